Context: an optimization exercise on an open-source flow, tuned for small area. The choices shown serve that exercise and are no tape-out recipe. The RTL was checked by simulation tests, not by an equivalence proof against the original design. The runs stand in the order in which they began. Some may have run side by side, so a run need not build on the results above it, and the first need not be the original design. Not every run is shown, and edits may drop behaviour that the tests do not exercise. The flow treats the clock pin as an ideal source, which a real chip does not have.

`flow/config.mk`:
```
export PLATFORM = sky130hd
export DESIGN_NAME = synth_top
export DESIGN_NICKNAME = synth_top
export VERILOG_FILES = /design/flow/design.v
export SDC_FILE = /design/flow/constraint.sdc
export NUM_CORES = 4
export LEC_CHECK = 0
export CAP_MARGIN = 20
export CORE_MARGIN = 2
export CORE_UTILIZATION = 40
export SLEW_MARGIN = 20
```
`flow/constraint.sdc`:
```
create_clock -name core_clock -period 100.0 [get_ports {clk}]
set_input_delay 20.0000 -clock core_clock [delete_from_list [all_inputs] [get_ports {clk}]]
set_output_delay 20.0000 -clock core_clock [all_outputs]
set_load 0.01 [all_outputs]
```
`flow/design.v`:
```
`timescale 1ns / 1ps
module debounce(pb_debounced, pb, clk);
    output pb_debounced;
    input pb;
    input clk;
    reg [3:0] DFF;
    always @(posedge clk) begin
        DFF[3:1] <= DFF[2:0];
        DFF[0] <= pb;
    end
    assign pb_debounced = (DFF == 4'b1111) ? 1'b1 : 1'b0;
endmodule
module button(clk, btn, rst_n);
    input clk;
    input btn;
    output reg rst_n;
    always @(posedge clk) begin
        rst_n <= ~btn;
    end
endmodule
module one_pulse(clk, signal, op);
    input clk;
    input signal;
    output reg op;
    reg delay;
    always @(posedge clk) begin
        if (signal == 1'b1 && delay == 1'b0)
            op <= 1'b1;
        else
            op <= 1'b0;
        delay <= signal;
    end
endmodule
`timescale 1ns / 1ps
module clock_divider(
    input clk,
    input rst_n,
    input [31:0] num,
    output reg clk_div
    );
    reg [31:0] count;
    wire enough;
    assign enough = count >= num - 32'd1;
    always @(posedge clk) begin
        if (~rst_n || !enough) begin
            clk_div <= 1'b0;
        end else begin            
            clk_div <= 1'b1;
        end
        if (~rst_n || enough) begin
            count <= 32'd0;
        end else begin            
            count <= count + 32'd1;
        end
    end
endmodule
`timescale 1ns / 1ps
module pulse_wave_gen(
    input clk,
    input rst,
    input sample_tick,
    input [15:0]wave_length,  
    input [6:0]amplitude,
    input [5:0] duty,
    output [7:0]out
    );
    wire [15:0] high_length;
    wire [15:0] low_length;
    assign high_length = (wave_length * duty) >> 6;
    assign low_length = wave_length - high_length;
    wire state_transition;
    reg state;
    reg [15:0]sample_count;
    parameter up = 1'b0;
    parameter down = 1'b1;
    always @(posedge clk) begin
        if (state_transition || ~rst) begin
            sample_count <= 16'd0;
        end else begin
            if (sample_tick) 
                sample_count <= sample_count + 16'd1;
            else
                sample_count <= sample_count;
        end
        if (~rst) begin
            state <= up;
        end else begin
            if (state_transition)
                state <= ~state;
            else
                state <= state;
        end
    end
    assign state_transition = (sample_count >= high_length && state == up) || (sample_count >= low_length && state == down);
    assign out = (state == down)? (8'd127 - amplitude) : (8'd127 + amplitude);
endmodule
`timescale 1ns / 1ps
module triangle_wave_gen(
    input clk,
    input rst,
    input sample_tick,
    input [15:0]wave_length,  
    input [6:0]amplitude,
    output [7:0]out
    );
    wire [15:0] first_half_length;
    wire [15:0] second_half_length;
    assign first_half_length = wave_length >> 1;
    assign second_half_length = wave_length - first_half_length;
    wire state_transition;
    reg state;
    reg [15:0]sample_count;
    parameter up = 1'b0;
    parameter down = 1'b1;
    always @(posedge clk) begin
        if (state_transition || ~rst) begin
            sample_count <= 16'd0;
        end else begin
            if (sample_tick) 
                sample_count <= sample_count + 16'd1;
            else
                sample_count <= sample_count;
        end
        if (~rst) begin
            state <= up;
        end else begin
            if (state_transition)
                state <= ~state;
            else
                state <= state;
        end
    end
    assign state_transition = (sample_count >= first_half_length && state == up) || (sample_count >= second_half_length && state == down);
    assign out = (state == up)? (sample_count * amplitude * 2 / first_half_length) + (8'd127 - amplitude) : ((second_half_length - sample_count)* amplitude * 2 / second_half_length) + (8'd127 - amplitude);
endmodule
`timescale 1ns / 1ps
module AD_envelope_gen(
    input clk,
    input rst,
    input sample_tick,
    input [15:0]attack_time,
    input [15:0]decay_time,
    input [6:0] amplitude,
    input note_pressed,
    output [7:0]envelope
    );
    wire note_start;
    one_pulse op1(clk, note_pressed, note_start);
    wire state_transition;
    reg [15:0] sample_count;
    reg [1:0] state;
    wire [1:0] next_state;
    parameter attack = 2'd0;
    parameter decay = 2'd1;
    parameter idle = 2'd2;
    assign state_transition = (sample_count >= attack_time && state == attack) || (sample_count >= decay_time && state == decay) || note_start;
    assign next_state = note_start ? attack : (state + 2'd1);
    always @(posedge clk) begin
        if (~rst) begin
            state <= idle;
        end else begin
            if (state_transition)
                state <= next_state;
            else
                state <= state;
        end
        if (~rst || state_transition) begin
            sample_count <= 16'd0;
        end else begin
            if (sample_tick) begin
                sample_count <= sample_count + 16'd1;
            end else begin
                sample_count <= sample_count;
            end
        end
    end
    reg [11:0] ve;
    always @(posedge clk) begin
        if (~rst) begin
            ve <= 8'd0;
        end else begin
            if (sample_tick) begin
                if (state == attack)
                    ve <= amplitude * sample_count / attack_time;
                else if (state == decay)
                    ve <= amplitude * (decay_time - sample_count) / decay_time;
                else
                    ve <= 8'd0;
            end else begin
                ve <= ve;
            end
        end
    end
    assign envelope = ve > 8'd255 ? 8'd255 : ve[7:0];
endmodule
`timescale 1ns / 1ps
module noise_gen(
    input clk,
    input rst,
    input clk_div,
    input [6:0] amplitude,
    output [7:0] out
    );
    reg [7:0] noise;
    always @(posedge clk) begin
        if (~rst) begin
            noise <= 8'd27;
        end else begin
            if (clk_div) begin
                noise[7] <= noise[6];
                noise[6] <= noise[5];
                noise[5] <= noise[4];
                noise[4] <= noise[3];
                noise[3] <= noise[2];
                noise[2] <= noise[1];
                noise[1] <= noise[0];
                noise[0] <= noise[3] ^ noise[7];
            end else begin
                noise <= noise;
            end
        end
    end
    assign out = ((noise * amplitude) / 16'd127) + 8'd127 - amplitude;
endmodule
`timescale 1ns / 1ps
module mixer(
    input clk,
    input rst,
    input sample_tick,
    input [7:0] in0,
    input [7:0] in1,
    input [7:0] in2,
    input [7:0] in3,
    output reg [7:0] out
    );
    reg [9:0] mixed_value;
    wire [7:0] next_value;
    wire [9:0] sum;
    assign sum = ((in0 + in1) + (in2 + in3));
    always @(posedge clk) begin
        if (~rst) begin
            mixed_value <= 10'd0;
            out <= 8'd127;
        end else begin
            mixed_value <= (sum > 10'd381)? sum - 10'd381 : 10'd0;
            out <= sample_tick ? next_value : out;
        end
    end
    assign next_value = (mixed_value > 10'd255)? 8'd255 : mixed_value[7:0];    
endmodule
`timescale 1ns / 1ps
module PWM_gen (
    input clk,
    input rst,
    input [7:0] duty,
    output reg PWM
);
reg [7:0] count;
always @(posedge clk) begin
    if (~rst) begin
        count <= 8'd0;
        PWM <= 1'b0;
    end else begin
        count <= count + 8'd1;
        if(count < duty)
            PWM <= 1'b1;
        else
            PWM <= 1'b0;
    end
end
endmodule
`timescale 1ns / 1ps
module synth_top(
    input clk,
    input rst,
    input btnL,
    input [15:0] sw,
    output [3:0] led,
	output pmod_1,	 
	output pmod_2,	 
	output pmod_4	 
    );
    wire trigger_noise;
    debounce dn(trigger_noise, btnL, clk);
    assign led = sw[3:0];
    assign pmod_2 = 1'd1;	 
    assign pmod_4 = 1'd1;	 
    wire sample_tick;
    wire noise_tick;
    wire rst_n;
    button br(clk, rst, rst_n);
    clock_divider cd(
        clk,
        rst_n,
        16'd1024,
        sample_tick
    );
    clock_divider cdn(
        clk,
        rst_n,
        {16'd0, 16'b1110_1110_0110_0001},
        noise_tick
    );
    wire wnotecd, wnotecd2;
    clock_divider cdnote(
        clk,
        rst_n,
        32'd250_000,
        wnotecd
    );
    clock_divider cdnote2(
        clk,
        rst_n,
        32'd125_000,
        wnotecd2
    );
    reg [15:0] pulse1_wave_len;
    reg [15:0] pulse2_wave_len;
    reg [15:0] tri_wave_len;
    parameter [0:31] score_amp1 = 32'b1111_1111_1111_1111_0000_0000_0000_0000;
    parameter [0:31] score_amp2 = 32'b1000_0010_1000_0000_0000_0000_0000_0000;
    reg [4:0] score_ptr;
    always @(posedge clk) begin
        if (score_ptr == 5'd0) begin
            pulse2_wave_len <= 16'd148;
        end else begin
            pulse2_wave_len <= 16'd187;
        end
        if (~rst_n) begin
            tri_wave_len <= 16'd1493;
        end else begin
            if (wnotecd) begin
                if (tri_wave_len == 16'd747) begin
                    tri_wave_len <= 16'd1493;
                end else begin
                    tri_wave_len <= 16'd747;
                end
            end else begin
                tri_wave_len <= tri_wave_len;
            end
        end
        if (~rst_n) begin
            pulse1_wave_len <= 16'd373;
        end else begin
            if (wnotecd2) begin
                if (pulse1_wave_len == 16'd373) begin
                    pulse1_wave_len <= 16'd333;
                end else if (pulse1_wave_len == 16'd333) begin
                    pulse1_wave_len <= 16'd296;
                end else if (pulse1_wave_len == 16'd296) begin
                    pulse1_wave_len <= 16'd249;
                end else begin
                    pulse1_wave_len <= 16'd373;
                end
            end else begin
                pulse1_wave_len <= pulse1_wave_len;
            end
        end
        if (~rst_n) begin
            score_ptr <= 5'd0;
        end else begin
            if (wnotecd2) begin
                score_ptr <= score_ptr + 5'd1;
            end else begin
                score_ptr <= score_ptr;
            end
        end
    end
    wire [7:0] pulse1_out;
    wire [7:0] pulse2_out;
    wire [7:0] triangle_out;
    wire [7:0] noise_out;
    wire [7:0] mixer_out;
    pulse_wave_gen pwg1(
        .clk(clk),
        .rst(rst_n),
        .sample_tick(sample_tick),
        .wave_length(pulse1_wave_len),  
        .amplitude(7'd7 * score_amp1[score_ptr]),
        .duty(31),
        .out(pulse1_out)
    );
    pulse_wave_gen pwg2(
        .clk(clk),
        .rst(rst_n),
        .sample_tick(sample_tick),
        .wave_length(pulse2_wave_len),  
        .amplitude(7'd15 * score_amp2[score_ptr]),
        .duty(8),
        .out(pulse2_out)
    );
    triangle_wave_gen twg(
        .clk(clk),
        .rst(rst_n),
        .sample_tick(sample_tick),
        .wave_length(tri_wave_len),  
        .amplitude(127),
        .out(triangle_out)
    );
    wire [7:0] noise_envelope;
    AD_envelope_gen noise_ad(
    .clk(clk),
    .rst(rst_n),
    .sample_tick(sample_tick),
    .attack_time(200),
    .decay_time(5000),
    .amplitude(127),
    .note_pressed(trigger_noise),
    .envelope(noise_envelope)
    );
    noise_gen ng(
        .clk(clk),
        .rst(rst_n),
        .clk_div(noise_tick),
        .amplitude(noise_envelope),
        .out(noise_out)
    );
    reg [7:0] pulse1;
    reg [7:0] pulse2;
    reg [7:0] triangle;
    reg [7:0] noise;
    always @(posedge clk) begin
        if (sw[3])
            pulse1 <= pulse1_out;
        else
            pulse1 <= 8'd127;
        if (sw[2])
            pulse2 <= pulse2_out;
        else
            pulse2 <= 8'd127;
        if (sw[1])
            triangle <= triangle_out;
        else
            triangle <= 8'd127;
        if (sw[0])
            noise <= noise_out;
        else
            noise <= 8'd127;
    end
    mixer mx(
        .clk(clk),
        .rst(rst_n),
        .sample_tick(sample_tick),
        .in0(pulse1),
        .in1(pulse2),
        .in2(triangle),
        .in3(noise),
        .out(mixer_out)
    );
    PWM_gen audio_out(
        .clk(clk),
        .rst(rst_n),
        .duty(mixer_out),
        .PWM(pmod_1)
    );
endmodule
```
`flow/run.sh`:
```
#!/bin/bash
# synth_recipe.tcl (not shown) runs the flow's synth.tcl, then flattens the netlist and writes it again
# the make line also repeats each setting of config.mk as NAME=value (left out here)
make -C /OpenROAD-flow-scripts/flow DESIGN_CONFIG=/design/flow/config.mk WORK_HOME=/design/flow/orfs CLKGATE_MAP_FILE= SYNTH_SCRIPT=/design/flow/synth_recipe.tcl finish
```
==> metrics.cfg, run 1 <==
[synthesis]
synth_top_area_cell = ha_1
synth_seq_cells = 291
yosys.area_share.simple_pct = 24.33
synth_compound_area_share_pct = 24.62
async_flop_share_pct = 0
synth_mux_area_share_pct = 3.383
yosysWarnings = 18
synth-xor-area-share_pct = 8.437
synth_top_family_by_area = adder cells
ys_seq_area_share_pct = 9.174
syn-cell-area_um2 = 63500
synth_top_cell_area_share_pct = 17.56
synth_area_leaders = ha_1 18%, dfxtp_1 9.2%, fa_1 7.5%
synthAdderAreaFrac_pct = 25.31
syn_inst = 8372
synth_enable_flop_cells = 0
ys.flop_type = dfxtp_1
syn_area_per_cell_um2 = 7.585
ys_types = 143

[critical_path]
crit_type = reg2reg
startpoint_type = register
crit_family = compound AO/OA/AOI/OAI gates
worstSetupStartpoint = tri_wave_len[9]
path_depth = 554
cpMaxStageDelayCell = or4_4
path_common_cell = o21a_1
worst-path-buf-inv = 30
critPathCaptureType = register
endpoint = triangle[0]
cpPeakStageDelay_ns = 0.58
crit_arrival_ns = 97.26
required_ns = 100.39
critPathMaxFanout = 14
r2r_end = triangle[0]
reg2reg_depth = 554
worstReg2RegStart = tri_wave_len[9]
worst-r2r-setup-slack_ns = 3.13

[global_routing]
grt_usage_pct = 20.27
antenna_found_initial = 1
grt_pass1_vias = 59020
grt_pass1_wl_um = 285100
grt_max_degree = 56
overflow = 0

[die]
initial_core_util_pct = 40.19
row_count = 146
die_x_um = 402.4
die_h_um = 402.4
core-area_um2 = 158000
die_area_um2 = 162000
io_pins = 26

[timing]
finalClockSkew_ns = 0.01870
worstMarginPinSlew_ns = 1.052
setup_viol_count_final = 0
setup_slack_ns = 3.129
rsz0062_at_grt = yes
slew_headroom_pct = 29.57
fin_crit_sh_pct = 96.87
drv_slew = 0
clock.fmax_mhz = 10.32
holdWs_ns = 0.3365
hold_viol = 0
period_needed_ns = 96.87

[drt]
dr.pass1.iters = 6
drt_wl_total_um = 171600
vias_per_cell = 5.620
drtAntennaViolNets = 0
drt-wirelength-per-cell_um = 15.65
drt-initial-drc-count = 3742
drcViolationCount = 0
vias = 61620

[layout]
areaGrowthSynthToFinish_pct = 14.68
final_nets = 10010
fillers = 15620
drive_above_1_share_pct = 13.30
regArea_um2 = 5838
multi_input_area_um2 = 57130
most-common-layout-cells = 862 x ha_1, 757 x nand2_1, 686 x nor2_1
layout_commonest_cell = ha_1

[hold_path]
hold_depth = 0
hp-class = reg2reg
hold_start = dn.DFF[0]
min_delay_worst_endpoint = dn.DFF[1]

[place]
place_congestion = 0.8791
pre_cts_slack_ns = -1.091
portBuffers = 11
dp_hpwl_um = 137400

[cts]
h-tree-depth = 2
clockRootBuffer = clkbuf_16
cts_buffers = 36
path_clk_slew_ns = 0.06
cts_tree = built
cts.sinks = 291
clock_path_buffers = 3
clk_latency_ns = 0.55

[run]
drv_cap = 0

[status]
status = no timing/DRC/antenna violations

-- repair_timing --
action	4_1_cts	5_1_grt
gates cloned	0	4
pin swaps	6	240
setup buffers	8	147
gates resized for setup	19	287
setup endpoints to repair	1	3
hold buffers	0	0
-- Yosys cell counts (18+ instances only) --
cell       instances
mux2_2           102
nor2_1           736
clkbuf_1         125
xor2_1           205
nand3b_1          30
nand4_1          115
nand3_1          210
nor2b_1          110
nor3_1           411
a21oi_1          469
a31oi_1           62
o21ai_1           44
or4_1             26
buf_1             27
mux2i_1           82
dfxtp_1          291
and4_1            21
a21boi_0          29
buf_2             28
ha_1             891
inv_1            556
o2111ai_1         23
a21o_1           157
nand2_1          765
nor3b_1           20
o31ai_1          160
o21bai_1          63
o211ai_1          68
o22ai_1           23
or2_2             82
and3_1            97
o21a_1           356
o31a_1            18
a211o_1           29
a211oi_1          53
or3_1             81
nor4_1            70
o21ai_0          381
a41oi_1           21
xnor2_1          403
and2_1           106
nand2b_1         107
fa_1             239
o211a_1           27
-- flip-flops by register name, summed over array words and instances, names as in the netlist, 4 cells and up --
register / flops
cdn.count: 32
noise_ad.sample_count: 16
pulse1_wave_len: 7
cdnote.count: 32
mx.mixed_value: 10
cdnote2.count: 32
score_ptr: 5
audio_out.count: 8
ng.noise: 8
cd.count: 32
dn.DFF: 4
mx.out: 8
triangle: 8
pulse2: 4
pwg1.sample_count: 16
pulse1: 4
noise: 8
noise_ad.ve: 8
twg.sample_count: 16
pwg2.sample_count: 16
-- metal layers --
metal | vias up | wire, um | GRT usage, %
met3 | 180 | 4660 | 0.9755
met2 | 962 | 82080 | 36.03
met5 | - | 0 | 0
li1 | 31310 | - | -
met1 | 29170 | 82140 | 27.41
met4 | 0 | 2747 | 3.285
-- layout make-up --
cell class | count | area share [%]
antenna | 1 | 0.003436
clock buffer | 47 | 1.335
clock inverter | 19 | 0.2629
inverter | 558 | 2.895
multi-input combinational | 7476 | 78.45
sequential | 291 | 8.016
tap | 2072 | 3.560
timing repair buffer | 501 | 5.477
-- how the worst max path moves through the flow --
stage / to / slack, ns / depth (start not counted)
global placement: triangle[0] / 0.21 / 547
floorplan: triangle[0] / -0.27 / 587
-- stage by stage --
stage	area [um2]	cells	setup TNS (ns)	util, %
after CTS	70280	10810	0	44.48
after detailed placement	68970	10740	-1.091	43.65
final	72830	10970	0	46.09
after global placement	68960	10740	0	43.64
after floorplan	65020	8528	-0.2674	-
after global routing	72820	10960	-3.225	46.09
-- cell families after synthesis --
| group | count (synthesis) |
|---|---|
| xor+xnor | 610 |
| compound gates | 2265 |
| mux | 196 |
| buf+inv | 761 |
| fa+ha+maj | 1144 |
| simple gates | 3103 |
| flops | 291 |
| other cells | 2 |
Power of run 1 is not shown: the default activity estimate is doubtful for this run.
==> run 2, diff against run 1 <==
==> flow/design.v (replaced) <==
`timescale 1ns / 1ps
module synth_top(
    input clk,
    input rst,
    input btnL,
    input [15:0] sw,
    output [3:0] led,
    output pmod_1,   
    output pmod_2,   
    output pmod_4    
    );
    assign led = sw[3:0];
    assign pmod_2 = 1'b1;
    assign pmod_4 = 1'b1;
    reg rst_n;
    always @(posedge clk) rst_n <= ~rst;
    reg [9:0] ph;
    always @(posedge clk) ph <= rst_n ? ph + 10'd1 : 10'd0;
    localparam integer P_NOTE = 125000;
    localparam integer P_NOISE = 61025;
    localparam [6:0] NOTE_FR = P_NOTE / 1024 - 1;
    localparam [6:0] NOTE_PH = (P_NOTE % 1024) / 8;
    localparam [5:0] NOISE_FR = P_NOISE / 1024 - 1;
    localparam [9:0] NOISE_PH = P_NOISE % 1024;
    localparam [5:0] NOISE_FR0 = (P_NOISE - 1022) / 1024;
    localparam [9:0] NOISE_PH0 = (P_NOISE - 1022) % 1024;
    wire upd = ph == 10'd1022;    
    wire ini = ph == 10'd1023;    
    reg [2:0] run;
    always @(posedge clk)
        run <= btnL ? (run[2] ? 3'd5 : run + 3'd1) : 3'd0;
    wire ns1 = run[2] & ~run[0];
    reg nsf;
    always @(posedge clk)
        nsf <= ~rst_n ? ns1 : (upd ? 1'b0 : (nsf | ns1));
    wire ns_win = nsf | ns1;
    reg [6:0] fc;
    reg [6:0] fp;
    wire note_nf = fc == 7'd0;            
    wire note_0 = note_nf & (fp == 7'd0);  
    wire [7:0] fp_sum = fp + NOTE_PH;
    always @(posedge clk) begin
        if (~rst_n) begin
            fc <= NOTE_FR;
            fp <= NOTE_PH;
        end else if (upd) begin
            if (note_nf) begin
                fc <= NOTE_FR + fp_sum[7];
                fp <= fp_sum[6:0];
            end else begin
                fc <= fc - 7'd1;
            end
        end
    end
    reg [5:0] nc;
    reg [9:0] np;
    wire noise_nf = nc == 6'd0;
    wire [10:0] np_sum = np + NOISE_PH;
    always @(posedge clk) begin
        if (~rst_n) begin
            nc <= NOISE_FR0;
            np <= NOISE_PH0;
        end else if (upd) begin
            if (noise_nf) begin
                nc <= NOISE_FR + np_sum[10];
                np <= np_sum[9:0];
            end else begin
                nc <= nc - 6'd1;
            end
        end
    end
    reg [4:0] sp;
    wire [4:0] sp_n = sp + note_nf;
    function [7:0] thr1;
        input s;
        input [1:0] i;
        case ({s, i})
            3'd0: thr1 = 8'd180;
            3'd1: thr1 = 8'd161;
            3'd2: thr1 = 8'd143;
            3'd3: thr1 = 8'd120;
            3'd4: thr1 = 8'd193;
            3'd5: thr1 = 8'd172;
            3'd6: thr1 = 8'd153;
            default: thr1 = 8'd129;
        endcase
    endfunction
    function [7:0] thr2;
        input s;
        input first;
        case ({s, first})
            2'd0: thr2 = 8'd23;
            2'd1: thr2 = 8'd18;
            2'd2: thr2 = 8'd164;
            default: thr2 = 8'd130;
        endcase
    endfunction
    function [9:0] thrt;
        input s;
        input lng;
        case ({s, lng})
            2'd0: thrt = 10'd373;
            2'd1: thrt = 10'd746;
            2'd2: thrt = 10'd374;
            default: thrt = 10'd747;
        endcase
    endfunction
    reg p1s, p2s, ts;
    reg [7:0] p1c, p2c;
    reg [9:0] tc;
    wire [7:0] p1c1 = p1c + 8'd1;
    wire [7:0] p2c1 = p2c + 8'd1;
    wire [9:0] tc1 = tc + 10'd1;
    wire p1t = (~note_0 & (p1c1 >= thr1(p1s, sp[1:0]))) |
               (note_nf & (p1c1 >= thr1(p1s, sp_n[1:0])));
    wire p2t = (p2c1 >= thr2(p2s, sp == 5'd0)) |
               (note_nf & (p2c1 >= thr2(p2s, sp_n == 5'd0)));
    wire tt  = (~note_0 & (tc1 >= thrt(ts, ~sp[1]))) |
               (note_nf & (tc1 >= thrt(ts, ~sp_n[1])));
    reg est;
    reg [6:0] eq;
    reg [12:0] er;
    reg est_n;
    reg [6:0] eq_n;
    reg [12:0] er_n;
    always @(*) begin
        est_n = est;
        eq_n = eq;
        er_n = er;
        if (ns_win) begin
            est_n = 1'b0;
            eq_n = 7'd0;
            er_n = 13'd0;
        end else if (~est) begin
            if (er[7:0] >= 8'd73) begin
                if (eq == 7'd126) begin
                    est_n = 1'b1;
                    eq_n = 7'd9;
                    er_n = 13'd176;
                end else begin
                    eq_n = eq + 7'd1;
                    er_n = er - 13'd73;
                end
            end else begin
                er_n = er + 13'd127;
            end
        end else begin
            if (er >= 13'd127) begin
                er_n = er - 13'd127;
            end else if (eq != 7'd0) begin
                eq_n = eq - 7'd1;
                er_n = er + 13'd4873;
            end else if (er != 13'd0) begin
                eq_n = 7'd13;
                er_n = er + 13'd409;
            end
        end
    end
    reg [7:0] lfsr;
    always @(posedge clk) begin
        if (~rst_n) begin
            sp <= 5'd0;
            p1s <= 1'b0; p1c <= 8'd0;
            p2s <= 1'b0; p2c <= 8'd0;
            ts <= 1'b0;  tc <= 10'd0;
            est <= 1'b1; eq <= 7'd0; er <= 13'd0;
            lfsr <= 8'd27;
        end else if (upd) begin
            sp <= sp_n;
            p1s <= p1s ^ p1t; p1c <= p1t ? 8'd0 : p1c1;
            p2s <= p2s ^ p2t; p2c <= p2t ? 8'd0 : p2c1;
            ts <= ts ^ tt;    tc <= tt ? 10'd0 : tc1;
            est <= est_n; eq <= eq_n; er <= er_n;
            if (noise_nf)
                lfsr <= {lfsr[6:0], lfsr[3] ^ lfsr[7]};
        end
    end
    wire [9:0] tm = thrt(ts, ~sp[1]);
    reg [9:0] tacc;
    reg [7:0] tq;
    wire [10:0] tsum = tacc + 10'd254;
    wire tge = tsum >= {1'b0, tm};
    always @(posedge clk) begin
        if (~rst_n) begin
            tacc <= 10'd0;
            tq <= 8'd0;
        end else if (ini) begin
            tacc <= ts ? tm - 10'd1 : 10'd0;
            tq <= ts ? 8'd254 : 8'd0;
        end else if (ph < tc) begin
            tacc <= tge ? tsum - tm : tsum;
            if (tge)
                tq <= ts ? tq - 8'd1 : tq + 8'd1;
        end
    end
    reg [6:0] nacc;
    reg [7:0] nq;
    wire [7:0] nsum = nacc + eq;
    wire nge = nsum >= 8'd127;
    always @(posedge clk) begin
        if (~rst_n) begin
            nacc <= 7'd0;
            nq <= 8'd127;
        end else if (ini) begin
            nacc <= 7'd0;
            nq <= {1'b0, ~eq};
        end else if (ph[9:8] == 2'd0 && ph[7:0] < lfsr) begin
            nacc <= nge ? nsum - 8'd127 : nsum;
            if (nge)
                nq <= nq + 8'd1;
        end
    end
    wire [6:0] a1 = sp[4] ? 7'd0 : 7'd7;
    wire [6:0] a2 = (sp == 5'd0 || sp == 5'd6 || sp == 5'd8) ? 7'd15 : 7'd0;
    wire [7:0] v1 = sw[3] ? (p1s ? 8'd127 - a1 : 8'd127 + a1) : 8'd127;
    wire [7:0] v2 = sw[2] ? (p2s ? 8'd127 - a2 : 8'd127 + a2) : 8'd127;
    wire [7:0] v3 = sw[1] ? tq : 8'd127;
    wire [7:0] v4 = sw[0] ? nq : 8'd127;
    wire [9:0] sum = (v1 + v2) + (v3 + v4);
    wire [9:0] mixed = (sum > 10'd381) ? sum - 10'd381 : 10'd0;
    wire [7:0] mix = (mixed > 10'd255) ? 8'd255 : mixed[7:0];
    reg [7:0] duty;
    reg nz;
    reg pwm;
    always @(posedge clk) begin
        if (~rst_n) begin
            duty <= 8'd127;
            nz <= 1'b1;
            pwm <= 1'b0;
        end else begin
            if (upd) begin
                duty <= mix;
                nz <= duty != 8'd0;
            end
            pwm <= (ph == 10'd0) ? nz : (ph[7:0] < duty);
        end
    end
    assign pmod_1 = pwm;
endmodule
--- a/flow/config.mk
+++ b/flow/config.mk
@@ -5,7 +5,8 @@
 export SDC_FILE = /design/flow/constraint.sdc
 export NUM_CORES = 4
 export LEC_CHECK = 0
+export ABC_AREA = 1
 export CAP_MARGIN = 20
 export CORE_MARGIN = 2
-export CORE_UTILIZATION = 40
+export CORE_UTILIZATION = 60
 export SLEW_MARGIN = 20
==> run 2 against run 1 <==
Die area decreased by 86%. Cell count decreased by 80%. Clock skew decreased by 0.0082 ns. Sequential share of layout area increased by 14 points. Still clean. Critical endpoint is now led[1].
==> metrics.cfg, run 2 <==
[synthesis]
ys_seq_area_share_pct = 23.50  ; was 9.174%
ys.flop_type = dfxtp_1  ; unchanged
yosysWarnings = 1  ; was 18
synth_top_area_cell = dfxtp_1  ; was ha_1
synth_seq_cells = 151  ; was 291
syn-cell-area_um2 = 12860  ; was 63500 um2
syn_inst = 1883  ; was 8372
syn_area_per_cell_um2 = 6.830  ; was 7.585 um2
ys_types = 66  ; was 143
synth_area_leaders = dfxtp_1 24%, ha_1 13%, nand2_1 11%  ; was ha_1 18%, dfxtp_1 9.2%, fa_1 7.5%
synth_common_cells = 378 x nand2_1, 251 x inv_1, 157 x a21oi_1  ; was 891 x ha_1, 765 x nand2_1, 736 x nor2_1
yosysMostFrequentCell = nand2_1  ; was ha_1
synth_top_cell_area_share_pct = 23.50  ; was 17.56%
synth_enable_flop_cells = 0  ; unchanged
async_flop_share_pct = 0  ; unchanged

[critical_path]
path_cells = clkdlybuf4s50_1, clkdlybuf4s50_1
crit_arrival_ns = 21.13  ; was 97.26 ns
critPathCaptureType = output pin  ; was register
crit_type = in2out  ; was reg2reg
cpPeakStageDelay_ns = 0.57  ; was 0.58 ns
cpMaxStageDelayCell = clkdlybuf4s50_1  ; was or4_4
path_common_cell = clkdlybuf4s50_1  ; was o21a_1
critPathMaxFanout = 5  ; was 14
crit_family = buffers and inverters  ; was compound AO/OA/AOI/OAI gates
startpoint_type = input port  ; was register
required_ns = 80.00  ; was 100.39 ns
worst-path-buf-inv = 2  ; was 30

[cts]
cts.sinks = 151  ; was 291
cts_hold_buf = 0  ; unchanged
path_clk_slew_ns = 0.07  ; was 0.06 ns
h-tree-depth = 4  ; was 2
clk_latency_ns = 0.44  ; was 0.55 ns
clock_path_buffers = 2  ; was 3
clockRootBuffer = clkbuf_16  ; unchanged
cts_setup_buffers = 0  ; was 8
cts_tree = built  ; unchanged
cts_buffers = 17  ; was 36
postCtsResizedCells = 0  ; was 19

[drt]
vias_per_cell = 5.465  ; was 5.620
dr.pass1.iters = 7  ; was 6
drtAntennaViolNets = 0  ; unchanged
drt-wirelength-per-cell_um = 13.42  ; was 15.65 um
drt_wl_total_um = 28810  ; was 171600 um
vias = 11730  ; was 61620
drcViolationCount = 0  ; unchanged
drt-initial-drc-count = 704  ; was 3742

[die]
row_count = 53  ; was 146
core-area_um2 = 21020  ; was 158000 um2
die_h_um = 150.4  ; was 402.4 um
die_x_um = 150.4  ; was 402.4 um
initial_core_util_pct = 61.18  ; was 40.19%
io_pins = 26  ; unchanged
die_area_um2 = 22620  ; was 162000 um2

[global_routing]
antenna_found_initial = 0  ; was 1
grt_max_degree = 68  ; was 56
grt_pass1_wl_um = 49020  ; was 285100 um
overflow = 0  ; unchanged
grt_usage_pct = 26.24  ; was 20.27%
grt_pass1_vias = 10460  ; was 59020

[layout]
most-common-layout-cells = 378 x nand2_1, 251 x inv_1, 157 x a21oi_1  ; was 862 x ha_1, 757 x nand2_1, 686 x nor2_1
drive_above_1_share_pct = 6.895  ; was 13.30%
final_nets = 2031  ; was 10010
largest_reg_flops = 13
areaGrowthSynthToFinish_pct = 6.100  ; was 14.68%
fillers = 1936  ; was 15620
layout_commonest_cell = nand2_1  ; was ha_1
antenna_cells = 0  ; was 1
max_flop_register = er

[timing]
final.setup.tns_ns = 0  ; unchanged
worstMarginPinSlew_ns = 0.7599  ; was 1.052 ns
finalClockSkew_ns = 0.01052  ; was 0.01870 ns
clock.fmax_mhz = 24.31  ; was 10.32 MHz
rsz0062_at_grt = no  ; was yes
period_needed_ns = 41.13  ; was 96.87 ns
slew_headroom_pct = 49.27  ; was 29.57%
setup_viol_count_final = 0  ; unchanged
drv_slew = 0  ; unchanged
hold_viol = 0  ; unchanged
fin_crit_sh_pct = 41.13  ; was 96.87%

[place]
dp_hpwl_um = 21510  ; was 137400 um
place_congestion = 0.9353  ; was 0.8791
portBuffers = 11  ; unchanged

[status]
status = no timing/DRC/antenna violations  ; unchanged

[run]
drv_cap = 0  ; unchanged

[hold_path]
hp-class = reg2reg  ; unchanged

-- run 2: changes by cell type after synthesis, sizes merged, moves of 147 or more --
cell	delta
inv	-289
xor2	-147
nand2	-372
a21oi	-310
ha	-756
o21ai	-308
fa	-220
a21o	-153
o21a	-349
nor3	-389
o31ai	-162
nor2	-570
xnor2	-378
-- run 2: metrics by stage --
step / area (um2) / setup slack [ns] / cells / hold WS, ns / util [%]
finish: 13650 / 58.87 / 2146 / 0.4654 / 64.91
global route: 13650 / 58.83 / 2146 / 0.4849 / 64.91
CTS: 13650 / 58.86 / 2146 / 0.4657 / 64.91
detailed placement: 13050 / 58.87 / 2114 / 0.4463 / 62.06
global placement: 13050 / 58.88 / 2114 / 0.4422 / 62.06
floorplan: 12860 / 59.88 / 1884 / 0.4264 / -
-- run 2: layout make-up --
type / instances / area [um2] / area share (%)
clock inverter: 15 / 175.2 / 1.284
sequential: 151 / 3024 / 22.16
multi-input combinational: 1399 / 8493 / 62.24
clock buffer: 17 / 425.4 / 3.118
tap: 275 / 344.1 / 2.522
timing repair buffer: 16 / 147.6 / 1.082
inverter: 273 / 1036 / 7.592
-- run 2: cells by family after synthesis --
group | Yosys count | synth area share, %
adders and majority gates | 154 | 16.09
AOI/OAI and AO/OA | 343 | 15.12
xor gates and xnor gates | 85 | 5.964
other | 1 | 0.02916
and+or+nand+nor | 815 | 28.74
buffers and inverters | 334 | 10.56
DFF | 151 | 23.50
-- run 2: path summary, 6_finish.rpt --
kind           from       to  cells past startpoint  slack (ns)
max           sw[1]   led[1]                      2       58.87
min          run[2]   run[1]                      1        0.47
max reg2reg   sp[1]  duty[0]                     22       95.25
min reg2reg  run[2]   run[1]                      1        0.47
-- run 2: per-layer routing --
layer | up-vias | wire [um] | global-route usage, %
li1 | 6157 | - | -
met1 | 5351 | 14620 | 37.73
met2 | 200 | 12930 | 42.36
met3 | 19 | 1041 | 3.182
met4 | 0 | 225 | 5.330
met5 | - | 0 | 0
Power of run 2 is not shown: the default activity estimate is doubtful for this run.
==> run 3, diff against run 2 <==
==> flow/design.v (replaced) <==
`timescale 1ns / 1ps
module button(clk, btn, rst_n);
    input clk;
    input btn;
    output reg rst_n;
    always @(posedge clk)
        rst_n <= ~btn;
endmodule
module debounce(clk, rst_n, upd, pb, win);
    input clk;
    input rst_n;
    input upd;
    input pb;
    output win;
    reg [2:0] run;
    always @(posedge clk)
        run <= pb ? (run[2] ? 3'd5 : run + 3'd1) : 3'd0;
    wire ns1 = run[2] & ~run[0];
    reg seen;
    always @(posedge clk)
        seen <= ~rst_n ? ns1 : (~upd & (seen | ns1));
    assign win = seen | ns1;
endmodule
`timescale 1ns / 1ps
module clock_divider(
    input clk,
    input rst_n,
    input upd,
    output note_nf,     
    output note_0,      
    output noise_nf     
    );
    localparam integer P_NOTE = 125000;
    localparam integer P_NOISE = 61025;
    localparam [6:0] NOTE_FR = P_NOTE / 1024 - 1;
    localparam [6:0] NOTE_PH = (P_NOTE % 1024) / 8;
    localparam [5:0] NOISE_FR = P_NOISE / 1024 - 1;
    localparam [9:0] NOISE_PH = P_NOISE % 1024;
    localparam [5:0] NOISE_FR0 = (P_NOISE - 1022) / 1024;
    localparam [9:0] NOISE_PH0 = (P_NOISE - 1022) % 1024;
    reg [6:0] fc;
    reg [6:0] fp;
    assign note_nf = fc == 7'd0;
    assign note_0 = note_nf & (fp == 7'd0);
    wire [7:0] fp_sum = fp + NOTE_PH;
    always @(posedge clk) begin
        if (~rst_n) begin
            fc <= NOTE_FR;
            fp <= NOTE_PH;
        end else if (upd) begin
            if (note_nf) begin
                fc <= NOTE_FR + fp_sum[7];
                fp <= fp_sum[6:0];
            end else begin
                fc <= fc - 7'd1;
            end
        end
    end
    reg [5:0] nc;
    reg [9:0] np;
    assign noise_nf = nc == 6'd0;
    wire [10:0] np_sum = np + NOISE_PH;
    always @(posedge clk) begin
        if (~rst_n) begin
            nc <= NOISE_FR0;
            np <= NOISE_PH0;
        end else if (upd) begin
            if (noise_nf) begin
                nc <= NOISE_FR + np_sum[10];
                np <= np_sum[9:0];
            end else begin
                nc <= nc - 6'd1;
            end
        end
    end
endmodule
`timescale 1ns / 1ps
module pulse1_gen(
    input clk,
    input rst_n,
    input upd,
    input note_nf,
    input note_0,
    input [1:0] idx,
    output reg s
    );
    reg [7:0] c;
    reg hit;
    always @(*)
        case ({s, idx})
            3'd0: hit = c == 8'd179;
            3'd1: hit = c == 8'd160;
            3'd2: hit = c == 8'd142;
            3'd3: hit = c == 8'd119;
            3'd4: hit = c == 8'd192;
            3'd5: hit = c == 8'd171;
            3'd6: hit = c == 8'd152;
            default: hit = c == 8'd128;
        endcase
    reg hit_n;
    always @(*)
        case ({s, idx})
            3'd0: hit_n = c >= 8'd160;
            3'd1: hit_n = c >= 8'd142;
            3'd2: hit_n = c >= 8'd119;
            3'd4: hit_n = c >= 8'd171;
            3'd5: hit_n = c >= 8'd152;
            3'd6: hit_n = c >= 8'd128;
            default: hit_n = 1'b0;
        endcase
    wire t = (~note_0 & hit) | (note_nf & hit_n);
    always @(posedge clk) begin
        if (~rst_n) begin
            s <= 1'b0;
            c <= 8'd0;
        end else if (upd) begin
            s <= s ^ t;
            c <= t ? 8'd0 : c + 8'd1;
        end
    end
endmodule
module pulse2_gen(
    input clk,
    input rst_n,
    input upd,
    input note_nf,
    input [4:0] sp,
    output reg s
    );
    reg [7:0] c;
    wire first = sp == 5'd0;
    wire hit = s ? (first ? c == 8'd129 : c == 8'd163)
                 : (first ? c == 8'd17 : c == 8'd22);
    wire hit_n = (&sp) & (s ? c >= 8'd129 : c >= 8'd17);
    wire t = hit | (note_nf & hit_n);
    always @(posedge clk) begin
        if (~rst_n) begin
            s <= 1'b0;
            c <= 8'd0;
        end else if (upd) begin
            s <= s ^ t;
            c <= t ? 8'd0 : c + 8'd1;
        end
    end
endmodule
`timescale 1ns / 1ps
module triangle_wave_gen(
    input clk,
    input rst_n,
    input upd,
    input ph0,
    input [9:0] ph,
    input note_nf,
    input note_0,
    input sp1,           
    input sp0,           
    output [7:0] out
    );
    reg s;
    reg [9:0] c;
    reg hit;
    always @(*)
        case ({s, sp1})
            2'd0: hit = c == 10'd745;
            2'd1: hit = c == 10'd372;
            2'd2: hit = c == 10'd746;
            default: hit = c == 10'd373;
        endcase
    wire hit_s = s ? c >= 10'd373 : c >= 10'd372;
    wire shorten = note_nf & sp0 & ~sp1;
    wire t = ((~note_0 | ~sp0) & hit) | (shorten & hit_s);
    always @(posedge clk) begin
        if (~rst_n) begin
            s <= 1'b0;
            c <= 10'd0;
        end else if (upd) begin
            s <= s ^ t;
            c <= t ? 10'd0 : c + 10'd1;
        end
    end
    function [9:0] radd;
        input [9:0] x;
        input [9:0] y;
        integer i;
        reg cy;
        begin
            cy = 1'b0;
            for (i = 0; i < 10; i = i + 1) begin
                radd[i] = x[i] ^ y[i] ^ cy;
                cy = (x[i] & y[i]) | (cy & (x[i] ^ y[i]));
            end
        end
    endfunction
    function rle;
        input [9:0] x;
        input [9:0] y;
        integer i;
        reg le;
        begin
            le = 1'b1;
            for (i = 0; i < 10; i = i + 1)
                le = y[i] ? (~x[i] | le) : (~x[i] & le);
            rle = le;
        end
    endfunction
    reg [9:0] acc;
    reg [7:0] q;
    reg ge;
    reg [9:0] wrap;    
    always @(*)
        case ({s, sp1})
            2'd0: begin ge = acc >= 10'd492; wrap = 10'd532; end
            2'd1: begin ge = acc >= 10'd119; wrap = 10'd905; end
            2'd2: begin ge = acc >= 10'd493; wrap = 10'd531; end
            default: begin ge = acc >= 10'd120; wrap = 10'd904; end
        endcase
    always @(posedge clk) begin
        if (ph0) begin
            acc <= s ? (sp1 ? 10'd373 : 10'd746) : 10'd0;
            q <= {7'd0, s};
        end else if (rle(ph, c)) begin
            acc <= radd(acc, ge ? wrap : 10'd254);
            q <= q + ge;
        end
    end
    assign out = q ^ {8{s}};
endmodule
`timescale 1ns / 1ps
module AD_envelope_gen(
    input clk,
    input rst_n,
    input upd,
    input note_start,
    output reg [6:0] q
    );
    reg s;
    reg [12:0] r;
    function [12:0] radd;
        input [12:0] x;
        input [12:0] y;
        integer i;
        reg cy;
        begin
            cy = 1'b0;
            for (i = 0; i < 13; i = i + 1) begin
                radd[i] = x[i] ^ y[i] ^ cy;
                cy = (x[i] & y[i]) | (cy & (x[i] ^ y[i]));
            end
        end
    endfunction
    wire a_wrap = r[7:0] >= 8'd73;           
    wire a_end = a_wrap & (q == 7'd126);     
    wire d_big = r >= 13'd127;               
    wire q_nz = q != 7'd0;
    wire idle = ~q_nz & (r == 13'd0);
    reg [12:0] k;
    always @(*)
        if (~s)
            k = a_wrap ? 13'd8119 : 13'd127;    
        else if (d_big)
            k = 13'd8065;                       
        else if (q_nz)
            k = 13'd4873;                       
        else
            k = 13'd409;                        
    wire [12:0] r_n = radd(r, k);
    function [6:0] qadd;
        input [6:0] x;
        input dn;
        integer i;
        reg cy;
        begin
            cy = 1'b1;
            for (i = 0; i < 7; i = i + 1) begin
                qadd[i] = x[i] ^ cy;
                cy = dn ? (cy & ~x[i]) : (cy & x[i]);
            end
        end
    endfunction
    always @(posedge clk) begin
        if (~rst_n | (upd & note_start)) begin
            s <= rst_n ? 1'b0 : 1'b1;
            q <= 7'd0;
            r <= 13'd0;
        end else if (upd) begin
            if (a_end & ~s) begin
                s <= 1'b1;
                q <= 7'd9;
                r <= 13'd176;
            end else if (~(s & idle)) begin
                r <= r_n;
                if (~s ? a_wrap : ~d_big)
                    q <= (s & ~q_nz) ? 7'd13 : qadd(q, s);
            end
        end
    end
endmodule
`timescale 1ns / 1ps
module noise_gen(
    input clk,
    input rst_n,
    input upd,
    input ph0,
    input [9:0] ph,
    input tick,
    input [6:0] a,
    output reg [7:0] q,
    output corr
    );
    reg [7:0] lfsr;
    always @(posedge clk) begin
        if (~rst_n)
            lfsr <= 8'd27;
        else if (upd & tick)
            lfsr <= {lfsr[6:0], lfsr[3] ^ lfsr[7]};
    end
    function rle;
        input [7:0] x;
        input [7:0] y;
        integer i;
        reg le;
        begin
            le = 1'b1;
            for (i = 0; i < 8; i = i + 1)
                le = y[i] ? (~x[i] | le) : (~x[i] & le);
            rle = le;
        end
    endfunction
    function [7:0] radd;
        input [6:0] x;
        input [6:0] y;
        input ci;
        integer i;
        reg cy;
        begin
            cy = ci;
            for (i = 0; i < 7; i = i + 1) begin
                radd[i] = x[i] ^ y[i] ^ cy;
                cy = (x[i] & y[i]) | (cy & (x[i] ^ y[i]));
            end
            radd[7] = cy;
        end
    endfunction
    reg [6:0] acc;
    reg cy;
    wire [7:0] sum = radd(acc, a, cy);
    always @(posedge clk) begin
        if (ph0) begin
            acc <= 7'd0;
            cy <= 1'b0;
            q <= {1'b0, ~a};
        end else if (ph[9:8] == 2'd0 && rle(ph[7:0], lfsr)) begin
            acc <= sum[6:0];
            cy <= sum[7];
            q <= q + sum[7];
        end
    end
    assign corr = (&acc[6:1]) & (acc[0] | cy);
endmodule
`timescale 1ns / 1ps
module mixer(
    input clk,
    input rst_n,
    input upd,
    input [3:0] sw,
    input [4:0] sp,
    input p1s,
    input p2s,
    input [7:0] tri_v,
    input [7:0] noise_q,
    input noise_c,       
    output reg [7:0] duty,
    output reg nz
    );
    wire a1 = ~sp[4];
    wire a2 = (sp == 5'd0) | (sp == 5'd6) | (sp == 5'd8);
    wire on1 = sw[3] & a1;
    wire on2 = sw[2] & a2;
    wire [7:0] v3 = sw[1] ? tri_v : 8'd127;
    wire [7:0] v4 = sw[0] ? noise_q : 8'd127;
    reg [9:0] k;
    always @(*)
        case ({on1, p1s, on2, p2s})
            4'b1010: k = 10'd919;    
            4'b1011: k = 10'd889;    
            4'b1110: k = 10'd905;    
            4'b1111: k = 10'd875;    
            4'b1000, 4'b1001: k = 10'd904;    
            4'b1100, 4'b1101: k = 10'd890;    
            4'b0010, 4'b0110: k = 10'd912;    
            4'b0011, 4'b0111: k = 10'd882;    
            default: k = 10'd897;    
        endcase
    function [9:0] radd;
        input [9:0] x;
        input [9:0] y;
        input ci;
        integer i;
        reg cy;
        begin
            cy = ci;
            for (i = 0; i < 10; i = i + 1) begin
                radd[i] = x[i] ^ y[i] ^ cy;
                cy = (x[i] & y[i]) | (cy & (x[i] ^ y[i]));
            end
        end
    endfunction
    wire [9:0] x = radd({2'd0, v3}, {2'd0, v4}, sw[0] & noise_c);
    wire [9:0] y = radd(x, k, 1'b0);
    wire [7:0] mix = y[9] ? 8'd0 : (y[8] ? 8'd255 : y[7:0]);
    always @(posedge clk) begin
        if (~rst_n) begin
            duty <= 8'd127;
            nz <= 1'b1;
        end else if (upd) begin
            duty <= mix;
            nz <= duty != 8'd0;
        end
    end
endmodule
`timescale 1ns / 1ps
module PWM_gen (
    input clk,
    input rst_n,
    input ph0,
    input [7:0] count,
    input [7:0] duty,
    input nz,
    output reg PWM
);
always @(posedge clk) begin
    if (~rst_n)
        PWM <= 1'b0;
    else
        PWM <= ph0 ? nz : (count < duty);
end
endmodule
`timescale 1ns / 1ps
module synth_top(
    input clk,
    input rst,
    input btnL,
    input [15:0] sw,
    output [3:0] led,
    output pmod_1,   
    output pmod_2,   
    output pmod_4    
    );
    assign led = sw[3:0];
    assign pmod_2 = 1'b1;
    assign pmod_4 = 1'b1;
    wire rst_n;
    button br(clk, rst, rst_n);
    reg [9:0] ph;
    always @(posedge clk) ph <= rst_n ? ph + 10'd1 : 10'd0;
    wire upd = ph == 10'd1022;    
    wire ph0 = ph == 10'd0;       
    wire ns_win;
    debounce dn(clk, rst_n, upd, btnL, ns_win);
    wire note_nf, note_0, noise_nf;
    clock_divider cd(clk, rst_n, upd, note_nf, note_0, noise_nf);
    reg [4:0] sp;
    wire [4:0] sp_n = sp + note_nf;
    always @(posedge clk)
        if (~rst_n)
            sp <= 5'd0;
        else if (upd)
            sp <= sp_n;
    wire p1s, p2s;
    pulse1_gen pwg1(clk, rst_n, upd, note_nf, note_0, sp[1:0], p1s);
    pulse2_gen pwg2(clk, rst_n, upd, note_nf, sp, p2s);
    wire [7:0] tri_v;
    triangle_wave_gen twg(clk, rst_n, upd, ph0, ph, note_nf, note_0, sp[1], sp[0], tri_v);
    wire [6:0] env;
    AD_envelope_gen noise_ad(clk, rst_n, upd, ns_win, env);
    wire [7:0] noise_q;
    wire noise_c;
    noise_gen ng(clk, rst_n, upd, ph0, ph, noise_nf, env, noise_q, noise_c);
    wire [7:0] duty;
    wire nz;
    mixer mx(clk, rst_n, upd, sw[3:0], sp, p1s, p2s, tri_v, noise_q, noise_c, duty, nz);
    PWM_gen audio_out(clk, rst_n, ph0, ph[7:0], duty, nz, pmod_1);
endmodule
==> run 3 against run 2 <==
Still clean on timing, DRC and antenna. Maximum frequency about the same. Sequential share of layout area grew 8.9 points. Flip-flop and latch count up 1. Synthesized cell count shrank 30%. Area after synthesis decreased by 25%. Worst setup slack got worse by 0.029 ns. Core utilization rose by 1.0 points. Worst hold slack lost 0.025 ns. Via count decreased by 30%. Non-clock buffer count fell by 2. Critical path depth stayed put. Count of clock-buffer cells in the layout increased by 5. Highest routed layer unchanged.
==> metrics.cfg, run 3 <==
[layout]
largest_reg_flops = 13  ; unchanged
most-common-layout-cells = 280 x nand2_1, 195 x inv_1, 134 x nor2_1  ; was 378 x nand2_1, 251 x inv_1, 157 x a21oi_1
drive_above_1_share_pct = 4.604  ; was 6.895%
antenna_cells = 0  ; unchanged
areaGrowthSynthToFinish_pct = 8.288  ; was 6.100%
max_flop_register = noise_ad.r  ; was er
layout_commonest_cell = nand2_1  ; unchanged
final_nets = 1413  ; was 2031

[drt]
vias_per_cell = 5.363  ; was 5.465
drt_wl_total_um = 21200  ; was 28810 um
drt-initial-drc-count = 572  ; was 704
drt-wirelength-per-cell_um = 13.76  ; was 13.42 um
drcViolationCount = 0  ; unchanged
drtAntennaViolNets = 0  ; unchanged
vias = 8264  ; was 11730
dr.pass1.iters = 5  ; was 7

[synthesis]
syn_inst = 1318  ; was 1883
synth_enable_flop_cells = 19  ; was 0
yosysMostFrequentCell = nand2_1  ; unchanged
ys.flop_type = dfxtp_1  ; unchanged
ys_types = 51  ; was 66
synth_top_cell_area_share_pct = 27.73  ; was 23.50%
synth_seq_cells = 152  ; was 151
ys_seq_area_share_pct = 33.67  ; was 23.50%
synth_top_area_cell = dfxtp_1  ; unchanged
synth_area_leaders = dfxtp_1 28%, nand2_1 11%, fa_1 8.5%  ; was dfxtp_1 24%, ha_1 13%, nand2_1 11%
syn-cell-area_um2 = 9602  ; was 12860 um2
synth_common_cells = 280 x nand2_1, 195 x inv_1, 134 x nor2_1  ; was 378 x nand2_1, 251 x inv_1, 157 x a21oi_1
syn_area_per_cell_um2 = 7.285  ; was 6.830 um2
async_flop_share_pct = 0  ; unchanged
yosysWarnings = 11  ; was 1

[timing]
drv_slew = 0  ; unchanged
final.setup.tns_ns = 0  ; unchanged
setup_slack_ns = 58.84  ; was 58.87 ns
worstMarginPinSlew_ns = 0.8592  ; was 0.7599 ns
period_needed_ns = 41.16  ; was 41.13 ns
clock.fmax_mhz = 24.29  ; was 24.31 MHz
slew_headroom_pct = 42.66  ; was 49.27%
rsz0062_at_grt = no  ; unchanged
setup_viol_count_final = 0  ; unchanged
finalClockSkew_ns = 0.01162  ; was 0.01052 ns
hold_viol = 0  ; unchanged
fin_crit_sh_pct = 41.16  ; was 41.13%

[cts]
clock_path_buffers = 2  ; unchanged
cts.sinks = 152  ; was 151
h-tree-depth = 4  ; unchanged
cts_hold_buf = 0  ; unchanged
clockRootBuffer = clkbuf_16  ; unchanged
cts_tree = built  ; unchanged
clk_latency_ns = 0.43  ; was 0.44 ns
cts_setup_buffers = 0  ; unchanged
postCtsResizedCells = 0  ; unchanged
cts_buffers = 17  ; unchanged
path_clk_slew_ns = 0.06  ; was 0.07 ns

[run]
drv_cap = 0  ; unchanged

[critical_path]
path_common_cell = clkdlybuf4s50_1  ; unchanged
cpPeakStageDelay_ns = 0.58  ; was 0.57 ns
startpoint_type = input port  ; unchanged
crit_type = in2out  ; unchanged
crit_family = buffers and inverters  ; unchanged
crit_arrival_ns = 21.16  ; was 21.13 ns
path_cells = clkdlybuf4s50_1, clkdlybuf4s50_1  ; unchanged
worst-path-buf-inv = 2  ; unchanged
critPathMaxFanout = 5  ; unchanged
critPathCaptureType = output pin  ; unchanged
cpMaxStageDelayCell = clkdlybuf4s50_1  ; unchanged
required_ns = 80.00  ; about the same

[global_routing]
grt_pass1_wl_um = 35790  ; was 49020 um
grt_usage_pct = 26.35  ; was 26.24%
overflow = 0  ; unchanged
antenna_found_initial = 0  ; unchanged
grt_pass1_vias = 7542  ; was 10460
grt_max_degree = 44  ; was 68

[status]
status = no timing/DRC/antenna violations  ; unchanged

[place]
dp_hpwl_um = 15200  ; was 21510 um
pre_cts_slack_ns = 58.88  ; was 58.87 ns
portBuffers = 11  ; unchanged
place_congestion = 0.8722  ; was 0.9353

[die]
row_count = 46  ; was 53
core-area_um2 = 15770  ; was 21020 um2
io_pins = 26  ; unchanged
initial_core_util_pct = 60.89  ; was 61.18%
die_area_um2 = 17030  ; was 22620 um2
die_x_um = 130.5  ; was 150.4 um
die_h_um = 130.5  ; was 150.4 um

[hold_path]
hp-class = reg2reg  ; unchanged

run 3: through the flow:
stage          hold slack, ns  instances  util (%)  area, um2
2_1_floorplan          0.4110       1319         -       9605
3_3_place_gp           0.4325       1509     62.18       9806
3_5_place_dp           0.4320       1509     62.18       9806
4_1_cts                0.4420       1541     65.93      10400
5_1_grt                0.4672       1541     65.93      10400
6_report               0.4403       1541     65.93      10400
run 3: metal layers:
| layer | track usage [%] | routed length, um | up-vias |
|---|---|---|---|
| met1 | 35.67 | 10310 | 3834 |
| met5 | 0 | 0 | - |
| met4 | 7.196 | 318 | 0 |
| met2 | 44.06 | 9879 | 133 |
| li1 | - | - | 4270 |
| met3 | 4.275 | 687 | 27 |
run 3: cells by family after synthesis:
| family | share of synthesized area [%] |
|---|---|
| compound gates | 12.90 |
| flops | 33.67 |
| other cells | 0.03906 |
| buf+inv | 10.06 |
| simple gates | 26.43 |
| fa+ha+maj | 13.89 |
| xor+xnor | 3.010 |
run 3: layout make-up:
cell class                      count  area, um2
Timing Repair Buffer               14      132.6
Clock buffer                       22      475.5
Tap cell                          216      270.3
Sequential cell                   152       3233
Multi-Input combinational cell    925       5406
Fill cell                        1439       5373
Clock inverter                     10      116.4
Inverter                          202      763.2
run 3: final timing paths:
kind	start	endpoint	slack, ns	cells after the start
setup / recovery	sw[0]	led[0]	58.84	2
hold / removal	dn.run[2]	dn.run[1]	0.44	1
setup reg to reg	twg.s	twg.acc[9]	93.96	26
hold reg to reg	dn.run[2]	dn.run[1]	0.44	1
Power of run 3 is not shown: the default activity estimate is doubtful for this run.
==> run 4, diff against run 3 <==
--- a/flow/design.v
+++ b/flow/design.v
@@ -42,35 +42,29 @@
     reg [6:0] fp;
     assign note_nf = fc == 7'd0;
     assign note_0 = note_nf & (fp == 7'd0);
-    wire [7:0] fp_sum = fp + NOTE_PH;
+    wire ld = upd & note_nf;
+    wire [7:0] fp_sum = fp + (ld ? NOTE_PH : 7'd0);
     always @(posedge clk) begin
         if (~rst_n) begin
             fc <= NOTE_FR;
             fp <= NOTE_PH;
-        end else if (upd) begin
-            if (note_nf) begin
-                fc <= NOTE_FR + fp_sum[7];
-                fp <= fp_sum[6:0];
-            end else begin
-                fc <= fc - 7'd1;
-            end
+        end else begin
+            fc <= ld ? NOTE_FR + fp_sum[7] : fc - upd;
+            fp <= fp_sum[6:0];
         end
     end
     reg [5:0] nc;
     reg [9:0] np;
     assign noise_nf = nc == 6'd0;
-    wire [10:0] np_sum = np + NOISE_PH;
+    wire nld = upd & noise_nf;
+    wire [10:0] np_sum = np + (nld ? NOISE_PH : 10'd0);
     always @(posedge clk) begin
         if (~rst_n) begin
             nc <= NOISE_FR0;
             np <= NOISE_PH0;
-        end else if (upd) begin
-            if (noise_nf) begin
-                nc <= NOISE_FR + np_sum[10];
-                np <= np_sum[9:0];
-            end else begin
-                nc <= nc - 6'd1;
-            end
+        end else begin
+            nc <= nld ? NOISE_FR + np_sum[10] : nc - upd;
+            np <= np_sum[9:0];
         end
     end
 endmodule
@@ -110,13 +104,8 @@
         endcase
     wire t = (~note_0 & hit) | (note_nf & hit_n);
     always @(posedge clk) begin
-        if (~rst_n) begin
-            s <= 1'b0;
-            c <= 8'd0;
-        end else if (upd) begin
-            s <= s ^ t;
-            c <= t ? 8'd0 : c + 8'd1;
-        end
+        s <= rst_n & (s ^ (upd & t));
+        c <= (~rst_n | (upd & t)) ? 8'd0 : c + upd;
     end
 endmodule
 module pulse2_gen(
@@ -134,13 +123,8 @@
     wire hit_n = (&sp) & (s ? c >= 8'd129 : c >= 8'd17);
     wire t = hit | (note_nf & hit_n);
     always @(posedge clk) begin
-        if (~rst_n) begin
-            s <= 1'b0;
-            c <= 8'd0;
-        end else if (upd) begin
-            s <= s ^ t;
-            c <= t ? 8'd0 : c + 8'd1;
-        end
+        s <= rst_n & (s ^ (upd & t));
+        c <= (~rst_n | (upd & t)) ? 8'd0 : c + upd;
     end
 endmodule
 `timescale 1ns / 1ps
@@ -170,13 +154,8 @@
     wire shorten = note_nf & sp0 & ~sp1;
     wire t = ((~note_0 | ~sp0) & hit) | (shorten & hit_s);
     always @(posedge clk) begin
-        if (~rst_n) begin
-            s <= 1'b0;
-            c <= 10'd0;
-        end else if (upd) begin
-            s <= s ^ t;
-            c <= t ? 10'd0 : c + 10'd1;
-        end
+        s <= rst_n & (s ^ (upd & t));
+        c <= (~rst_n | (upd & t)) ? 10'd0 : c + upd;
     end
     function [9:0] radd;
         input [9:0] x;
@@ -214,16 +193,18 @@
             2'd2: begin ge = acc >= 10'd493; wrap = 10'd531; end
             default: begin ge = acc >= 10'd120; wrap = 10'd904; end
         endcase
+    wire le = rle(ph, c);
+    wire it = s ? (~le & (sp1 ? ph <= 10'd374 : ph <= 10'd747)) : le;
     always @(posedge clk) begin
         if (ph0) begin
-            acc <= s ? (sp1 ? 10'd373 : 10'd746) : 10'd0;
-            q <= {7'd0, s};
-        end else if (rle(ph, c)) begin
-            acc <= radd(acc, ge ? wrap : 10'd254);
-            q <= q + ge;
+            acc <= 10'd0;
+            q <= 8'd0;
+        end else begin
+            acc <= radd(acc, it ? (ge ? wrap : 10'd254) : 10'd0);
+            q <= q + (it & ge);
         end
     end
-    assign out = q ^ {8{s}};
+    assign out = q;
 endmodule
 `timescale 1ns / 1ps
 module AD_envelope_gen(
@@ -263,14 +244,17 @@
             k = 13'd4873;                       
         else
             k = 13'd409;                        
-    wire [12:0] r_n = radd(r, k);
+    wire step = upd & ~(s & idle);
+    wire [12:0] r_n = radd(r, step ? k : 13'd0);
+    wire qstep = step & (~s ? a_wrap : ~d_big);
     function [6:0] qadd;
         input [6:0] x;
+        input en;
         input dn;
         integer i;
         reg cy;
         begin
-            cy = 1'b1;
+            cy = en;
             for (i = 0; i < 7; i = i + 1) begin
                 qadd[i] = x[i] ^ cy;
                 cy = dn ? (cy & ~x[i]) : (cy & x[i]);
@@ -279,19 +263,16 @@
     endfunction
     always @(posedge clk) begin
         if (~rst_n | (upd & note_start)) begin
-            s <= rst_n ? 1'b0 : 1'b1;
+            s <= ~rst_n;
             q <= 7'd0;
             r <= 13'd0;
-        end else if (upd) begin
-            if (a_end & ~s) begin
-                s <= 1'b1;
-                q <= 7'd9;
-                r <= 13'd176;
-            end else if (~(s & idle)) begin
-                r <= r_n;
-                if (~s ? a_wrap : ~d_big)
-                    q <= (s & ~q_nz) ? 7'd13 : qadd(q, s);
-            end
+        end else if (upd & a_end & ~s) begin
+            s <= 1'b1;
+            q <= 7'd9;
+            r <= 13'd176;
+        end else begin
+            r <= r_n;
+            q <= (qstep & s & ~q_nz) ? 7'd13 : qadd(q, qstep, s);
         end
     end
 endmodule
@@ -343,15 +324,16 @@
     endfunction
     reg [6:0] acc;
     reg cy;
-    wire [7:0] sum = radd(acc, a, cy);
+    wire it = (ph[9:8] == 2'd0) & rle(ph[7:0], lfsr);
+    wire [7:0] sum = radd(acc, it ? a : 7'd0, it & cy);
     always @(posedge clk) begin
         if (ph0) begin
             acc <= 7'd0;
             cy <= 1'b0;
             q <= {1'b0, ~a};
-        end else if (ph[9:8] == 2'd0 && rle(ph[7:0], lfsr)) begin
+        end else begin
             acc <= sum[6:0];
-            cy <= sum[7];
+            cy <= it ? sum[7] : cy;
             q <= q + sum[7];
         end
     end
@@ -460,12 +442,8 @@
     wire note_nf, note_0, noise_nf;
     clock_divider cd(clk, rst_n, upd, note_nf, note_0, noise_nf);
     reg [4:0] sp;
-    wire [4:0] sp_n = sp + note_nf;
     always @(posedge clk)
-        if (~rst_n)
-            sp <= 5'd0;
-        else if (upd)
-            sp <= sp_n;
+        sp <= rst_n ? sp + (upd & note_nf) : 5'd0;
     wire p1s, p2s;
     pulse1_gen pwg1(clk, rst_n, upd, note_nf, note_0, sp[1:0], p1s);
     pulse2_gen pwg2(clk, rst_n, upd, note_nf, sp, p2s);
==> run 4 against run 3 <==
Design area is 5.6% lower. Count of clock-buffer cells in the layout is 3 lower. Worst setup slack worse by 0.040 ns. Non-clock buffer count is 2 higher. Largest cell class unchanged.
==> metrics.cfg, run 4 <==
[status]
status = no timing/DRC/antenna violations  ; unchanged

[die]
core-area_um2 = 14590  ; was 15770 um2
die_x_um = 126.3  ; was 130.5 um
io_pins = 26  ; unchanged
die_area_um2 = 15940  ; was 17030 um2
initial_core_util_pct = 61.48  ; was 60.89%
die_h_um = 126.3  ; was 130.5 um
row_count = 44  ; was 46

[global_routing]
overflow = 0  ; unchanged
grt_usage_pct = 25.12  ; was 26.35%
grt_pass1_vias = 7169  ; was 7542
antenna_found_initial = 0  ; unchanged
grt_busiest_layer = met2  ; unchanged
grt_use_met1_pct = 33.87  ; was 35.67%
gr-usage-met3_pct = 4.885  ; was 4.275%
grt_pass1_wl_um = 32750  ; was 35790 um
grtUsageMet2_pct = 41.59  ; was 44.06%
grt_max_degree = 42  ; was 44

[critical_path]
worst-r2r-setup-slack_ns = 93.78  ; was 93.96 ns
startpoint_type = input port  ; unchanged
crit_family = buffers and inverters  ; unchanged
path_cells = clkdlybuf4s50_1, clkdlybuf4s50_1  ; unchanged
path_common_cell = clkdlybuf4s50_1  ; unchanged
critPathMaxFanout = 7  ; was 5
crit_type = in2out  ; unchanged
critPathCaptureType = output pin  ; unchanged
cpPeakStageDelay_ns = 0.61  ; was 0.58 ns
cpMaxStageDelayCell = clkdlybuf4s50_1  ; unchanged
required_ns = 80.00  ; about the same
worst-path-buf-inv = 2  ; unchanged
crit_arrival_ns = 21.20  ; was 21.16 ns

[run]
drv_cap = 0  ; unchanged

[timing]
drv_slew = 0  ; unchanged
fin_crit_sh_pct = 41.20  ; was 41.16%
slew_headroom_pct = 58.86  ; was 42.66%
worstMarginPinSlew_ns = 0.6124  ; was 0.8592 ns
setup_viol_count_final = 0  ; unchanged
period_needed_ns = 41.20  ; was 41.16 ns
final.setup.tns_ns = 0  ; unchanged
finalClockSkew_ns = 0.007727  ; was 0.01162 ns
hold_viol = 0  ; unchanged
setup_slack_ns = 58.80  ; was 58.84 ns
rsz0062_at_grt = no  ; unchanged
clock.fmax_mhz = 24.27  ; was 24.29 MHz

[place]
dp_hpwl_um = 13870  ; was 15200 um
place_congestion = 0.9123  ; was 0.8722
portBuffers = 11  ; unchanged
pre_cts_slack_ns = 58.78  ; was 58.88 ns

[synthesis]
synth_seq_cells = 152  ; unchanged
syn_inst = 1198  ; was 1318
synth_enable_flop_cells = 1  ; was 19
yosysMostFrequentCell = inv_1  ; was nand2_1
syn_area_per_cell_um2 = 7.486  ; was 7.285 um2
syn-cell-area_um2 = 8969  ; was 9602 um2
ys.flop_type = dfxtp_1  ; unchanged
synth_top_area_cell = dfxtp_1  ; unchanged
ys_seq_area_share_pct = 34.04  ; was 33.67%
yosysWarnings = 11  ; unchanged
ys_types = 50  ; was 51
synth_area_leaders = dfxtp_1 34%, fa_1 9.2%, inv_1 9.1%  ; was dfxtp_1 28%, nand2_1 11%, fa_1 8.5%
synth_common_cells = 217 x inv_1, 179 x nand2_1, 159 x nor2_1  ; was 280 x nand2_1, 195 x inv_1, 134 x nor2_1
synth_top_cell_area_share_pct = 33.71  ; was 27.73%
async_flop_share_pct = 0  ; unchanged

[layout]
layout_commonest_cell = inv_1  ; was nand2_1
max_flop_register = noise_ad.r  ; unchanged
antenna_cells = 0  ; unchanged
largest_reg_flops = 13  ; unchanged
drive_above_1_share_pct = 6.306  ; was 4.604%
most-common-layout-cells = 217 x inv_1, 179 x nand2_1, 159 x nor2_1  ; was 280 x nand2_1, 195 x inv_1, 134 x nor2_1
fillers = 1299  ; was 1439
areaGrowthSynthToFinish_pct = 9.417  ; was 8.288%
final_nets = 1311  ; was 1413

[cts]
cts_setup_buffers = 0  ; unchanged
clk_latency_ns = 0.42  ; was 0.43 ns
cts_buffers = 17  ; unchanged
h-tree-depth = 4  ; unchanged
cts_hold_buf = 0  ; unchanged
clock_path_buffers = 2  ; unchanged
cts_tree = built  ; unchanged
clockRootBuffer = clkbuf_16  ; unchanged
path_clk_slew_ns = 0.06  ; about the same
postCtsResizedCells = 0  ; unchanged
cts.sinks = 152  ; unchanged

[drt]
drt_wl_total_um = 18790  ; was 21200 um
dr.pass1.iters = 5  ; unchanged
drcViolationCount = 0  ; unchanged
drt-initial-drc-count = 512  ; was 572
drt-wirelength-per-cell_um = 13.37  ; was 13.76 um
drtAntennaViolNets = 0  ; unchanged
vias = 7395  ; was 8264
vias_per_cell = 5.263  ; was 5.363

[hold_path]
hp-class = reg2reg  ; unchanged

run 4: cell types whose count changed in the layout (fill, tap and decap cells not counted), moves of 18 or more:
cell,delta
dfxtp_1,+18
nor2_1,+25
inv_1,+22
nand2_1,-101
nand3_1,-25
edfxtp_1,-18
o21ai_0,-30
run 4: path summary, 6_finish.rpt:
path	from	end	depth (start not counted)
worst min-delay path	ph[0]	ph[0]	1
worst max register to register	noise_ad.s	noise_ad.r[12]	24
worst max-delay path	sw[0]	led[0]	2
worst min register to register	ph[0]	ph[0]	1
run 4: layer usage:
metal | vias up | share of wire, %
met1 | 3404 | 48
met5 | - | 0
met2 | 141 | 47
li1 | 3836 | -
met4 | 0 | 0.89
met3 | 14 | 3.9
run 4: cell families after synthesis:
| logic type | Yosys count | synth area share [%] |
|---|---|---|
| AND/OR/NAND/NOR | 502 | 25.31 |
| other | 1 | 0.04181 |
| buffers and inverters | 248 | 10.87 |
| AO/OA/AOI/OAI | 170 | 10.57 |
| XOR/XNOR | 40 | 3.906 |
| adder cells (fa/ha/maj) | 84 | 15.15 |
| flip-flops | 152 | 34.04 |
| multiplexers | 1 | 0.1116 |
run 4: area by class of cell:
class	count	area, um2	area share [%]
multi-input combinational	799	4951	50.45
sequential	152	3053	31.11
inverter	222	833.3	8.492
clock buffer	19	452.9	4.616
tap	184	230.2	2.346
timing repair buffer	16	147.6	1.505
clock inverter	13	145.1	1.479
run 4: through the flow:
stage	instance area (um2)	cells	utilization (%)	hold WS, ns
2_1_floorplan	8972	1199	-	0.4173
3_3_place_gp	9215	1373	63.16	0.4296
3_5_place_dp	9215	1373	63.16	0.4375
4_1_cts	9813	1405	67.26	0.4495
5_1_grt	9813	1405	67.26	0.4708
6_report	9813	1405	67.26	0.4511
Power of run 4 is not shown: the default activity estimate is doubtful for this run.
==> run 5, diff against run 4 <==
==> flow/flow/run.sh (new file) <==
#!/bin/bash
# Layout flow: the standard synthesis, then the combinational logic of
# its netlist is re-mapped by ABC with an area-oriented script (every
# register instance is kept as it is: same name, same cell), then the standard flow's
# standard layout steps from floorplan to finish. Clock tree synthesis uses
# small buffers and no dummy loads.
set -euo pipefail
HERE=$(pwd)
R=$HERE/orfs/results/sky130hd/synth_top/base
LIB=$FLOW_HOME/platforms/sky130hd/lib/sky130_fd_sc_hd__tt_025C_1v80.lib
YOSYS=$FLOW_HOME/../tools/install/yosys/bin/yosys
[ -x "$YOSYS" ] || YOSYS=yosys

export CTS_ARGS="-sink_clustering_enable -repair_clock_nets -buf_list sky130_fd_sc_hd__clkbuf_8 -dont_use_dummy_load"

bash standard.sh synth > 1_standard_synth.log 2>&1
cp $R/1_2_yosys.v standard_1_2_yosys.v

cat > remap.ys <<EOY
read_liberty -ignore_miss_func $LIB
read_verilog $HERE/standard_1_2_yosys.v
hierarchy -top synth_top
setattr -mod -set keep_hierarchy 1 sky130_fd_sc_hd__dfxtp_1 sky130_fd_sc_hd__edfxtp_1 sky130_fd_sc_hd__conb_1
flatten
opt_clean
abc -liberty $LIB -dont_use sky130_fd_sc_hd__lpflow_bleeder_1 -dont_use sky130_fd_sc_hd__lpflow_clkbufkapwr_1 -dont_use sky130_fd_sc_hd__lpflow_clkbufkapwr_16 -dont_use sky130_fd_sc_hd__lpflow_clkbufkapwr_2 -dont_use sky130_fd_sc_hd__lpflow_clkbufkapwr_4 -dont_use sky130_fd_sc_hd__lpflow_clkbufkapwr_8 -dont_use sky130_fd_sc_hd__lpflow_clkinvkapwr_1 -dont_use sky130_fd_sc_hd__lpflow_clkinvkapwr_16 -dont_use sky130_fd_sc_hd__lpflow_clkinvkapwr_2 -dont_use sky130_fd_sc_hd__lpflow_clkinvkapwr_4 -dont_use sky130_fd_sc_hd__lpflow_clkinvkapwr_8 -dont_use sky130_fd_sc_hd__lpflow_decapkapwr_12 -dont_use sky130_fd_sc_hd__lpflow_decapkapwr_3 -dont_use sky130_fd_sc_hd__lpflow_decapkapwr_4 -dont_use sky130_fd_sc_hd__lpflow_decapkapwr_6 -dont_use sky130_fd_sc_hd__lpflow_decapkapwr_8 -dont_use sky130_fd_sc_hd__lpflow_inputiso0n_1 -dont_use sky130_fd_sc_hd__lpflow_inputiso0p_1 -dont_use sky130_fd_sc_hd__lpflow_inputiso1n_1 -dont_use sky130_fd_sc_hd__lpflow_inputiso1p_1 -dont_use sky130_fd_sc_hd__lpflow_inputisolatch_1 -dont_use sky130_fd_sc_hd__lpflow_isobufsrc_1 -dont_use sky130_fd_sc_hd__lpflow_isobufsrc_16 -dont_use sky130_fd_sc_hd__lpflow_isobufsrc_2 -dont_use sky130_fd_sc_hd__lpflow_isobufsrc_4 -dont_use sky130_fd_sc_hd__lpflow_isobufsrc_8 -dont_use sky130_fd_sc_hd__lpflow_isobufsrckapwr_16 -dont_use sky130_fd_sc_hd__lpflow_lsbuf_lh_hl_isowell_tap_1 -dont_use sky130_fd_sc_hd__lpflow_lsbuf_lh_hl_isowell_tap_2 -dont_use sky130_fd_sc_hd__lpflow_lsbuf_lh_hl_isowell_tap_4 -dont_use sky130_fd_sc_hd__lpflow_lsbuf_lh_isowell_4 -dont_use sky130_fd_sc_hd__lpflow_lsbuf_lh_isowell_tap_1 -dont_use sky130_fd_sc_hd__lpflow_lsbuf_lh_isowell_tap_2 -dont_use sky130_fd_sc_hd__lpflow_lsbuf_lh_isowell_tap_4 -dont_use sky130_fd_sc_hd__probe_p_8 -dont_use sky130_fd_sc_hd__probec_p_8  -script "+&get -n;&st;&dc2;&dch -f;&nf -a -R 1000;&put"
opt_clean -purge
hilomap -singleton -hicell sky130_fd_sc_hd__conb_1 HI -locell sky130_fd_sc_hd__conb_1 LO
insbuf -buf sky130_fd_sc_hd__buf_4 A X
splitnets
opt_clean -purge
stat -liberty $LIB
select synth_top
write_verilog -noattr -nohex -nodec -selected $HERE/remapped.v
EOY
ok=0
if "$YOSYS" -l 1_remap_yosys.log -s remap.ys > /dev/null 2>&1; then
    grep -o '^ *sky130_fd_sc_hd__e\?dfxtp_1 [^ ]*' standard_1_2_yosys.v | sed 's/^ *//' | sort > regs_standard.txt
    grep -o '^ *sky130_fd_sc_hd__e\?dfxtp_1 [^ ]*' remapped.v | sed 's/^ *//' | sort > regs_remapped.txt
    if [ -s regs_standard.txt ] && cmp -s regs_standard.txt regs_remapped.txt; then ok=1; fi
fi
if [ $ok = 1 ]; then
    echo "using the re-mapped netlist" > remap_result.txt
    cp remapped.v $R/1_2_yosys.v
    rm -f $R/1_synth.odb $R/1_synth.sdc
else
    echo "re-mapping rejected; using the standard netlist" > remap_result.txt
fi

bash standard.sh > 2_standard_layout.log 2>&1
==> flow/standard.sh (new file) <==
#!/bin/bash
# synth_recipe.tcl (not shown) runs the flow's synth.tcl, then flattens the netlist and writes it again
# the make line also repeats each setting of config.mk as NAME=value (left out here)
make -C /OpenROAD-flow-scripts/flow DESIGN_CONFIG=/design/flow/config.mk WORK_HOME=/design/flow/orfs CLKGATE_MAP_FILE= SYNTH_SCRIPT=/design/flow/synth_recipe.tcl "${@:-finish}"
--- a/flow/config.mk
+++ b/flow/config.mk
@@ -9,4 +9,5 @@
 export CAP_MARGIN = 20
 export CORE_MARGIN = 2
 export CORE_UTILIZATION = 60
+export CTS_BUF_LIST = sky130_fd_sc_hd__clkbuf_2
 export SLEW_MARGIN = 20
removed: flow/run.sh
==> run 5 against run 4 <==
Critical endpoint unchanged. Count of clock-buffer cells in the layout is 2 lower. Clock skew is 0.017 ns higher. Still clean on timing, DRC and antenna. Area after synthesis is 11% lower. Worst hold slack worse by 0.0075 ns. Synthesized cell count is 13% lower. Design area is 12% lower.
==> metrics.cfg, run 5 <==
[status]
status = no timing/DRC/antenna violations  ; unchanged

[die]
die_x_um = 119.5  ; was 126.3 um
die_h_um = 119.5  ; was 126.3 um
die_area_um2 = 14290  ; was 15940 um2
initial_core_util_pct = 60.96  ; was 61.48%
io_pins = 26  ; unchanged
row_count = 42  ; was 44
core-area_um2 = 13140  ; was 14590 um2

[layout]
layout_commonest_cell = dfxtp_1  ; was inv_1
most-common-layout-cells = 151 x dfxtp_1, 133 x nor2_1, 112 x a21oi_1  ; was 217 x inv_1, 179 x nand2_1, 159 x nor2_1
drive_above_1_share_pct = 2.425  ; was 6.306%
areaGrowthSynthToFinish_pct = 7.421  ; was 9.417%
largest_reg_flops = 13  ; unchanged
final_nets = 1093  ; was 1311
max_flop_register = noise_ad.r  ; unchanged
antenna_cells = 0  ; unchanged
stdcell_count = 1248  ; was 1405

[cts]
cts_buffers = 17  ; unchanged
cts_tree = built  ; unchanged
cts_setup_buffers = 0  ; unchanged
cts_hold_buf = 0  ; unchanged
h-tree-depth = 4  ; unchanged
clk_latency_ns = 0.45  ; was 0.42 ns
cts.sinks = 152  ; unchanged
clock_path_buffers = 2  ; unchanged
path_clk_slew_ns = 0.09  ; was 0.06 ns
postCtsResizedCells = 0  ; unchanged
clockRootBuffer = clkbuf_8  ; was clkbuf_16

[timing]
setup_viol_count_final = 0  ; unchanged
holdWs_ns = 0.4436  ; was 0.4511 ns
period_needed_ns = 41.18  ; was 41.20 ns
hold_viol = 0  ; unchanged
finalClockSkew_ns = 0.02448  ; was 0.007727 ns
rsz0062_at_grt = no  ; unchanged
final.setup.tns_ns = 0  ; unchanged
drv_slew = 0  ; unchanged
fin_crit_sh_pct = 41.18  ; was 41.20%
clock.fmax_mhz = 24.28  ; was 24.27 MHz
slew_headroom_pct = 42.55  ; was 58.86%
worstMarginPinSlew_ns = 0.8593  ; was 0.6124 ns

[global_routing]
gr-usage-met3_pct = 5.941  ; was 4.885%
grt_usage_pct = 25.50  ; was 25.12%
grt_busiest_layer = met2  ; unchanged
grtUsageMet2_pct = 41.96  ; was 41.59%
antenna_found_initial = 0  ; unchanged
grt_max_degree = 45  ; was 42
grt_pass1_wl_um = 30310  ; was 32750 um
grt_use_met1_pct = 33.68  ; was 33.87%
grt_pass1_vias = 6590  ; was 7169
overflow = 0  ; unchanged

[critical_path]
required_ns = 80.00  ; about the same
crit_type = in2out  ; unchanged
startpoint_type = input port  ; unchanged
crit_arrival_ns = 21.18  ; was 21.20 ns
path_common_cell = clkdlybuf4s50_1  ; unchanged
crit_family = buffers and inverters  ; unchanged
cpMaxStageDelayCell = clkdlybuf4s50_1  ; unchanged
worst-path-buf-inv = 2  ; unchanged
cpPeakStageDelay_ns = 0.60  ; was 0.61 ns
critPathCaptureType = output pin  ; unchanged
path_cells = clkdlybuf4s50_1, clkdlybuf4s50_1  ; unchanged
critPathMaxFanout = 6  ; was 7

[drt]
drcViolationCount = 0  ; unchanged
vias = 7404  ; was 7395
drt_wl_total_um = 17640  ; was 18790 um
drt-wirelength-per-cell_um = 14.13  ; was 13.37 um
vias_per_cell = 5.933  ; was 5.263
drtAntennaViolNets = 0  ; unchanged
drt-initial-drc-count = 452  ; was 512
dr.pass1.iters = 6  ; was 5

[synthesis]
syn_area_per_cell_um2 = 7.693  ; was 7.486 um2
yosysWarnings = 11  ; unchanged
syn-cell-area_um2 = 8009  ; was 8969 um2
syn_inst = 1041  ; was 1198

[place]
portBuffers = 11  ; unchanged
dp_hpwl_um = 12280  ; was 13870 um
place_congestion = 0.8578  ; was 0.9123
numPlacedInstances = 1231  ; was 1373

[run]
drv_cap = 0  ; unchanged

[hold_path]
hp-class = reg2reg  ; unchanged

## run 5: cell count changes in the layout (fill, tap and decap cells not counted), moves of 24 or more
cell	delta
and3_1	+24
o21ai_0	+32
nor2_1	-26
clkinv_1	+40
inv_1	-217
ha_1	-43
nand2_1	-100
xnor2_1	+29
a21oi_1	+48
fa_1	-41
## run 5: worst register-to-register path: cells and delay by family, from the launching register on
kind	cells	cell delay, ns
buf+inv	1	0.20
flops	1	0.42
fa+ha+maj	1	0.38
simple gates	15	1.99
compound gates	16	2.62
## run 5: worst paths after layout
check / slack [ns] / endpoint / from / cells after the start
max: 58.82 / led[0] / sw[0] / 2
min: 0.44 / cd.np[4] / cd.np[4] / 2
max reg2reg: 94.30 / twg.acc[9] / ph[1] / 33
min reg2reg: 0.44 / cd.np[4] / cd.np[4] / 2
## run 5: layer usage
layer / part of all wire, % / vias up
met3: 4.2 / 17
li1: - / 3874
met4: 1.3 / 0
met5: 0 / -
met1: 49 / 3382
met2: 46 / 131
## run 5: cell type report
| cell class | count | area, um2 |
|---|---|---|
| multi-input combinational | 844 | 4780 |
| fill | 1173 | 4534 |
| sequential | 152 | 3053 |
| clock buffer | 17 | 234.0 |
| tap | 176 | 220.2 |
| timing repair buffer | 18 | 162.7 |
| inverter | 41 | 153.9 |
## run 5: stage by stage
stage | util, % | area [um2] | setup WS (ns)
after floorplan | - | 8013 | 59.88
after global placement | 63.70 | 8369 | 58.81
after detailed placement | 63.70 | 8369 | 58.80
after CTS | 65.49 | 8603 | 58.80
after global routing | 65.49 | 8603 | 58.79
final | 65.49 | 8603 | 58.82
Power of run 5 is not shown: the default activity estimate is doubtful for this run.
==> run 6, diff against run 5 <==
--- a/flow/design.v
+++ b/flow/design.v
@@ -138,7 +138,11 @@
     input note_0,
     input sp1,           
     input sp0,           
-    output [7:0] out
+    input [7:0] lfsr,    
+    input [6:0] a,       
+    output reg [7:0] out,
+    output reg [7:0] nq,
+    output ncorr
     );
     reg s;
     reg [9:0] c;
@@ -157,19 +161,6 @@
         s <= rst_n & (s ^ (upd & t));
         c <= (~rst_n | (upd & t)) ? 10'd0 : c + upd;
     end
-    function [9:0] radd;
-        input [9:0] x;
-        input [9:0] y;
-        integer i;
-        reg cy;
-        begin
-            cy = 1'b0;
-            for (i = 0; i < 10; i = i + 1) begin
-                radd[i] = x[i] ^ y[i] ^ cy;
-                cy = (x[i] & y[i]) | (cy & (x[i] ^ y[i]));
-            end
-        end
-    endfunction
     function rle;
         input [9:0] x;
         input [9:0] y;
@@ -183,7 +174,7 @@
         end
     endfunction
     reg [9:0] acc;
-    reg [7:0] q;
+    reg cy;
     reg ge;
     reg [9:0] wrap;    
     always @(*)
@@ -195,16 +186,46 @@
         endcase
     wire le = rle(ph, c);
     wire it = s ? (~le & (sp1 ? ph <= 10'd374 : ph <= 10'd747)) : le;
+    wire nw = ph[9:8] == 2'b11;
+    wire nini = nw & (ph[7:0] == 8'd0);
+    wire [7:0] pl = ph[7:0];
+    wire nle = pl <= lfsr;
+    wire itn = nw & nle & ~nini;
+    function [10:0] radd;
+        input [9:0] x;
+        input [9:0] y;
+        input ci;
+        integer i;
+        reg cc;
+        begin
+            cc = ci;
+            radd[10] = 1'b0;
+            for (i = 0; i < 10; i = i + 1) begin
+                radd[i] = x[i] ^ y[i] ^ cc;
+                cc = (x[i] & y[i]) | (cc & (x[i] ^ y[i]));
+                if (i == 6) radd[10] = cc;
+            end
+        end
+    endfunction
+    wire [9:0] op = it ? (ge ? wrap : 10'd254) : (itn ? {3'd0, a} : 10'd0);
+    wire [10:0] sum = radd(acc, op, itn & cy);
     always @(posedge clk) begin
-        if (ph0) begin
+        if (ph0 | nini) begin
             acc <= 10'd0;
-            q <= 8'd0;
+            cy <= 1'b0;
         end else begin
-            acc <= radd(acc, it ? (ge ? wrap : 10'd254) : 10'd0);
-            q <= q + (it & ge);
+            acc <= itn ? {3'd0, sum[6:0]} : sum[9:0];
+            cy <= itn ? sum[10] : cy;
+        end
+        if (ph0) begin
+            out <= 8'd0;
+            nq <= {1'b0, ~a};
+        end else begin
+            out <= out + (it & ge);
+            nq <= nq + (itn & sum[10]);
         end
     end
-    assign out = q;
+    assign ncorr = (&acc[6:1]) & (acc[0] | cy);
 endmodule
 `timescale 1ns / 1ps
 module AD_envelope_gen(
@@ -281,63 +302,15 @@
     input clk,
     input rst_n,
     input upd,
-    input ph0,
-    input [9:0] ph,
     input tick,
-    input [6:0] a,
-    output reg [7:0] q,
-    output corr
+    output reg [7:0] lfsr
     );
-    reg [7:0] lfsr;
     always @(posedge clk) begin
         if (~rst_n)
             lfsr <= 8'd27;
         else if (upd & tick)
             lfsr <= {lfsr[6:0], lfsr[3] ^ lfsr[7]};
     end
-    function rle;
-        input [7:0] x;
-        input [7:0] y;
-        integer i;
-        reg le;
-        begin
-            le = 1'b1;
-            for (i = 0; i < 8; i = i + 1)
-                le = y[i] ? (~x[i] | le) : (~x[i] & le);
-            rle = le;
-        end
-    endfunction
-    function [7:0] radd;
-        input [6:0] x;
-        input [6:0] y;
-        input ci;
-        integer i;
-        reg cy;
-        begin
-            cy = ci;
-            for (i = 0; i < 7; i = i + 1) begin
-                radd[i] = x[i] ^ y[i] ^ cy;
-                cy = (x[i] & y[i]) | (cy & (x[i] ^ y[i]));
-            end
-            radd[7] = cy;
-        end
-    endfunction
-    reg [6:0] acc;
-    reg cy;
-    wire it = (ph[9:8] == 2'd0) & rle(ph[7:0], lfsr);
-    wire [7:0] sum = radd(acc, it ? a : 7'd0, it & cy);
-    always @(posedge clk) begin
-        if (ph0) begin
-            acc <= 7'd0;
-            cy <= 1'b0;
-            q <= {1'b0, ~a};
-        end else begin
-            acc <= sum[6:0];
-            cy <= it ? sum[7] : cy;
-            q <= q + sum[7];
-        end
-    end
-    assign corr = (&acc[6:1]) & (acc[0] | cy);
 endmodule
 `timescale 1ns / 1ps
 module mixer(
@@ -447,13 +420,15 @@
     wire p1s, p2s;
     pulse1_gen pwg1(clk, rst_n, upd, note_nf, note_0, sp[1:0], p1s);
     pulse2_gen pwg2(clk, rst_n, upd, note_nf, sp, p2s);
-    wire [7:0] tri_v;
-    triangle_wave_gen twg(clk, rst_n, upd, ph0, ph, note_nf, note_0, sp[1], sp[0], tri_v);
     wire [6:0] env;
     AD_envelope_gen noise_ad(clk, rst_n, upd, ns_win, env);
+    wire [7:0] lfsr;
+    noise_gen ng(clk, rst_n, upd, noise_nf, lfsr);
+    wire [7:0] tri_v;
     wire [7:0] noise_q;
     wire noise_c;
-    noise_gen ng(clk, rst_n, upd, ph0, ph, noise_nf, env, noise_q, noise_c);
+    triangle_wave_gen twg(clk, rst_n, upd, ph0, ph, note_nf, note_0, sp[1], sp[0],
+                          lfsr, env, tri_v, noise_q, noise_c);
     wire [7:0] duty;
     wire nz;
     mixer mx(clk, rst_n, upd, sw[3:0], sp, p1s, p2s, tri_v, noise_q, noise_c, duty, nz);
==> run 6 against run 5 <==
Still clean on timing, DRC and antenna. Via count fell by 3.2%. Die area fell by 3.8%. Clock skew up 0.0037 ns. Register-to-register slack got worse by 1.1 ns. Wire length fell by 4.7%. Global-route usage decreased by 0.21 points. Design area shrank 3.7%. Worst setup slack worse by 0.20 ns. Critical path depth stayed put. Synthesized cell count shrank 3.7%. First-iteration DRC count up 27%. Core utilization rose by 0.43 points. Critical endpoint is now led[1].
==> metrics.cfg, run 6 <==
[synthesis]
yosysWarnings = 11  ; unchanged
syn_inst = 1003  ; was 1041
syn-cell-area_um2 = 7695  ; was 8009 um2
syn_area_per_cell_um2 = 7.672  ; was 7.693 um2

[drt]
vias = 7164  ; was 7404
drt-initial-drc-count = 575  ; was 452
vias_per_cell = 5.940  ; was 5.933
drt-wirelength-per-cell_um = 13.94  ; was 14.13 um
drt_wl_total_um = 16810  ; was 17640 um
dr.pass1.iters = 5  ; was 6
drtAntennaViolNets = 0  ; unchanged
drcViolationCount = 0  ; unchanged

[global_routing]
grt_pass1_vias = 6153  ; was 6590
grt_max_degree = 72  ; was 45
overflow = 0  ; unchanged
antenna_found_initial = 0  ; unchanged
grt_pass1_wl_um = 27960  ; was 30310 um
grt_usage_pct = 25.28  ; was 25.50%

[die]
die_h_um = 117.2  ; was 119.5 um
io_pins = 26  ; unchanged
die_area_um2 = 13750  ; was 14290 um2
row_count = 41  ; was 42
core-area_um2 = 12570  ; was 13140 um2
die_x_um = 117.2  ; was 119.5 um
initial_core_util_pct = 61.22  ; was 60.96%

[critical_path]
startpoint_type = input port  ; unchanged
cpPeakStageDelay_ns = 0.75  ; was 0.60 ns
crit_arrival_ns = 21.38  ; was 21.18 ns
critPathCaptureType = output pin  ; unchanged
critPathMaxFanout = 15  ; was 6
cpMaxStageDelayCell = clkdlybuf4s50_1  ; unchanged
path_common_cell = clkdlybuf4s50_1  ; unchanged
crit_type = in2out  ; unchanged
path_cells = clkdlybuf4s50_1, clkdlybuf4s50_1  ; unchanged
worst-path-buf-inv = 2  ; unchanged
required_ns = 80.00  ; about the same
worst-r2r-setup-slack_ns = 93.17  ; was 94.30 ns
crit_family = buffers and inverters  ; unchanged

[cts]
clock_path_buffers = 2  ; unchanged
clockRootBuffer = clkbuf_8  ; unchanged
cts_tree = built  ; unchanged
h-tree-depth = 4  ; unchanged
path_clk_slew_ns = 0.07  ; was 0.09 ns
cts.sinks = 145  ; was 152
cts_hold_buf = 0  ; unchanged
postCtsResizedCells = 0  ; unchanged
cts_setup_buffers = 0  ; unchanged
cts_buffers = 17  ; unchanged
clk_latency_ns = 0.46  ; was 0.45 ns

[run]
drv_cap = 0  ; unchanged

[layout]
layout_commonest_cell = dfxtp_1  ; unchanged
most-common-layout-cells = 143 x dfxtp_1, 115 x nor2_1, 104 x nand2_1  ; was 151 x dfxtp_1, 133 x nor2_1, 112 x a21oi_1
drive_above_1_share_pct = 2.611  ; was 2.425%
final_nets = 1055  ; was 1093
areaGrowthSynthToFinish_pct = 7.659  ; was 7.421%
largest_reg_flops = 13  ; unchanged
antenna_cells = 0  ; unchanged
max_flop_register = noise_ad.r  ; unchanged

[timing]
hold_viol = 0  ; unchanged
drv_slew = 0  ; unchanged
clock.fmax_mhz = 24.17  ; was 24.28 MHz
worstMarginPinSlew_ns = 0.9647  ; was 0.8593 ns
final.setup.tns_ns = 0  ; unchanged
period_needed_ns = 41.38  ; was 41.18 ns
rsz0062_at_grt = no  ; unchanged
fin_crit_sh_pct = 41.38  ; was 41.18%
slew_headroom_pct = 34.78  ; was 42.55%
finalClockSkew_ns = 0.02820  ; was 0.02448 ns
setup_viol_count_final = 0  ; unchanged

[hold_path]
hp-class = reg2reg  ; unchanged

[place]
portBuffers = 11  ; unchanged
dp_hpwl_um = 11890  ; was 12280 um
place_congestion = 0.8684  ; was 0.8578

[status]
status = no timing/DRC/antenna violations  ; unchanged

==> run 6: changes by cell type in the layout (fill, tap and decap cells not counted), sizes merged, moves of 7 or more <==
cell   delta
nand2    +25
nor4      -7
nand3    -12
nor3      -7
nor2     -18
dfxtp     -7
a21oi    -13
==> run 6: path summary, 6_finish.rpt <==
check | start | to | cells past startpoint
max reg2reg | twg.c[1] | twg.nq[5] | 33
min | cd.np[7] | cd.np[7] | 2
max | sw[1] | led[1] | 2
min reg2reg | cd.np[7] | cd.np[7] | 2
==> run 6: final cells by class <==
cell class                 instances  area (um2)
clock buffer                      17       234.0
fill                            1198        4284
inverter                          46       172.7
multi-input combinational        808        4588
sequential                       145        2914
tap                              172       215.2
timing repair buffer              18       160.2
==> run 6: stage by stage <==
stage | area (um2) | cells | setup slack (ns) | hold WS, ns | utilization (%)
after floorplan | 7699 | 1004 | 59.88 | 0.4260 | -
after global placement | 8045 | 1188 | 58.63 | 0.4436 | 64.01
after detailed placement | 8045 | 1188 | 58.61 | 0.4469 | 64.01
after CTS | 8279 | 1205 | 58.61 | 0.4556 | 65.87
after global routing | 8284 | 1206 | 58.54 | 0.4862 | 65.91
final | 8284 | 1206 | 58.62 | 0.4543 | 65.91
==> run 6: per-layer routing <==
metal,vias up,wire length (um),track usage [%]
li1,3722,-,-
met1,3313,8243,33.33
met2,111,7768,42.15
met3,18,639,5.613
met4,0,162,6.353
met5,-,0,0
Power of run 6 is not shown: the default activity estimate is doubtful for this run.
==> run 7, diff against run 6 <==
==> flow/design.v: back to that of run 4 <==
--- a/flow/flow/run.sh
+++ b/flow/flow/run.sh
@@ -11,7 +11,7 @@
 YOSYS=$FLOW_HOME/../tools/install/yosys/bin/yosys
 [ -x "$YOSYS" ] || YOSYS=yosys
 
-export CTS_ARGS="-sink_clustering_enable -repair_clock_nets -buf_list sky130_fd_sc_hd__clkbuf_8 -dont_use_dummy_load"
+export CTS_ARGS="-sink_clustering_enable -repair_clock_nets -buf_list {sky130_fd_sc_hd__clkbuf_4 sky130_fd_sc_hd__clkbuf_8} -dont_use_dummy_load"
 
 bash standard.sh synth > 1_standard_synth.log 2>&1
 cp $R/1_2_yosys.v standard_1_2_yosys.v
==> run 7 against run 6 <==
Flip-flop and latch count up 7. Non-clock buffer count unchanged. Clock skew down 0.0037 ns. Cell count up 3.5%. Register-to-register slack better by 1.1 ns. Synthesized cell count up 3.8%. Maximum frequency up 0.49%. Die area up 3.9%. Design area up 3.9%. Global-route usage up 0.21 points. Area after synthesis up 4.1%. Count of clock-buffer cells in the layout unchanged.
==> metrics.cfg, run 7 <==
[cts]
cts_hold_buf = 0  ; unchanged
cts_buffers = 17  ; unchanged
cts.sinks = 152  ; was 145
postCtsResizedCells = 0  ; unchanged
clockRootBuffer = clkbuf_8  ; unchanged
path_clk_slew_ns = 0.09  ; was 0.07 ns
cts_setup_buffers = 0  ; unchanged
cts_tree = built  ; unchanged
clk_latency_ns = 0.45  ; was 0.46 ns
clock_path_buffers = 2  ; unchanged
h-tree-depth = 4  ; unchanged

[global_routing]
grt_pass1_vias = 6590  ; was 6153
grt_max_degree = 45  ; was 72
antenna_found_initial = 0  ; unchanged
grt_pass1_wl_um = 30310  ; was 27960 um
overflow = 0  ; unchanged
grt_usage_pct = 25.50  ; was 25.28%

[drt]
drtAntennaViolNets = 0  ; unchanged
drt-wirelength-per-cell_um = 14.13  ; was 13.94 um
drt-initial-drc-count = 452  ; was 575
drt_wl_total_um = 17640  ; was 16810 um
vias = 7404  ; was 7164
drcViolationCount = 0  ; unchanged
vias_per_cell = 5.933  ; was 5.940
dr.pass1.iters = 6  ; was 5

[layout]
max_flop_register = noise_ad.r  ; unchanged
most-common-layout-cells = 151 x dfxtp_1, 133 x nor2_1, 112 x a21oi_1  ; was 143 x dfxtp_1, 115 x nor2_1, 104 x nand2_1
layout_commonest_cell = dfxtp_1  ; unchanged
areaGrowthSynthToFinish_pct = 7.421  ; was 7.659%
final_nets = 1093  ; was 1055
drive_above_1_share_pct = 2.425  ; was 2.611%
regArea_um2 = 3053  ; was 2914 um2
multi_input_area_um2 = 4780  ; was 4588 um2
antenna_cells = 0  ; unchanged
fillers = 1173  ; was 1198
largest_reg_flops = 13  ; unchanged

[die]
row_count = 42  ; was 41
die_h_um = 119.5  ; was 117.2 um
core-area_um2 = 13140  ; was 12570 um2
die_area_um2 = 14290  ; was 13750 um2
die_x_um = 119.5  ; was 117.2 um
io_pins = 26  ; unchanged
initial_core_util_pct = 60.96  ; was 61.22%

[timing]
slew_headroom_pct = 42.55  ; was 34.78%
drv_slew = 0  ; unchanged
rsz0062_at_grt = no  ; unchanged
final.setup.tns_ns = 0  ; unchanged
setup_viol_count_final = 0  ; unchanged
setup_slack_ns = 58.82  ; was 58.62 ns
hold_viol = 0  ; unchanged
finalClockSkew_ns = 0.02448  ; was 0.02820 ns
clock.fmax_mhz = 24.28  ; was 24.17 MHz
fin_crit_sh_pct = 41.18  ; was 41.38%
worstMarginPinSlew_ns = 0.8593  ; was 0.9647 ns
period_needed_ns = 41.18  ; was 41.38 ns

[hold_path]
min_delay_worst_endpoint = cd.np[4]  ; was cd.np[7]
hp-class = reg2reg  ; unchanged
hold_start = cd.np[4]  ; was cd.np[7]
hold_depth = 2  ; unchanged

[synthesis]
syn-cell-area_um2 = 8009  ; was 7695 um2
yosysWarnings = 11  ; unchanged
syn_area_per_cell_um2 = 7.693  ; was 7.672 um2
syn_inst = 1041  ; was 1003

[critical_path]
cpMaxStageDelayCell = clkdlybuf4s50_1  ; unchanged
crit_family = buffers and inverters  ; unchanged
required_ns = 80.00  ; about the same
cpPeakStageDelay_ns = 0.60  ; was 0.75 ns
path_common_cell = clkdlybuf4s50_1  ; unchanged
crit_type = in2out  ; unchanged
path_cells = clkdlybuf4s50_1, clkdlybuf4s50_1  ; unchanged
path_depth = 2  ; unchanged
critPathMaxFanout = 6  ; was 15
startpoint_type = input port  ; unchanged
worstReg2RegStart = ph[1]  ; was twg.c[1]
worst-path-buf-inv = 2  ; unchanged
reg2reg_depth = 33  ; unchanged
crit_arrival_ns = 21.18  ; was 21.38 ns
critPathCaptureType = output pin  ; unchanged
r2r_end = twg.acc[9]  ; was twg.nq[5]
worst-r2r-setup-slack_ns = 94.30  ; was 93.17 ns

[place]
place_congestion = 0.8578  ; was 0.8684
portBuffers = 11  ; unchanged
pre_cts_slack_ns = 58.80  ; was 58.61 ns
dp_hpwl_um = 12280  ; was 11890 um

[run]
drv_cap = 0  ; unchanged

[status]
status = no timing/DRC/antenna violations  ; unchanged

[run 7: area by class of cell]
type,count,share of cell area (%)
timing repair buffer,18,1.891
tap,176,2.560
multi-input combinational,844,55.56
sequential,152,35.49
inverter,41,1.789
clock buffer,17,2.720
[run 7: per-layer routing]
metal	global-route usage [%]	vias up	wire length (um)
met2	41.96	131	8037
met4	6.912	0	227
li1	-	3874	-
met3	5.941	17	735
met5	0	-	0
met1	33.68	3382	8635
[run 7: worst max-delay path by stage]
stage	endpoint	slack [ns]	from
after floorplan	led[0]	59.88	sw[0]
after global placement	led[0]	58.81	sw[0]
after detailed placement	led[0]	58.80	sw[0]
after CTS	led[0]	58.80	sw[0]
after global routing	led[0]	58.79	sw[0]
final	led[0]	58.82	sw[0]
[run 7: stage by stage]
stage	cell area [um2]	utilization (%)	hold WS, ns	cells
floorplan	8013	-	0.4175	1042
global placement	8369	63.70	0.4296	1231
detailed placement	8369	63.70	0.4322	1231
CTS	8603	65.49	0.4468	1248
global route	8603	65.49	0.4661	1248
finish	8603	65.49	0.4436	1248
Power of run 7 is not shown: the default activity estimate is doubtful for this run.
==> run 8, diff against run 7 <==
--- a/flow/flow/run.sh
+++ b/flow/flow/run.sh
@@ -11,7 +11,8 @@
 YOSYS=$FLOW_HOME/../tools/install/yosys/bin/yosys
 [ -x "$YOSYS" ] || YOSYS=yosys
 
-export CTS_ARGS="-sink_clustering_enable -repair_clock_nets -buf_list {sky130_fd_sc_hd__clkbuf_4 sky130_fd_sc_hd__clkbuf_8} -dont_use_dummy_load"
+export CTS_ARGS="-sink_clustering_enable -repair_clock_nets -buf_list sky130_fd_sc_hd__clkbuf_8 -dont_use_dummy_load"
+export BUFFER_PORTS_ARGS="-buffer_cell sky130_fd_sc_hd__buf_1"
 
 bash standard.sh synth > 1_standard_synth.log 2>&1
 cp $R/1_2_yosys.v standard_1_2_yosys.v
==> run 8 against run 7 <==
Still clean. Area after synthesis unchanged. First-iteration DRC count increased by 6.9%. Sequential share of layout area increased by 0.32 points. Via count increased by 0.53%. Core utilization decreased by 0.58 points. Synthesized cell count unchanged. Flip-flop and latch count unchanged. Worst setup slack improved by 0.76 ns. Count of clock-buffer cells in the layout unchanged. Largest cell class unchanged.
==> metrics.cfg, run 8 <==
[layout]
fillers = 1194  ; was 1173
most-common-layout-cells = 151 x dfxtp_1, 133 x nor2_1, 112 x a21oi_1  ; unchanged
regArea_um2 = 3053  ; unchanged
largest_reg_flops = 13  ; unchanged
antenna_cells = 0  ; unchanged
final_nets = 1092  ; was 1093
layout_commonest_cell = dfxtp_1  ; unchanged
multi_input_area_um2 = 4780  ; unchanged
max_flop_register = noise_ad.r  ; unchanged
drive_above_1_share_pct = 2.334  ; was 2.425%
areaGrowthSynthToFinish_pct = 6.468  ; was 7.421%

[cts]
postCtsResizedCells = 0  ; unchanged
cts.sinks = 152  ; unchanged
cts_buffers = 17  ; unchanged
h-tree-depth = 4  ; unchanged
cts_setup_buffers = 0  ; unchanged
path_clk_slew_ns = 0.07  ; was 0.09 ns
cts_hold_buf = 0  ; unchanged
clockRootBuffer = clkbuf_8  ; unchanged
clk_latency_ns = 0.45  ; about the same
clock_path_buffers = 2  ; unchanged
cts_tree = built  ; unchanged

[timing]
period_needed_ns = 40.42  ; was 41.18 ns
worstMarginPinSlew_ns = 0.9040  ; was 0.8593 ns
slew_headroom_pct = 39.56  ; was 42.55%
holdWs_ns = 0.4401  ; was 0.4436 ns
final.setup.tns_ns = 0  ; unchanged
rsz0062_at_grt = no  ; unchanged
clock.fmax_mhz = 24.74  ; was 24.28 MHz
setup_viol_count_final = 0  ; unchanged
fin_crit_sh_pct = 40.42  ; was 41.18%
drv_slew = 0  ; unchanged
finalClockSkew_ns = 0.02440  ; was 0.02448 ns
hold_viol = 0  ; unchanged

[drt]
drt_wl_total_um = 17920  ; was 17640 um
drt-wirelength-per-cell_um = 14.37  ; was 14.13 um
drcViolationCount = 0  ; unchanged
drt-initial-drc-count = 483  ; was 452
vias = 7443  ; was 7404
vias_per_cell = 5.969  ; was 5.933
dr.pass1.iters = 5  ; was 6
drtAntennaViolNets = 0  ; unchanged

[die]
die_x_um = 119.5  ; unchanged
die_h_um = 119.5  ; unchanged
initial_core_util_pct = 60.96  ; unchanged
core-area_um2 = 13140  ; unchanged
die_area_um2 = 14290  ; unchanged
io_pins = 26  ; unchanged
row_count = 42  ; unchanged

[hold_path]
hp-class = reg2reg  ; unchanged

[critical_path]
cpMaxStageDelayCell = buf_1  ; was clkdlybuf4s50_1
crit_type = in2out  ; unchanged
critPathMaxFanout = 6  ; unchanged
path_cells = buf_1, buf_1  ; was clkdlybuf4s50_1, clkdlybuf4s50_1
critPathCaptureType = output pin  ; unchanged
cpPeakStageDelay_ns = 0.24  ; was 0.60 ns
startpoint_type = input port  ; unchanged
crit_arrival_ns = 20.42  ; was 21.18 ns
required_ns = 80.00  ; about the same
crit_family = buffers and inverters  ; unchanged
path_common_cell = buf_1  ; was clkdlybuf4s50_1
worst-path-buf-inv = 2  ; unchanged

[global_routing]
grt_max_degree = 45  ; unchanged
grt_usage_pct = 25.39  ; was 25.50%
overflow = 0  ; unchanged
grt_pass1_wl_um = 29970  ; was 30310 um
grt_pass1_vias = 6456  ; was 6590
antenna_found_initial = 0  ; unchanged

[place]
portBuffers = 11  ; unchanged
dp_hpwl_um = 12560  ; was 12280 um
place_congestion = 0.9130  ; was 0.8578

[run]
drv_cap = 0  ; unchanged

[synthesis]
syn_area_per_cell_um2 = 7.693  ; unchanged
syn-cell-area_um2 = 8009  ; unchanged
syn_inst = 1041  ; unchanged
yosysWarnings = 11  ; unchanged

[status]
status = no timing/DRC/antenna violations  ; unchanged

## run 8: final timing paths
check             startpoint          to  slack, ns  cells past startpoint
hold reg to reg     cd.np[4]    cd.np[4]       0.44                      2
setup / recovery       sw[0]      led[0]      59.58                      2
hold / removal      cd.np[4]    cd.np[4]       0.44                      2
setup reg to reg       ph[1]  twg.acc[9]      94.21                     33
## run 8: layer usage
| layer | global-route usage (%) | part of all wire, % | vias to the layer above |
|---|---|---|---|
| li1 | - | - | 3864 |
| met1 | 34.59 | 50 | 3417 |
| met2 | 40.54 | 45 | 138 |
| met3 | 5.751 | 4.2 | 24 |
| met4 | 7.206 | 1.4 | 0 |
| met5 | 0 | 0 | - |
## run 8: area by class of cell
type / count / share of cell area, %
well taps: 176 / 2.583
repair buffers: 17 / 1.012
multi-input cells: 844 / 56.05
inverters: 41 / 1.805
flip-flops and latches: 152 / 35.80
clock buffers: 17 / 2.744
## run 8: through the flow
step / cells / util (%) / cell area (um2) / worst slack [ns]
6_report: 1247 / 64.90 / 8527 / 59.58
5_1_grt: 1247 / 64.90 / 8527 / 59.53
2_1_floorplan: 1042 / - / 8013 / 59.88
4_1_cts: 1247 / 64.90 / 8527 / 59.56
3_3_place_gp: 1230 / 63.12 / 8293 / 59.56
3_5_place_dp: 1230 / 63.12 / 8293 / 59.57
Power of run 8 is not shown: the default activity estimate is doubtful for this run.
==> run 9, diff against run 8 <==
==> flow/design.v: back to that of run 6 <==
==> flow/flow/run.sh (replaced) <==
#!/bin/bash
# Layout flow: the standard synthesis; then the combinational logic of
# its netlist is re-mapped by ABC with area-oriented scripts (every register
# instance is kept as it is: same name, same cell) and the smallest result
# is kept; then the standard layout steps from floorplan to finish.
# Clock tree synthesis uses clkbuf_8 buffers and no dummy loads; ports are
# buffered with buf_1.
set -uo pipefail
HERE=$(pwd)
R=$HERE/orfs/results/sky130hd/synth_top/base
LIB=$FLOW_HOME/platforms/sky130hd/lib/sky130_fd_sc_hd__tt_025C_1v80.lib
YOSYS=$FLOW_HOME/../tools/install/yosys/bin/yosys
[ -x "$YOSYS" ] || YOSYS=yosys

export CTS_ARGS="-sink_clustering_enable -repair_clock_nets -buf_list sky130_fd_sc_hd__clkbuf_8 -dont_use_dummy_load"
export BUFFER_PORTS_ARGS="-buffer_cell sky130_fd_sc_hd__buf_1"

bash standard.sh synth > 1_standard_synth.log 2>&1 || exit 1
cp $R/1_2_yosys.v standard_1_2_yosys.v
grep -o '^ *sky130_fd_sc_hd__e\?dfxtp_1 [^ ]*' standard_1_2_yosys.v | sed 's/^ *//' | sort > regs_standard.txt

# remap N SCRIPT: writes remap_N.v and its area to remap_N.area
remap() {
    cat > remap_$1.ys <<EOY
read_liberty -ignore_miss_func $LIB
read_verilog $HERE/standard_1_2_yosys.v
hierarchy -top synth_top
setattr -mod -set keep_hierarchy 1 sky130_fd_sc_hd__dfxtp_1 sky130_fd_sc_hd__edfxtp_1 sky130_fd_sc_hd__conb_1
flatten
opt_clean
abc -liberty $LIB -dont_use sky130_fd_sc_hd__lpflow_bleeder_1 -dont_use sky130_fd_sc_hd__lpflow_clkbufkapwr_1 -dont_use sky130_fd_sc_hd__lpflow_clkbufkapwr_16 -dont_use sky130_fd_sc_hd__lpflow_clkbufkapwr_2 -dont_use sky130_fd_sc_hd__lpflow_clkbufkapwr_4 -dont_use sky130_fd_sc_hd__lpflow_clkbufkapwr_8 -dont_use sky130_fd_sc_hd__lpflow_clkinvkapwr_1 -dont_use sky130_fd_sc_hd__lpflow_clkinvkapwr_16 -dont_use sky130_fd_sc_hd__lpflow_clkinvkapwr_2 -dont_use sky130_fd_sc_hd__lpflow_clkinvkapwr_4 -dont_use sky130_fd_sc_hd__lpflow_clkinvkapwr_8 -dont_use sky130_fd_sc_hd__lpflow_decapkapwr_12 -dont_use sky130_fd_sc_hd__lpflow_decapkapwr_3 -dont_use sky130_fd_sc_hd__lpflow_decapkapwr_4 -dont_use sky130_fd_sc_hd__lpflow_decapkapwr_6 -dont_use sky130_fd_sc_hd__lpflow_decapkapwr_8 -dont_use sky130_fd_sc_hd__lpflow_inputiso0n_1 -dont_use sky130_fd_sc_hd__lpflow_inputiso0p_1 -dont_use sky130_fd_sc_hd__lpflow_inputiso1n_1 -dont_use sky130_fd_sc_hd__lpflow_inputiso1p_1 -dont_use sky130_fd_sc_hd__lpflow_inputisolatch_1 -dont_use sky130_fd_sc_hd__lpflow_isobufsrc_1 -dont_use sky130_fd_sc_hd__lpflow_isobufsrc_16 -dont_use sky130_fd_sc_hd__lpflow_isobufsrc_2 -dont_use sky130_fd_sc_hd__lpflow_isobufsrc_4 -dont_use sky130_fd_sc_hd__lpflow_isobufsrc_8 -dont_use sky130_fd_sc_hd__lpflow_isobufsrckapwr_16 -dont_use sky130_fd_sc_hd__lpflow_lsbuf_lh_hl_isowell_tap_1 -dont_use sky130_fd_sc_hd__lpflow_lsbuf_lh_hl_isowell_tap_2 -dont_use sky130_fd_sc_hd__lpflow_lsbuf_lh_hl_isowell_tap_4 -dont_use sky130_fd_sc_hd__lpflow_lsbuf_lh_isowell_4 -dont_use sky130_fd_sc_hd__lpflow_lsbuf_lh_isowell_tap_1 -dont_use sky130_fd_sc_hd__lpflow_lsbuf_lh_isowell_tap_2 -dont_use sky130_fd_sc_hd__lpflow_lsbuf_lh_isowell_tap_4 -dont_use sky130_fd_sc_hd__probe_p_8 -dont_use sky130_fd_sc_hd__probec_p_8  -script "$2"
opt_clean -purge
hilomap -singleton -hicell sky130_fd_sc_hd__conb_1 HI -locell sky130_fd_sc_hd__conb_1 LO
insbuf -buf sky130_fd_sc_hd__buf_4 A X
splitnets
opt_clean -purge
tee -o $HERE/remap_$1.stat stat -liberty $LIB
select synth_top
write_verilog -noattr -nohex -nodec -selected $HERE/remap_$1.v
EOY
    rm -f remap_$1.area
    if timeout 1200 "$YOSYS" -l 1_remap_$1_yosys.log -s remap_$1.ys > /dev/null 2>&1; then
        grep -o '^ *sky130_fd_sc_hd__e\?dfxtp_1 [^ ]*' remap_$1.v | sed 's/^ *//' | sort > regs_remap_$1.txt
        if [ -s regs_standard.txt ] && cmp -s regs_standard.txt regs_remap_$1.txt; then
            grep "Chip area" remap_$1.stat | tail -1 | awk '{print $NF}' > remap_$1.area
        fi
    fi
}

remap 0 "+&get -n;&st;&dc2;&dc2;&dch -f;&nf -a -R 1000;&put"
remap 1 "+&get -n;&st;&deepsyn -T 240 -o;&dch -f;&nf -a -R 1000;&put" &
remap 2 "+&get -n;&st;&deepsyn -T 240;&dch -f;&nf -a -R 1000;&put" &
remap 3 "+&get -n;&st;&deepsyn -T 240 -S 7;&dch -f;&nf -a -R 1000;&put" &
remap 4 "+&get -n;&st;&dc2;&deepsyn -T 240 -S 3;&dch -f;&nf -a -R 1000;&put" &
wait

best=""
for n in 0 1 2 3 4; do
    if [ -s remap_$n.area ]; then
        a=$(cat remap_$n.area)
        echo "remap $n: $a" >> remap_result.txt
        if [ -z "$best" ] || awk -v a="$a" -v b="$(cat remap_$best.area)" 'BEGIN{exit !(a < b)}'; then best=$n; fi
    else
        echo "remap $n: rejected" >> remap_result.txt
    fi
done
if [ -n "$best" ]; then
    echo "using remap $best" >> remap_result.txt
    cp remap_$best.v $R/1_2_yosys.v
    rm -f $R/1_synth.odb $R/1_synth.sdc
else
    echo "using the standard netlist" >> remap_result.txt
fi

bash standard.sh > 2_standard_layout.log 2>&1
--- a/flow/config.mk
+++ b/flow/config.mk
@@ -9,5 +9,4 @@
 export CAP_MARGIN = 20
 export CORE_MARGIN = 2
 export CORE_UTILIZATION = 60
-export CTS_BUF_LIST = sky130_fd_sc_hd__clkbuf_2
 export SLEW_MARGIN = 20
==> run 9 against run 8 <==
Critical path depth is the same. Still clean. Largest cell class unchanged. Wire length fell by 8.8%. Non-clock buffer count increased by 2. Count of clock-buffer cells in the layout unchanged. Worst hold slack lost 0.0036 ns. Via count is 10% lower. Die area shrank 8.9%. Sequential share of layout area rose by 1.7 points. Critical endpoint unchanged. Critical path type unchanged.
==> metrics.cfg, run 9 <==
[drt]
drtAntennaViolNets = 0  ; unchanged
drt-initial-drc-count = 515  ; was 483
vias_per_cell = 6.100  ; was 5.969
drt_wl_total_um = 16340  ; was 17920 um
vias = 6680  ; was 7443
dr.pass1.iters = 5  ; unchanged
drcViolationCount = 0  ; unchanged
drt-wirelength-per-cell_um = 14.92  ; was 14.37 um

[global_routing]
gr-usage-met3_pct = 5.558  ; was 5.751%
grtUsageMet2_pct = 43.29  ; was 40.54%
grt_use_met1_pct = 34.18  ; was 34.59%
grt_max_degree = 39  ; was 45
grt_usage_pct = 26.12  ; was 25.39%
grt_pass1_vias = 6080  ; was 6456
antenna_found_initial = 0  ; unchanged
grt_pass1_wl_um = 27610  ; was 29970 um
overflow = 0  ; unchanged
grt_busiest_layer = met2  ; unchanged

[timing]
slew_headroom_pct = 47.71  ; was 39.56%
clock.fmax_mhz = 24.73  ; was 24.74 MHz
setup_slack_ns = 59.57  ; was 59.58 ns
hold_viol = 0  ; unchanged
rsz0062_at_grt = no  ; unchanged
finalClockSkew_ns = 0.02428  ; was 0.02440 ns
final.setup.tns_ns = 0  ; unchanged
setup_viol_count_final = 0  ; unchanged
worstMarginPinSlew_ns = 0.7795  ; was 0.9040 ns
drv_slew = 0  ; unchanged
fin_crit_sh_pct = 40.43  ; was 40.42%
period_needed_ns = 40.43  ; was 40.42 ns

[cts]
clock_path_buffers = 2  ; unchanged
cts_setup_buffers = 0  ; unchanged
cts_tree = built  ; unchanged
clk_latency_ns = 0.45  ; about the same
h-tree-depth = 4  ; unchanged
clockRootBuffer = clkbuf_8  ; unchanged
cts_buffers = 17  ; unchanged
cts_hold_buf = 0  ; unchanged
cts.sinks = 145  ; was 152
postCtsResizedCells = 0  ; unchanged
path_clk_slew_ns = 0.07  ; about the same

[critical_path]
required_ns = 80.00  ; about the same
cpMaxStageDelayCell = buf_1  ; unchanged
worst-r2r-setup-slack_ns = 92.49  ; was 94.21 ns
r2r_end = twg.nq[7]  ; was twg.acc[9]
endpoint = led[0]  ; unchanged
path_depth = 2  ; unchanged
crit_family = buffers and inverters  ; unchanged
path_cells = buf_1, buf_1  ; unchanged
worstReg2RegStart = ph[1]  ; unchanged
crit_type = in2out  ; unchanged
worstSetupStartpoint = sw[0]  ; unchanged
startpoint_type = input port  ; unchanged
reg2reg_depth = 34  ; was 33
path_common_cell = buf_1  ; unchanged
cpPeakStageDelay_ns = 0.25  ; was 0.24 ns
critPathCaptureType = output pin  ; unchanged
critPathMaxFanout = 8  ; was 6
crit_arrival_ns = 20.43  ; was 20.42 ns
worst-path-buf-inv = 2  ; unchanged

[place]
pre_cts_slack_ns = 59.57  ; about the same
post_dp_cell_area_um2 = 7535  ; was 8293 um2
portBuffers = 11  ; unchanged
place_congestion = 0.9095  ; was 0.9130
dp_hpwl_um = 11800  ; was 12560 um

[layout]
most-common-layout-cells = 144 x dfxtp_1, 120 x nor2_1, 86 x a21oi_1  ; was 151 x dfxtp_1, 133 x nor2_1, 112 x a21oi_1
final_area_um2 = 7774  ; was 8527 um2
max_flop_register = noise_ad.r  ; unchanged
multi_input_area_um2 = 4210  ; was 4780 um2
layout_commonest_cell = dfxtp_1  ; unchanged
drive_above_1_share_pct = 2.954  ; was 2.334%
antenna_cells = 0  ; unchanged
final_nets = 969  ; was 1092
areaGrowthSynthToFinish_pct = 6.918  ; was 6.468%
fillers = 1072  ; was 1194
final_core_util_pct = 65.26  ; was 64.90%
largest_reg_flops = 13  ; unchanged
regArea_um2 = 2913  ; was 3053 um2

[status]
status = no timing/DRC/antenna violations  ; unchanged

[die]
die_h_um = 114.1  ; was 119.5 um
row_count = 40  ; was 42
io_pins = 26  ; unchanged
core-area_um2 = 11910  ; was 13140 um2
die_area_um2 = 13010  ; was 14290 um2
initial_core_util_pct = 61.04  ; was 60.96%
die_x_um = 114.1  ; was 119.5 um

[hold_path]
hold_start = cd.np[8]  ; was cd.np[4]
hp-class = reg2reg  ; unchanged

[synthesis]
syn-cell-area_um2 = 7271  ; was 8009 um2
syn_inst = 916  ; was 1041
yosysWarnings = 11  ; unchanged
syn_area_per_cell_um2 = 7.937  ; was 7.693 um2

[run]
drv_cap = 0  ; unchanged

[run 9: cell count changes in the layout (fill, tap and decap cells not counted), sizes merged, moves of 6 or more]
cell,change
a21oi,-26
maj3,+6
clkinv,-6
nand3,-12
o21ai,-25
nor2,-13
nand2,+6
nand2b,-10
dfxtp,-7
a221oi,-6
a211oi,-6
a31oi,-6
[run 9: area by class of cell]
class | count | area share (%)
repair buffers | 19 | 1.304
flip-flops and latches | 145 | 37.47
inverters | 35 | 1.690
multi-input cells | 732 | 54.16
well taps | 147 | 2.366
clock buffers | 17 | 3.010
[run 9: per-stage QoR]
step           instances  hold slack, ns
2_1_floorplan        917          0.4170
3_5_place_dp        1078          0.4280
6_report            1095          0.4365
5_1_grt             1095          0.4513
4_1_cts             1095          0.4381
3_3_place_gp        1078          0.4251
[run 9: layer usage]
| layer | vias up | wire [um] |
|---|---|---|
| li1 | 3364 | - |
| met1 | 3095 | 7736 |
| met2 | 194 | 7550 |
| met3 | 27 | 814 |
| met4 | 0 | 238 |
| met5 | - | 0 |
[run 9: worst min-delay path, delay by kind of cell (launching register included)]
kind,cells,cell delay (ns)
buf+inv,1,0.04
flops,1,0.31
compound gates,1,0.04
[run 9: how the worst min path moves through the flow]
stage | to | depth (start not counted)
3_3_place_gp | cd.np[5] | 1
3_5_place_dp | cd.np[8] | 2
4_1_cts | cd.np[8] | 2
5_1_grt | cd.np[8] | 2
6_report | cd.np[8] | 2
2_1_floorplan | cd.np[8] | 2
Power of run 9 is not shown: the default activity estimate is doubtful for this run.
==> run 10, diff against run 9 <==
--- a/flow/design.v
+++ b/flow/design.v
@@ -28,7 +28,8 @@
     input upd,
     output note_nf,     
     output note_0,      
-    output noise_nf     
+    output noise_nf,    
+    output [4:0] sp     
     );
     localparam integer P_NOTE = 125000;
     localparam integer P_NOISE = 61025;
@@ -43,6 +44,18 @@
     assign note_nf = fc == 7'd0;
     assign note_0 = note_nf & (fp == 7'd0);
     wire ld = upd & note_nf;
+    function [6:0] inv128;
+        input [6:0] x;
+        integer i;
+        begin
+            inv128 = 7'd0;
+            for (i = 0; i < 128; i = i + 1)
+                if (((x * i) % 128) == 1)
+                    inv128 = i;
+        end
+    endfunction
+    localparam [6:0] NOTE_INV = inv128(NOTE_PH);
+    assign sp = fp[4:0] * NOTE_INV[4:0] - 5'd1;
     wire [7:0] fp_sum = fp + (ld ? NOTE_PH : 7'd0);
     always @(posedge clk) begin
         if (~rst_n) begin
@@ -413,10 +426,8 @@
     wire ns_win;
     debounce dn(clk, rst_n, upd, btnL, ns_win);
     wire note_nf, note_0, noise_nf;
-    clock_divider cd(clk, rst_n, upd, note_nf, note_0, noise_nf);
-    reg [4:0] sp;
-    always @(posedge clk)
-        sp <= rst_n ? sp + (upd & note_nf) : 5'd0;
+    wire [4:0] sp;
+    clock_divider cd(clk, rst_n, upd, note_nf, note_0, noise_nf, sp);
     wire p1s, p2s;
     pulse1_gen pwg1(clk, rst_n, upd, note_nf, note_0, sp[1:0], p1s);
     pulse2_gen pwg2(clk, rst_n, upd, note_nf, sp, p2s);
--- a/flow/flow/run.sh
+++ b/flow/flow/run.sh
@@ -48,14 +48,10 @@
 }
 
 remap 0 "+&get -n;&st;&dc2;&dc2;&dch -f;&nf -a -R 1000;&put"
-remap 1 "+&get -n;&st;&deepsyn -T 240 -o;&dch -f;&nf -a -R 1000;&put" &
-remap 2 "+&get -n;&st;&deepsyn -T 240;&dch -f;&nf -a -R 1000;&put" &
-remap 3 "+&get -n;&st;&deepsyn -T 240 -S 7;&dch -f;&nf -a -R 1000;&put" &
-remap 4 "+&get -n;&st;&dc2;&deepsyn -T 240 -S 3;&dch -f;&nf -a -R 1000;&put" &
 wait
 
 best=""
-for n in 0 1 2 3 4; do
+for n in 0; do
     if [ -s remap_$n.area ]; then
         a=$(cat remap_$n.area)
         echo "remap $n: $a" >> remap_result.txt
--- a/flow/config.mk
+++ b/flow/config.mk
@@ -9,4 +9,5 @@
 export CAP_MARGIN = 20
 export CORE_MARGIN = 2
 export CORE_UTILIZATION = 60
+export GPL_TIMING_DRIVEN = 0
 export SLEW_MARGIN = 20
==> run 10 against run 9 <==
Still clean. Via count up 11%. Clock skew up 0.0044 ns. First-iteration DRC count up 20%. Register-to-register slack better by 0.29 ns. Die area up 3.3%. Global-route usage up 1.9 points. Cell count up 8.7%.
==> metrics.cfg, run 10 <==
[layout]
final_nets = 1043  ; was 969
areaGrowthSynthToFinish_pct = 7.704  ; was 6.918%
multi_input_area_um2 = 4528  ; was 4210 um2
layout_commonest_cell = dfxtp_1  ; unchanged
drive_above_1_share_pct = 3.327  ; was 2.954%
most-common-layout-cells = 138 x dfxtp_1, 118 x nor2_1, 98 x a21oi_1  ; was 144 x dfxtp_1, 120 x nor2_1, 86 x a21oi_1
regArea_um2 = 2814  ; was 2913 um2
largest_reg_flops = 13  ; unchanged
fillers = 1088  ; was 1072
max_flop_register = noise_ad.r  ; unchanged
antenna_cells = 0  ; unchanged

[global_routing]
grt_pass1_vias = 6669  ; was 6080
antenna_found_initial = 0  ; unchanged
grt_max_degree = 32  ; was 39
overflow = 0  ; unchanged
grt_pass1_wl_um = 30310  ; was 27610 um
grt_usage_pct = 28.00  ; was 26.12%

[critical_path]
worst-path-buf-inv = 3  ; was 2
path_cells = buf_1, buf_4, buf_1  ; was buf_1, buf_1
worstSetupStartpoint = sw[0]  ; unchanged
startpoint_type = input port  ; unchanged
critPathCaptureType = output pin  ; unchanged
required_ns = 80.00  ; about the same
crit_type = in2out  ; unchanged
worstReg2RegStart = twg.c[1]  ; was ph[1]
crit_family = buffers and inverters  ; unchanged
critPathMaxFanout = 7  ; was 8
crit_arrival_ns = 20.62  ; was 20.43 ns
cpPeakStageDelay_ns = 0.30  ; was 0.25 ns
cpMaxStageDelayCell = buf_1  ; unchanged
path_common_cell = buf_1  ; unchanged

[place]
dp_hpwl_um = 13400  ; was 11800 um
portBuffers = 11  ; unchanged
place_congestion = 0.8990  ; was 0.9095

[synthesis]
syn_area_per_cell_um2 = 7.626  ; was 7.937 um2
yosysWarnings = 11  ; unchanged
syn_inst = 986  ; was 916
syn-cell-area_um2 = 7520  ; was 7271 um2

[timing]
hold_viol = 0  ; unchanged
fin_crit_sh_pct = 40.62  ; was 40.43%
finalClockSkew_ns = 0.02866  ; was 0.02428 ns
clock.fmax_mhz = 24.62  ; was 24.73 MHz
final.setup.tns_ns = 0  ; unchanged
slew_headroom_pct = 33.39  ; was 47.71%
rsz0062_at_grt = no  ; unchanged
setup_viol_count_final = 0  ; unchanged
period_needed_ns = 40.62  ; was 40.43 ns
worstMarginPinSlew_ns = 0.9901  ; was 0.7795 ns
drv_slew = 0  ; unchanged

[cts]
cts.sinks = 140  ; was 145
clockRootBuffer = clkbuf_8  ; unchanged
clk_latency_ns = 0.46  ; was 0.45 ns
cts_hold_buf = 0  ; unchanged
clock_path_buffers = 2  ; unchanged
cts_tree = built  ; unchanged
postCtsResizedCells = 0  ; unchanged
cts_setup_buffers = 0  ; unchanged
h-tree-depth = 4  ; unchanged
path_clk_slew_ns = 0.09  ; was 0.07 ns
cts_buffers = 17  ; unchanged

[die]
die_area_um2 = 13440  ; was 13010 um2
die_h_um = 116.0  ; was 114.1 um
initial_core_util_pct = 62.09  ; was 61.04%
row_count = 40  ; unchanged
core-area_um2 = 12110  ; was 11910 um2
io_pins = 26  ; unchanged
die_x_um = 116.0  ; was 114.1 um

[drt]
drt-wirelength-per-cell_um = 15.30  ; was 14.92 um
drt_wl_total_um = 18210  ; was 16340 um
drtAntennaViolNets = 0  ; unchanged
drcViolationCount = 0  ; unchanged
vias_per_cell = 6.216  ; was 6.100
dr.pass1.iters = 6  ; was 5
drt-initial-drc-count = 620  ; was 515
vias = 7397  ; was 6680

[status]
status = no timing/DRC/antenna violations  ; unchanged

[run]
drv_cap = 0  ; unchanged

[hold_path]
hp-class = reg2reg  ; unchanged
hold_start = cd.np[8]  ; unchanged

[run 10: area by class of cell]
| class | count | share of cell area, % |
|---|---|---|
| clock buffers | 17 | 2.889 |
| inverters | 45 | 2.086 |
| repair buffers | 18 | 1.313 |
| flip-flops and latches | 140 | 34.74 |
| multi-input cells | 797 | 55.91 |
| plain buffers | 5 | 0.4635 |
| well taps | 168 | 2.595 |
[run 10: stage by stage]
| step | std cells | cell area (um2) | hold slack [ns] | util (%) | setup WS (ns) |
|---|---|---|---|---|---|
| floorplan | 987 | 7523 | 0.4260 | - | 59.88 |
| CTS | 1190 | 8099 | 0.4573 | 66.87 | 59.38 |
| finish | 1190 | 8099 | 0.4616 | 66.87 | 59.38 |
| global route | 1190 | 8099 | 0.4835 | 66.87 | 59.34 |
| detailed placement | 1173 | 7865 | 0.4431 | 64.94 | 59.38 |
| global placement | 1166 | 7775 | 0.4400 | 64.19 | 59.40 |
[run 10: final timing paths]
| kind | to | slack (ns) | cells past startpoint |
|---|---|---|---|
| max | led[0] | 59.38 | 3 |
| min | cd.np[8] | 0.46 | 1 |
| max reg2reg | twg.nq[4] | 92.78 | 33 |
| min reg2reg | cd.np[8] | 0.46 | 1 |
[run 10: layer usage]
| layer | global-route usage [%] | routed length, um | vias up |
|---|---|---|---|
| li1 | - | - | 3650 |
| met1 | 36.36 | 8192 | 3450 |
| met2 | 45.85 | 8468 | 244 |
| met3 | 6.172 | 1070 | 53 |
| met4 | 10.48 | 476 | 0 |
| met5 | 0 | 0 | - |
Power of run 10 is not shown: the default activity estimate is doubtful for this run.
==> run 11, diff against run 10 <==
--- a/flow/flow/run.sh
+++ b/flow/flow/run.sh
@@ -48,10 +48,14 @@
 }
 
 remap 0 "+&get -n;&st;&dc2;&dc2;&dch -f;&nf -a -R 1000;&put"
+remap 1 "+&get -n;&st;&deepsyn -T 240 -o;&dch -f;&nf -a -R 1000;&put" &
+remap 2 "+&get -n;&st;&deepsyn -T 240;&dch -f;&nf -a -R 1000;&put" &
+remap 3 "+&get -n;&st;&deepsyn -T 240 -S 7;&dch -f;&nf -a -R 1000;&put" &
+remap 4 "+&get -n;&st;&dc2;&deepsyn -T 240 -S 3;&dch -f;&nf -a -R 1000;&put" &
 wait
 
 best=""
-for n in 0; do
+for n in 0 1 2 3 4; do
     if [ -s remap_$n.area ]; then
         a=$(cat remap_$n.area)
         echo "remap $n: $a" >> remap_result.txt
--- a/flow/config.mk
+++ b/flow/config.mk
@@ -9,5 +9,4 @@
 export CAP_MARGIN = 20
 export CORE_MARGIN = 2
 export CORE_UTILIZATION = 60
-export GPL_TIMING_DRIVEN = 0
 export SLEW_MARGIN = 20
==> run 11 against run 10 <==
Still clean. Maximum frequency increased by 0.23%. Via count decreased by 11%. Non-clock buffer count decreased by 7. Global-route usage decreased by 1.4 points. Area after synthesis decreased by 5.3%. Synthesized cell count decreased by 8.4%. Critical path type unchanged. Largest cell class unchanged.
==> metrics.cfg, run 11 <==
[status]
status = no timing/DRC/antenna violations  ; unchanged

[global_routing]
grt_pass1_wl_um = 28080  ; was 30310 um
grt_max_degree = 41  ; was 32
overflow = 0  ; unchanged
antenna_found_initial = 0  ; unchanged
grt_pass1_vias = 6031  ; was 6669
grt_usage_pct = 26.65  ; was 28.00%

[critical_path]
cpPeakStageDelay_ns = 0.32  ; was 0.30 ns
critPathCaptureType = output pin  ; unchanged
crit_type = in2out  ; unchanged
crit_family = buffers and inverters  ; unchanged
path_cells = buf_1, buf_1  ; was buf_1, buf_4, buf_1
cpMaxStageDelayCell = buf_1  ; unchanged
required_ns = 80.00  ; about the same
crit_arrival_ns = 20.53  ; was 20.62 ns
worst-path-buf-inv = 2  ; was 3
startpoint_type = input port  ; unchanged
critPathMaxFanout = 12  ; was 7
path_common_cell = buf_1  ; unchanged

[cts]
cts.sinks = 140  ; unchanged
path_clk_slew_ns = 0.07  ; was 0.09 ns
cts_buffers = 17  ; unchanged
clockRootBuffer = clkbuf_8  ; unchanged
cts_setup_buffers = 0  ; unchanged
h-tree-depth = 4  ; unchanged
clk_latency_ns = 0.44  ; was 0.46 ns
cts_hold_buf = 0  ; unchanged
clock_path_buffers = 2  ; unchanged
cts_tree = built  ; unchanged
postCtsResizedCells = 0  ; unchanged

[layout]
final_core_util_pct = 65.93  ; was 66.87%
drive_above_1_share_pct = 2.575  ; was 3.327%
largest_reg_flops = 13  ; unchanged
max_flop_register = noise_ad.r  ; unchanged
final_nets = 953  ; was 1043
areaGrowthSynthToFinish_pct = 6.606  ; was 7.704%
layout_commonest_cell = dfxtp_1  ; unchanged
most-common-layout-cells = 139 x dfxtp_1, 96 x nor2_1, 91 x a21oi_1  ; was 138 x dfxtp_1, 118 x nor2_1, 98 x a21oi_1
antenna_cells = 0  ; unchanged

[timing]
final.setup.tns_ns = 0  ; unchanged
period_needed_ns = 40.53  ; was 40.62 ns
setup_slack_ns = 59.47  ; was 59.38 ns
fin_crit_sh_pct = 40.53  ; was 40.62%
drv_slew = 0  ; unchanged
slew_headroom_pct = 44.40  ; was 33.39%
worstMarginPinSlew_ns = 0.8252  ; was 0.9901 ns
hold_viol = 0  ; unchanged
clock.fmax_mhz = 24.68  ; was 24.62 MHz
setup_viol_count_final = 0  ; unchanged
rsz0062_at_grt = no  ; unchanged
finalClockSkew_ns = 0.02403  ; was 0.02866 ns
holdWs_ns = 0.4538  ; was 0.4616 ns

[die]
io_pins = 26  ; unchanged
initial_core_util_pct = 61.84  ; was 62.09%
die_x_um = 113.0  ; was 116.0 um
core-area_um2 = 11520  ; was 12110 um2
die_h_um = 113.0  ; was 116.0 um
die_area_um2 = 12760  ; was 13440 um2
row_count = 39  ; was 40

[place]
portBuffers = 11  ; unchanged
dp_hpwl_um = 11730  ; was 13400 um
pre_cts_slack_ns = 59.48  ; was 59.38 ns
place_congestion = 0.8941  ; was 0.8990

[drt]
drt-initial-drc-count = 499  ; was 620
drcViolationCount = 0  ; unchanged
vias = 6567  ; was 7397
vias_per_cell = 6.109  ; was 6.216
drt_wl_total_um = 16310  ; was 18210 um
dr.pass1.iters = 17  ; was 6
drtAntennaViolNets = 0  ; unchanged
drt-wirelength-per-cell_um = 15.17  ; was 15.30 um

[synthesis]
yosysWarnings = 11  ; unchanged
syn_inst = 903  ; was 986
syn-cell-area_um2 = 7122  ; was 7520 um2
syn_area_per_cell_um2 = 7.887  ; was 7.626 um2

[hold_path]
hp-class = reg2reg  ; unchanged

[run]
drv_cap = 0  ; unchanged

-- run 11: layout make-up --
| type | instances | area [um2] |
|---|---|---|
| Multi-Input combinational cell | 721 | 4145 |
| Fill cell | 1028 | 3924 |
| Sequential cell | 140 | 2813 |
| Clock buffer | 17 | 234.0 |
| Tap cell | 143 | 178.9 |
| Inverter | 38 | 142.6 |
| Timing Repair Buffer | 16 | 78.83 |
-- run 11: per-stage QoR --
| stage | std cells | instance area, um2 |
|---|---|---|
| after floorplan | 904 | 7126 |
| after global placement | 1058 | 7358 |
| after detailed placement | 1058 | 7358 |
| after CTS | 1075 | 7592 |
| after global routing | 1075 | 7592 |
| final | 1075 | 7592 |
-- run 11: per-layer routing --
metal | wire length [um] | vias to the layer above | GRT usage (%)
met5 | 0 | - | 0
met1 | 7778 | 3053 | 36.80
li1 | - | 3316 | -
met2 | 7394 | 178 | 42.81
met3 | 945 | 20 | 6.374
met4 | 190 | 0 | 5.854
-- run 11: path summary, 6_finish.rpt --
| kind | start | endpoint | slack, ns | depth (start not counted) |
|---|---|---|---|---|
| setup / recovery | sw[0] | led[0] | 59.47 | 2 |
| hold / removal | cd.np[9] | cd.np[9] | 0.45 | 1 |
| setup reg to reg | ph[1] | twg.nq[4] | 93.70 | 30 |
| hold reg to reg | cd.np[9] | cd.np[9] | 0.45 | 1 |
Power of run 11 is not shown: the default activity estimate is doubtful for this run.
==> run 12, diff against run 11 <==
--- a/flow/flow/run.sh
+++ b/flow/flow/run.sh
@@ -48,10 +48,10 @@
 }
 
 remap 0 "+&get -n;&st;&dc2;&dc2;&dch -f;&nf -a -R 1000;&put"
-remap 1 "+&get -n;&st;&deepsyn -T 240 -o;&dch -f;&nf -a -R 1000;&put" &
-remap 2 "+&get -n;&st;&deepsyn -T 240;&dch -f;&nf -a -R 1000;&put" &
-remap 3 "+&get -n;&st;&deepsyn -T 240 -S 7;&dch -f;&nf -a -R 1000;&put" &
-remap 4 "+&get -n;&st;&dc2;&deepsyn -T 240 -S 3;&dch -f;&nf -a -R 1000;&put" &
+remap 1 "+&get -n;&st;&deepsyn -T 240;&put;dch -f;amap -m" &
+remap 2 "+&get -n;&st;&deepsyn -T 240 -S 3;&put;dch -f;amap -m" &
+remap 3 "+&get -n;&st;&deepsyn -T 240 -S 7;&put;dch -f;amap -m" &
+remap 4 "+&get -n;&st;&deepsyn -T 240 -S 11;&put;dch -f;amap -m" &
 wait
 
 best=""
==> run 12 against run 11 <==
Area after synthesis is 1.2% lower. Die area shrank 1.2%. First-iteration DRC count increased by 20%. Design area shrank 1.4%. Critical endpoint unchanged. Largest cell class unchanged.
==> metrics.cfg, run 12 <==
[timing]
worstMarginPinSlew_ns = 0.9567  ; was 0.8252 ns
finalClockSkew_ns = 0.01890  ; was 0.02403 ns
fin_crit_sh_pct = 40.28  ; was 40.53%
rsz0062_at_grt = no  ; unchanged
slew_headroom_pct = 34.57  ; was 44.40%
drv_slew = 0  ; unchanged
period_needed_ns = 40.28  ; was 40.53 ns
setup_viol_count_final = 0  ; unchanged
final.setup.tns_ns = 0  ; unchanged
hold_viol = 0  ; unchanged
clock.fmax_mhz = 24.82  ; was 24.68 MHz

[critical_path]
crit_family = buffers and inverters  ; unchanged
path_common_cell = buf_1  ; unchanged
crit_arrival_ns = 20.28  ; was 20.53 ns
cpMaxStageDelayCell = buf_1  ; unchanged
required_ns = 80.00  ; about the same
startpoint_type = input port  ; unchanged
crit_type = in2out  ; unchanged
path_cells = buf_1, buf_1  ; unchanged
critPathCaptureType = output pin  ; unchanged
cpPeakStageDelay_ns = 0.16  ; was 0.32 ns
worst-path-buf-inv = 2  ; unchanged
critPathMaxFanout = 3  ; was 12

[cts]
clockRootBuffer = clkbuf_8  ; unchanged
clk_latency_ns = 0.45  ; was 0.44 ns
cts_tree = built  ; unchanged
cts_setup_buffers = 0  ; unchanged
h-tree-depth = 4  ; unchanged
cts_buffers = 17  ; unchanged
cts.sinks = 140  ; unchanged
path_clk_slew_ns = 0.06  ; was 0.07 ns
postCtsResizedCells = 0  ; unchanged
clock_path_buffers = 2  ; unchanged
cts_hold_buf = 0  ; unchanged

[global_routing]
grt_pass1_vias = 6559  ; was 6031
grt_pass1_wl_um = 28970  ; was 28080 um
grt_max_degree = 21  ; was 41
grt_usage_pct = 27.71  ; was 26.65%
antenna_found_initial = 0  ; unchanged
overflow = 0  ; unchanged

[place]
portBuffers = 11  ; unchanged
dp_hpwl_um = 12760  ; was 11730 um
place_congestion = 0.9226  ; was 0.8941
post_dp_cell_area_um2 = 7251  ; was 7358 um2

[drt]
dr.pass1.iters = 6  ; was 17
drt-initial-drc-count = 599  ; was 499
drt-wirelength-per-cell_um = 14.62  ; was 15.17 um
vias = 6937  ; was 6567
vias_per_cell = 6.027  ; was 6.109
drtAntennaViolNets = 0  ; unchanged
drt_wl_total_um = 16830  ; was 16310 um
drcViolationCount = 0  ; unchanged

[status]
status = no timing/DRC/antenna violations  ; unchanged

[die]
row_count = 39  ; unchanged
die_h_um = 112.3  ; was 113.0 um
io_pins = 26  ; unchanged
die_area_um2 = 12610  ; was 12760 um2
initial_core_util_pct = 61.60  ; was 61.84%
die_x_um = 112.3  ; was 113.0 um
core-area_um2 = 11420  ; was 11520 um2

[synthesis]
syn-cell-area_um2 = 7034  ; was 7122 um2
syn_area_per_cell_um2 = 7.178  ; was 7.887 um2
syn_inst = 980  ; was 903
yosysWarnings = 11  ; unchanged

[layout]
final_area_um2 = 7490  ; was 7592 um2
layout_commonest_cell = nor2_1  ; was dfxtp_1
max_flop_register = noise_ad.r  ; unchanged
antenna_cells = 0  ; unchanged
final_nets = 1029  ; was 953
drive_above_1_share_pct = 2.183  ; was 2.575%
areaGrowthSynthToFinish_pct = 6.475  ; was 6.606%
largest_reg_flops = 13  ; unchanged
most-common-layout-cells = 206 x nor2_1, 139 x dfxtp_1, 129 x clkinv_1  ; was 139 x dfxtp_1, 96 x nor2_1, 91 x a21oi_1

[run]
drv_cap = 0  ; unchanged

[hold_path]
hp-class = reg2reg  ; unchanged

-- run 12: cell types whose count changed in the layout (fill, tap and decap cells not counted), moves of 8 or more --
cell,previous run,this run
nand2b_1,14,0
a211oi_1,4,36
a21oi_1,91,56
maj3_1,13,0
clkinv_1,38,129
xnor2_1,46,0
a221oi_1,4,12
o21ai_0,68,86
nor2_1,96,206
nand3_1,33,6
xor2_1,24,0
a21o_1,11,0
-- run 12: path summary, 6_finish.rpt --
path | startpoint | end | slack, ns | cells after the start
setup / recovery | sw[0] | led[0] | 59.72 | 2
hold / removal | cd.fc[6] | cd.fc[6] | 0.45 | 2
setup reg to reg | ph[1] | twg.nq[6] | 93.46 | 45
hold reg to reg | cd.fc[6] | cd.fc[6] | 0.45 | 2
-- run 12: layout make-up --
class,count,area [um2]
fill,1037,3929
multi-input combinational,707,3709
inverter,129,484.2
clock buffer,17,234.0
tap,143,178.9
sequential,140,2813
timing repair buffer,15,71.32
-- run 12: per-layer routing --
metal  vias to the layer above  part of all wire (%)  track usage (%)
li1                       3541                     -                -
met1                      3181                    47            35.73
met2                       181                    46            45.70
met3                        34                   5.2            6.641
met4                         0                   1.9            9.675
met5                         -                     0                0
-- run 12: per-stage QoR --
stage | instances | util, % | hold slack, ns | worst slack, ns
after floorplan | 981 | - | 0.4138 | 59.88
after global placement | 1134 | 63.50 | 0.4280 | 59.71
after detailed placement | 1134 | 63.50 | 0.4447 | 59.71
after CTS | 1151 | 65.55 | 0.4538 | 59.71
after global routing | 1151 | 65.59 | 0.4733 | 59.69
final | 1151 | 65.59 | 0.4480 | 59.72
Power of run 12 is not shown: the default activity estimate is doubtful for this run.
==> run 13, diff against run 12 <==
--- a/flow/design.v
+++ b/flow/design.v
@@ -29,7 +29,8 @@
     output note_nf,     
     output note_0,      
     output noise_nf,    
-    output [4:0] sp     
+    output [4:0] sp,    
+    output reg [7:0] lfsr    
     );
     localparam integer P_NOTE = 125000;
     localparam integer P_NOISE = 61025;
@@ -68,6 +69,7 @@
     end
     reg [5:0] nc;
     reg [9:0] np;
+    reg [1:0] m3;
     assign noise_nf = nc == 6'd0;
     wire nld = upd & noise_nf;
     wire [10:0] np_sum = np + (nld ? NOISE_PH : 10'd0);
@@ -75,11 +77,33 @@
         if (~rst_n) begin
             nc <= NOISE_FR0;
             np <= NOISE_PH0;
+            m3 <= 2'd1;
         end else begin
             nc <= nld ? NOISE_FR + np_sum[10] : nc - upd;
             np <= np_sum[9:0];
+            if (nld)
+                m3 <= (m3 == 2'd2) ? 2'd0 : m3 + 2'd1;
         end
     end
+    localparam [1:0] NOISE_OFF = NOISE_PH0 - NOISE_PH;
+    localparam [1:0] NOISE_INV = NOISE_PH[1] ? 2'd3 : 2'd1;    
+    wire [1:0] m4 = (np[1:0] - NOISE_OFF) * NOISE_INV;
+    always @(*)
+        case ({m3, m4})
+            {2'd1, 2'd1}: lfsr = 8'd27;     
+            {2'd2, 2'd2}: lfsr = 8'd55;     
+            {2'd0, 2'd3}: lfsr = 8'd110;    
+            {2'd1, 2'd0}: lfsr = 8'd221;    
+            {2'd2, 2'd1}: lfsr = 8'd186;    
+            {2'd0, 2'd2}: lfsr = 8'd116;    
+            {2'd1, 2'd3}: lfsr = 8'd232;    
+            {2'd2, 2'd0}: lfsr = 8'd208;    
+            {2'd0, 2'd1}: lfsr = 8'd161;    
+            {2'd1, 2'd2}: lfsr = 8'd67;     
+            {2'd2, 2'd3}: lfsr = 8'd134;    
+            {2'd0, 2'd0}: lfsr = 8'd13;     
+            default: lfsr = 8'd13;
+        endcase
 endmodule
 `timescale 1ns / 1ps
 module pulse1_gen(
@@ -311,20 +335,6 @@
     end
 endmodule
 `timescale 1ns / 1ps
-module noise_gen(
-    input clk,
-    input rst_n,
-    input upd,
-    input tick,
-    output reg [7:0] lfsr
-    );
-    always @(posedge clk) begin
-        if (~rst_n)
-            lfsr <= 8'd27;
-        else if (upd & tick)
-            lfsr <= {lfsr[6:0], lfsr[3] ^ lfsr[7]};
-    end
-endmodule
 `timescale 1ns / 1ps
 module mixer(
     input clk,
@@ -427,14 +437,13 @@
     debounce dn(clk, rst_n, upd, btnL, ns_win);
     wire note_nf, note_0, noise_nf;
     wire [4:0] sp;
-    clock_divider cd(clk, rst_n, upd, note_nf, note_0, noise_nf, sp);
+    wire [7:0] lfsr;
+    clock_divider cd(clk, rst_n, upd, note_nf, note_0, noise_nf, sp, lfsr);
     wire p1s, p2s;
     pulse1_gen pwg1(clk, rst_n, upd, note_nf, note_0, sp[1:0], p1s);
     pulse2_gen pwg2(clk, rst_n, upd, note_nf, sp, p2s);
     wire [6:0] env;
     AD_envelope_gen noise_ad(clk, rst_n, upd, ns_win, env);
-    wire [7:0] lfsr;
-    noise_gen ng(clk, rst_n, upd, noise_nf, lfsr);
     wire [7:0] tri_v;
     wire [7:0] noise_q;
     wire noise_c;
--- a/flow/flow/run.sh
+++ b/flow/flow/run.sh
@@ -12,7 +12,7 @@
 YOSYS=$FLOW_HOME/../tools/install/yosys/bin/yosys
 [ -x "$YOSYS" ] || YOSYS=yosys
 
-export CTS_ARGS="-sink_clustering_enable -repair_clock_nets -buf_list sky130_fd_sc_hd__clkbuf_8 -dont_use_dummy_load"
+export CTS_ARGS="-sink_clustering_enable -repair_clock_nets -buf_list sky130_fd_sc_hd__clkbuf_16 -dont_use_dummy_load"
 export BUFFER_PORTS_ARGS="-buffer_cell sky130_fd_sc_hd__buf_1"
 
 bash standard.sh synth > 1_standard_synth.log 2>&1 || exit 1
@@ -48,14 +48,10 @@
 }
 
 remap 0 "+&get -n;&st;&dc2;&dc2;&dch -f;&nf -a -R 1000;&put"
-remap 1 "+&get -n;&st;&deepsyn -T 240;&put;dch -f;amap -m" &
-remap 2 "+&get -n;&st;&deepsyn -T 240 -S 3;&put;dch -f;amap -m" &
-remap 3 "+&get -n;&st;&deepsyn -T 240 -S 7;&put;dch -f;amap -m" &
-remap 4 "+&get -n;&st;&deepsyn -T 240 -S 11;&put;dch -f;amap -m" &
 wait
 
 best=""
-for n in 0 1 2 3 4; do
+for n in 0; do
     if [ -s remap_$n.area ]; then
         a=$(cat remap_$n.area)
         echo "remap $n: $a" >> remap_result.txt
==> run 13 against run 12 <==
Still clean. Maximum frequency fell by 0.61%. Synthesized cell count fell by 0.82%. Critical path depth did not move. Flip-flop and latch count fell by 6. Cell count rose by 1.7%. Design area rose by 8.5%. Via count rose by 3.7%. Critical endpoint unchanged. Largest cell class unchanged.
==> metrics.cfg, run 13 <==
[timing]
clock.fmax_mhz = 24.67  ; was 24.82 MHz
drv_slew = 0  ; unchanged
setup_viol_count_final = 0  ; unchanged
slew_headroom_pct = 38.25  ; was 34.57%
finalClockSkew_ns = 0.02306  ; was 0.01890 ns
final.setup.tns_ns = 0  ; unchanged
period_needed_ns = 40.53  ; was 40.28 ns
worstMarginPinSlew_ns = 0.9242  ; was 0.9567 ns
rsz0062_at_grt = no  ; unchanged
fin_crit_sh_pct = 40.53  ; was 40.28%
hold_viol = 0  ; unchanged

[hold_path]
hp-class = reg2reg  ; unchanged
hold_depth = 2  ; unchanged
min_delay_worst_endpoint = cd.np[8]  ; was cd.fc[6]
hold_start = cd.np[8]  ; was cd.fc[6]

[drt]
dr.pass1.iters = 8  ; was 6
drt-met1-wl_um = 8054  ; was 7850 um
vias_per_cell = 6.151  ; was 6.027
drt-wirelength-per-cell_um = 15.48  ; was 14.62 um
wl_met3_um = 876  ; was 878 um
drtAntennaViolNets = 0  ; unchanged
drt_wl_total_um = 18110  ; was 16830 um
drt-initial-drc-count = 510  ; was 599
dr.max_layer_used = met4  ; unchanged
drcViolationCount = 0  ; unchanged
wl_met2_um = 8843  ; was 7790 um
vias = 7197  ; was 6937

[critical_path]
worstReg2RegStart = ph[1]  ; unchanged
startpoint_type = input port  ; unchanged
crit_arrival_ns = 20.53  ; was 20.28 ns
path_cells = buf_1, buf_1  ; unchanged
cpMaxStageDelayCell = buf_1  ; unchanged
worst-path-buf-inv = 2  ; unchanged
r2r_end = twg.nq[5]  ; was twg.nq[6]
cpPeakStageDelay_ns = 0.33  ; was 0.16 ns
crit_family = buffers and inverters  ; unchanged
critPathMaxFanout = 7  ; was 3
crit_type = in2out  ; unchanged
critPathCaptureType = output pin  ; unchanged
required_ns = 80.00  ; about the same
reg2reg_depth = 33  ; was 45
path_common_cell = buf_1  ; unchanged
worst-r2r-setup-slack_ns = 92.66  ; was 93.46 ns

[place]
dp_hpwl_um = 12780  ; was 12760 um
portBuffers = 11  ; unchanged
place_congestion = 0.9493  ; was 0.9226

[die]
row_count = 40  ; was 39
core-area_um2 = 12060  ; was 11420 um2
initial_core_util_pct = 61.59  ; was 61.60%
die_h_um = 115.3  ; was 112.3 um
io_pins = 26  ; unchanged
die_x_um = 115.3  ; was 112.3 um
die_area_um2 = 13290  ; was 12610 um2

[synthesis]
syn_inst = 972  ; was 980
syn-cell-area_um2 = 7428  ; was 7034 um2
yosysWarnings = 10  ; was 11
syn_area_per_cell_um2 = 7.642  ; was 7.178 um2

[cts]
path_clk_slew_ns = 0.06  ; about the same
cts.sinks = 134  ; was 140
clock_path_buffers = 2  ; unchanged
h-tree-depth = 4  ; unchanged
clk_latency_ns = 0.43  ; was 0.45 ns
cts_tree = built  ; unchanged
cts_setup_buffers = 0  ; unchanged
cts_hold_buf = 0  ; unchanged
clockRootBuffer = clkbuf_16  ; was clkbuf_8
postCtsResizedCells = 0  ; unchanged
cts_buffers = 17  ; unchanged

[layout]
multi_input_area_um2 = 4563  ; was 3709 um2
layout_commonest_cell = dfxtp_1  ; was nor2_1
drive_above_1_share_pct = 2.495  ; was 2.183%
fillers = 1035  ; was 1037
final_nets = 1023  ; was 1029
max_flop_register = noise_ad.r  ; unchanged
areaGrowthSynthToFinish_pct = 9.382  ; was 6.475%
largest_reg_flops = 13  ; unchanged
regArea_um2 = 2693  ; was 2813 um2
most-common-layout-cells = 133 x dfxtp_1, 115 x nor2_1, 99 x nand2_1  ; was 206 x nor2_1, 139 x dfxtp_1, 129 x clkinv_1
antenna_cells = 0  ; unchanged

[global_routing]
grt_usage_pct = 28.67  ; was 27.71%
overflow = 0  ; unchanged
grt_pass1_wl_um = 30550  ; was 28970 um
grt_max_degree = 51  ; was 21
grt_pass1_vias = 6669  ; was 6559
antenna_found_initial = 0  ; unchanged

[status]
status = no timing/DRC/antenna violations  ; unchanged

[run]
drv_cap = 0  ; unchanged

run 13: final cells by class:
cell class,instances,area share [%]
flip-flops and latches,134,33.14
well taps,168,2.587
multi-input cells,794,56.16
inverters,40,1.848
clock buffers,17,5.236
repair buffers,17,1.032
run 13: stage by stage:
| stage | cell area, um2 | worst slack [ns] | cells | hold WS [ns] | util, % |
|---|---|---|---|---|---|
| after floorplan | 7432 | 59.88 | 973 | 0.4170 | - |
| after global placement | 7687 | 59.50 | 1151 | 0.4264 | 63.73 |
| after detailed placement | 7687 | 59.48 | 1151 | 0.4324 | 63.73 |
| after CTS | 8113 | 59.45 | 1168 | 0.4421 | 67.26 |
| after global routing | 8125 | 59.45 | 1170 | 0.4655 | 67.37 |
| final | 8125 | 59.47 | 1170 | 0.4390 | 67.37 |
run 13: worst max-delay path by stage:
stage | cells past startpoint | endpoint | startpoint | slack [ns]
after global routing | 2 | led[0] | sw[0] | 59.45
after floorplan | 1 | led[0] | sw[0] | 59.88
after CTS | 2 | led[0] | sw[0] | 59.45
after global placement | 2 | led[0] | sw[0] | 59.50
final | 2 | led[0] | sw[0] | 59.47
after detailed placement | 2 | led[0] | sw[0] | 59.48
run 13: layer usage:
layer | up-vias | GRT usage [%]
met5 | - | 0
met4 | 0 | 9.960
met1 | 3365 | 34.89
met2 | 215 | 49.41
met3 | 30 | 7.169
li1 | 3587 | -
Power of run 13 is not shown: the default activity estimate is doubtful for this run.
==> run 14, diff against run 13 <==
--- a/flow/flow/run.sh
+++ b/flow/flow/run.sh
@@ -12,7 +12,7 @@
 YOSYS=$FLOW_HOME/../tools/install/yosys/bin/yosys
 [ -x "$YOSYS" ] || YOSYS=yosys
 
-export CTS_ARGS="-sink_clustering_enable -repair_clock_nets -buf_list sky130_fd_sc_hd__clkbuf_16 -dont_use_dummy_load"
+export CTS_ARGS="-sink_clustering_enable -repair_clock_nets -buf_list sky130_fd_sc_hd__clkbuf_8 -dont_use_dummy_load"
 export BUFFER_PORTS_ARGS="-buffer_cell sky130_fd_sc_hd__buf_1"
 
 bash standard.sh synth > 1_standard_synth.log 2>&1 || exit 1
@@ -68,4 +68,43 @@
     echo "using the standard netlist" >> remap_result.txt
 fi
 
-bash standard.sh > 2_standard_layout.log 2>&1
+bash standard.sh cts > 2_standard_cts.log 2>&1 || exit 1
+
+# Clock leaf buffers that drive few flip-flops are swapped for the smaller
+# clkbuf_4 (same footprint origin, so the placement stays legal).
+cp $R/4_cts.odb cts_before_resize.odb
+cat > resize_clk.tcl <<EOT
+read_db $R/4_cts.odb
+set block [ord::get_db_block]
+set small [[ord::get_db] findMaster sky130_fd_sc_hd__clkbuf_4]
+set n 0
+foreach inst [\$block getInsts] {
+    if {[[\$inst getMaster] getName] ne "sky130_fd_sc_hd__clkbuf_8"} { continue }
+    set it [\$inst findITerm X]
+    if {\$it eq "NULL"} { continue }
+    set net [\$it getNet]
+    if {\$net eq "NULL"} { continue }
+    set sinks 0
+    set leaf 1
+    foreach t [\$net getITerms] {
+        if {[\$t getIoType] eq "OUTPUT"} { continue }
+        if {[string match "*df*" [[[\$t getInst] getMaster] getName]]} {
+            incr sinks
+        } else {
+            set leaf 0
+        }
+    }
+    if {\$leaf && \$sinks > 0 && \$sinks <= 10} {
+        \$inst swapMaster \$small
+        incr n
+    }
+}
+puts "downsized \$n clock buffers"
+write_db $R/4_cts.odb
+EOT
+if ! openroad -no_init -exit resize_clk.tcl > 3_resize_clk.log 2>&1; then
+    cp cts_before_resize.odb $R/4_cts.odb
+    echo "clock buffer resize failed; kept the CTS result" >> 3_resize_clk.log
+fi
+
+bash standard.sh > 4_standard_layout.log 2>&1
==> run 14 against run 13 <==
Core utilization decreased by 2.4 points. Count of clock-buffer cells in the layout unchanged. Cell count about the same. Worst hold slack improved by 0.0019 ns. Flip-flop and latch count unchanged. Clock skew increased by 0.012 ns. First-iteration DRC count increased by 11%. Synthesized cell count unchanged. Non-clock buffer count decreased by 1. Sequential share of layout area increased by 1.2 points. Critical path depth unchanged.
==> metrics.cfg, run 14 <==
[die]
die_h_um = 115.3  ; unchanged
io_pins = 26  ; unchanged
core-area_um2 = 12060  ; unchanged
die_area_um2 = 13290  ; unchanged
initial_core_util_pct = 61.59  ; unchanged
die_x_um = 115.3  ; unchanged
row_count = 40  ; unchanged

[critical_path]
startpoint_type = input port  ; unchanged
cpPeakStageDelay_ns = 0.33  ; about the same
critPathCaptureType = output pin  ; unchanged
required_ns = 80.00  ; about the same
crit_family = buffers and inverters  ; unchanged
worst-path-buf-inv = 2  ; unchanged
critPathMaxFanout = 7  ; unchanged
cpMaxStageDelayCell = buf_1  ; unchanged
crit_arrival_ns = 20.53  ; about the same
path_cells = buf_1, buf_1  ; unchanged
crit_type = in2out  ; unchanged
path_common_cell = buf_1  ; unchanged

[timing]
drv_slew = 0  ; unchanged
hold_viol = 0  ; unchanged
fin_crit_sh_pct = 40.53  ; about the same
finalClockSkew_ns = 0.03525  ; was 0.02306 ns
slew_headroom_pct = 26.95  ; was 38.25%
worstMarginPinSlew_ns = 1.090  ; was 0.9242 ns
final.setup.tns_ns = 0  ; unchanged
rsz0062_at_grt = no  ; unchanged
setup_viol_count_final = 0  ; unchanged
clock.fmax_mhz = 24.67  ; about the same
period_needed_ns = 40.53  ; about the same

[cts]
cts_setup_buffers = 0  ; unchanged
clockRootBuffer = clkbuf_8  ; was clkbuf_16
cts.sinks = 134  ; unchanged
path_clk_slew_ns = 0.08  ; was 0.06 ns
h-tree-depth = 4  ; unchanged
cts_tree = built  ; unchanged
clock_path_buffers = 2  ; unchanged
postCtsResizedCells = 0  ; unchanged
cts_buffers = 17  ; unchanged
clk_latency_ns = 0.45  ; was 0.43 ns
cts_hold_buf = 0  ; unchanged

[run]
drv_cap = 0  ; unchanged

[drt]
drt-wirelength-per-cell_um = 15.31  ; was 15.48 um
drcViolationCount = 0  ; unchanged
drtAntennaViolNets = 0  ; unchanged
dr.pass1.iters = 5  ; was 8
drt_wl_total_um = 17900  ; was 18110 um
vias_per_cell = 6.136  ; was 6.151
vias = 7173  ; was 7197
drt-initial-drc-count = 564  ; was 510

[layout]
final_core_util_pct = 64.94  ; was 67.37%
max_flop_register = noise_ad.r  ; unchanged
layout_commonest_cell = dfxtp_1  ; unchanged
antenna_cells = 0  ; unchanged
final_nets = 1022  ; was 1023
largest_reg_flops = 13  ; unchanged
most-common-layout-cells = 133 x dfxtp_1, 115 x nor2_1, 99 x nand2_1  ; unchanged
areaGrowthSynthToFinish_pct = 5.440  ; was 9.382%
drive_above_1_share_pct = 2.398  ; was 2.495%

[synthesis]
syn_area_per_cell_um2 = 7.642  ; unchanged
syn-cell-area_um2 = 7428  ; unchanged
syn_inst = 972  ; unchanged
yosysWarnings = 10  ; unchanged

[global_routing]
grt_pass1_vias = 6626  ; was 6669
grt_max_degree = 51  ; unchanged
grtUsageMet2_pct = 48.20  ; was 49.41%
overflow = 0  ; unchanged
grt_busiest_layer = met2  ; unchanged
antenna_found_initial = 0  ; unchanged
grt_use_met1_pct = 34.55  ; was 34.89%
grt_usage_pct = 28.07  ; was 28.67%
grt_pass1_wl_um = 30030  ; was 30550 um
gr-usage-met3_pct = 6.484  ; was 7.169%

[place]
portBuffers = 11  ; unchanged
place_congestion = 0.9493  ; unchanged
dp_hpwl_um = 12780  ; unchanged

[hold_path]
hp-class = reg2reg  ; unchanged

[status]
status = no timing/DRC/antenna violations  ; unchanged

[run 14: layer usage]
layer / vias to the layer above / share of wire, % / wire, um
met5: - / 0 / 0
met4: 0 / 1.6 / 292
met3: 32 / 5.0 / 888
met2: 205 / 49 / 8775
met1: 3361 / 44 / 7944
li1: 3575 / - / -
[run 14: path summary, 6_finish.rpt]
path | startpoint | to | slack, ns | cells after the start
setup / recovery | sw[0] | led[0] | 59.47 | 2
hold / removal | cd.np[8] | cd.np[8] | 0.44 | 2
setup reg to reg | ph[1] | twg.nq[5] | 92.65 | 33
hold reg to reg | cd.np[8] | cd.np[8] | 0.44 | 2
[run 14: layout make-up]
cell class                 instances  area [um2]
inverter                          40       150.1
sequential                       134        2693
clock buffer                      17       140.1
multi-input combinational        794        4563
timing repair buffer              16       76.32
tap                              168       210.2
fill                            1083        4229
[run 14: metrics by stage]
stage	cells	worst slack (ns)	cell area, um2	hold slack, ns
floorplan	973	59.88	7432	0.4170
global placement	1151	59.50	7687	0.4264
detailed placement	1151	59.48	7687	0.4324
CTS	1168	59.48	7921	0.4445
global route	1169	59.46	7833	0.4680
finish	1169	59.47	7833	0.4410
Power of run 14 is not shown: the default activity estimate is doubtful for this run.
==> run 15, diff against run 14 <==
--- a/flow/flow/run.sh
+++ b/flow/flow/run.sh
@@ -48,10 +48,14 @@
 }
 
 remap 0 "+&get -n;&st;&dc2;&dc2;&dch -f;&nf -a -R 1000;&put"
+remap 1 "+&get -n;&st;&deepsyn -T 240;&put;dch -f;amap -m" &
+remap 2 "+&get -n;&st;&deepsyn -T 240 -S 3;&put;dch -f;amap -m" &
+remap 3 "+&get -n;&st;&deepsyn -T 240 -S 7;&put;dch -f;amap -m" &
+remap 4 "+&get -n;&st;&deepsyn -T 240 -S 11;&put;dch -f;amap -m" &
 wait
 
 best=""
-for n in 0; do
+for n in 0 1 2 3 4; do
     if [ -s remap_$n.area ]; then
         a=$(cat remap_$n.area)
         echo "remap $n: $a" >> remap_result.txt
@@ -68,43 +72,4 @@
     echo "using the standard netlist" >> remap_result.txt
 fi
 
-bash standard.sh cts > 2_standard_cts.log 2>&1 || exit 1
-
-# Clock leaf buffers that drive few flip-flops are swapped for the smaller
-# clkbuf_4 (same footprint origin, so the placement stays legal).
-cp $R/4_cts.odb cts_before_resize.odb
-cat > resize_clk.tcl <<EOT
-read_db $R/4_cts.odb
-set block [ord::get_db_block]
-set small [[ord::get_db] findMaster sky130_fd_sc_hd__clkbuf_4]
-set n 0
-foreach inst [\$block getInsts] {
-    if {[[\$inst getMaster] getName] ne "sky130_fd_sc_hd__clkbuf_8"} { continue }
-    set it [\$inst findITerm X]
-    if {\$it eq "NULL"} { continue }
-    set net [\$it getNet]
-    if {\$net eq "NULL"} { continue }
-    set sinks 0
-    set leaf 1
-    foreach t [\$net getITerms] {
-        if {[\$t getIoType] eq "OUTPUT"} { continue }
-        if {[string match "*df*" [[[\$t getInst] getMaster] getName]]} {
-            incr sinks
-        } else {
-            set leaf 0
-        }
-    }
-    if {\$leaf && \$sinks > 0 && \$sinks <= 10} {
-        \$inst swapMaster \$small
-        incr n
-    }
-}
-puts "downsized \$n clock buffers"
-write_db $R/4_cts.odb
-EOT
-if ! openroad -no_init -exit resize_clk.tcl > 3_resize_clk.log 2>&1; then
-    cp cts_before_resize.odb $R/4_cts.odb
-    echo "clock buffer resize failed; kept the CTS result" >> 3_resize_clk.log
-fi
-
-bash standard.sh > 4_standard_layout.log 2>&1
+bash standard.sh > 2_standard_layout.log 2>&1
==> run 15 against run 14 <==
Critical endpoint unchanged. Count of clock-buffer cells in the layout did not move. Maximum frequency rose by 0.56%. Core utilization rose by 0.25 points. Flip-flop and latch count did not move. Still clean on timing, DRC and antenna. Design area fell by 5.4%. Register-to-register slack improved by 0.91 ns. Global-route usage fell by 1.9 points. Synthesized cell count rose by 3.0%. First-iteration DRC count fell by 6.4%. Wire length fell by 13%. Sequential share of layout area rose by 1.9 points.
==> metrics.cfg, run 15 <==
[drt]
drcViolationCount = 0  ; unchanged
drt-initial-drc-count = 528  ; was 564
drt_wl_total_um = 15620  ; was 17900 um
vias_per_cell = 5.724  ; was 6.136
dr.pass1.iters = 5  ; unchanged
drt-wirelength-per-cell_um = 13.33  ; was 15.31 um
drtAntennaViolNets = 0  ; unchanged
vias = 6708  ; was 7173

[critical_path]
worstSetupStartpoint = sw[0]  ; unchanged
crit_arrival_ns = 20.31  ; was 20.53 ns
path_common_cell = buf_1  ; unchanged
cpMaxStageDelayCell = buf_1  ; unchanged
path_cells = buf_1, buf_1  ; unchanged
worstReg2RegStart = twg.c[1]  ; was ph[1]
startpoint_type = input port  ; unchanged
crit_family = buffers and inverters  ; unchanged
crit_type = in2out  ; unchanged
critPathCaptureType = output pin  ; unchanged
required_ns = 80.00  ; about the same
worst-path-buf-inv = 2  ; unchanged
critPathMaxFanout = 3  ; was 7
cpPeakStageDelay_ns = 0.17  ; was 0.33 ns

[place]
dp_hpwl_um = 11670  ; was 12780 um
pre_cts_slack_ns = 59.69  ; was 59.48 ns
portBuffers = 11  ; unchanged
place_congestion = 0.9652  ; was 0.9493

[hold_path]
hp-class = reg2reg  ; unchanged
hold_start = twg.out[7]  ; was cd.np[8]

[timing]
setup_slack_ns = 59.70  ; was 59.47 ns
rsz0062_at_grt = no  ; unchanged
fin_crit_sh_pct = 40.31  ; was 40.53%
drv_slew = 0  ; unchanged
slew_headroom_pct = 33.14  ; was 26.95%
finalClockSkew_ns = 0.02613  ; was 0.03525 ns
period_needed_ns = 40.31  ; was 40.53 ns
final.setup.tns_ns = 0  ; unchanged
worstMarginPinSlew_ns = 0.9953  ; was 1.090 ns
clock.fmax_mhz = 24.81  ; was 24.67 MHz
hold_viol = 0  ; unchanged
setup_viol_count_final = 0  ; unchanged

[run]
drv_cap = 0  ; unchanged

[global_routing]
antenna_found_initial = 0  ; unchanged
grt_pass1_vias = 5867  ; was 6626
grt_usage_pct = 26.12  ; was 28.07%
grt_pass1_wl_um = 26730  ; was 30030 um
overflow = 0  ; unchanged
grt_max_degree = 36  ; was 51

[cts]
cts_setup_buffers = 0  ; unchanged
cts.sinks = 134  ; unchanged
h-tree-depth = 4  ; unchanged
postCtsResizedCells = 0  ; unchanged
clock_path_buffers = 2  ; unchanged
cts_buffers = 17  ; unchanged
cts_hold_buf = 0  ; unchanged
path_clk_slew_ns = 0.05  ; was 0.08 ns
clockRootBuffer = clkbuf_8  ; unchanged
cts_tree = built  ; unchanged
clk_latency_ns = 0.46  ; was 0.45 ns

[die]
die_h_um = 111.7  ; was 115.3 um
die_x_um = 111.7  ; was 115.3 um
core-area_um2 = 11370  ; was 12060 um2
io_pins = 26  ; unchanged
initial_core_util_pct = 61.23  ; was 61.59%
die_area_um2 = 12480  ; was 13290 um2
row_count = 39  ; was 40

[layout]
areaGrowthSynthToFinish_pct = 6.470  ; was 5.440%
max_flop_register = noise_ad.r  ; unchanged
antenna_cells = 0  ; unchanged
fillers = 1082  ; was 1083
layout_commonest_cell = nor2_1  ; was dfxtp_1
drive_above_1_share_pct = 2.041  ; was 2.398%
largest_reg_flops = 13  ; unchanged
most-common-layout-cells = 232 x nor2_1, 133 x dfxtp_1, 126 x clkinv_1  ; was 133 x dfxtp_1, 115 x nor2_1, 99 x nand2_1
final_nets = 1050  ; was 1022

[status]
status = no timing/DRC/antenna violations  ; unchanged

[synthesis]
syn_area_per_cell_um2 = 6.955  ; was 7.642 um2
syn_inst = 1001  ; was 972
yosysWarnings = 10  ; unchanged
syn-cell-area_um2 = 6962  ; was 7428 um2

-- run 15: per-layer routing --
metal | routed length, um | track usage (%) | vias up
met1 | 7887 | 36.33 | 2964
li1 | - | - | 3589
met3 | 774 | 5.988 | 20
met5 | 0 | 0 | -
met2 | 6682 | 39.76 | 135
met4 | 277 | 9.877 | 0
-- run 15: worst paths after layout --
check                                  end  slack, ns  cells after the start
worst min register to register  twg.out[7]       0.46                      1
worst min-delay path            twg.out[7]       0.46                      1
worst max-delay path                led[0]      59.70                      2
worst max register to register   twg.nq[7]      93.56                     43
-- run 15: area by class of cell --
cell class / count / area, um2 / area share [%]
Clock buffer: 17 / 234.0 / 3.157
Multi-Input combinational cell: 737 / 3762 / 50.76
Timing Repair Buffer: 15 / 71.32 / 0.9622
Tap cell: 143 / 178.9 / 2.414
Inverter: 126 / 473.0 / 6.381
Sequential cell: 134 / 2693 / 36.33
-- run 15: per-stage QoR --
step | hold WS, ns | cell area (um2) | std cells | utilization (%)
2_1_floorplan | 0.4163 | 6965 | 1002 | -
3_3_place_gp | 0.4242 | 7178 | 1155 | 63.13
3_5_place_dp | 0.4323 | 7178 | 1155 | 63.13
4_1_cts | 0.4642 | 7412 | 1172 | 65.19
5_1_grt | 0.4830 | 7412 | 1172 | 65.19
6_report | 0.4600 | 7412 | 1172 | 65.19
Power of run 15 is not shown: the default activity estimate is doubtful for this run.
==> run 16, diff against run 15 <==
--- a/flow/flow/run.sh
+++ b/flow/flow/run.sh
@@ -3,7 +3,8 @@
 # its netlist is re-mapped by ABC with area-oriented scripts (every register
 # instance is kept as it is: same name, same cell) and the smallest result
 # is kept; then the standard layout steps from floorplan to finish.
-# Clock tree synthesis uses clkbuf_8 buffers and no dummy loads; ports are
+# Clock tree synthesis uses clkbuf_8 buffers and no dummy loads, then leaf
+# buffers driving at most 10 flip-flops become clkbuf_4; ports are
 # buffered with buf_1.
 set -uo pipefail
 HERE=$(pwd)
@@ -72,4 +73,43 @@
     echo "using the standard netlist" >> remap_result.txt
 fi
 
-bash standard.sh > 2_standard_layout.log 2>&1
+bash standard.sh cts > 2_standard_cts.log 2>&1 || exit 1
+
+# Clock leaf buffers that drive few flip-flops are swapped for the smaller
+# clkbuf_4 (same footprint origin, so the placement stays legal).
+cp $R/4_cts.odb cts_before_resize.odb
+cat > resize_clk.tcl <<EOT
+read_db $R/4_cts.odb
+set block [ord::get_db_block]
+set small [[ord::get_db] findMaster sky130_fd_sc_hd__clkbuf_4]
+set n 0
+foreach inst [\$block getInsts] {
+    if {[[\$inst getMaster] getName] ne "sky130_fd_sc_hd__clkbuf_8"} { continue }
+    set it [\$inst findITerm X]
+    if {\$it eq "NULL"} { continue }
+    set net [\$it getNet]
+    if {\$net eq "NULL"} { continue }
+    set sinks 0
+    set leaf 1
+    foreach t [\$net getITerms] {
+        if {[\$t getIoType] eq "OUTPUT"} { continue }
+        if {[string match "*df*" [[[\$t getInst] getMaster] getName]]} {
+            incr sinks
+        } else {
+            set leaf 0
+        }
+    }
+    if {\$leaf && \$sinks > 0 && \$sinks <= 10} {
+        \$inst swapMaster \$small
+        incr n
+    }
+}
+puts "downsized \$n clock buffers"
+write_db $R/4_cts.odb
+EOT
+if ! openroad -no_init -exit resize_clk.tcl > 3_resize_clk.log 2>&1; then
+    cp cts_before_resize.odb $R/4_cts.odb
+    echo "clock buffer resize failed; kept the CTS result" >> 3_resize_clk.log
+fi
+
+bash standard.sh > 4_standard_layout.log 2>&1
==> run 16 against run 15 <==
Register-to-register slack worse by 2.1 ns. Worst hold slack worse by 0.0075 ns. Clock skew up 0.0024 ns. Critical path depth unchanged. Non-clock buffer count is 2 lower. Die area down 0.50%. Core utilization fell by 1.0 points. Synthesized cell count fell by 1.0%. Wire length rose by 3.1%. Maximum frequency is 0.11% higher. Via count is 3.0% higher. Worst setup slack better by 0.046 ns. Critical path type unchanged. Highest routed layer unchanged.
==> metrics.cfg, run 16 <==
[timing]
finalClockSkew_ns = 0.02853  ; was 0.02613 ns
period_needed_ns = 40.26  ; was 40.31 ns
slew_headroom_pct = 38.63  ; was 33.14%
hold_viol = 0  ; unchanged
setup_viol_count_final = 0  ; unchanged
drv_slew = 0  ; unchanged
fin_crit_sh_pct = 40.26  ; was 40.31%
rsz0062_at_grt = no  ; unchanged
worstMarginPinSlew_ns = 0.9087  ; was 0.9953 ns
clock.fmax_mhz = 24.84  ; was 24.81 MHz
final.setup.tns_ns = 0  ; unchanged

[die]
initial_core_util_pct = 61.17  ; was 61.23%
row_count = 39  ; unchanged
die_area_um2 = 12420  ; was 12480 um2
io_pins = 26  ; unchanged
core-area_um2 = 11320  ; was 11370 um2
die_h_um = 111.4  ; was 111.7 um
die_x_um = 111.4  ; was 111.7 um

[critical_path]
worst-path-buf-inv = 2  ; unchanged
cpMaxStageDelayCell = buf_1  ; unchanged
startpoint_type = input port  ; unchanged
critPathCaptureType = output pin  ; unchanged
worst-r2r-setup-slack_ns = 91.43  ; was 93.56 ns
path_cells = buf_1, buf_1  ; unchanged
required_ns = 80.00  ; about the same
crit_family = buffers and inverters  ; unchanged
crit_arrival_ns = 20.26  ; was 20.31 ns
reg2reg_depth = 52  ; was 43
cpPeakStageDelay_ns = 0.16  ; was 0.17 ns
r2r_end = twg.nq[7]  ; unchanged
path_common_cell = buf_1  ; unchanged
worstReg2RegStart = ph[2]  ; was twg.c[1]
critPathMaxFanout = 2  ; was 3
crit_type = in2out  ; unchanged

[global_routing]
grt_max_degree = 36  ; unchanged
grt_pass1_wl_um = 27860  ; was 26730 um
antenna_found_initial = 0  ; unchanged
grtUsageMet2_pct = 45.28  ; was 39.76%
grt_usage_pct = 26.96  ; was 26.12%
grt_pass1_vias = 6272  ; was 5867
grt_busiest_layer = met2  ; unchanged
gr-usage-met3_pct = 5.934  ; was 5.988%
overflow = 0  ; unchanged
grt_use_met1_pct = 33.86  ; was 36.33%

[cts]
h-tree-depth = 4  ; unchanged
clockRootBuffer = clkbuf_8  ; unchanged
cts.sinks = 134  ; unchanged
clk_latency_ns = 0.42  ; was 0.46 ns
cts_setup_buffers = 0  ; unchanged
cts_buffers = 17  ; unchanged
clock_path_buffers = 2  ; unchanged
path_clk_slew_ns = 0.10  ; was 0.05 ns
cts_tree = built  ; unchanged
cts_hold_buf = 0  ; unchanged
postCtsResizedCells = 0  ; unchanged

[drt]
drt_wl_total_um = 16110  ; was 15620 um
drtAntennaViolNets = 0  ; unchanged
drt-initial-drc-count = 561  ; was 528
dr.pass1.iters = 6  ; was 5
drcViolationCount = 0  ; unchanged
drt-wirelength-per-cell_um = 13.88  ; was 13.33 um
vias = 6908  ; was 6708
vias_per_cell = 5.955  ; was 5.724

[synthesis]
yosysWarnings = 10  ; unchanged
syn_inst = 991  ; was 1001
syn_area_per_cell_um2 = 6.988  ; was 6.955 um2
syn-cell-area_um2 = 6925  ; was 6962 um2

[layout]
max_flop_register = noise_ad.r  ; unchanged
antenna_cells = 0  ; unchanged
fillers = 1048  ; was 1082
drive_above_1_share_pct = 1.868  ; was 2.041%
layout_commonest_cell = nor2_1  ; unchanged
final_nets = 1038  ; was 1050
most-common-layout-cells = 214 x nor2_1, 142 x clkinv_1, 133 x dfxtp_1  ; was 232 x nor2_1, 133 x dfxtp_1, 126 x clkinv_1
areaGrowthSynthToFinish_pct = 4.932  ; was 6.470%
largest_reg_flops = 13  ; unchanged

[hold_path]
hp-class = reg2reg  ; unchanged
hold_depth = 2  ; was 1
hold_start = cd.nc[5]  ; was twg.out[7]
min_delay_worst_endpoint = cd.nc[5]  ; was twg.out[7]

[place]
portBuffers = 11  ; unchanged
dp_hpwl_um = 12200  ; was 11670 um
place_congestion = 0.9214  ; was 0.9652

[run]
drv_cap = 0  ; unchanged

[status]
status = no timing/DRC/antenna violations  ; unchanged

==> run 16: changes by cell type in the layout (fill, tap and decap cells not counted), moves of 8 or more <==
cell and change:
clkinv_1 +16, o22ai_1 +8, nor2_1 -18, a21oi_1 -10
nor4_1 +8, clkbuf_8 -15, nand3_1 -9, a31oi_1 -8
clkbuf_4 +15
==> run 16: worst max path at each step <==
| stage | depth (start not counted) | slack [ns] | endpoint | startpoint |
|---|---|---|---|---|
| 2_1_floorplan | 1 | 59.88 | led[0] | sw[0] |
| 3_3_place_gp | 2 | 59.75 | led[3] | sw[3] |
| 3_5_place_dp | 2 | 59.74 | led[2] | sw[2] |
| 4_1_cts | 2 | 59.74 | led[2] | sw[2] |
| 5_1_grt | 2 | 59.72 | led[2] | sw[2] |
| 6_report | 2 | 59.74 | led[2] | sw[2] |
==> run 16: area by class of cell <==
cell class | count | area [um2] | area share (%)
multi-input cells | 711 | 3666 | 50.45
flip-flops and latches | 134 | 2693 | 37.05
inverters | 142 | 533.0 | 7.335
well taps | 143 | 178.9 | 2.462
clock buffers | 17 | 140.1 | 1.928
repair buffers | 13 | 56.30 | 0.7748
==> run 16: layer usage <==
layer | part of all wire [%] | wire length, um
met5 | 0 | 0
met3 | 5.6 | 904
met1 | 46 | 7336
met4 | 2.3 | 365
met2 | 47 | 7499
==> run 16: worst register-to-register path, delay by kind of cell (launching register included) <==
family                 cells  cell delay [ns]
AOI/OAI and AO/OA         22             3.15
buffers and inverters      8             1.05
DFF                        1             0.47
and+or+nand+nor           22             3.77
==> run 16: per-stage QoR <==
stage                     utilization, %  hold WS (ns)  area, um2  worst slack, ns  cells
after floorplan                        -        0.4229       6929            59.88    992
after global placement             62.95        0.4328       7127            59.75   1143
after detailed placement           62.95        0.4412       7127            59.74   1143
after CTS                          65.02        0.4520       7361            59.74   1160
after global routing               64.19        0.4854       7267            59.72   1160
final                              64.19        0.4525       7267            59.74   1160
Power of run 16 is not shown: the default activity estimate is doubtful for this run.

[separate check: timing with driven ports]
The results above use ideal ports. As a check the final layouts listed here were re-extracted and re-timed, cells and wires unchanged.
Step 1: set_driving_cell puts a clkbuf_16 on clk and a buf_2 on each other input, an assumption about the parent block.
Step 2 also shifts input and output timing later by t, the mid clock arrival at the registers, as if the neighbouring blocks saw the same clock.
Three values: no drivers, after step 1, after step 2; two values: the first two.
run | t, ns | setup WS [ns] | worst slew at a driven data input, ns
run 1 | 0.598 | 3.129 / 3.129 / 3.129 | 0.03
run 2 | 0.479 | 58.868 / 58.846 / 58.846 | 0.03
run 3 | 0.471 | 58.839 / 58.817 / 58.817 | 0.03
run 4 | 0.456 | 58.800 / 58.778 / 58.778 | 0.03
run 5 | 0.478 | 58.821 / 58.799 / 58.799 | 0.03
run 6 | 0.484 | 58.620 / 58.598 / 58.598 | 0.03
run 7 | 0.478 | 58.821 / 58.799 / 58.799 | 0.03
run 8 | 0.486 | 59.576 / 59.556 / 59.556 | 0.03
run 9 | 0.471 | 59.565 / 59.541 / 59.541 | 0.03
run 10 | 0.485 | 59.383 / 59.361 / 59.361 | 0.03
run 11 | 0.467 | 59.475 / 59.448 / 59.448 | 0.03
run 12 | 0.476 | 59.716 / 59.692 / 59.692 | 0.03
run 13 | 0.466 | 59.468 / 59.443 / 59.443 | 0.03
run 14 | 0.470 | 59.467 / 59.444 / 59.444 | 0.03
run 15 | 0.484 | 59.695 / 59.673 / 59.673 | 0.03
run 16 | 0.448 | 59.741 / 59.718 / 59.718 | 0.03
After both steps setup and hold are still met in every run listed. For run 11, which loses most, drivers alone change the setup slack by -0.027 ns; drivers and shift together by -0.027 ns.
